Context: an optimization exercise on an open-source flow, tuned for small area, a short achievable clock period and few clock cycles. The choices shown serve that exercise and are no tape-out recipe. Where RTL was checked, it was by simulation tests only, not by an equivalence proof against the original. Runs are listed by start time; runs that overlapped did not see each other's results, and the first one shown may already differ from the original design. Not every run is shown, and edits may drop behaviour that the tests do not exercise. For run 2, only the layout was checked, not whether the RTL still works. Power is estimated from default activity; no workload was simulated.

### design/flow/run.sh
#!/bin/bash
# synth_recipe.tcl (not shown) runs the flow's synth.tcl, then flattens the netlist and writes it again
# the make line also repeats each setting of config.mk as NAME=value (left out here)
make -C /OpenROAD-flow-scripts/flow DESIGN_CONFIG=/design/flow/config.mk WORK_HOME=/design/flow/orfs CLKGATE_MAP_FILE= SYNTH_SCRIPT=/design/flow/synth_recipe.tcl finish
### design/flow/config.mk
export PLATFORM = sky130hd
export DESIGN_NAME = LASER
export DESIGN_NICKNAME = LASER
export VERILOG_FILES = /design/flow/design.v
export SDC_FILE = /design/flow/constraint.sdc
export NUM_CORES = 4
export LEC_CHECK = 0
export CAP_MARGIN = 20
export CORE_MARGIN = 2
export CORE_UTILIZATION = 40
export PLACE_DENSITY = 0.6
export SLEW_MARGIN = 20
### design/flow/constraint.sdc
create_clock -name core_clock -period 10.0 [get_ports {CLK}]
set_input_delay 2.0000 -clock core_clock [delete_from_list [all_inputs] [get_ports {CLK}]]
set_output_delay 2.0000 -clock core_clock [all_outputs]
set_load 0.01 [all_outputs]
### design/flow/design.v
module LASER (
    input CLK,
    input RST,
    input [3:0] X,
    input [3:0] Y,
    output reg [3:0] C1X,
    output reg [3:0] C1Y,
    output reg [3:0] C2X,
    output reg [3:0] C2Y,
    output reg DONE
);
integer i;
genvar gv_i;
reg [2:0] state, next_state;
localparam Idle = 3'd0;
localparam ReadData = 3'd1;
localparam FindC_0 = 3'd2;
localparam FindC_1 = 3'd3;
localparam Count_0 = 3'd4;
localparam Count_1 = 3'd5;
localparam Compare = 3'd6;
localparam Output = 3'd7;
reg [3:0] pts [39:0][1:0];
reg [5:0] cnt;
wire [5:0] cnt_add_1 = cnt + 6'd1;
wire read_end = (cnt == 6'd39);
wire [4:0] cnt_mul_20 = (cnt == 0) ? 5'd0 : 5'd20;
reg [3:0] cx, cy;
wire [3:0] cx_begin_0 = 4'd15, cy_begin_0 = 4'd0;
wire [3:0] cx_begin_1 = 4'd12, cy_begin_1 = 4'd2; 
wire [3:0] cx_end = 4'd3, cy_end = 4'd12;
wire find_end = (cx == cx_end && cy == cy_end);
wire [3:0] cx_next = (cx == cx_end) ? 4'd13 : cx - 4'd1;
wire [3:0] cy_next = (cx == cx_end) ? cy + 4'd1 : cy;
reg [4:0] cx_max, cy_max;
reg in_curr [39:0];
reg in_curr_max [39:0];
reg in_circle [39:0];
wire in_both [39:0];
wire in [19:0];
generate 
    for (gv_i = 0; gv_i < 20; gv_i = gv_i + 1) begin: CK
        wire [3:0] x_sel = pts[cnt_mul_20 + gv_i][0]; 
        wire [3:0] y_sel = pts[cnt_mul_20 + gv_i][1];
        checkIn u_ck (.x(x_sel), .y(y_sel), .cx(cx), .cy(cy), .in(in[gv_i]));
    end
endgenerate
generate
    for (gv_i = 0; gv_i < 40; gv_i = gv_i + 1) begin
        assign in_both[gv_i] = (in_curr[gv_i] || in_circle[gv_i]); 
    end
endgenerate
wire [1:0] in_both_1 [19:0];
reg  [1:0] in_both_1_reg [19:0];
wire [2:0] in_both_2 [9:0];
wire [3:0] in_both_3 [4:0];
generate
    for (gv_i = 0; (gv_i << 1) < 40; gv_i = gv_i + 1) begin
        assign in_both_1[gv_i] = in_both[(gv_i << 1)] + in_both[(gv_i << 1) + 1];
    end
    for (gv_i = 0; (gv_i << 1) < 20; gv_i = gv_i + 1) begin
        assign in_both_2[gv_i] = in_both_1_reg[(gv_i << 1)] + in_both_1_reg[(gv_i << 1) + 1];
    end
    for (gv_i = 0; (gv_i << 1) < 10; gv_i = gv_i + 1) begin
        assign in_both_3[gv_i] = in_both_2[(gv_i << 1)] + in_both_2[(gv_i << 1) + 1];
    end
endgenerate
wire [4:0] t0 = (in_both_3[4] + in_both_3[3]) , t1 = (in_both_3[2] + in_both_3[1]);
wire [5:0] in_curr_total = t0 + t1 + in_both_3[0]; 
reg [5:0] in_total_max;
reg [5:0] last_in_total_max;
reg last_state;      
reg improve;
wire changeXY = (last_state) ? (C1X != cx || C1Y != cy) : (C2X != cx || C2Y != cy);
always @(*) begin
    next_state = state;
    case(state) 
        Idle:
            next_state = ReadData;
        ReadData:
            if (read_end) next_state = FindC_0;
        FindC_0:
            next_state = FindC_1;
        FindC_1:
            if (cnt == 6'd1) next_state = Count_0;
        Count_0:
            next_state = Count_1;
        Count_1:
            if (find_end) next_state = Compare;
            else next_state = FindC_1;
        Compare: begin
            if (!improve && (last_in_total_max == in_total_max)) begin
                next_state = Output;
            end
            else begin
                next_state = FindC_1;
            end
        end
        Output: begin
            if (DONE) begin
                next_state = ReadData;    
            end 
        end
    endcase
end
always@(posedge CLK or posedge RST) begin
    if (RST) begin 
        DONE <= 1'b0;
        state <= Idle;
    end
    else begin
        if (state == Output && !DONE) begin
            DONE <= 1'b1;
        end
        else begin
            DONE <= 1'b0;
        end
        state <= next_state;        
    end
end
always @(posedge CLK) begin    
    case (state)
        Idle: begin
            C1X <= 4'd0; C1Y <= 4'd0;
            C2X <= 4'd0; C2Y <= 4'd0;
            cx_max <= 0; cy_max <= 0;
            cnt <= 6'd1;
            pts[39][0] <= X;
            pts[39][1] <= Y;
            improve <= 1'b1;
            for (i = 0; i < 40; i = i + 1) begin
                in_curr[i] <= 0;
                in_curr_max[i] <= 0;
                in_circle[i] <= 0;
            end
            for (i = 0; i < 20; i = i + 1) begin
                in_both_1_reg[i] <= 0;
            end
        end
        ReadData: begin
            cnt <= cnt_add_1;
            C1X <= 4'd0; C1Y <= 4'd0;
            C2X <= 4'd0; C2Y <= 4'd0;
            cx_max <= 0; cy_max <= 0;
            improve <= 1'b1;
            for (i = 0; i < 40; i = i + 1) begin
                in_curr[i] <= 0;
                in_curr_max[i] <= 0;
                in_circle[i] <= 0;
            end
            for (i = 0; i < 20; i = i + 1) begin
                in_both_1_reg[i] <= 0;
            end
            pts[39][0] <= X;
            pts[39][1] <= Y;
            for (i = 0; i < 39; i = i + 1) begin
                pts[i][0] <= pts[i+1][0];
                pts[i][1] <= pts[i+1][1];
            end
            in_total_max <= 0;
            last_in_total_max <= 0;
            last_state <= 1'b0;
        end
        FindC_0: begin
            cx <= cx_begin_0;
            cy <= cy_begin_0;
            cnt <= 6'd0;
        end
        FindC_1: begin
            cnt <= cnt_add_1;
            for (i = 0; i < 20; i = i + 1) begin
                in_curr[cnt_mul_20 + i] <= in[i];
            end
        end
        Count_0: begin
            for (i = 0; i < 20; i = i + 1) begin
                in_both_1_reg[i] <= in_both_1[i];
            end
        end
        Count_1: begin
            cnt <= 6'd0;
            if (find_end) begin
                cx <= cx_begin_1;
                cy <= cy_begin_1;
                last_state <= ~last_state;
            end
            else begin
                cx <= cx_next;
                cy <= cy_next;
            end
            if (in_curr_total >= in_total_max) begin
                if (changeXY || (in_curr_total > in_total_max)) begin
                    for (i = 0; i < 40; i = i + 1) begin
                        in_curr_max[i] <= in_curr[i];
                    end
                    cx_max <= cx;
                    cy_max <= cy;
                    in_total_max <= in_curr_total;                    
                end
            end
        end
        Compare: begin
            if (last_state) begin
                C1X <= cx_max;
                C1Y <= cy_max;
            end
            else begin
                C2X <= cx_max;
                C2Y <= cy_max;
            end
            if (last_in_total_max == in_total_max) begin
                if (improve) begin
                    improve <= 1'b0;
                    in_total_max <= 0;
                end
                else begin
                    improve <= 1'b1;
                end
            end
            else begin
                last_in_total_max <= in_total_max;
                in_total_max <= 0;
            end
            for (i = 0; i < 40; i = i + 1) begin
                in_circle[i] <= in_curr_max[i];
            end
        end
        Output: begin
            cnt <= 6'b0;
        end
    endcase
end
endmodule
module checkIn (
    input [3:0] x, y, cx, cy,
    output in
);
    wire [3:0] xd_abs = (x > cx) ? x - cx : cx - x;
    wire [3:0] yd_abs = (y > cy) ? y - cy : cy - y;
    wire [3:0] ld, sd;
    assign ld = (xd_abs > yd_abs) ? xd_abs : yd_abs;
    assign sd = (xd_abs > yd_abs) ? yd_abs : xd_abs;
    assign in = ((ld <= 4'd4 && sd <= 4'd0) || 
                 (ld <= 4'd3 && sd <= 4'd2)); 
endmodule
==> impl_results.md, run 1 <==
* CP max-delay cell: fa_1
* Rows at 108
* Final setup viols at 0
* Setup TNS at 0 ns
* R2r worst-path depth at 20
* Synth unique cells at 76
* DRT Pass-1 Iters at 5
* First-pass GRT wire length at 128000 µm
* Max Used Layer: met4
* Hold Path Origin: pts[68][2]
* Fin crit share at 69.1%
* Critical Path End Type: register
* Clock insertion delay at the later pin of the skew report at 0.63 ns
* Vias per cell at 5.23
* Area growth from synthesis to layout at 10.6%
* Seq/Total Area, Yosys at 44.7%
* Max reg flops at 320
* Synth Cell Area at approximately 35000 µm²
* CP peak stage delay at 0.55 ns
* Min-delay worst type: register to register
* Total Nets Final at 3590
* Die extent in x at 301 µm
* # DRC at 0
* Async set-reset flop share out of synthesis at 0.746%
* FMAX at 145 MHz
* Synth top area share at 42.6%
* Core Box Area at 87000 µm²
* EDFF count, synth at 499
* Metal3 WL at 3080 µm
* Flop and latch count out of synthesis at 536
* Most frequent CP cell: fa_1
* Vias post-DR at 22283
* DP Wirelength at 58000 µm
* Post-synth top area cell: edfxtp_1
* Max Buffers Root-to-Sink at 3
* Hold Fails Final Rpt at 0
* DIE HEIGHT at 301 µm
* Final wirelength at just over 80000 µm
* Antenna Cells at 0
* RSZ-0062 raised after global routing: false
* Post-CTS Setup Bufs at 0
* Starting Density at 40.5%
* Worst hold path stage count at 0
* Syn_nets at 3522
* Post-synthesis cell count at 2994
* Routed met1 length at 38600 µm
* CTS root buf: clkbuf_16
* Max-cap violations at 0
* Inserted Clock Buffers at 60
* Port bufs at 26
* GP Congestion at 0.835
* DRT iter0 DRCs at 1389
* Antenna violations before repair at 0
* Tmin final at 6.91 ns
* Max Clock Skew at 0.0283 ns
* Detail Route met2 WL at 38200 µm
* Die Area at about 90000 µm²
* Hold Path Sink: pts[70][2]
* Largest net degree at the start of global routing at 159
* Final Max Tran Viols at 0
* Rel. slew slack at 29.5%
* Avg WL per Cell at 19.3 µm
* Synth Area per Inst at 11.8 µm²
* R2R Setup Slk at 3.09 ns
* CTS clk-pin slew, worst paths at roughly 0.06 ns
* Critical path required time at 10.26 ns
* Crit Path Max Fanout at 48
* Clock sink count at 536
* Worst slack, placed at between 3 and 4 ns
* WP buf/inv at 3
* Cell family with most CP delay: adder cells
* Slew @ Worst Pin at 1.06 ns
* Status: finished clean
* ANT nets after route at 0
* CP Cell Sequence: fa_1, fa_1, fa_1, fa_1, fa_1, inv_1, fa_1, inv_1, ha_1, fa_1, a21o_1, a21oi_1, xnor2_1, ha_1, nand2_1, or2_2, a311oi_1, a211oi_1, nor3_2, buf_4
* Setup slack after layout at between 3 and 4 ns
* Primary FF master, synth: edfxtp_1
* Hold bufs inserted after CTS at 0
* Post_cts resized at 0
* Io pins at 27
* Worst reg2reg path endpoint: in_curr_max[25]
* WS Path Type: register to register
* Worst setup SP type: register
* Share of cells above drive strength 1 at 8.05%
* Number of global-route vias before repair at 22221
* Top post-synthesis cells by area: edfxtp_1 43%, ha_1 14%, mux2i_1 7.0%
* Reg with most FFs: pts
* CTS tree: built
* GR Overflow Total at 0
* Worst R2R Start: in_both_1_reg[0][1]
* Total GRT Usage at between 10% and 20%
* H-tree lvl count at 2
* CP Data Arrival Time at approximately 7.2 ns
* Yosys warns at 9
synthesized netlist by cell type, types with 47 or more instances:
master / count
mux2i_1: 246
nand2_1: 193
edfxtp_1: 499
and2_1: 110
inv_1: 345
a21oi_1: 173
and3_1: 56
o21ai_0: 47
ha_1: 404
nor2_1: 78
fa_1: 114
xnor2_1: 49
a21o_1: 91
area by class of cell:
class | count | area (µm²)
well taps | 1155 | 1450
flip-flops and latches | 536 | 15700
repair buffers | 60 | 541
fillers | 8138 | 48100
inverters | 346 | 1300
multi-input cells | 2058 | 18000
clock buffers | 76 | 1590
clock inverters | 29 | 313
worst max path at each step:
stage | to | slack, ns | start | cells after the start
2_1_floorplan | cx_max[0] | 0.67 | in_both_1_reg[0][1] | 19
3_3_place_gp | in_curr_max[22] | 3.17 | in_both_1_reg[0][1] | 20
3_5_place_dp | in_curr_max[22] | 3.04 | in_both_1_reg[0][1] | 20
4_1_cts | in_curr_max[13] | 3.01 | in_both_1_reg[0][1] | 20
5_1_grt | in_curr_max[13] | 2.81 | in_both_1_reg[0][1] | 20
6_report | in_curr_max[25] | 3.09 | in_both_1_reg[0][1] | 20
layer usage:
layer,GRT usage (%),vias to the layer above
li1,-,10905
met1,25.2,10899
met2,30.3,363
met3,2.24,116
met4,5.44,0
met5,0,-
stage by stage:
stage          instances  hold WS, ns  utilization, %  cell area, µm²
2_1_floorplan       2994        0.426               -           35200
3_5_place_dp        4155        0.432            42.6           37000
5_1_grt             4260        0.446            44.7           38900
4_1_cts             4260        0.430            44.7           38900
6_report            4260        0.428            44.7           38900
3_3_place_gp        4155        0.427            42.6           37000
cell usage in the layout, fill, tap and decap left out, drive strengths merged, types with 48 or more instances in the layout:
cell,count
mux2,48
o21ai,78
ha,404
xnor2,49
a21oi,189
nor2,78
edfxtp,499
mux2i,250
and2,112
fa,114
a21o,91
inv,349
nand2,193
and3,56
clkbuf,76
kinds of logic after synthesis:
logic type / share of synthesized area (%)
simple gates: 10.2
flops: 44.7
fa+ha+maj: 20.8
compound gates: 9.24
buf+inv: 4.31
mux: 8.78
xor+xnor: 1.89
Testbench counts, summed over its fixed seeds: cycles 237,757.
Power of run 1 is not shown: the default activity estimate is doubtful for this run.
==> inputs of run 2 (changes only) <==
==> design/flow/design.v (replaced) <==
module LASER (
    input CLK,
    input RST,
    input [3:0] X,
    input [3:0] Y,
    output reg [3:0] C1X,
    output reg [3:0] C1Y,
    output reg [3:0] C2X,
    output reg [3:0] C2Y,
    output reg DONE
);
localparam S_LOAD = 3'd0, S_ISSUE = 3'd1, S_W1 = 3'd2, S_W2 = 3'd3,
           S_FIN = 3'd4, S_MEMO = 3'd5, S_DONE = 3'd6;
reg [2:0] st;
reg [5:0] lcnt;
reg [3:0] rcy;           
reg       p1;            
reg       rA;            
reg [3:0] px [0:39];
reg [3:0] py [0:39];
reg       inc [0:39];    
reg [2:0] wc [0:39];     
integer i;
wire issue_row = (st == S_ISSUE);
wire issue_R   = (st == S_FIN);       
wire [3:0] w_cy = issue_R ? by : rcy;
function [2:0] rowcls(input [3:0] y, input [3:0] cy);
    reg [3:0] dy;
    begin
        dy = (y > cy) ? y - cy : cy - y;
        case (dy)
            4'd0: rowcls = 3'd4;
            4'd1, 4'd2: rowcls = 3'd3;
            4'd3: rowcls = 3'd2;
            4'd4: rowcls = 3'd1;
            default: rowcls = 3'd0;
        endcase
    end
endfunction
reg        m_v, m_R, m_mode15, m_first;
reg [1:0]  m_vcls;       
reg [3:0]  m_cy;
reg [3:0] bx, by;        
reg [5:0] mr;            
wire [10:0] mask [0:39];
wire [39:0] inc_new;
wire [39:0] colbits [0:10];
reg  [10:0] m_selh;      
function cov(input [15:0] o, input [2:0] cls, input integer c);
    integer v, ad;
    begin
        cov = 1'b0;
        for (v = 0; v < 16; v = v + 1) begin
            ad = (v > c) ? v - c : c - v;
            if (ad == 0)      cov = cov | (o[v] & (cls != 3'd0));
            else if (ad <= 2) cov = cov | (o[v] & (cls >= 3'd2));
            else if (ad == 3) cov = cov | (o[v] & (cls >= 3'd3));
            else if (ad == 4) cov = cov | (o[v] & (cls == 3'd4));
        end
    end
endfunction
genvar g, u;
generate
    for (g = 0; g < 40; g = g + 1) begin : PT
        wire [15:0] oh = 16'd1 << px[g];
        for (u = 0; u < 11; u = u + 1) begin : UN
            if (u < 2) begin : M2
                assign mask[g][u] = m_mode15 ? cov(oh, wc[g], 15 - u) : cov(oh, wc[g], 13 - u);
            end else begin : M1
                assign mask[g][u] = cov(oh, wc[g], 13 - u);
            end
            assign colbits[u][g] = mask[g][u] | inc[g];
        end
        assign inc_new[g] = |(mask[g] & m_selh);
    end
endgenerate
wire [5:0] pcnt [0:10];
generate
    for (u = 0; u < 11; u = u + 1) begin : PC
        pc40 upc (.v(colbits[u]), .s(pcnt[u]));
    end
endgenerate
reg [5:0]  cnt [0:10];
reg        s_v, s_mode15, s_first;
reg [10:0] s_valid, s_nonref;
reg [3:0]  s_cy;
wire [3:0] refx = ls ? C1X : C2X;
wire [3:0] refy = ls ? C1Y : C2Y;
reg ls;
wire [10:0] m_valid = (m_vcls == 2'd1) ? 11'b00000000011 :
                      (m_vcls == 2'd2) ? 11'b11111111110 : 11'b11111111111;
wire [10:0] m_isref;
generate
    for (u = 0; u < 11; u = u + 1) begin : RF
        wire [3:0] cxu = m_mode15 ? (4'd15 - u) : (4'd13 - u);
        assign m_isref[u] = (cxu == refx) && (m_cy == refy);
    end
endgenerate
wire [10:0] att;
wire [10:0] cand;
generate
    for (u = 0; u < 11; u = u + 1) begin : SU
        wire [10:0] ge;
        for (g = 0; g < 11; g = g + 1) begin : GE
            assign ge[g] = !s_valid[g] || (cnt[u] >= cnt[g]);
        end
        assign att[u] = s_valid[u] && (&ge);
        assign cand[u] = att[u] && s_nonref[u];
    end
endgenerate
reg [5:0] m_row;
reg [3:0] lidx;
reg       hasL;
integer k;
always @(*) begin
    m_row = 6'd0;
    for (k = 0; k < 11; k = k + 1)
        m_row = m_row | (att[k] ? cnt[k] : 6'd0);
    lidx = 4'd0;
    hasL = 1'b0;
    for (k = 0; k < 11; k = k + 1)
        if (cand[k]) begin lidx = k; hasL = 1'b1; end
end
wire [3:0] lx = (s_mode15 ? 4'd15 : 4'd13) - lidx;
reg [5:0] last, mb;
reg       improve;
reg [1:0] np;            
wire fin   = (st == S_FIN) || (st == S_MEMO);
wire [3:0] ox = (st == S_MEMO) ? (ls ? C2X : C1X) : bx;
wire [3:0] oy = (st == S_MEMO) ? (ls ? C2Y : C1Y) : by;
wire [5:0] om = (st == S_MEMO) ? mb : mr;
wire [3:0] vx = ls ? C2X : C1X;
wire [3:0] vy = ls ? C2Y : C1Y;
wire stop = (last == om) && !improve;
wire hit  = (np == 2'd2) && (ox == vx) && (oy == vy);
always @(posedge CLK or posedge RST) begin
    if (RST) begin
        st <= S_LOAD;
        lcnt <= 6'd0;
        DONE <= 1'b0;
        m_v <= 1'b0;
        s_v <= 1'b0;
    end else begin
        DONE <= 1'b0;
        m_v <= issue_row;
        s_v <= m_v;
        case (st)
            S_LOAD: begin
                lcnt <= lcnt + 6'd1;
                if (lcnt == 6'd39) st <= S_ISSUE;
            end
            S_ISSUE: if (rcy == 4'd12 && !rA) st <= S_W1;
            S_W1: st <= S_W2;
            S_W2: st <= S_FIN;
            S_FIN, S_MEMO: begin
                if (stop) begin
                    st <= S_DONE;
                    DONE <= 1'b1;
                end else if (hit) st <= S_MEMO;
                else if (st == S_FIN) st <= S_ISSUE;
            end
            S_DONE: begin
                st <= S_LOAD;
                lcnt <= 6'd0;
            end
            default: st <= S_LOAD;
        endcase
    end
end
always @(posedge CLK) begin
    for (i = 0; i < 39; i = i + 1) begin
        px[i] <= px[i+1];
        py[i] <= py[i+1];
        wc[i] <= rowcls(py[i+1], w_cy);
        inc[i] <= (st == S_LOAD) ? 1'b0 : (m_R ? inc_new[i+1] : inc[i+1]);
    end
    px[39] <= (st == S_LOAD) ? X : px[0];
    py[39] <= (st == S_LOAD) ? Y : py[0];
    wc[39] <= rowcls(py[0], w_cy);
    inc[39] <= (st == S_LOAD) ? 1'b0 : (m_R ? inc_new[0] : inc[0]);
    if (st == S_LOAD) begin
        rcy <= 4'd0;
        rA <= 1'b1;
        p1 <= 1'b1;
    end else if (st == S_ISSUE) begin
        if (rA) rA <= 1'b0;
        else rcy <= rcy + 4'd1;
    end else if (st == S_FIN) begin
        rcy <= 4'd2;
        p1 <= 1'b0;
    end
    m_R <= issue_R;
    m_mode15 <= issue_R ? (bx > 4'd13) : rA;
    m_selh <= 11'd1 << ((bx > 4'd13) ? 4'd15 - bx : 4'd13 - bx);
    m_first <= rA || (!p1 && rcy == 4'd2);
    m_vcls <= rA ? 2'd1 : (!p1 && rcy == 4'd2) ? 2'd2 : 2'd0;
    m_cy <= rcy;
    for (i = 0; i < 11; i = i + 1) cnt[i] <= pcnt[i];
    s_mode15 <= m_mode15;
    s_first <= m_first;
    s_valid <= m_valid;
    s_nonref <= ~m_isref;
    s_cy <= m_cy;
    if (s_v) begin
        if (s_first || m_row > mr) begin
            mr <= m_row;
            bx <= hasL ? lx : refx;
            by <= hasL ? s_cy : refy;
        end else if (m_row == mr && hasL) begin
            bx <= lx;
            by <= s_cy;
        end
    end
    if (st == S_LOAD) begin
        C1X <= 4'd0; C1Y <= 4'd0; C2X <= 4'd0; C2Y <= 4'd0;
        ls <= 1'b0;
        last <= 6'd0;
        improve <= 1'b1;
        np <= 2'd0;
    end else if (fin) begin
        ls <= ~ls;
        if (!ls) begin C1X <= ox; C1Y <= oy; end
        else begin C2X <= ox; C2Y <= oy; end
        mb <= last;
        if (np != 2'd2) np <= np + 2'd1;
        if (last == om) begin
            if (improve) improve <= 1'b0;
        end else last <= om;
    end
end
endmodule
module pc40(input [39:0] v, output [5:0] s);
  wire t1;
  wire t2;
  wire t3;
  wire t4;
  wire t5;
  wire t6;
  wire t7;
  wire t8;
  wire t9;
  wire t10;
  wire t11;
  wire t12;
  wire t13;
  wire t14;
  wire t15;
  wire t16;
  wire t17;
  wire t18;
  wire t19;
  wire t20;
  wire t21;
  wire t22;
  wire t23;
  wire t24;
  wire t25;
  wire t26;
  wire t27;
  wire t28;
  wire t29;
  wire t30;
  wire t31;
  wire t32;
  wire t33;
  wire t34;
  wire t35;
  wire t36;
  wire t37;
  wire t38;
  wire t39;
  wire t40;
  wire t41;
  wire t42;
  wire t43;
  wire t44;
  wire t45;
  wire t46;
  wire t47;
  wire t48;
  wire t49;
  wire t50;
  wire t51;
  wire t52;
  wire t53;
  wire t54;
  wire t55;
  wire t56;
  wire t57;
  wire t58;
  wire t59;
  wire t60;
  wire t61;
  wire t62;
  wire t63;
  wire t64;
  wire t65;
  wire t66;
  assign t1 = v[39] ^ v[38] ^ v[37];
  assign t2 = (v[39] & v[38]) | (v[39] & v[37]) | (v[38] & v[37]);
  assign t3 = v[36] ^ v[35] ^ v[34];
  assign t4 = (v[36] & v[35]) | (v[36] & v[34]) | (v[35] & v[34]);
  assign t5 = v[33] ^ v[32] ^ v[31];
  assign t6 = (v[33] & v[32]) | (v[33] & v[31]) | (v[32] & v[31]);
  assign t7 = v[30] ^ v[29] ^ v[28];
  assign t8 = (v[30] & v[29]) | (v[30] & v[28]) | (v[29] & v[28]);
  assign t9 = v[27] ^ v[26] ^ v[25];
  assign t10 = (v[27] & v[26]) | (v[27] & v[25]) | (v[26] & v[25]);
  assign t11 = v[24] ^ v[23] ^ v[22];
  assign t12 = (v[24] & v[23]) | (v[24] & v[22]) | (v[23] & v[22]);
  assign t13 = v[21] ^ v[20] ^ v[19];
  assign t14 = (v[21] & v[20]) | (v[21] & v[19]) | (v[20] & v[19]);
  assign t15 = v[18] ^ v[17] ^ v[16];
  assign t16 = (v[18] & v[17]) | (v[18] & v[16]) | (v[17] & v[16]);
  assign t17 = v[15] ^ v[14] ^ v[13];
  assign t18 = (v[15] & v[14]) | (v[15] & v[13]) | (v[14] & v[13]);
  assign t19 = v[12] ^ v[11] ^ v[10];
  assign t20 = (v[12] & v[11]) | (v[12] & v[10]) | (v[11] & v[10]);
  assign t21 = v[9] ^ v[8] ^ v[7];
  assign t22 = (v[9] & v[8]) | (v[9] & v[7]) | (v[8] & v[7]);
  assign t23 = v[6] ^ v[5] ^ v[4];
  assign t24 = (v[6] & v[5]) | (v[6] & v[4]) | (v[5] & v[4]);
  assign t25 = v[3] ^ v[2] ^ v[1];
  assign t26 = (v[3] & v[2]) | (v[3] & v[1]) | (v[2] & v[1]);
  assign t27 = v[0] ^ t25 ^ t23;
  assign t28 = (v[0] & t25) | (v[0] & t23) | (t25 & t23);
  assign t29 = t21 ^ t19 ^ t17;
  assign t30 = (t21 & t19) | (t21 & t17) | (t19 & t17);
  assign t31 = t15 ^ t13 ^ t11;
  assign t32 = (t15 & t13) | (t15 & t11) | (t13 & t11);
  assign t33 = t9 ^ t7 ^ t5;
  assign t34 = (t9 & t7) | (t9 & t5) | (t7 & t5);
  assign t35 = t26 ^ t24 ^ t22;
  assign t36 = (t26 & t24) | (t26 & t22) | (t24 & t22);
  assign t37 = t20 ^ t18 ^ t16;
  assign t38 = (t20 & t18) | (t20 & t16) | (t18 & t16);
  assign t39 = t14 ^ t12 ^ t10;
  assign t40 = (t14 & t12) | (t14 & t10) | (t12 & t10);
  assign t41 = t8 ^ t6 ^ t4;
  assign t42 = (t8 & t6) | (t8 & t4) | (t6 & t4);
  assign t43 = t3 ^ t1 ^ t33;
  assign t44 = (t3 & t1) | (t3 & t33) | (t1 & t33);
  assign t45 = t31 ^ t29 ^ t27;
  assign t46 = (t31 & t29) | (t31 & t27) | (t29 & t27);
  assign t47 = t2 ^ t41 ^ t39;
  assign t48 = (t2 & t41) | (t2 & t39) | (t41 & t39);
  assign t49 = t37 ^ t35 ^ t34;
  assign t50 = (t37 & t35) | (t37 & t34) | (t35 & t34);
  assign t51 = t32 ^ t30 ^ t28;
  assign t52 = (t32 & t30) | (t32 & t28) | (t30 & t28);
  assign t53 = t42 ^ t40 ^ t38;
  assign t54 = (t42 & t40) | (t42 & t38) | (t40 & t38);
  assign t55 = t51 ^ t49 ^ t47;
  assign t56 = (t51 & t49) | (t51 & t47) | (t49 & t47);
  assign t57 = t36 ^ t53 ^ t52;
  assign t58 = (t36 & t53) | (t36 & t52) | (t53 & t52);
  assign t59 = t46 ^ t44 ^ t55;
  assign t60 = (t46 & t44) | (t46 & t55) | (t44 & t55);
  assign t61 = t50 ^ t48 ^ t57;
  assign t62 = (t50 & t48) | (t50 & t57) | (t48 & t57);
  assign t63 = t56 ^ t61 ^ t60;
  assign t64 = (t56 & t61) | (t56 & t60) | (t61 & t60);
  assign t65 = t54 ^ t58 ^ t62;
  assign t66 = (t54 & t58) | (t54 & t62) | (t58 & t62);
  assign s = {1'b0,t66,t64,t63,t59,t43} + {1'b0,1'b0,t65,1'b0,1'b0,t45};
endmodule
==> run 2 against run 1 <==
  * Sequential cell count increased by 113
  * Critical path type unchanged
  * Wire length rose to 3.8 times the previous value
  * Final area up 110%
  * Highest routed layer is now met5
  * Non-clock buffer count increased by 59
  * Clock-buffer cell count rose by 34
  * Via count grew to 3.6 times the previous value
  * Register-to-register slack improved by 0.40 ns
  * Synthesized cell count rose to 3.6 times the previous value
  * Still clean on timing, DRC and antenna
  * Worst hold slack worse by 0.095 ns
==> impl_results.md, run 2 <==
* Max Buffers Root-to-Sink at 3 (unchanged)
* Inst Count DP at 12675 (+210%)
* P_leak at 34.0 nW
* Commonest non-fill, non-tap cell in the layout: nor2_1
* Switching power at between 0.008 and 0.009 W
* Antenna violations before repair at 8 (+8)
* Critical path required time at 10.68 ns (+0.42 ns)
* Avg WL per Cell at 24.0 µm (+25%)
* Fin crit share at 65.1% (-4.0 points)
* CTS clk-pin slew, worst paths at 0.06 ns (about the same)
* GR Overflow Total at 0 (unchanged)
* Hold Fails Final Rpt at 0 (unchanged)
* DRT iter0 DRCs at 10803 (+680%)
* Power share of the combinational group at ~60%
* Async set-reset flop share out of synthesis at 1.85% (+1.1 points)
* Primary FF master, synth: dfxtp_1
* Cell area power density at around 210 nW/µm²
* Critical Path End Type: register
* CTS tree: built
* Finished Layout Cells at 12833 (+200%)
* Io pins at 27 (unchanged)
* Area growth from synthesis to layout at 5.90%
* Die Area at 201000 µm² (+120%)
* Die extent in x at 448 µm (+49%)
* Post-CTS Setup Bufs at 0 (unchanged)
* Synth top area share at 15.7% (-27 points)
* Port bufs at 26 (unchanged)
* Syn_nets at 11800 (+240%)
* Status: finished clean
* Synth cell count leaders: 1022 x nor2_1, 1013 x a21oi_1, 998 x nand2_1
* WS Path Type: register to register
* Rel. slew slack at 20.2% (-9.2 points)
* Post_cts resized at 0 (unchanged)
* Clock insertion delay at the later pin of the skew report at 0.77 ns (+0.14 ns)
* Dpl cell area at 80400 µm² (+120%)
* FMAX at 154 MHz (+6.2%)
* H-tree lvl count at 3 (+1)
* Synth Area per Inst at 7.40 µm² (-37%)
* Total Nets Final at 11287 (+210%)
* Rows at 162 (+50%)
* Flop and latch count out of synthesis at 649 (+21%)
* Sequential cell area at 13300 µm² (-16%)
* DP Wirelength at 229000 µm (+290%)
* Clock sink count at 649 (+21%)
* Top post-synthesis cells by area: dfxtp_1 16%, fa_1 11%, ha_1 11%
* Vias per cell at 6.33 (+21%)
* Largest net degree at the start of global routing at 75 (-53%)
* Core Box Area at 195000 µm² (+120%)
* Worst setup SP type: register
* DIE HEIGHT at 448 µm (+49%)
* Number of global-route vias before repair at 74339 (+230%)
* ANT nets after route at 0 (unchanged)
* GP Congestion at 1.07 (+28%)
* Final setup viols at 0 (unchanged)
* Setup slack after layout at 3.49 ns (+0.402 ns)
* Crit Path Max Fanout at 25 (-48%)
* Cell with the most instances after synthesis: nor2_1
* Post-synthesis cell count at 10650 (+260%)
* Post-synth top area cell: dfxtp_1
* Max-cap violations at 0 (unchanged)
* Hold bufs inserted after CTS at 0 (unchanged)
* Largest regs: px x160, py x160, wc x120
* Yosys warns at 11 (+2)
* Min-delay worst type: register to register
* Setup TNS at 0 ns (unchanged)
* RSZ-0062 raised after global routing: false
* Multi-input logic area at 59800 µm² (+230%)
* Synth unique cells at 94 (+24%)
* Inserted Clock Buffers at 84 (+40%)
* CP Data Arrival Time at 7.19 ns (+0.02 ns)
* Share of cells above drive strength 1 at 4.82% (-3.2 points)
* EDFF count, synth at 20 (-96%)
* Final wirelength at 308000 µm (+280%)
* Sequential share of power at 21.6%
* Tmin final at 6.51 ns (-0.402 ns)
* Utilization after layout at 42.7% (-2.0 points)
* DRT Pass-1 Iters at 8 (+3)
* # fillers at 19846 (+140%)
* Total GRT Usage at 29.6% (+11 points)
* Design internal power at 0.00868 W
* Final non-filler cell area at 83500 µm² (+110%)
* Maximum vdd ir drop at approximately 0.25 mV
* Clk pwr share at 19.2%
* CTS root buf: clkbuf_16
* Worst slack, placed at 3.61 ns (+0.562 ns)
* Final Max Tran Viols at 0 (unchanged)
* Slew @ Worst Pin at 1.19 ns (+0.128 ns)
* Seq/Total Area, Yosys at 16.8% (-28 points)
* First-pass GRT wire length at 462000 µm (+260%)
* # DRC at 0 (unchanged)
* Max Clock Skew at 0.0497 ns (+0.0214 ns)
* Vias post-DR at 81216 (+260%)
* Sw Ratio at roughly 50%
* Starting Density at 40.3% (-0.12 points)
* Synth Cell Area at 78800 µm² (+120%)
* Most frequent cells in the layout: 1022 x nor2_1, 1012 x a21oi_1, 998 x nand2_1
-- run 2: cells by family (layout without fill, tap and decap cells) --
family                   after synthesis  count (layout)  synth area share (%)
AO/OA/AOI/OAI                       3587            3587                  29.3
AND/OR/NAND/NOR                     3376            3376                  20.0
buffers and inverters               1551            1106                  7.39
adder cells (fa/ha/maj)             1152            1152                  22.5
flip-flops                           649             649                  16.8
multiplexers                         170             170                  2.20
XOR/XNOR                             165             165                  1.83
other                                  0               4                     0
-- run 2: final cells by class --
type / instances / share of cell area (%)
Clock inverter: 44 / 0.802
Timing Repair Buffer: 119 / 1.16
Clock buffer: 110 / 2.81
Tap cell: 2624 / 3.93
Antenna cell: 4 / 0.0120
Multi-Input combinational cell: 8450 / 71.6
Sequential cell: 649 / 15.9
Inverter: 833 / 3.75
-- run 2: worst max-delay path: stages (launching register included) --
cell and delay, ns:
dfxtp_1 0.86, nor4bb_1 0.45, a21oi_1 0.12, o2bb2ai_1 0.16
mux2_2 0.18, a21oi_1 0.08, maj3_1 0.39, o22ai_1 0.25
nor2_1 0.17, fa_1 0.51, fa_1 0.50, fa_1 0.58
inv_1 0.07, fa_1 0.53, fa_1 0.44, fa_1 0.41
ha_1 0.35, a31oi_1 0.22, xnor2_1 0.15
-- run 2: layer usage --
layer  routed length [µm]  share of wire (%)  GRT usage [%]  up-vias
li1                     -                  -              -    37195
met3                30400                9.9           5.37      883
met2               131000                 42           44.2     4583
met1               128000                 41           40.2    38553
met4                19400                6.3           16.1        2
met5                   12             0.0039              0        -
-- run 2: power groups by stage --
stage | Combinational, W | Clock [W] | Sequential (W)
finish | 0.0103 | 0.00333 | 0.00375
global route | 0.0111 | 0.00350 | 0.00375
CTS | 0.00990 | 0.00341 | 0.00369
detailed placement | 0.00983 | 0 | 0.00375
global placement | 0.00958 | 0 | 0.00375
floorplan | 0.00664 | 0 | 0.00317
-- run 2: final timing paths --
check | depth (start not counted) | startpoint | endpoint | slack [ns]
worst max register to register | 18 | px[30][2] | cnt[1][4] | 3.49
min in group asynchronous | 2 | RST | st[2] | 1.59
worst min register to register | 0 | m_first | s_first | 0.33
max in group asynchronous | 2 | RST | lcnt[2] | 8.07
worst max-delay path | 18 | px[30][2] | cnt[1][4] | 3.49
worst min-delay path | 0 | m_first | s_first | 0.33
-- run 2: metrics by stage --
| stage | hold WS, ns | total power, W |
|---|---|---|
| final | 0.333 | 0.0174 |
| after global routing | 0.344 | 0.0184 |
| after CTS | 0.338 | 0.0170 |
| after detailed placement | 0.324 | 0.0136 |
| after global placement | 0.320 | 0.0133 |
| after floorplan | 0.310 | 0.00981 |
==> inputs of run 3 (changes only) <==
==> design/flow/design.v (replaced) <==
module LASER (
    input CLK,
    input RST,
    input [3:0] X,
    input [3:0] Y,
    output reg [3:0] C1X,
    output reg [3:0] C1Y,
    output reg [3:0] C2X,
    output reg [3:0] C2Y,
    output reg DONE
);
localparam S_LOAD = 3'd0, S_ISSUE = 3'd1, S_W1 = 3'd2,
           S_FIN = 3'd4, S_MEMO = 3'd5, S_DONE = 3'd6;
reg [2:0] st;
reg [5:0] lcnt;
reg [3:0] rcy;           
reg       p1;            
reg       rA;            
reg       ls;
reg [3:0] px [0:39];
reg [3:0] py [0:39];
reg       inc [0:39];    
reg [3:0] bx, by;        
reg [5:0] mr;            
reg [5:0] circ;          
wire [3:0] refx = ls ? C1X : C2X;
wire [3:0] refy = ls ? C1Y : C2Y;
integer i;
genvar g, u;
wire op_row = (st == S_ISSUE);
wire op_R   = (st == S_FIN);           
wire [3:0] o_cy = op_R ? by : rcy;
wire o_mode15 = op_R ? (bx > 4'd13) : rA;
wire [3:0] o_sel = o_mode15 ? 4'd15 - bx : 4'd13 - bx;
wire [10:0] o_selh = 11'd1 << o_sel;
wire [10:0] mask [0:39];
wire [39:0] inc_new;
wire [19:0] colA [0:10];
wire [19:0] colB [0:10];
generate
    for (g = 0; g < 40; g = g + 1) begin : PT
        wire [3:0] dy = (py[g] > o_cy) ? py[g] - o_cy : o_cy - py[g];
        wire keep = !(inc[g] && !op_R);
        wire a0 = keep && (dy <= 4'd4);
        wire a2 = keep && (dy <= 4'd3);
        wire a3 = keep && (dy <= 4'd2);
        wire a4 = keep && (dy == 4'd0);
        wire [24:0] T;         
        for (u = 0; u < 25; u = u + 1) begin : TH
            if (u <= 3) begin : LO assign T[u] = 1'b1; end
            else if (u >= 19) begin : HI assign T[u] = 1'b0; end
            else begin : MID assign T[u] = (px[g] >= u - 3); end
        end
        for (u = 0; u < 11; u = u + 1) begin : UN
            if (u < 2) begin : M2
                assign mask[g][u] = o_mode15 ?
                    ((a0 & T[18-u] & ~T[19-u]) | (a2 & T[16-u] & ~T[21-u]) | (a3 & T[15-u] & ~T[22-u]) | (a4 & T[14-u] & ~T[23-u])) :
                    ((a0 & T[16-u] & ~T[17-u]) | (a2 & T[14-u] & ~T[19-u]) | (a3 & T[13-u] & ~T[20-u]) | (a4 & T[12-u] & ~T[21-u]));
            end else begin : M1
                assign mask[g][u] = (a0 & T[16-u] & ~T[17-u]) | (a2 & T[14-u] & ~T[19-u]) | (a3 & T[13-u] & ~T[20-u]) | (a4 & T[12-u] & ~T[21-u]);
            end
            if (g < 20) begin : CA assign colA[u][g] = mask[g][u]; end
            else begin : CB assign colB[u][g-20] = mask[g][u]; end
        end
        assign inc_new[g] = |(mask[g] & o_selh);
    end
endgenerate
wire [4:0] pa [0:10];
wire [4:0] pb [0:10];
generate
    for (u = 0; u < 11; u = u + 1) begin : PC
        pc20 upa (.v(colA[u]), .s(pa[u]));
        pc20 upb (.v(colB[u]), .s(pb[u]));
    end
endgenerate
wire [10:0] o_valid = rA ? 11'b00000000011 :
                      (!p1 && rcy == 4'd2) ? 11'b11111111110 : 11'b11111111111;
wire [10:0] o_isref;
generate
    for (u = 0; u < 11; u = u + 1) begin : RF
        wire [3:0] cxu = o_mode15 ? (4'd15 - u) : (4'd13 - u);
        assign o_isref[u] = (cxu == refx) && (o_cy == refy);
    end
endgenerate
reg [4:0]  ca [0:10];
reg [4:0]  cb [0:10];
reg        s_v, s_R, s_mode15, s_first;
reg [10:0] s_valid, s_nonref, s_selh;
reg [3:0]  s_cy;
wire [5:0] cnt [0:10];
wire [10:0] att, cand, gtm, eqm;
generate
    for (u = 0; u < 11; u = u + 1) begin : SU
        assign cnt[u] = ca[u] + cb[u];
    end
    for (u = 0; u < 11; u = u + 1) begin : SC
        wire [10:0] ge;
        for (g = 0; g < 11; g = g + 1) begin : GE
            assign ge[g] = !s_valid[g] || (cnt[u] >= cnt[g]);
        end
        assign att[u] = s_R ? s_selh[u] : (s_valid[u] && (&ge));
        assign cand[u] = att[u] && s_nonref[u];
        assign gtm[u] = cnt[u] > mr;
        assign eqm[u] = cnt[u] == mr;
    end
endgenerate
reg [5:0] m_row;
reg [3:0] lidx;
reg       hasL;
integer k;
always @(*) begin
    m_row = 6'd0;
    for (k = 0; k < 11; k = k + 1)
        m_row = m_row | (att[k] ? cnt[k] : 6'd0);
    lidx = 4'd0;
    hasL = 1'b0;
    for (k = 0; k < 11; k = k + 1)
        if (cand[k]) begin lidx = k; hasL = 1'b1; end
end
wire rowgt = |(att & gtm);
wire roweq = |(att & eqm);
wire [3:0] lx = (s_mode15 ? 4'd15 : 4'd13) - lidx;
reg [5:0] last, mb;
reg       improve;
reg [1:0] np;            
wire fin   = (st == S_FIN) || (st == S_MEMO);
wire memo  = (st == S_MEMO);
wire [3:0] vx = ls ? C2X : C1X;      
wire [3:0] vy = ls ? C2Y : C1Y;
wire [3:0] ox = memo ? vx : bx;
wire [3:0] oy = memo ? vy : by;
wire [5:0] om = memo ? mb : mr + circ;
wire stop = (last == om) && !improve;
wire hit  = (np == 2'd2) && (ox == vx) && (oy == vy);
always @(posedge CLK or posedge RST) begin
    if (RST) begin
        st <= S_LOAD;
        lcnt <= 6'd0;
        DONE <= 1'b0;
        s_v <= 1'b0;
        s_R <= 1'b0;
    end else begin
        DONE <= 1'b0;
        s_v <= op_row;
        s_R <= op_R;
        case (st)
            S_LOAD: begin
                lcnt <= lcnt + 6'd1;
                if (lcnt == 6'd39) st <= S_ISSUE;
            end
            S_ISSUE: if (rcy == 4'd12 && !rA) st <= S_W1;
            S_W1: st <= S_FIN;
            S_FIN, S_MEMO: begin
                if (stop) begin
                    st <= S_DONE;
                    DONE <= 1'b1;
                end else if (hit) st <= S_MEMO;
                else if (st == S_FIN) st <= S_ISSUE;
            end
            S_DONE: begin
                st <= S_LOAD;
                lcnt <= 6'd0;
            end
            default: st <= S_LOAD;
        endcase
    end
end
always @(posedge CLK) begin
    for (i = 0; i < 39; i = i + 1) begin
        px[i] <= px[i+1];
        py[i] <= py[i+1];
        inc[i] <= (st == S_LOAD) ? 1'b0 : (op_R ? inc_new[i+1] : inc[i+1]);
    end
    px[39] <= (st == S_LOAD) ? X : px[0];
    py[39] <= (st == S_LOAD) ? Y : py[0];
    inc[39] <= (st == S_LOAD) ? 1'b0 : (op_R ? inc_new[0] : inc[0]);
    if (st == S_LOAD) begin
        rcy <= 4'd0;
        rA <= 1'b1;
        p1 <= 1'b1;
    end else if (st == S_ISSUE) begin
        if (rA) rA <= 1'b0;
        else rcy <= rcy + 4'd1;
    end else if (st == S_FIN) begin
        rcy <= 4'd2;
        p1 <= 1'b0;
    end
    for (i = 0; i < 11; i = i + 1) begin
        ca[i] <= pa[i];
        cb[i] <= pb[i];
    end
    s_mode15 <= o_mode15;
    s_first <= rA || (!p1 && rcy == 4'd2);
    s_valid <= o_valid;
    s_nonref <= ~o_isref;
    s_selh <= o_selh;
    s_cy <= o_cy;
    if (s_v) begin
        if (s_first || rowgt) begin
            mr <= m_row;
            bx <= hasL ? lx : refx;
            by <= hasL ? s_cy : refy;
        end else if (roweq && hasL) begin
            bx <= lx;
            by <= s_cy;
        end
    end
    if (s_R) circ <= m_row;
    if (st == S_LOAD) begin
        C1X <= 4'd0; C1Y <= 4'd0; C2X <= 4'd0; C2Y <= 4'd0;
        ls <= 1'b0;
        last <= 6'd0;
        improve <= 1'b1;
        np <= 2'd0;
        circ <= 6'd0;
    end else if (fin) begin
        ls <= ~ls;
        if (!ls) begin C1X <= ox; C1Y <= oy; end
        else begin C2X <= ox; C2Y <= oy; end
        mb <= last;
        if (np != 2'd2) np <= np + 2'd1;
        if (last == om) begin
            if (improve) improve <= 1'b0;
        end else last <= om;
    end
end
endmodule
module pc20(input [19:0] v, output [4:0] s);
  wire t1;
  wire t2;
  wire t3;
  wire t4;
  wire t5;
  wire t6;
  wire t7;
  wire t8;
  wire t9;
  wire t10;
  wire t11;
  wire t12;
  wire t13;
  wire t14;
  wire t15;
  wire t16;
  wire t17;
  wire t18;
  wire t19;
  wire t20;
  wire t21;
  wire t22;
  wire t23;
  wire t24;
  wire t25;
  wire t26;
  wire t27;
  wire t28;
  assign t1 = v[0] ^ v[1] ^ v[2];
  assign t2 = (v[0] & v[1]) | (v[0] & v[2]) | (v[1] & v[2]);
  assign t3 = v[3] ^ v[4] ^ v[5];
  assign t4 = (v[3] & v[4]) | (v[3] & v[5]) | (v[4] & v[5]);
  assign t5 = v[6] ^ v[7] ^ v[8];
  assign t6 = (v[6] & v[7]) | (v[6] & v[8]) | (v[7] & v[8]);
  assign t7 = v[9] ^ v[10] ^ v[11];
  assign t8 = (v[9] & v[10]) | (v[9] & v[11]) | (v[10] & v[11]);
  assign t9 = v[12] ^ v[13] ^ v[14];
  assign t10 = (v[12] & v[13]) | (v[12] & v[14]) | (v[13] & v[14]);
  assign t11 = v[15] ^ v[16] ^ v[17];
  assign t12 = (v[15] & v[16]) | (v[15] & v[17]) | (v[16] & v[17]);
  assign t13 = t1 ^ t3 ^ t5;
  assign t14 = (t1 & t3) | (t1 & t5) | (t3 & t5);
  assign t15 = t7 ^ t9 ^ t11;
  assign t16 = (t7 & t9) | (t7 & t11) | (t9 & t11);
  assign t17 = t2 ^ t4 ^ t6;
  assign t18 = (t2 & t4) | (t2 & t6) | (t4 & t6);
  assign t19 = t8 ^ t10 ^ t12;
  assign t20 = (t8 & t10) | (t8 & t12) | (t10 & t12);
  assign t21 = t13 ^ t15 ^ v[18];
  assign t22 = (t13 & t15) | (t13 & v[18]) | (t15 & v[18]);
  assign t23 = t14 ^ t16 ^ t17;
  assign t24 = (t14 & t16) | (t14 & t17) | (t16 & t17);
  assign t25 = t22 ^ t23 ^ t19;
  assign t26 = (t22 & t23) | (t22 & t19) | (t23 & t19);
  assign t27 = t24 ^ t18 ^ t20;
  assign t28 = (t24 & t18) | (t24 & t20) | (t18 & t20);
  assign s = {1'b0,t28,t26,t25,t21} + {1'b0,1'b0,t27,1'b0,v[19]};
endmodule
==> run 3 against run 2 <==
  * Non-clock buffer count up 71
  * Critical path depth up 6
  * Power is 50% higher
  * Utilization rose by 0.11 points
  * Synthesized cell count is 2.2% higher
  * Cell count increased by 3.0%
  * Sequential cell count down 79
  * Die area grew 1.9%
  * Sequential power is 18% lower
  * Setup slack got worse by 2.5 ns
  * Largest cell class unchanged
  * Highest routed layer unchanged
==> impl_results.md, run 3 <==
* Status: finished clean
* Critical path required time at 10.69 ns (about the same)
* Final setup viols at 0 (unchanged)
* Slew @ Worst Pin at 1.14 ns (-0.0486 ns)
* Cell with the most instances after synthesis: nand2_1
* CTS tree: built
* Final Max Tran Viols at 0 (unchanged)
* Clock sink count at 570 (-12%)
* Core Box Area at 200000 µm² (+2.2%)
* Total Nets Final at 11573 (+2.5%)
* Vias per cell at 6.79 (+7.3%)
* Worst setup SP type: register
* Commonest non-fill, non-tap cell in the layout: nand2_1
* GP Congestion at 1.05 (-1.7%)
* Synth unique cells at 140 (+49%)
* Final wirelength at 376000 µm (+22%)
* Min Hold Slack at 0.323 ns (-0.00963 ns)
* Critical Path End Type: register
* Sequential share of power at 11.8% (-9.8 points)
* Inserted Clock Buffers at 82 (-2.4%)
* Tmin final at 8.96 ns (+2.45 ns)
* Switching power at 0.0143 W (+64%)
* Inst Count DP at 13053 (+3.0%)
* Largest regs: px x160, py x160
* First-pass GRT wire length at 546000 µm (+18%)
* Max-cap violations at 0 (unchanged)
* Hold bufs inserted after CTS at 0 (unchanged)
* # fillers at 20228 (+1.9%)
* H-tree lvl count at 3 (unchanged)
* Multi-input logic area at 63000 µm² (+5.4%)
* Power share of the combinational group at 75.4% (+16 points)
* Hold Fails Final Rpt at 0 (unchanged)
* # DRC at 0 (unchanged)
* CP Data Arrival Time at 9.64 ns (+2.45 ns)
* Clk pwr share at 12.8% (-6.4 points)
* Min-delay worst type: register to register
* Clock insertion delay at the later pin of the skew report at 0.76 ns (about the same)
* Vias post-DR at 89746 (+11%)
* GR Overflow Total at 0 (unchanged)
* Flop and latch count out of synthesis at 570 (-12%)
* Maximum vdd ir drop at 0.306 mV (+24%)
* WS Path Type: register to register
* Syn_nets at 11980 (+1.5%)
* Setup TNS at 0 ns (unchanged)
* Fin crit share at 89.6% (+25 points)
* Rows at 164 (+1.2%)
* Dpl cell area at 82400 µm² (+2.5%)
* RSZ-0062 raised after global routing: false
* DRT Pass-1 Iters at 14 (+6)
* ANT nets after route at 0 (unchanged)
* Port bufs at 26 (unchanged)
* Number of global-route vias before repair at 81555 (+9.7%)
* Most frequent cells in the layout: 1040 x nand2_1, 924 x nor2_1, 892 x a21oi_1
* Die extent in x at 452 µm (+0.93%)
* Post-CTS Setup Bufs at 0 (unchanged)
* CTS root buf: clkbuf_16
* EDFF count, synth at 20 (unchanged)
* Io pins at 27 (unchanged)
* Yosys warns at 11 (unchanged)
* Share of cells above drive strength 1 at 5.91% (+1.1 points)
* DIE HEIGHT at 452 µm (+0.93%)
* Finished Layout Cells at 13219 (+3.0%)
* FMAX at 112 MHz (-27%)
* Avg WL per Cell at 28.5 µm (+18%)
* Synth Area per Inst at 7.38 µm² (-0.34%)
* Synth cell count leaders: 1049 x nand2_1, 925 x nor2_1, 893 x a21oi_1
* Starting Density at 40.2% (-0.12 points)
* Total GRT Usage at 35.1% (+5.5 points)
* DP Wirelength at 275000 µm (+20%)
* Rel. slew slack at 22.0% (+1.8 points)
* Largest net degree at the start of global routing at 95 (+27%)
* Synth Cell Area at 80300 µm² (+1.9%)
* Area growth from synthesis to layout at 6.48%
* P_leak at 35.1 nW (+3.3%)
* DRT iter0 DRCs at 13928 (+29%)
* Cell area power density at 305 nW/µm² (+46%)
* Primary FF master, synth: dfxtp_1
* Sequential cell area at 11700 µm² (-12%)
* Max Buffers Root-to-Sink at 3 (unchanged)
* Die Area at 204000 µm² (+1.9%)
* Final non-filler cell area at 85500 µm² (+2.4%)
* Async set-reset flop share out of synthesis at 2.11% (+0.26 points)
* Design internal power at 0.0118 W (+36%)
* Seq/Total Area, Yosys at 14.5% (-2.3 points)
* Post-synth top area cell: dfxtp_1
* Post_cts resized at 0 (unchanged)
* Antenna violations before repair at 29 (+21)
* Synth top area share at 13.4% (-2.3 points)
* Top post-synthesis cells by area: dfxtp_1 13%, ha_1 11%, fa_1 9.0%
* Max Clock Skew at 0.0539 ns (+0.00417 ns)
* CTS clk-pin slew, worst paths at 0.06 ns (about the same)
* Post-synthesis cell count at 10888 (+2.2%)
* Crit Path Max Fanout at 19 (-24%)
* Sw Ratio at 54.8% (+4.7 points)
[run 3: cell types whose count changed after synthesis, moves of 70 or more]
cell / change
or2_2: -123
a21oi_1: -120
a31oi_1: +101
nor2_1: -97
clkbuf_1: -95
mux2i_1: -93
nand2b_1: -89
fa_1: -83
a211oi_1: +81
o211ai_1: +80
dfxtp_1: -79
buf_2: +70
nand3_1: +70
[run 3: cell type report]
type	instances	share of cell area [%]
clock inverter	50	0.923
multi-input combinational	8857	73.7
sequential	570	13.7
clock buffer	100	2.60
timing repair buffer	190	1.79
inverter	780	3.44
antenna	16	0.0468
tap	2656	3.89
[run 3: logic make-up (layout without fill, tap and decap cells)]
kind of cell / count (synthesis) / in the layout / share of synthesized area (%)
other: 0 / 16 / 0
buffers and inverters: 1461 / 1120 / 7.18
AND/OR/NAND/NOR: 3526 / 3526 / 21.0
multiplexers: 87 / 87 / 1.14
flip-flops: 570 / 570 / 14.5
XOR/XNOR: 188 / 188 / 2.08
adder cells (fa/ha/maj): 1124 / 1124 / 20.7
AO/OA/AOI/OAI: 3932 / 3932 / 33.3
[run 3: power groups by stage]
stage	sequential (W)	clock, W	combinational, W
2_1_floorplan	0.00276	0	0.0125
3_3_place_gp	0.00311	0	0.0182
3_5_place_dp	0.00311	0	0.0188
4_1_cts	0.00306	0.00337	0.0189
5_1_grt	0.00309	0.00344	0.0211
6_report	0.00308	0.00333	0.0197
[run 3: worst paths after layout]
path	startpoint	endpoint	cells past startpoint	slack (ns)
min in group asynchronous	RST	lcnt[2]	2	1.62
worst max-delay path	st[2]	cb[1][3]	24	1.04
worst max register to register	st[2]	cb[1][3]	24	1.04
max in group asynchronous	RST	s_R	2	7.97
worst min register to register	py[37][2]	py[36][2]	0	0.32
worst min-delay path	py[37][2]	py[36][2]	0	0.32
[run 3: critical path, cell delays in order (launching register included)]
cell and delay, ns:
dfrtp_1 0.72, or3b_4 0.60, inv_4 0.22, nor2_1 0.09, a21oi_4 0.15, clkinv_2 0.49, buf_12 0.40, ha_1 0.41
a41oi_1 0.53, mux2i_1 0.25, nand2_1 0.07, a32oi_1 0.80, nand2b_1 0.47, or4_1 0.60, o311ai_0 0.12, o31a_1 0.26
fa_1 0.47, fa_1 0.56, inv_1 0.06, fa_1 0.44, fa_1 0.43, inv_1 0.06, ha_1 0.26, a31oi_1 0.23
xnor2_1 0.14
[run 3: metal layers]
layer	vias to the layer above	share of wire [%]	GRT usage, %
met5	-	0.057	0
met2	6094	40	50.2
met1	42899	41	48.1
li1	39556	-	-
met4	24	6.1	18.3
met3	1173	12	8.93
[run 3: metrics by stage]
step                      power [W]  utilization [%]  setup slack [ns]
final                        0.0261             42.8              1.04
after global routing         0.0277             42.8             0.675
after CTS                    0.0254             42.8              1.25
after detailed placement     0.0219             41.3              1.29
after global placement       0.0213             41.3              1.47
after floorplan              0.0153                -              1.09
Testbench counts for the RTL of run 3, summed over its fixed seeds: cycles 9,661.
==> inputs of run 4 (changes only) <==
--- a/design/flow/design.v
+++ b/design/flow/design.v
@@ -9,60 +9,84 @@
     output reg [3:0] C2Y,
     output reg DONE
 );
-localparam S_LOAD = 3'd0, S_ISSUE = 3'd1, S_W1 = 3'd2,
+localparam S_LOAD = 3'd0, S_ISSUE = 3'd1, S_W1 = 3'd2, S_W2 = 3'd3,
            S_FIN = 3'd4, S_MEMO = 3'd5, S_DONE = 3'd6;
 reg [2:0] st;
 reg [5:0] lcnt;
 reg [3:0] rcy;           
 reg       p1;            
 reg       rA;            
+reg       selR;          
 reg       ls;
 reg [3:0] px [0:39];
 reg [3:0] py [0:39];
 reg       inc [0:39];    
+reg [2:0] wc [0:39];     
 reg [3:0] bx, by;        
 reg [5:0] mr;            
 reg [5:0] circ;          
 wire [3:0] refx = ls ? C1X : C2X;
 wire [3:0] refy = ls ? C1Y : C2Y;
-integer i;
+integer i, k;
 genvar g, u;
-wire op_row = (st == S_ISSUE);
-wire op_R   = (st == S_FIN);           
-wire [3:0] o_cy = op_R ? by : rcy;
-wire o_mode15 = op_R ? (bx > 4'd13) : rA;
-wire [3:0] o_sel = o_mode15 ? 4'd15 - bx : 4'd13 - bx;
-wire [10:0] o_selh = 11'd1 << o_sel;
+wire [3:0] w_cy = selR ? by : rcy;
+function [2:0] rowcls(input [3:0] y, input [3:0] cy);
+    reg [4:0] d;
+    begin
+        d = {1'b0, y} - {1'b0, cy};
+        case (d)
+            5'd0: rowcls = 3'd4;
+            5'd1, 5'd2, 5'd30, 5'd31: rowcls = 3'd3;
+            5'd3, 5'd29: rowcls = 3'd2;
+            5'd4, 5'd28: rowcls = 3'd1;
+            default: rowcls = 3'd0;
+        endcase
+    end
+endfunction
+reg        m_v, m_R, m_mode15, m_first;
+reg [10:0] m_valid, m_selh;
+reg [3:0]  m_cy;
+function [11:0] winpat(input [1:0] l, input a0, input a2, input a3, input a4);
+    integer kk, dd;
+    begin
+        for (kk = 0; kk < 12; kk = kk + 1) begin
+            dd = kk - 4 - l;
+            if (dd < 0) dd = -dd;
+            winpat[kk] = (dd == 0) ? a0 : (dd <= 2) ? a2 : (dd == 3) ? a3 : (dd == 4) ? a4 : 1'b0;
+        end
+    end
+endfunction
+function covbit(input [11:0] P, input [3:0] H, input integer c);
+    integer h;
+    begin
+        covbit = 1'b0;
+        for (h = 0; h < 4; h = h + 1)
+            if (c - 4*h + 4 >= 0 && c - 4*h + 4 < 12) covbit = covbit | (H[h] & P[c - 4*h + 4]);
+    end
+endfunction
 wire [10:0] mask [0:39];
 wire [39:0] inc_new;
 wire [19:0] colA [0:10];
 wire [19:0] colB [0:10];
 generate
     for (g = 0; g < 40; g = g + 1) begin : PT
-        wire [3:0] dy = (py[g] > o_cy) ? py[g] - o_cy : o_cy - py[g];
-        wire keep = !(inc[g] && !op_R);
-        wire a0 = keep && (dy <= 4'd4);
-        wire a2 = keep && (dy <= 4'd3);
-        wire a3 = keep && (dy <= 4'd2);
-        wire a4 = keep && (dy == 4'd0);
-        wire [24:0] T;         
-        for (u = 0; u < 25; u = u + 1) begin : TH
-            if (u <= 3) begin : LO assign T[u] = 1'b1; end
-            else if (u >= 19) begin : HI assign T[u] = 1'b0; end
-            else begin : MID assign T[u] = (px[g] >= u - 3); end
-        end
+        wire keep = !inc[g] || m_R;
+        wire a0 = keep && (wc[g] != 3'd0);
+        wire a2 = keep && (wc[g] >= 3'd2);
+        wire a3 = keep && (wc[g] >= 3'd3);
+        wire a4 = keep && (wc[g] == 3'd4);
+        wire [11:0] P = winpat(px[g][1:0], a0, a2, a3, a4);
+        wire [3:0] H = 4'd1 << px[g][3:2];
         for (u = 0; u < 11; u = u + 1) begin : UN
             if (u < 2) begin : M2
-                assign mask[g][u] = o_mode15 ?
-                    ((a0 & T[18-u] & ~T[19-u]) | (a2 & T[16-u] & ~T[21-u]) | (a3 & T[15-u] & ~T[22-u]) | (a4 & T[14-u] & ~T[23-u])) :
-                    ((a0 & T[16-u] & ~T[17-u]) | (a2 & T[14-u] & ~T[19-u]) | (a3 & T[13-u] & ~T[20-u]) | (a4 & T[12-u] & ~T[21-u]));
+                assign mask[g][u] = m_mode15 ? covbit(P, H, 15 - u) : covbit(P, H, 13 - u);
             end else begin : M1
-                assign mask[g][u] = (a0 & T[16-u] & ~T[17-u]) | (a2 & T[14-u] & ~T[19-u]) | (a3 & T[13-u] & ~T[20-u]) | (a4 & T[12-u] & ~T[21-u]);
+                assign mask[g][u] = covbit(P, H, 13 - u);
             end
             if (g < 20) begin : CA assign colA[u][g] = mask[g][u]; end
             else begin : CB assign colB[u][g-20] = mask[g][u]; end
         end
-        assign inc_new[g] = |(mask[g] & o_selh);
+        assign inc_new[g] = |(mask[g] & m_selh);
     end
 endgenerate
 wire [4:0] pa [0:10];
@@ -73,13 +97,11 @@
         pc20 upb (.v(colB[u]), .s(pb[u]));
     end
 endgenerate
-wire [10:0] o_valid = rA ? 11'b00000000011 :
-                      (!p1 && rcy == 4'd2) ? 11'b11111111110 : 11'b11111111111;
-wire [10:0] o_isref;
+wire [10:0] m_isref;
 generate
     for (u = 0; u < 11; u = u + 1) begin : RF
-        wire [3:0] cxu = o_mode15 ? (4'd15 - u) : (4'd13 - u);
-        assign o_isref[u] = (cxu == refx) && (o_cy == refy);
+        wire [3:0] cxu = m_mode15 ? (4'd15 - u) : (4'd13 - u);
+        assign m_isref[u] = (cxu == refx) && (m_cy == refy);
     end
 endgenerate
 reg [4:0]  ca [0:10];
@@ -107,7 +129,6 @@
 reg [5:0] m_row;
 reg [3:0] lidx;
 reg       hasL;
-integer k;
 always @(*) begin
     m_row = 6'd0;
     for (k = 0; k < 11; k = k + 1)
@@ -137,19 +158,26 @@
         st <= S_LOAD;
         lcnt <= 6'd0;
         DONE <= 1'b0;
+        m_v <= 1'b0;
         s_v <= 1'b0;
+        m_R <= 1'b0;
         s_R <= 1'b0;
+        selR <= 1'b0;
     end else begin
         DONE <= 1'b0;
-        s_v <= op_row;
-        s_R <= op_R;
+        m_v <= (st == S_ISSUE);
+        s_v <= m_v;
+        m_R <= selR;
+        s_R <= m_R;
+        selR <= (st == S_W2);
         case (st)
             S_LOAD: begin
                 lcnt <= lcnt + 6'd1;
                 if (lcnt == 6'd39) st <= S_ISSUE;
             end
             S_ISSUE: if (rcy == 4'd12 && !rA) st <= S_W1;
-            S_W1: st <= S_FIN;
+            S_W1: st <= S_W2;
+            S_W2: st <= S_FIN;
             S_FIN, S_MEMO: begin
                 if (stop) begin
                     st <= S_DONE;
@@ -169,11 +197,13 @@
     for (i = 0; i < 39; i = i + 1) begin
         px[i] <= px[i+1];
         py[i] <= py[i+1];
-        inc[i] <= (st == S_LOAD) ? 1'b0 : (op_R ? inc_new[i+1] : inc[i+1]);
+        wc[i] <= rowcls(py[i+1], w_cy);
+        inc[i] <= (st == S_LOAD) ? 1'b0 : (m_R ? inc_new[i+1] : inc[i+1]);
     end
     px[39] <= (st == S_LOAD) ? X : px[0];
     py[39] <= (st == S_LOAD) ? Y : py[0];
-    inc[39] <= (st == S_LOAD) ? 1'b0 : (op_R ? inc_new[0] : inc[0]);
+    wc[39] <= rowcls(py[0], w_cy);
+    inc[39] <= (st == S_LOAD) ? 1'b0 : (m_R ? inc_new[0] : inc[0]);
     if (st == S_LOAD) begin
         rcy <= 4'd0;
         rA <= 1'b1;
@@ -185,16 +215,21 @@
         rcy <= 4'd2;
         p1 <= 1'b0;
     end
+    m_mode15 <= selR ? (bx > 4'd13) : rA;
+    m_selh <= 11'd1 << ((bx > 4'd13) ? 4'd15 - bx : 4'd13 - bx);
+    m_first <= rA || (!p1 && rcy == 4'd2);
+    m_valid <= rA ? 11'b00000000011 : (!p1 && rcy == 4'd2) ? 11'b11111111110 : 11'b11111111111;
+    m_cy <= rcy;
     for (i = 0; i < 11; i = i + 1) begin
         ca[i] <= pa[i];
         cb[i] <= pb[i];
     end
-    s_mode15 <= o_mode15;
-    s_first <= rA || (!p1 && rcy == 4'd2);
-    s_valid <= o_valid;
-    s_nonref <= ~o_isref;
-    s_selh <= o_selh;
-    s_cy <= o_cy;
+    s_mode15 <= m_mode15;
+    s_first <= m_first;
+    s_valid <= m_valid;
+    s_nonref <= ~m_isref;
+    s_selh <= m_selh;
+    s_cy <= m_cy;
     if (s_v) begin
         if (s_first || rowgt) begin
             mr <= m_row;
@@ -205,7 +240,6 @@
             by <= s_cy;
         end
     end
-    if (s_R) circ <= m_row;
     if (st == S_LOAD) begin
         C1X <= 4'd0; C1Y <= 4'd0; C2X <= 4'd0; C2Y <= 4'd0;
         ls <= 1'b0;
@@ -213,15 +247,18 @@
         improve <= 1'b1;
         np <= 2'd0;
         circ <= 6'd0;
-    end else if (fin) begin
-        ls <= ~ls;
-        if (!ls) begin C1X <= ox; C1Y <= oy; end
-        else begin C2X <= ox; C2Y <= oy; end
-        mb <= last;
-        if (np != 2'd2) np <= np + 2'd1;
-        if (last == om) begin
-            if (improve) improve <= 1'b0;
-        end else last <= om;
+    end else begin
+        if (s_R) circ <= m_row;
+        if (fin) begin
+            ls <= ~ls;
+            if (!ls) begin C1X <= ox; C1Y <= oy; end
+            else begin C2X <= ox; C2Y <= oy; end
+            mb <= last;
+            if (np != 2'd2) np <= np + 2'd1;
+            if (last == om) begin
+                if (improve) improve <= 1'b0;
+            end else last <= om;
+        end
     end
 end
 endmodule
==> run 4 against run 3 <==
  * Sequential power up 14%
  * Final area up 0.87%
  * Synthesized cell count down 9.1%
  * Still clean
  * Power down 3.1%
  * Register-to-register slack better by 2.4 ns
  * Wire length down 24%
  * Highest routed layer is now met4
  * Clock skew up 0.012 ns
  * Worst hold slack better by 0.0041 ns
  * Combinational power down 7%
  * Area after synthesis about the same
==> impl_results.md, run 4 <==
* Cell area power density at 293 nW/µm² (-3.9%)
* First-pass GRT wire length at 435000 µm (-20%)
* Switching power at 0.0133 W (-7.3%)
* Io pins at 27 (unchanged)
* Cell with the most instances after synthesis: ha_1
* Post-synth top area cell: ha_1
* Worst setup SP type: register
* Total Nets Final at 11250 (-2.8%)
* XOR/XNOR share of the synthesized area at 2.51% (+0.44 points)
* R2r worst-path depth at 19 (-21%)
* CP max-delay cell: dfrtp_4
* ANT nets after route at 0 (unchanged)
* Final Max Tran Viols at 0 (unchanged)
* Fin crit share at 65.4% (-24 points)
* Async set-reset flop share out of synthesis at 2.11% (about the same)
* Rows at 164 (unchanged)
* Synth Cell Area at 80400 µm² (about the same)
* Most frequent cells in the layout: 1172 x ha_1, 946 x a21oi_1, 920 x inv_1
* Largest regs: px x160, py x160, wc x120
* FMAX at 153 MHz (+37%)
* Die Area at 205000 µm² (about the same)
* Critical path required time at 10.58 ns (-0.11 ns)
* EDFF count, synth at 20 (unchanged)
* Starting Density at 40.3% (about the same)
* # DRC at 0 (unchanged)
* Synth top area share at 18.2% (+4.8 points)
* Final setup viols at 0 (unchanged)
* Rel. slew slack at 25.8% (+3.8 points)
* CP Cell Sequence: buf_12, nand2b_1, o21ai_1, nor2_1, nand4b_1, a21oi_1, a21oi_1, nor2_1, a21oi_1, mux4_2, nor2b_1, fa_1, fa_1, inv_1, fa_1, inv_1, fa_1, ha_1, xor2_1
* GR Overflow Total at 0 (unchanged)
* DRT Pass-1 Iters at 9 (-5)
* Min-delay worst type: register to register
* Post-synthesis cell count at 9897 (-9.1%)
* CTS tree: built
* # fillers at 19598 (-3.1%)
* Status: finished clean
* P_leak at 36.3 nW (+3.4%)
* Worst reg2reg path endpoint: ca[1][2]
* GP Congestion at 1.02 (-2.5%)
* Setup crit end: ca[1][2]
* Hold bufs inserted after CTS at 0 (unchanged)
* Primary FF master, synth: dfxtp_1
* CTS clk-pin slew, worst paths at 0.06 ns (about the same)
* CP startpoint: m_R
* DRT iter0 DRCs at 7463 (-46%)
* Vias post-DR at 75616 (-16%)
* Synth unique cells at 104 (-26%)
* Final non-filler cell area at 86300 µm² (+0.87%)
* Max Buffers Root-to-Sink at 3 (unchanged)
* Post-CTS Setup Bufs at 0 (unchanged)
* Core Box Area at 200000 µm² (unchanged)
* Synth Area per Inst at 8.12 µm² (+10%)
* Area growth from synthesis to layout at 7.34%
* Clock sink count at 712 (+25%)
* Design internal power at 0.0120 W (+2.0%)
* Critical Path End Type: register
* Compound-Gate Fraction of Synth Area at 25.2% (-8.1 points)
* Inserted Clock Buffers at 90 (+9.8%)
* Commonest non-fill, non-tap cell in the layout: ha_1
* Flop and latch count out of synthesis at 712 (+25%)
* Power share of the combinational group at 72.6% (-2.8 points)
* Vias per cell at 6.08 (-10%)
* Top post-synthesis cells by area: ha_1 18%, dfxtp_1 17%, fa_1 9.0%
* Total GRT Usage at 27.1% (-8.0 points)
* Final wirelength at 286000 µm (-24%)
* Clock insertion delay at the later pin of the skew report at 0.77 ns (about the same)
* Crit Path Max Fanout at 56 (+37)
* CP Data Arrival Time at 7.12 ns (-2.52 ns)
* Most frequent CP cell: fa_1
* Port bufs at 26 (unchanged)
* Sequential share of power at 13.8% (+2.0 points)
* RSZ-0062 raised after global routing: false
* Max-cap violations at 0 (unchanged)
* Share of cells above drive strength 1 at 5.15% (-0.76 points)
* Seq/Total Area, Yosys at 18.1% (+3.5 points)
* CP peak stage delay at 0.75 ns (-0.05 ns)
* Post-Synth Adder-Cell Area at 27.4% (+6.7 points)
* Number of global-route vias before repair at 72180 (-11%)
* Maximum vdd ir drop at 0.256 mV (-16%)
* Sw Ratio at 52.4% (-2.4 points)
* Avg WL per Cell at 23.0 µm (-19%)
* Dpl cell area at 83200 µm² (+0.90%)
* DIE HEIGHT at 452 µm (about the same)
* Max Clock Skew at 0.0657 ns (+0.0119 ns)
* Setup TNS at 0 ns (unchanged)
* Post_cts resized at 0 (unchanged)
* Tmin final at 6.54 ns (-2.42 ns)
* H-tree lvl count at 3 (unchanged)
* CTS root buf: clkbuf_16
* Simple-gate area share of the yosys netlist at 16.2% (-4.9 points)
* WS Path Type: register to register
* Die extent in x at 452 µm (about the same)
* Hold Path Origin: m_valid[9]
* Combinational family with the most area after synthesis: adder cells
* Post-synthesis mux area share at 4.28% (+3.1 points)
* Hold Fails Final Rpt at 0 (unchanged)
* Antenna violations before repair at 6 (-79%)
* DP Wirelength at 217000 µm (-21%)
* R2R Setup Slk at 3.46 ns (+2.42 ns)
* Worst R2R Start: m_R
* Clk pwr share at 13.6% (+0.8 points)
* Yosys warns at 13 (+2)
* Largest net degree at the start of global routing at 81 (-15%)
* Syn_nets at 11439 (-4.5%)
* Slew @ Worst Pin at 1.10 ns (-0.0337 ns)
* Synth cell count leaders: 1172 x ha_1, 948 x a21oi_1, 927 x inv_1
## run 4: cell type report
type | instances | area (µm²) | share of cell area, %
multi-input cells | 7835 | 60800 | 70.5
clock buffers | 125 | 2550 | 2.96
flip-flops and latches | 712 | 14500 | 16.9
diodes | 1 | 2.50 | 0.00290
repair buffers | 112 | 931 | 1.08
well taps | 2656 | 3320 | 3.85
inverters | 957 | 3600 | 4.18
clock inverters | 43 | 522 | 0.605
## run 4: logic make-up (layout without fill, tap and decap cells)
group | after synthesis | in the layout
compound gates | 3103 | 3103
xor+xnor | 229 | 229
fa+ha+maj | 1547 | 1547
buf+inv | 1350 | 1237
flops | 712 | 712
mux | 291 | 291
other cells | 0 | 1
simple gates | 2665 | 2665
## run 4: per-stage QoR
step / hold WS [ns] / util, % / setup WS [ns] / std cells / total power, W
global placement: 0.318 / 41.7 / 3.58 / 12272 / 0.0207
global route: 0.334 / 43.2 / 3.27 / 12441 / 0.0270
floorplan: 0.310 / - / 2.03 / 9897 / 0.0153
CTS: 0.329 / 43.2 / 3.63 / 12440 / 0.0248
detailed placement: 0.315 / 41.7 / 3.71 / 12272 / 0.0212
finish: 0.328 / 43.2 / 3.46 / 12441 / 0.0253
## run 4: how the worst min path moves through the flow
stage | endpoint | depth (start not counted)
2_1_floorplan | s_first | 0
3_3_place_gp | s_valid[9] | 0
3_5_place_dp | s_valid[9] | 0
4_1_cts | s_valid[9] | 0
5_1_grt | s_valid[9] | 0
6_report | s_valid[9] | 0
## run 4: power groups by stage
stage	clock network [W]	registers, W	logic, W
floorplan	0	0.00339	0.0119
global placement	0	0.00355	0.0172
detailed placement	0	0.00355	0.0176
CTS	0.00352	0.00349	0.0178
global route	0.00364	0.00353	0.0198
finish	0.00343	0.00350	0.0183
## run 4: worst max-delay path: cells and delay by family, from the launching register on
kind | cells | cell delay [ns]
simple gates | 5 | 1.07
mux | 1 | 0.48
compound gates | 4 | 0.64
fa+ha+maj | 5 | 2.29
xor+xnor | 1 | 0.42
flops | 1 | 0.75
buf+inv | 3 | 0.54
## run 4: layer usage
layer	GRT usage (%)	part of all wire, %
met1	36.2	43
met2	41.8	43
met3	5.36	8.7
met4	12.7	5.2
met5	0	0
Testbench counts for the RTL of run 4, summed over its fixed seeds: cycles 10,017.
==> inputs of run 5 (changes only) <==
--- a/design/flow/design.v
+++ b/design/flow/design.v
@@ -10,7 +10,7 @@
     output reg DONE
 );
 localparam S_LOAD = 3'd0, S_ISSUE = 3'd1, S_W1 = 3'd2, S_W2 = 3'd3,
-           S_FIN = 3'd4, S_MEMO = 3'd5, S_DONE = 3'd6;
+           S_FIN = 3'd4, S_MEMO = 3'd5, S_DONE = 3'd6, S_W3 = 3'd7;
 reg [2:0] st;
 reg [5:0] lcnt;
 reg [3:0] rcy;           
@@ -29,17 +29,24 @@
 wire [3:0] refy = ls ? C1Y : C2Y;
 integer i, k;
 genvar g, u;
+wire [39:0] inc_new;
+wire [39:0] inc_d;
+generate
+    for (g = 0; g < 40; g = g + 1) begin : ID
+        assign inc_d[g] = (st == S_LOAD) ? 1'b0 : (m_R ? inc_new[(g+1)%40] : inc[(g+1)%40]);
+    end
+endgenerate
 wire [3:0] w_cy = selR ? by : rcy;
 function [2:0] rowcls(input [3:0] y, input [3:0] cy);
     reg [4:0] d;
     begin
         d = {1'b0, y} - {1'b0, cy};
         case (d)
-            5'd0: rowcls = 3'd4;
-            5'd1, 5'd2, 5'd30, 5'd31: rowcls = 3'd3;
-            5'd3, 5'd29: rowcls = 3'd2;
-            5'd4, 5'd28: rowcls = 3'd1;
-            default: rowcls = 3'd0;
+            5'd0: rowcls = 3'b111;
+            5'd1, 5'd2, 5'd30, 5'd31: rowcls = 3'b110;
+            5'd3, 5'd29: rowcls = 3'b100;
+            5'd4, 5'd28: rowcls = 3'b001;
+            default: rowcls = 3'b000;
         endcase
     end
 endfunction
@@ -47,13 +54,16 @@
 reg [10:0] m_valid, m_selh;
 reg [3:0]  m_cy;
 function [11:0] winpat(input [1:0] l, input a0, input a2, input a3, input a4);
-    integer kk, dd;
+    integer kk, ll, dd;
+    reg [11:0] r [0:3];
     begin
-        for (kk = 0; kk < 12; kk = kk + 1) begin
-            dd = kk - 4 - l;
-            if (dd < 0) dd = -dd;
-            winpat[kk] = (dd == 0) ? a0 : (dd <= 2) ? a2 : (dd == 3) ? a3 : (dd == 4) ? a4 : 1'b0;
-        end
+        for (ll = 0; ll < 4; ll = ll + 1)
+            for (kk = 0; kk < 12; kk = kk + 1) begin
+                dd = kk - 4 - ll;
+                if (dd < 0) dd = -dd;
+                r[ll][kk] = (dd == 0) ? a0 : (dd <= 2) ? a2 : (dd == 3) ? a3 : (dd == 4) ? a4 : 1'b0;
+            end
+        winpat = r[l];
     end
 endfunction
 function covbit(input [11:0] P, input [3:0] H, input integer c);
@@ -65,16 +75,14 @@
     end
 endfunction
 wire [10:0] mask [0:39];
-wire [39:0] inc_new;
 wire [19:0] colA [0:10];
 wire [19:0] colB [0:10];
 generate
     for (g = 0; g < 40; g = g + 1) begin : PT
-        wire keep = !inc[g] || m_R;
-        wire a0 = keep && (wc[g] != 3'd0);
-        wire a2 = keep && (wc[g] >= 3'd2);
-        wire a3 = keep && (wc[g] >= 3'd3);
-        wire a4 = keep && (wc[g] == 3'd4);
+        wire a0 = wc[g][2] | wc[g][0];
+        wire a2 = wc[g][2];
+        wire a3 = wc[g][1];
+        wire a4 = wc[g][1] & wc[g][0];
         wire [11:0] P = winpat(px[g][1:0], a0, a2, a3, a4);
         wire [3:0] H = 4'd1 << px[g][3:2];
         for (u = 0; u < 11; u = u + 1) begin : UN
@@ -107,40 +115,35 @@
 reg [4:0]  ca [0:10];
 reg [4:0]  cb [0:10];
 reg        s_v, s_R, s_mode15, s_first;
-reg [10:0] s_valid, s_nonref, s_selh;
+reg [10:0] s_valid, s_nonref;
 reg [3:0]  s_cy;
-wire [5:0] cnt [0:10];
-wire [10:0] att, cand, gtm, eqm;
-generate
-    for (u = 0; u < 11; u = u + 1) begin : SU
-        assign cnt[u] = ca[u] + cb[u];
+function [10:0] join2(input [10:0] a, input [10:0] b);
+    begin
+        if (b[10:5] > a[10:5]) join2 = b;
+        else if (b[10:5] == a[10:5]) join2 = {a[10:5], b[0] ? b[4:1] : a[4:1], a[0] | b[0]};
+        else join2 = a;
     end
-    for (u = 0; u < 11; u = u + 1) begin : SC
-        wire [10:0] ge;
-        for (g = 0; g < 11; g = g + 1) begin : GE
-            assign ge[g] = !s_valid[g] || (cnt[u] >= cnt[g]);
-        end
-        assign att[u] = s_R ? s_selh[u] : (s_valid[u] && (&ge));
-        assign cand[u] = att[u] && s_nonref[u];
-        assign gtm[u] = cnt[u] > mr;
-        assign eqm[u] = cnt[u] == mr;
+endfunction
+wire [10:0] leaf [0:10];
+generate
+    for (u = 0; u < 11; u = u + 1) begin : LF
+        wire [5:0] cnt = ca[u] + cb[u];
+        assign leaf[u] = {s_valid[u] ? cnt : 6'd0, u[3:0], s_valid[u] & s_nonref[u]};
     end
 endgenerate
-reg [5:0] m_row;
-reg [3:0] lidx;
-reg       hasL;
-always @(*) begin
-    m_row = 6'd0;
-    for (k = 0; k < 11; k = k + 1)
-        m_row = m_row | (att[k] ? cnt[k] : 6'd0);
-    lidx = 4'd0;
-    hasL = 1'b0;
-    for (k = 0; k < 11; k = k + 1)
-        if (cand[k]) begin lidx = k; hasL = 1'b1; end
-end
-wire rowgt = |(att & gtm);
-wire roweq = |(att & eqm);
-wire [3:0] lx = (s_mode15 ? 4'd15 : 4'd13) - lidx;
+wire [10:0] g0 = join2(join2(leaf[0], leaf[1]), join2(leaf[2], leaf[3]));
+wire [10:0] g1 = join2(join2(leaf[4], leaf[5]), join2(leaf[6], leaf[7]));
+wire [10:0] g2 = join2(join2(leaf[8], leaf[9]), leaf[10]);
+reg [10:0] t0, t1, t2;
+reg        t_v, t_R, t_mode15, t_first;
+reg [3:0]  t_cy;
+wire [10:0] row = join2(join2(t0, t1), t2);
+wire [5:0] m_row = row[10:5];
+wire [3:0] lidx = row[4:1];
+wire       hasL = row[0];
+wire rowgt = m_row > mr;
+wire roweq = m_row == mr;
+wire [3:0] lx = (t_mode15 ? 4'd15 : 4'd13) - lidx;
 reg [5:0] last, mb;
 reg       improve;
 reg [1:0] np;            
@@ -160,16 +163,20 @@
         DONE <= 1'b0;
         m_v <= 1'b0;
         s_v <= 1'b0;
+        t_v <= 1'b0;
         m_R <= 1'b0;
         s_R <= 1'b0;
+        t_R <= 1'b0;
         selR <= 1'b0;
     end else begin
         DONE <= 1'b0;
         m_v <= (st == S_ISSUE);
         s_v <= m_v;
+        t_v <= s_v;
         m_R <= selR;
         s_R <= m_R;
-        selR <= (st == S_W2);
+        t_R <= s_R;
+        selR <= (st == S_W3);
         case (st)
             S_LOAD: begin
                 lcnt <= lcnt + 6'd1;
@@ -177,7 +184,8 @@
             end
             S_ISSUE: if (rcy == 4'd12 && !rA) st <= S_W1;
             S_W1: st <= S_W2;
-            S_W2: st <= S_FIN;
+            S_W2: st <= S_W3;
+            S_W3: st <= S_FIN;
             S_FIN, S_MEMO: begin
                 if (stop) begin
                     st <= S_DONE;
@@ -194,16 +202,12 @@
     end
 end
 always @(posedge CLK) begin
-    for (i = 0; i < 39; i = i + 1) begin
-        px[i] <= px[i+1];
-        py[i] <= py[i+1];
-        wc[i] <= rowcls(py[i+1], w_cy);
-        inc[i] <= (st == S_LOAD) ? 1'b0 : (m_R ? inc_new[i+1] : inc[i+1]);
-    end
-    px[39] <= (st == S_LOAD) ? X : px[0];
-    py[39] <= (st == S_LOAD) ? Y : py[0];
-    wc[39] <= rowcls(py[0], w_cy);
-    inc[39] <= (st == S_LOAD) ? 1'b0 : (m_R ? inc_new[0] : inc[0]);
+    for (i = 0; i < 40; i = i + 1) begin
+        px[i] <= (i == 39) ? ((st == S_LOAD) ? X : px[0]) : px[i+1];
+        py[i] <= (i == 39) ? ((st == S_LOAD) ? Y : py[0]) : py[i+1];
+        inc[i] <= inc_d[i];
+        wc[i] <= (selR || !inc_d[i]) ? rowcls(py[(i+1)%40], w_cy) : 3'b000;
+    end
     if (st == S_LOAD) begin
         rcy <= 4'd0;
         rA <= 1'b1;
@@ -226,18 +230,21 @@
     end
     s_mode15 <= m_mode15;
     s_first <= m_first;
-    s_valid <= m_valid;
+    s_valid <= m_R ? m_selh : m_valid;
     s_nonref <= ~m_isref;
-    s_selh <= m_selh;
     s_cy <= m_cy;
-    if (s_v) begin
-        if (s_first || rowgt) begin
+    t0 <= g0; t1 <= g1; t2 <= g2;
+    t_mode15 <= s_mode15;
+    t_first <= s_first;
+    t_cy <= s_cy;
+    if (t_v) begin
+        if (t_first || rowgt) begin
             mr <= m_row;
             bx <= hasL ? lx : refx;
-            by <= hasL ? s_cy : refy;
+            by <= hasL ? t_cy : refy;
         end else if (roweq && hasL) begin
             bx <= lx;
-            by <= s_cy;
+            by <= t_cy;
         end
     end
     if (st == S_LOAD) begin
@@ -248,7 +255,7 @@
         np <= 2'd0;
         circ <= 6'd0;
     end else begin
-        if (s_R) circ <= m_row;
+        if (t_R) circ <= m_row;
         if (fin) begin
             ls <= ~ls;
             if (!ls) begin C1X <= ox; C1Y <= oy; end
--- a/design/flow/config.mk
+++ b/design/flow/config.mk
@@ -7,6 +7,6 @@
 export LEC_CHECK = 0
 export CAP_MARGIN = 20
 export CORE_MARGIN = 2
-export CORE_UTILIZATION = 40
-export PLACE_DENSITY = 0.6
+export CORE_UTILIZATION = 55
+export PLACE_DENSITY = 0.65
 export SLEW_MARGIN = 20
==> run 5 against run 4 <==
  * Register-to-register slack better by 0.91 ns
  * Global-route usage up 11 points
  * Non-clock buffer count down 28
  * Clock skew down 0.015 ns
  * Area after synthesis down 14%
  * Synthesized cell count down 12%
  * Still clean
  * Critical endpoint is now by[1]
  * Sequential cell count up 33
  * Final area down 15%
  * Die area down 37%
  * Clock-buffer cell count unchanged
  * Via count down 11%
  * Worst hold slack worse by 0.0012 ns
==> impl_results.md, run 5 <==
* Status: finished clean
* Rows at 130 (-21%)
* Io pins at 27 (unchanged)
* Post-CTS Setup Bufs at 0 (unchanged)
* Crit Path Max Fanout at 12 (-79%)
* CP max-delay cell: o41ai_1
* CTS root buf: clkbuf_16
* DP Wirelength at 184000 µm (-15%)
* P_leak at 29.7 nW (-18%)
* Synth cell count leaders: 708 x dfxtp_1, 682 x inv_1, 660 x nand2_1
* Fin crit share at 56.3% (-9.1 points)
* Cell area power density at 246 nW/µm² (-16%)
* Async set-reset flop share out of synthesis at 2.28% (+0.18 points)
* Synth unique cells at 114 (+9.6%)
* Total Nets Final at 8995 (-20%)
* Clock sink count at 745 (+4.6%)
* Yosys warns at 93 (+80)
* Most frequent CP cell: a21oi_1
* Vias per cell at 6.71 (+10%)
* Clock insertion delay at the later pin of the skew report at 0.75 ns (-0.02 ns)
* Die extent in x at 359 µm (-21%)
* R2R Setup Slk at 4.37 ns (+0.91 ns)
* Post-synth top area cell: dfxtp_1
* DRT Pass-1 Iters at 9 (unchanged)
* Synth top area share at 20.4% (+2.2 points)
* CP Data Arrival Time at 6.12 ns (-1.00 ns)
* Primary FF master, synth: dfxtp_1
* Die Area at 129000 µm² (-37%)
* Largest regs: px x160, py x160, wc x120
* Post-synthesis cell count at 8725 (-12%)
* Dpl cell area at 69500 µm² (-16%)
* GR Overflow Total at 0 (unchanged)
* Avg WL per Cell at 25.7 µm (+12%)
* Max Buffers Root-to-Sink at 3 (unchanged)
* Max Clock Skew at 0.0511 ns (-0.0146 ns)
* DIE HEIGHT at 359 µm (-21%)
* Port bufs at 26 (unchanged)
* Slew @ Worst Pin at 1.08 ns (-0.0222 ns)
* Worst slack, placed at 4.50 ns (+0.793 ns)
* Area growth from synthesis to layout at 5.08%
* Final non-filler cell area at 72900 µm² (-15%)
* CP Cell Sequence: inv_1, ha_1, o21ai_0, a21oi_1, o41ai_1, nor2_1, mux2i_1, ha_1, or2_2, a21oi_1, a21oi_1, nand2_1, a21oi_1, ha_1, nor2b_1, o21a_1, o21a_1, o21ai_0, a221oi_1, nand2_1, mux2_2
* Syn_nets at 9455 (-17%)
* Tmin final at 5.63 ns (-0.906 ns)
* # DRC at 0 (unchanged)
* Vias post-DR at 67088 (-11%)
* Rel. slew slack at 27.8% (+2.0 points)
* Starting Density at 55.3% (+15 points)
* Inserted Clock Buffers at 91 (+1.1%)
* Final Max Tran Viols at 0 (unchanged)
* Min-delay worst type: register to register
* EDFF count, synth at 20 (unchanged)
* Total GRT Usage at 38.3% (+11 points)
* Setup TNS at 0 ns (unchanged)
* CP peak stage delay at 0.54 ns (-0.21 ns)
* Commonest non-fill, non-tap cell in the layout: dfxtp_1
* First-pass GRT wire length at 383000 µm (-12%)
* Maximum vdd ir drop at 0.372 mV (+45%)
* Final setup viols at 0 (unchanged)
* Min Hold Slack at 0.326 ns (-0.00116 ns)
* Number of global-route vias before repair at 60563 (-16%)
* Synth Area per Inst at 7.95 µm² (-2.1%)
* Hold bufs inserted after CTS at 0 (unchanged)
* Utilization after layout at 58.1% (+15 points)
* Synth Cell Area at 69400 µm² (-14%)
* Core Box Area at 125000 µm² (-37%)
* DRT iter0 DRCs at 10271 (+38%)
* Worst setup SP type: register
* Seq/Total Area, Yosys at 21.9% (+3.8 points)
* Cell with the most instances after synthesis: dfxtp_1
* Top post-synthesis cells by area: dfxtp_1 20%, fa_1 10%, ha_1 6.5%
* Setup slack after layout at 4.37 ns (+0.906 ns)
* RSZ-0062 raised after global routing: false
* WS Path Type: register to register
* Critical Path End Type: register
* GP Congestion at 1.03 (+0.68%)
* CTS tree: built
* Hold Fails Final Rpt at 0 (unchanged)
* FMAX at 178 MHz (+16%)
* Share of cells above drive strength 1 at 5.40% (+0.24 points)
* Flop and latch count out of synthesis at 745 (+4.6%)
* Largest net degree at the start of global routing at 49 (-40%)
* Critical path required time at 10.49 ns (-0.09 ns)
* CTS clk-pin slew, worst paths at 0.06 ns (about the same)
* Final wirelength at 256000 µm (-10%)
* Post_cts resized at 0 (unchanged)
* H-tree lvl count at 3 (unchanged)
* Most frequent cells in the layout: 698 x dfxtp_1, 678 x inv_1, 657 x nand2_1
* Antenna violations before repair at 15 (+9)
* Max-cap violations at 0 (unchanged)
* ANT nets after route at 0 (unchanged)
## run 5: cell count changes after synthesis, sizes merged, moves of 73 or more
cell	delta
ha	-812
a21oi	-358
inv	-251
buf	+183
nor2	-167
nand2	-115
mux2i	-94
nor2b	+86
o21ai	-75
nor3b	+73
## run 5: worst paths after layout
| check | startpoint | end | depth (start not counted) |
|---|---|---|---|
| hold reg to reg | s_cy[3] | t_cy[3] | 0 |
| setup reg to reg | t0[7] | by[1] | 21 |
| max in group asynchronous | RST | m_R | 2 |
| min in group asynchronous | RST | lcnt[3] | 2 |
| setup / recovery | t0[7] | by[1] | 21 |
| hold / removal | s_cy[3] | t_cy[3] | 0 |
## run 5: where the power goes
part	switching [W]	internal, W	total (W)
combinational	0.00626	0.00376	0.0100
clock	0.00150	0.00217	0.00367
sequential	0.000656	0.00356	0.00421
## run 5: cells by family (layout without fill, tap and decap cells)
| kind of cell | after synthesis | in the layout | synth area share (%) |
|---|---|---|---|
| AND/OR/NAND/NOR | 2831 | 2831 | 21.8 |
| AO/OA/AOI/OAI | 2753 | 2753 | 27.1 |
| adder cells (fa/ha/maj) | 720 | 720 | 16.9 |
| buffers and inverters | 1340 | 956 | 7.69 |
| XOR/XNOR | 186 | 186 | 2.35 |
| multiplexers | 150 | 150 | 2.24 |
| other | 0 | 5 | 0 |
| flip-flops | 745 | 745 | 21.9 |
## run 5: routing by layer
metal  wire [µm]  GRT usage, %
met1      111000          55.3
met2      105000          54.5
met3       27700          7.95
met4       13600          17.6
met5          59             0
## run 5: layout make-up
class / count / area (µm²)
tap: 1650 / 2060
fill: 11523 / 52500
multi-input combinational: 6640 / 48900
sequential: 745 / 15200
antenna: 5 / 12.5
inverter: 703 / 2640
clock inverter: 44 / 669
clock buffer: 125 / 2670
timing repair buffer: 84 / 696
## run 5: critical path, delay by kind of cell, from the launching register on
family	cells	cell delay (ns)
buffers and inverters	1	0.04
adder cells (fa/ha/maj)	3	0.89
multiplexers	2	0.67
flip-flops	1	0.32
AO/OA/AOI/OAI	10	2.01
AND/OR/NAND/NOR	5	1.43
## run 5: metrics by stage
stage | std cells | power [W]
detailed placement | 9822 | 0.0139
global placement | 9822 | 0.0138
finish | 9996 | 0.0179
floorplan | 8725 | 0.0107
CTS | 9991 | 0.0177
global route | 9992 | 0.0190
Testbench counts for the RTL of run 5, summed over its fixed seeds: cycles 10,373.
==> inputs of run 6 (changes only) <==
--- a/design/flow/design.v
+++ b/design/flow/design.v
@@ -117,32 +117,59 @@
 reg        s_v, s_R, s_mode15, s_first;
 reg [10:0] s_valid, s_nonref;
 reg [3:0]  s_cy;
-function [10:0] join2(input [10:0] a, input [10:0] b);
+function gt6(input [5:0] x, input [5:0] y);
+    integer i;
+    reg c;
     begin
-        if (b[10:5] > a[10:5]) join2 = b;
-        else if (b[10:5] == a[10:5]) join2 = {a[10:5], b[0] ? b[4:1] : a[4:1], a[0] | b[0]};
-        else join2 = a;
+        c = 1'b0;
+        for (i = 0; i < 6; i = i + 1) c = (x[i] & ~y[i]) | (x[i] & c) | (~y[i] & c);
+        gt6 = c;
     end
 endfunction
-wire [10:0] leaf [0:10];
+wire [5:0] lm [0:10];    
+wire [10:0] lh;          
 generate
     for (u = 0; u < 11; u = u + 1) begin : LF
         wire [5:0] cnt = ca[u] + cb[u];
-        assign leaf[u] = {s_valid[u] ? cnt : 6'd0, u[3:0], s_valid[u] & s_nonref[u]};
+        assign lm[u] = s_valid[u] ? cnt : 6'd0;
+        assign lh[u] = s_valid[u] & s_nonref[u];
     end
 endgenerate
-wire [10:0] g0 = join2(join2(leaf[0], leaf[1]), join2(leaf[2], leaf[3]));
-wire [10:0] g1 = join2(join2(leaf[4], leaf[5]), join2(leaf[6], leaf[7]));
-wire [10:0] g2 = join2(join2(leaf[8], leaf[9]), leaf[10]);
+reg [10:0] gs [0:2];
+reg [10:0] win;
+integer q, r, gi;
+always @(*) begin
+    for (gi = 0; gi < 3; gi = gi + 1) begin
+        for (q = 4*gi; q < 4*gi + 4 && q < 11; q = q + 1) begin
+            win[q] = 1'b1;
+            for (r = 4*gi; r < 4*gi + 4 && r < 11; r = r + 1)
+                if (r != q) win[q] = win[q] & !gt6(lm[r], lm[q]);
+        end
+        gs[gi] = 11'd0;
+        for (q = 4*gi; q < 4*gi + 4 && q < 11; q = q + 1) begin
+            if (win[q]) gs[gi][10:5] = gs[gi][10:5] | lm[q];
+            if (win[q] & lh[q]) begin gs[gi][4:1] = q; gs[gi][0] = 1'b1; end
+        end
+    end
+end
 reg [10:0] t0, t1, t2;
 reg        t_v, t_R, t_mode15, t_first;
 reg [3:0]  t_cy;
-wire [10:0] row = join2(join2(t0, t1), t2);
-wire [5:0] m_row = row[10:5];
-wire [3:0] lidx = row[4:1];
-wire       hasL = row[0];
-wire rowgt = m_row > mr;
-wire roweq = m_row == mr;
+wire [5:0] m0 = t0[10:5], m1 = t1[10:5], m2 = t2[10:5];
+wire g10 = gt6(m1, m0), g01 = gt6(m0, m1);
+wire g20 = gt6(m2, m0), g02 = gt6(m0, m2);
+wire g21 = gt6(m2, m1), g12 = gt6(m1, m2);
+wire w0 = !g10 && !g20;
+wire w1 = !g01 && !g21;
+wire w2 = !g02 && !g12;
+wire [5:0] m_row = (w0 ? m0 : 6'd0) | (w1 ? m1 : 6'd0) | (w2 ? m2 : 6'd0);
+wire h0 = w0 && t0[0], h1 = w1 && t1[0], h2 = w2 && t2[0];
+wire hasL = h0 || h1 || h2;
+wire [3:0] lidx = h2 ? t2[4:1] : h1 ? t1[4:1] : t0[4:1];
+wire x0 = gt6(m0, mr), x1 = gt6(m1, mr), x2 = gt6(m2, mr);
+wire y0 = gt6(mr, m0), y1 = gt6(mr, m1), y2 = gt6(mr, m2);
+wire rowgt = x0 || x1 || x2;
+wire roweq = !rowgt && (!y0 || !y1 || !y2);
 wire [3:0] lx = (t_mode15 ? 4'd15 : 4'd13) - lidx;
 reg [5:0] last, mb;
 reg       improve;
@@ -154,7 +181,7 @@
 wire [3:0] ox = memo ? vx : bx;
 wire [3:0] oy = memo ? vy : by;
 wire [5:0] om = memo ? mb : mr + circ;
-wire stop = (last == om) && !improve;
+wire stop = (last == om) && !improve;    
 wire hit  = (np == 2'd2) && (ox == vx) && (oy == vy);
 always @(posedge CLK or posedge RST) begin
     if (RST) begin
@@ -187,7 +214,7 @@
             S_W2: st <= S_W3;
             S_W3: st <= S_FIN;
             S_FIN, S_MEMO: begin
-                if (stop) begin
+                if (stop || (hit && (last == om))) begin
                     st <= S_DONE;
                     DONE <= 1'b1;
                 end else if (hit) st <= S_MEMO;
@@ -233,7 +260,7 @@
     s_valid <= m_R ? m_selh : m_valid;
     s_nonref <= ~m_isref;
     s_cy <= m_cy;
-    t0 <= g0; t1 <= g1; t2 <= g2;
+    t0 <= gs[0]; t1 <= gs[1]; t2 <= gs[2];
     t_mode15 <= s_mode15;
     t_first <= s_first;
     t_cy <= s_cy;
==> run 6 against run 5 <==
  * Largest power group unchanged
  * Non-clock buffer count shrank 18
  * Sequential share of layout area up 1.7 points
  * Clock power down 8.7%
  * Critical path type unchanged
==> impl_results.md, run 6 <==
* Largest net degree at the start of global routing at 45 (-8.2%)
* Number of global-route vias before repair at 54254 (-10%)
* Critical Path End Type: register
* Status: finished clean
* Setup TNS at 0 ns (unchanged)
* Rows at 124 (-4.6%)
* CP peak stage delay at 0.67 ns (+0.13 ns)
* Share of cells above drive strength 1 at 4.68% (-0.72 points)
* Worst slack, placed at 5.07 ns (+0.572 ns)
* CP Cell Sequence: inv_2, buf_4, mux2_2, nand2_1, fa_1, fa_1, fa_1, fa_1, inv_1, ha_1, a31oi_1, xor2_1
* Cell area power density at 238 nW/µm² (-3.0%)
* Most frequent cells in the layout: 705 x dfxtp_1, 703 x inv_1, 653 x a21oi_1
* WP buf/inv at 3 (+2)
* Post-synth top area cell: dfxtp_1
* Utilization after layout at 58.7% (+0.60 points)
* Sequential cell area at 15200 µm² (about the same)
* Min-delay worst type: register to register
* DIE HEIGHT at 345 µm (-4.0%)
* Post-synthesis cell count at 8077 (-7.4%)
* Final Max Tran Viols at 0 (unchanged)
* # DRC at 0 (unchanged)
* Multi-input logic area at 44000 µm² (-10%)
* Largest regs: px x160, py x160, wc x120
* Die Area at 119000 µm² (-7.9%)
* Inserted Clock Buffers at 87 (-4.4%)
* DP Wirelength at 159000 µm (-14%)
* WS Path Type: register to register
* Top post-synthesis cells by area: dfxtp_1 22%, fa_1 11%, ha_1 5.8%
* First-pass GRT wire length at 329000 µm (-14%)
* Max Clock Skew at 0.0283 ns (-0.0228 ns)
* Cell family with most CP delay: adder cells
* Clock sink count at 745 (unchanged)
* ANT nets after route at 0 (unchanged)
* Fin crit share at 50.8% (-5.5 points)
* Synth cell count leaders: 708 x dfxtp_1, 706 x inv_1, 653 x a21oi_1
* Synth top area share at 22.2% (+1.8 points)
* Worst setup SP type: register
* R2r worst-path depth at 12 (-43%)
* Total Nets Final at 8375 (-6.9%)
* Synth Area per Inst at 7.90 µm² (-0.62%)
* Synth Cell Area at 63800 µm² (-8.0%)
* Max Buffers Root-to-Sink at 3 (unchanged)
* Antenna violations before repair at 2 (-13)
* CTS tree: built
* Critical path required time at 10.63 ns (+0.14 ns)
* Post-CTS Setup Bufs at 0 (unchanged)
* Seq/Total Area, Yosys at 23.8% (+1.9 points)
* DRT Pass-1 Iters at 7 (-2)
* WP depth at 12 (-43%)
* Hold bufs inserted after CTS at 0 (unchanged)
* Maximum vdd ir drop at 0.169 mV (-55%)
* Final wirelength at 217000 µm (-16%)
* Starting Density at 55.7% (+0.35 points)
* GR Overflow Total at 0 (unchanged)
* Async set-reset flop share out of synthesis at 2.28% (unchanged)
* Port bufs at 26 (unchanged)
* Vias post-DR at 59932 (-11%)
* Slew @ Worst Pin at 1.10 ns (+0.0195 ns)
* Vias per cell at 6.45 (-3.9%)
* Clock insertion delay at the later pin of the skew report at 0.71 ns (-0.04 ns)
* DRT iter0 DRCs at 7045 (-31%)
* Io pins at 27 (unchanged)
* H-tree lvl count at 3 (unchanged)
* Die extent in x at 345 µm (-4.0%)
* Worst hold path stage count at 0 (unchanged)
* RSZ-0062 raised after global routing: false
* CTS root buf: clkbuf_16
* Setup slack after layout at 4.92 ns (+0.551 ns)
* P_leak at 28.0 nW (-5.9%)
* Hold Fails Final Rpt at 0 (unchanged)
* CP max-delay cell: buf_4
* Total GRT Usage at 35.7% (-2.7 points)
* Primary FF master, synth: dfxtp_1
* Tmin final at 5.08 ns (-0.551 ns)
* Flop and latch count out of synthesis at 745 (unchanged)
* # fillers at 10480 (-9.1%)
* Most frequent CP cell: fa_1
* Cell with the most instances after synthesis: dfxtp_1
* Syn_nets at 8741 (-7.6%)
* EDFF count, synth at 20 (unchanged)
* CTS clk-pin slew, worst paths at 0.07 ns (about the same)
* Post_cts resized at 0 (unchanged)
* Avg WL per Cell at 23.3 µm (-9.2%)
* Core Box Area at 115000 µm² (-8.6%)
* FMAX at 197 MHz (+11%)
* CP Data Arrival Time at 5.71 ns (-0.41 ns)
* Final setup viols at 0 (unchanged)
* Area growth from synthesis to layout at 5.50%
* Commonest non-fill, non-tap cell in the layout: dfxtp_1
* Crit Path Max Fanout at 38 (+26)
* GP Congestion at 1.05 (+2.4%)
* Synth unique cells at 104 (-8.8%)
* Max-cap violations at 0 (unchanged)
* Rel. slew slack at 25.5% (-2.4 points)
* Yosys warns at 95 (+2.2%)
[run 6: cell families after synthesis]
| family | after synthesis | synth area share (%) |
|---|---|---|
| and+or+nand+nor | 2469 | 19.4 |
| muxes | 165 | 2.72 |
| adders and majority gates | 687 | 17.6 |
| AOI/OAI and AO/OA | 2597 | 26.8 |
| DFF | 745 | 23.8 |
| xor gates and xnor gates | 174 | 2.39 |
| buffers and inverters | 1240 | 7.36 |
[run 6: power breakdown]
group / switching, W / total, W / leakage (nW) / internal [W]
clock network: 0.00142 / 0.00335 / 1.46 / 0.00193
registers: 0.000651 / 0.00410 / 6.30 / 0.00345
logic: 0.00531 / 0.00858 / 20.2 / 0.00328
total: 0.00738 / 0.0160 / 28.0 / 0.00866
[run 6: metal layers]
metal  vias up  track usage [%]  part of all wire (%)
met3       511             8.35                    11
met4         0             15.9                   5.1
met2      3153             51.1                    41
met5         -                0                     0
li1      28090                -                     -
met1     28178             50.8                    43
[run 6: layout make-up]
type | count | share of cell area (%)
Antenna cell | 1 | 0.00372
Clock buffer | 113 | 3.57
Clock inverter | 47 | 0.859
Inverter | 719 | 4.01
Multi-Input combinational cell | 6092 | 65.3
Sequential cell | 745 | 22.6
Tap cell | 1512 | 2.81
Timing Repair Buffer | 66 | 0.832
[run 6: through the flow]
stage | cell area (µm²) | hold WS (ns) | total power [W] | instances
2_1_floorplan | 63800 | 0.310 | 0.00974 | 8077
3_3_place_gp | 64300 | 0.310 | 0.0123 | 9134
3_5_place_dp | 64300 | 0.312 | 0.0124 | 9134
4_1_cts | 67300 | 0.321 | 0.0158 | 9294
5_1_grt | 67300 | 0.322 | 0.0169 | 9294
6_report | 67300 | 0.326 | 0.0160 | 9295
[run 6: worst paths after layout]
kind	startpoint	endpoint	slack [ns]
hold reg to reg	s_cy[1]	t_cy[1]	0.33
max in group asynchronous	RST	m_R	7.73
setup / recovery	m_mode15	ca[1][3]	4.92
hold / removal	s_cy[1]	t_cy[1]	0.33
setup reg to reg	m_mode15	ca[1][3]	4.92
min in group asynchronous	RST	DONE	1.74
Testbench counts for the RTL of run 6, summed over its fixed seeds: cycles 10,268.
==> inputs of run 7 (changes only) <==
--- a/design/flow/design.v
+++ b/design/flow/design.v
@@ -21,7 +21,7 @@
 reg [3:0] px [0:39];
 reg [3:0] py [0:39];
 reg       inc [0:39];    
-reg [2:0] wc [0:39];     
+reg [3:0] wc [0:39];     
 reg [3:0] bx, by;        
 reg [5:0] mr;            
 reg [5:0] circ;          
@@ -31,21 +31,29 @@
 genvar g, u;
 wire [39:0] inc_new;
 wire [39:0] inc_d;
+wire [3:0] pyn [0:39];
+generate
+    for (g = 0; g < 40; g = g + 1) begin : PN
+        if (g == 39) begin : T assign pyn[g] = (st == S_LOAD) ? Y : py[0]; end
+        else begin : R assign pyn[g] = py[g+1]; end
+    end
+endgenerate
 generate
     for (g = 0; g < 40; g = g + 1) begin : ID
         assign inc_d[g] = (st == S_LOAD) ? 1'b0 : (m_R ? inc_new[(g+1)%40] : inc[(g+1)%40]);
     end
 endgenerate
-wire [3:0] w_cy = selR ? by : rcy;
+reg  [3:0] w_cy;         
+wire w_mode15 = selR ? (bx > 4'd13) : rA;
 function [2:0] rowcls(input [3:0] y, input [3:0] cy);
-    reg [4:0] d;
+    reg [4:0] e;
     begin
-        d = {1'b0, y} - {1'b0, cy};
-        case (d)
-            5'd0: rowcls = 3'b111;
-            5'd1, 5'd2, 5'd30, 5'd31: rowcls = 3'b110;
-            5'd3, 5'd29: rowcls = 3'b100;
-            5'd4, 5'd28: rowcls = 3'b001;
+        e = {1'b0, y} + {1'b0, ~cy};
+        case (e)
+            5'd15: rowcls = 3'b111;
+            5'd13, 5'd14, 5'd16, 5'd17: rowcls = 3'b110;
+            5'd12, 5'd18: rowcls = 3'b100;
+            5'd11, 5'd19: rowcls = 3'b001;
             default: rowcls = 3'b000;
         endcase
     end
@@ -53,27 +61,6 @@
 reg        m_v, m_R, m_mode15, m_first;
 reg [10:0] m_valid, m_selh;
 reg [3:0]  m_cy;
-function [11:0] winpat(input [1:0] l, input a0, input a2, input a3, input a4);
-    integer kk, ll, dd;
-    reg [11:0] r [0:3];
-    begin
-        for (ll = 0; ll < 4; ll = ll + 1)
-            for (kk = 0; kk < 12; kk = kk + 1) begin
-                dd = kk - 4 - ll;
-                if (dd < 0) dd = -dd;
-                r[ll][kk] = (dd == 0) ? a0 : (dd <= 2) ? a2 : (dd == 3) ? a3 : (dd == 4) ? a4 : 1'b0;
-            end
-        winpat = r[l];
-    end
-endfunction
-function covbit(input [11:0] P, input [3:0] H, input integer c);
-    integer h;
-    begin
-        covbit = 1'b0;
-        for (h = 0; h < 4; h = h + 1)
-            if (c - 4*h + 4 >= 0 && c - 4*h + 4 < 12) covbit = covbit | (H[h] & P[c - 4*h + 4]);
-    end
-endfunction
 wire [10:0] mask [0:39];
 wire [19:0] colA [0:10];
 wire [19:0] colB [0:10];
@@ -83,14 +70,33 @@
         wire a2 = wc[g][2];
         wire a3 = wc[g][1];
         wire a4 = wc[g][1] & wc[g][0];
-        wire [11:0] P = winpat(px[g][1:0], a0, a2, a3, a4);
+        wire [3:0] L = 4'd1 << px[g][1:0];
         wire [3:0] H = 4'd1 << px[g][3:2];
+        wire [11:0] P;
+        assign P[0] = (L[0] & a4);
+        assign P[1] = (L[0] & a3) | (L[1] & a4);
+        assign P[2] = (L[0] & a2) | (L[1] & a3) | (L[2] & a4);
+        assign P[3] = (L[0] & a2) | (L[1] & a2) | (L[2] & a3) | (L[3] & a4);
+        assign P[4] = (L[0] & a0) | (L[1] & a2) | (L[2] & a2) | (L[3] & a3);
+        assign P[5] = (L[0] & a2) | (L[1] & a0) | (L[2] & a2) | (L[3] & a2);
+        assign P[6] = (L[0] & a2) | (L[1] & a2) | (L[2] & a0) | (L[3] & a2);
+        assign P[7] = (L[0] & a3) | (L[1] & a2) | (L[2] & a2) | (L[3] & a0);
+        assign P[8] = (L[0] & a4) | (L[1] & a3) | (L[2] & a2) | (L[3] & a2);
+        assign P[9] = (L[1] & a4) | (L[2] & a3) | (L[3] & a2);
+        assign P[10] = (L[2] & a4) | (L[3] & a3);
+        assign P[11] = (L[3] & a4);
+        assign mask[g][0] = wc[g][3] ? ((H[2] & P[11]) | (H[3] & P[7])) : ((H[2] & P[9]) | (H[3] & P[5]));
+        assign mask[g][1] = wc[g][3] ? ((H[2] & P[10]) | (H[3] & P[6])) : ((H[2] & P[8]) | (H[3] & P[4]));
+        assign mask[g][2] = (H[1] & P[11]) | (H[2] & P[7]) | (H[3] & P[3]);
+        assign mask[g][3] = (H[1] & P[10]) | (H[2] & P[6]) | (H[3] & P[2]);
+        assign mask[g][4] = (H[1] & P[9]) | (H[2] & P[5]) | (H[3] & P[1]);
+        assign mask[g][5] = (H[1] & P[8]) | (H[2] & P[4]) | (H[3] & P[0]);
+        assign mask[g][6] = (H[0] & P[11]) | (H[1] & P[7]) | (H[2] & P[3]);
+        assign mask[g][7] = (H[0] & P[10]) | (H[1] & P[6]) | (H[2] & P[2]);
+        assign mask[g][8] = (H[0] & P[9]) | (H[1] & P[5]) | (H[2] & P[1]);
+        assign mask[g][9] = (H[0] & P[8]) | (H[1] & P[4]) | (H[2] & P[0]);
+        assign mask[g][10] = (H[0] & P[7]) | (H[1] & P[3]);
         for (u = 0; u < 11; u = u + 1) begin : UN
-            if (u < 2) begin : M2
-                assign mask[g][u] = m_mode15 ? covbit(P, H, 15 - u) : covbit(P, H, 13 - u);
-            end else begin : M1
-                assign mask[g][u] = covbit(P, H, 13 - u);
-            end
             if (g < 20) begin : CA assign colA[u][g] = mask[g][u]; end
             else begin : CB assign colB[u][g-20] = mask[g][u]; end
         end
@@ -171,6 +177,15 @@
 wire rowgt = x0 || x1 || x2;
 wire roweq = !rowgt && (!y0 || !y1 || !y2);
 wire [3:0] lx = (t_mode15 ? 4'd15 : 4'd13) - lidx;
+wire take_new = t_v && (t_first || rowgt);
+wire take_eq  = t_v && !(t_first || rowgt) && roweq && hasL;
+wire [3:0] bx_next = take_new ? (hasL ? lx : refx) : take_eq ? lx : bx;
+wire [3:0] by_next = take_new ? (hasL ? t_cy : refy) : take_eq ? t_cy : by;
+reg spec_ok_r;
+wire spec_ok_next = (bx_next == bx) && (by_next == by);
+wire [3:0] rcy_next = (st == S_LOAD) ? 4'd0 :
+                      (st == S_ISSUE) ? (rA ? rcy : rcy + 4'd1) :
+                      (st == S_FIN) ? (spec_ok_r ? 4'd3 : 4'd2) : rcy;
 reg [5:0] last, mb;
 reg       improve;
 reg [1:0] np;            
@@ -197,13 +212,14 @@
         selR <= 1'b0;
     end else begin
         DONE <= 1'b0;
-        m_v <= (st == S_ISSUE);
+        m_v <= (st == S_ISSUE) || ((st == S_LOAD) && (lcnt == 6'd39)) ||
+               ((st == S_FIN) && spec_ok_r && !(stop || hit));
         s_v <= m_v;
         t_v <= s_v;
         m_R <= selR;
         s_R <= m_R;
         t_R <= s_R;
-        selR <= (st == S_W3);
+        selR <= (st == S_W2) || ((st == S_W3) && !spec_ok_next);
         case (st)
             S_LOAD: begin
                 lcnt <= lcnt + 6'd1;
@@ -233,24 +249,23 @@
         px[i] <= (i == 39) ? ((st == S_LOAD) ? X : px[0]) : px[i+1];
         py[i] <= (i == 39) ? ((st == S_LOAD) ? Y : py[0]) : py[i+1];
         inc[i] <= inc_d[i];
-        wc[i] <= (selR || !inc_d[i]) ? rowcls(py[(i+1)%40], w_cy) : 3'b000;
+        wc[i][2:0] <= (selR || !inc_d[i]) ? rowcls(pyn[i], w_cy) : 3'b000;
+        wc[i][3] <= w_mode15 && (selR || !inc_d[i]) && (rowcls(pyn[i], w_cy) != 3'b000);
     end
+    rcy <= rcy_next;
     if (st == S_LOAD) begin
-        rcy <= 4'd0;
-        rA <= 1'b1;
+        rA <= (lcnt != 6'd39);
         p1 <= 1'b1;
-    end else if (st == S_ISSUE) begin
-        if (rA) rA <= 1'b0;
-        else rcy <= rcy + 4'd1;
+    end else if (st == S_DONE) begin
+        rA <= 1'b1;
     end else if (st == S_FIN) begin
-        rcy <= 4'd2;
         p1 <= 1'b0;
     end
-    m_mode15 <= selR ? (bx > 4'd13) : rA;
+    m_mode15 <= w_mode15;
     m_selh <= 11'd1 << ((bx > 4'd13) ? 4'd15 - bx : 4'd13 - bx);
-    m_first <= rA || (!p1 && rcy == 4'd2);
-    m_valid <= rA ? 11'b00000000011 : (!p1 && rcy == 4'd2) ? 11'b11111111110 : 11'b11111111111;
-    m_cy <= rcy;
+    m_first <= (st == S_FIN) || rA || (!p1 && rcy == 4'd2);
+    m_valid <= rA ? 11'b00000000011 : ((st == S_FIN) || (!p1 && rcy == 4'd2)) ? 11'b11111111110 : 11'b11111111111;
+    m_cy <= (st == S_FIN) ? 4'd2 : rcy;
     for (i = 0; i < 11; i = i + 1) begin
         ca[i] <= pa[i];
         cb[i] <= pb[i];
@@ -264,16 +279,11 @@
     t_mode15 <= s_mode15;
     t_first <= s_first;
     t_cy <= s_cy;
-    if (t_v) begin
-        if (t_first || rowgt) begin
-            mr <= m_row;
-            bx <= hasL ? lx : refx;
-            by <= hasL ? t_cy : refy;
-        end else if (roweq && hasL) begin
-            bx <= lx;
-            by <= t_cy;
-        end
-    end
+    if (t_v && (t_first || rowgt)) mr <= m_row;
+    bx <= bx_next;
+    by <= by_next;
+    w_cy <= (st == S_W2) ? by_next : (st == S_W3) ? (spec_ok_next ? 4'd2 : by_next) : rcy_next;
+    if (st == S_W3) spec_ok_r <= spec_ok_next;
     if (st == S_LOAD) begin
         C1X <= 4'd0; C1Y <= 4'd0; C2X <= 4'd0; C2Y <= 4'd0;
         ls <= 1'b0;
--- a/design/flow/config.mk
+++ b/design/flow/config.mk
@@ -7,6 +7,6 @@
 export LEC_CHECK = 0
 export CAP_MARGIN = 20
 export CORE_MARGIN = 2
-export CORE_UTILIZATION = 55
-export PLACE_DENSITY = 0.65
+export CORE_UTILIZATION = 65
+export PLACE_DENSITY = 0.72
 export SLEW_MARGIN = 20
==> run 7 against run 6 <==
  * Largest cell class unchanged
  * Critical path depth rose by 1
  * Critical endpoint is now cb[9][3]
  * Sequential cell count grew 45
  * Wire length decreased by 4.1%
  * Clock-buffer cell count shrank 2
  * Die area shrank 16%
  * Setup slack better by 0.19 ns
  * Synthesized cell count decreased by 2.2%
  * Area after synthesis is 1.5% lower
  * Maximum frequency is 3.9% higher
  * Utilization increased by 10 points
  * Power fell by 0.81%
  * Largest power group unchanged
  * Global-route usage grew 5.0 points
==> impl_results.md, run 7 <==
* Status: finished clean
* Clock sink count at 790 (+6.0%)
* Post-synth top area cell: dfxtp_1
* Sequential share of power at 26.8% (+1.2 points)
* Synth Cell Area at 62900 µm² (-1.5%)
* Critical Path End Type: register
* Final setup viols at 0 (unchanged)
* Critical path required time at 10.62 ns (about the same)
* Total GRT Usage at 40.7% (+5.0 points)
* Worst setup SP type: register
* DRT iter0 DRCs at 8100 (+15%)
* Max Used Layer: met5
* Share of cells above drive strength 1 at 4.58% (-0.10 points)
* Starting Density at 65.3% (+9.6 points)
* Port bufs at 26 (unchanged)
* Synth Area per Inst at 7.96 µm² (+0.77%)
* FMAX at 205 MHz (+3.9%)
* Top post-synthesis cells by area: dfxtp_1 24%, fa_1 11%, ha_1 5.9%
* Setup TNS at 0 ns (unchanged)
* Switching power at 0.00707 W (-4.3%)
* Area growth from synthesis to layout at 5.49% (about the same)
* Metal3 WL at 25400 µm (+7.7%)
* # DRC at 0 (unchanged)
* CP Data Arrival Time at 5.50 ns (-0.21 ns)
* Fin crit share at 48.9% (-1.9 points)
* H-tree lvl count at 3 (unchanged)
* Crit Path Max Fanout at 20 (-47%)
* Post-synthesis cell count at 7897 (-2.2%)
* Max Buffers Root-to-Sink at 3 (unchanged)
* Max Clock Skew at 0.0415 ns (+0.0133 ns)
* Die Area at 99200 µm² (-16%)
* Sw Ratio at 44.4% (-1.6 points)
* DP Wirelength at 155000 µm (-2.5%)
* Number of global-route vias before repair at 54032 (-0.41%)
* Clock insertion delay at the later pin of the skew report at 0.72 ns (about the same)
* Largest regs: px x160, py x160, wc x160
* CTS clk-pin slew, worst paths at 0.07 ns (about the same)
* Async set-reset flop share out of synthesis at 2.15% (-0.13 points)
* DIE HEIGHT at 315 µm (-8.6%)
* First-pass GRT wire length at 313000 µm (-4.8%)
* Power share of the combinational group at 51.7% (-1.8 points)
* DRT Pass-1 Iters at 9 (+2)
* Synth unique cells at 101 (-2.9%)
* Post_cts resized at 0 (unchanged)
* Hold bufs inserted after CTS at 0 (unchanged)
* Cell with the most instances after synthesis: nand2_1
* Io pins at 27 (unchanged)
* Synth cell count leaders: 800 x nand2_1, 759 x dfxtp_1, 656 x a21oi_1
* Max-cap violations at 0 (unchanged)
* Design internal power at 0.00884 W (+2.1%)
* Flop and latch count out of synthesis at 790 (+6.0%)
* CTS root buf: clkbuf_16
* Hold Fails Final Rpt at 0 (unchanged)
* P_leak at 27.1 nW (-3.0%)
* Detail Route met2 WL at 85800 µm (-2.9%)
* GR Overflow Total at 0 (unchanged)
* Vias per cell at 6.60 (+2.4%)
* Seq/Total Area, Yosys at 25.5% (+1.7 points)
* Antenna violations before repair at 7 (+5)
* Vias post-DR at 58922 (-1.7%)
* Core Box Area at 96300 µm² (-16%)
* Synth top area share at 24.2% (+2.0 points)
* Finished Layout Cells at 8925 (-4.0%)
* Inserted Clock Buffers at 88 (+1.1%)
* Largest net degree at the start of global routing at 50 (+11%)
* Syn_nets at 8561 (-2.1%)
* Inst Count DP at 8762 (-4.1%)
* Final Max Tran Viols at 0 (unchanged)
* RSZ-0062 raised after global routing: false
* WS Path Type: register to register
* GP Congestion at 1.05 (-0.22%)
* Clk pwr share at 21.5% (+0.6 points)
* Rows at 114 (-8.1%)
* Slew @ Worst Pin at 1.20 ns (+0.0980 ns)
* Yosys warns at 15 (-84%)
* Die extent in x at 315 µm (-8.6%)
* ANT nets after route at 0 (unchanged)
* Min-delay worst type: register to register
* Hold Path Origin: s_cy[2]
* Rel. slew slack at 19.2% (-6.2 points)
* EDFF count, synth at 14 (-30%)
* Tmin final at 4.89 ns (-0.192 ns)
* Worst R2R Start: px[28][2]
* Primary FF master, synth: dfxtp_1
* Avg WL per Cell at 23.3 µm (-0.12%)
* Most frequent cells in the layout: 800 x nand2_1, 758 x dfxtp_1, 656 x a21oi_1
* CTS tree: built
* Cell area power density at 240 nW/µm² (+0.69%)
* CP startpoint: px[28][2]
* Total Nets Final at 8240 (-1.6%)
* Post-CTS Setup Bufs at 0 (unchanged)
* Final wirelength at 208000 µm (-4.1%)
* Commonest non-fill, non-tap cell in the layout: nand2_1
* Maximum vdd ir drop at 0.239 mV (+42%)
* Routed met1 length at 84300 µm (-9.9%)
run 7: metal layers:
layer,GRT usage (%),vias to the layer above
met3,11.8,638
met1,55.3,27644
met2,58.3,3291
li1,-,27347
met4,21.8,2
met5,0,-
run 7: layout make-up:
cell class / count / area, µm²
antenna: 1 / 2.50
clock buffer: 111 / 2440
clock inverter: 51 / 638
fill: 7917 / 30000
inverter: 642 / 2410
multi-input combinational: 5988 / 42600
sequential: 790 / 16000
tap: 1276 / 1600
timing repair buffer: 66 / 581
run 7: through the flow:
step                      setup WS [ns]  hold WS, ns  area (µm²)  utilization [%]  total power, W
after floorplan                    4.75        0.310       62900                -         0.00986
after global placement             5.32        0.311       63200             65.7          0.0120
after detailed placement           5.29        0.314       63200             65.7          0.0122
after CTS                          5.21        0.327       66300             68.9          0.0157
after global routing               4.85        0.329       66300             68.9          0.0168
final                              5.11        0.326       66300             68.9          0.0159
run 7: worst paths after layout:
path                            end  slack (ns)  cells after the start
max reg2reg                cb[9][3]        5.11                     13
max                        cb[9][3]        5.11                     13
min reg2reg                 t_cy[2]        0.33                      0
min                         t_cy[2]        0.33                      0
max in group asynchronous      selR        7.68                      2
min in group asynchronous     st[1]        1.76                      2
run 7: worst max-delay path: stages (launching register included):
cell and delay [ns]:
dfxtp_1 0.72, clkinv_1 0.39, a211oi_1 0.36, a21oi_1 0.07, o21ai_0 0.33, o32a_1 0.30
fa_1 0.46, fa_1 0.46, fa_1 0.39, fa_1 0.49, inv_1 0.05, ha_1 0.35
a31oi_1 0.22, xor2_1 0.21
run 7: power by group through the flow:
stage	Combinational (W)	Clock, W	Sequential [W]
finish	0.00822	0.00343	0.00426
global route	0.00894	0.00359	0.00430
CTS	0.00798	0.00346	0.00422
detailed placement	0.00791	0	0.00428
global placement	0.00777	0	0.00428
floorplan	0.00602	0	0.00384
run 7: cells by family (layout without fill, tap and decap cells):
family	after synthesis	count (layout)	share of synthesized area [%]
multiplexers	127	127	2.11
buffers and inverters	1119	870	6.75
flip-flops	790	790	25.5
adder cells (fa/ha/maj)	736	736	18.6
AO/OA/AOI/OAI	2574	2574	26.5
AND/OR/NAND/NOR	2350	2350	17.7
XOR/XNOR	201	201	2.80
other	0	1	0
Testbench counts for the RTL of run 7, summed over its fixed seeds: cycles 10,001.
==> inputs of run 8 (changes only) <==
--- a/design/flow/design.v
+++ b/design/flow/design.v
@@ -62,8 +62,10 @@
 reg [10:0] m_valid, m_selh;
 reg [3:0]  m_cy;
 wire [10:0] mask [0:39];
-wire [19:0] colA [0:10];
-wire [19:0] colB [0:10];
+wire [9:0] colA [0:10];
+wire [9:0] colB [0:10];
+wire [9:0] colC [0:10];
+wire [9:0] colD [0:10];
 generate
     for (g = 0; g < 40; g = g + 1) begin : PT
         wire a0 = wc[g][2] | wc[g][0];
@@ -97,18 +99,24 @@
         assign mask[g][9] = (H[0] & P[8]) | (H[1] & P[4]) | (H[2] & P[0]);
         assign mask[g][10] = (H[0] & P[7]) | (H[1] & P[3]);
         for (u = 0; u < 11; u = u + 1) begin : UN
-            if (g < 20) begin : CA assign colA[u][g] = mask[g][u]; end
-            else begin : CB assign colB[u][g-20] = mask[g][u]; end
+            if (g < 10) begin : CA assign colA[u][g] = mask[g][u]; end
+            else if (g < 20) begin : CB assign colB[u][g-10] = mask[g][u]; end
+            else if (g < 30) begin : CC assign colC[u][g-20] = mask[g][u]; end
+            else begin : CD assign colD[u][g-30] = mask[g][u]; end
         end
         assign inc_new[g] = |(mask[g] & m_selh);
     end
 endgenerate
-wire [4:0] pa [0:10];
-wire [4:0] pb [0:10];
+wire [3:0] pa [0:10];
+wire [3:0] pb [0:10];
+wire [3:0] pc [0:10];
+wire [3:0] pd [0:10];
 generate
     for (u = 0; u < 11; u = u + 1) begin : PC
-        pc20 upa (.v(colA[u]), .s(pa[u]));
-        pc20 upb (.v(colB[u]), .s(pb[u]));
+        pc10 upa (.v(colA[u]), .s(pa[u]));
+        pc10 upb (.v(colB[u]), .s(pb[u]));
+        pc10 upc (.v(colC[u]), .s(pc[u]));
+        pc10 upd (.v(colD[u]), .s(pd[u]));
     end
 endgenerate
 wire [10:0] m_isref;
@@ -118,8 +126,10 @@
         assign m_isref[u] = (cxu == refx) && (m_cy == refy);
     end
 endgenerate
-reg [4:0]  ca [0:10];
-reg [4:0]  cb [0:10];
+reg [3:0]  ca [0:10];
+reg [3:0]  cb [0:10];
+reg [3:0]  cc [0:10];
+reg [3:0]  cd [0:10];
 reg        s_v, s_R, s_mode15, s_first;
 reg [10:0] s_valid, s_nonref;
 reg [3:0]  s_cy;
@@ -136,7 +146,7 @@
 wire [10:0] lh;          
 generate
     for (u = 0; u < 11; u = u + 1) begin : LF
-        wire [5:0] cnt = ca[u] + cb[u];
+        wire [5:0] cnt = ({1'b0, ca[u]} + {1'b0, cb[u]}) + ({1'b0, cc[u]} + {1'b0, cd[u]});
         assign lm[u] = s_valid[u] ? cnt : 6'd0;
         assign lh[u] = s_valid[u] & s_nonref[u];
     end
@@ -269,6 +279,8 @@
     for (i = 0; i < 11; i = i + 1) begin
         ca[i] <= pa[i];
         cb[i] <= pb[i];
+        cc[i] <= pc[i];
+        cd[i] <= pd[i];
     end
     s_mode15 <= m_mode15;
     s_first <= m_first;
@@ -306,7 +318,7 @@
     end
 end
 endmodule
-module pc20(input [19:0] v, output [4:0] s);
+module pc10(input [9:0] v, output [3:0] s);
   wire t1;
   wire t2;
   wire t3;
@@ -317,51 +329,15 @@
   wire t8;
   wire t9;
   wire t10;
-  wire t11;
-  wire t12;
-  wire t13;
-  wire t14;
-  wire t15;
-  wire t16;
-  wire t17;
-  wire t18;
-  wire t19;
-  wire t20;
-  wire t21;
-  wire t22;
-  wire t23;
-  wire t24;
-  wire t25;
-  wire t26;
-  wire t27;
-  wire t28;
   assign t1 = v[0] ^ v[1] ^ v[2];
   assign t2 = (v[0] & v[1]) | (v[0] & v[2]) | (v[1] & v[2]);
   assign t3 = v[3] ^ v[4] ^ v[5];
   assign t4 = (v[3] & v[4]) | (v[3] & v[5]) | (v[4] & v[5]);
   assign t5 = v[6] ^ v[7] ^ v[8];
   assign t6 = (v[6] & v[7]) | (v[6] & v[8]) | (v[7] & v[8]);
-  assign t7 = v[9] ^ v[10] ^ v[11];
-  assign t8 = (v[9] & v[10]) | (v[9] & v[11]) | (v[10] & v[11]);
-  assign t9 = v[12] ^ v[13] ^ v[14];
-  assign t10 = (v[12] & v[13]) | (v[12] & v[14]) | (v[13] & v[14]);
-  assign t11 = v[15] ^ v[16] ^ v[17];
-  assign t12 = (v[15] & v[16]) | (v[15] & v[17]) | (v[16] & v[17]);
-  assign t13 = t1 ^ t3 ^ t5;
-  assign t14 = (t1 & t3) | (t1 & t5) | (t3 & t5);
-  assign t15 = t7 ^ t9 ^ t11;
-  assign t16 = (t7 & t9) | (t7 & t11) | (t9 & t11);
-  assign t17 = t2 ^ t4 ^ t6;
-  assign t18 = (t2 & t4) | (t2 & t6) | (t4 & t6);
-  assign t19 = t8 ^ t10 ^ t12;
-  assign t20 = (t8 & t10) | (t8 & t12) | (t10 & t12);
-  assign t21 = t13 ^ t15 ^ v[18];
-  assign t22 = (t13 & t15) | (t13 & v[18]) | (t15 & v[18]);
-  assign t23 = t14 ^ t16 ^ t17;
-  assign t24 = (t14 & t16) | (t14 & t17) | (t16 & t17);
-  assign t25 = t22 ^ t23 ^ t19;
-  assign t26 = (t22 & t23) | (t22 & t19) | (t23 & t19);
-  assign t27 = t24 ^ t18 ^ t20;
-  assign t28 = (t24 & t18) | (t24 & t20) | (t18 & t20);
-  assign s = {1'b0,t28,t26,t25,t21} + {1'b0,1'b0,t27,1'b0,v[19]};
+  assign t7 = t1 ^ t3 ^ t5;
+  assign t8 = (t1 & t3) | (t1 & t5) | (t3 & t5);
+  assign t9 = t2 ^ t4 ^ t6;
+  assign t10 = (t2 & t4) | (t2 & t6) | (t4 & t6);
+  assign s = {1'b0,t10,t8,t7} + {1'b0,1'b0,t9,v[9]};
 endmodule
==> run 8 against run 7 <==
  * Worst hold slack worse by 0.0029 ns
  * Clock-buffer cell count is 15 higher
  * Via count is 3.7% higher
  * Global-route usage is 0.67 points lower
  * Setup slack better by 0.070 ns
  * Power is 23% higher
  * Still clean
  * Sequential share of layout area is 0.78 points higher
  * Synthesized cell count is 4.3% higher
==> impl_results.md, run 8 <==
* Status: finished clean
* # fillers at 8220 (+3.8%)
* Hold bufs inserted after CTS at 0 (unchanged)
* Multi-input logic area at 43600 µm² (+2.4%)
* Post-synth top area cell: dfxtp_1
* Switching power at 0.00885 W (+25%)
* GR Overflow Total at 0 (unchanged)
* Worst R2R Start: ca[0][1]
* Fin crit share at 48.2% (-0.70 points)
* Sequential cell area at 17400 µm² (+8.3%)
* Area growth from synthesis to layout at 5.68%
* Synth Cell Area at 65800 µm² (+4.7%)
* Total power draw at 0.0196 W (+23%)
* Design internal power at 0.0107 W (+21%)
* Commonest non-fill, non-tap cell in the layout: dfxtp_1
* Vias per cell at 6.52 (-1.2%)
* Slew @ Worst Pin at 1.20 ns (+0.00260 ns)
* CP startpoint: ca[0][1]
* Share of cells above drive strength 1 at 3.71% (-0.86 points)
* RSZ-0062 raised after global routing: false
* Crit Path Max Fanout at 7 (-65%)
* Cell with the most instances after synthesis: dfxtp_1
* Clock sink count at 856 (+8.4%)
* CP Data Arrival Time at 5.42 ns (-0.08 ns)
* Synth Area per Inst at 7.99 µm² (+0.38%)
* Yosys warns at 19 (+4)
* WP depth at 15 (+2)
* Starting Density at 65.6% (+0.34 points)
* Final wirelength at 212000 µm (+2.1%)
* WS Path Type: register to register
* Most frequent cells in the layout: 817 x dfxtp_1, 785 x inv_1, 751 x nand2_1
* H-tree lvl count at 3 (unchanged)
* R2R Setup Slk at 5.18 ns (+0.07 ns)
* Critical path required time at 10.60 ns (-0.02 ns)
* DRT iter0 DRCs at 9052 (+12%)
* CP peak stage delay at 0.64 ns (-0.08 ns)
* Synth unique cells at 95 (-5.9%)
* Max Buffers Root-to-Sink at 3 (unchanged)
* DRT Pass-1 Iters at 10 (+1)
* Worst setup SP type: register
* Utilization after layout at 69.4% (+0.49 points)
* Clk pwr share at 18.8% (-2.7 points)
* Final setup viols at 0 (unchanged)
* Largest net degree at the start of global routing at 37 (-26%)
* WP buf/inv at 2 (unchanged)
* Clock insertion delay at the later pin of the skew report at 0.72 ns (about the same)
* Setup crit end: t0[1]
* Max Clock Skew at 0.0362 ns (-0.00532 ns)
* Core Box Area at 100000 µm² (+4.2%)
* Total GRT Usage at 40.0% (-0.67 points)
* Hold Fails Final Rpt at 0 (unchanged)
* CP Cell Sequence: inv_1, fa_1, fa_1, inv_1, ha_1, and2_0, maj3_1, maj3_1, maj3_1, maj3_1, a21oi_1, o21ai_1, a21oi_1, nand2_1, a32o_1
* Post-synthesis cell count at 8237 (+4.3%)
* CTS clk-pin slew, worst paths at 0.06 ns (about the same)
* Die extent in x at 322 µm (+2.3%)
* Largest regs: px x160, py x160, wc x160
* Rel. slew slack at 19.8% (+0.58 points)
* Tmin final at 4.82 ns (-0.0705 ns)
* Vias post-DR at 61085 (+3.7%)
* CP max-delay cell: a21oi_1
* Die Area at 104000 µm² (+4.6%)
* FMAX at 208 MHz (+1.5%)
* Final non-filler cell area at 69600 µm² (+4.9%)
* Power share of the combinational group at 58.0% (+6.3 points)
* Dpl cell area at 66300 µm² (+4.8%)
* Worst reg2reg path endpoint: t0[1]
* P_leak at 28.7 nW (+5.8%)
* Synth cell count leaders: 825 x dfxtp_1, 792 x inv_1, 751 x nand2_1
* Avg WL per Cell at 22.7 µm (-2.7%)
* Maximum vdd ir drop at 0.299 mV (+25%)
* Primary FF master, synth: dfxtp_1
* Post-CTS Setup Bufs at 0 (unchanged)
* Async set-reset flop share out of synthesis at 1.99% (-0.17 points)
* Antenna violations before repair at 14 (+7)
* Total Nets Final at 8640 (+4.9%)
* First-pass GRT wire length at 324000 µm (+3.7%)
* Sequential share of power at 23.2% (-3.6 points)
* Cell area power density at 281 nW/µm² (+17%)
* Syn_nets at 8956 (+4.6%)
* GP Congestion at 1.04 (-1.2%)
* CTS tree: built
* Inserted Clock Buffers at 94 (+6.8%)
* Synth top area share at 25.1% (+0.92 points)
* Rows at 116 (+1.8%)
* EDFF count, synth at 14 (unchanged)
* DIE HEIGHT at 322 µm (+2.3%)
* Most frequent CP cell: maj3_1
* Flop and latch count out of synthesis at 856 (+8.4%)
* Top post-synthesis cells by area: dfxtp_1 25%, fa_1 12%, ha_1 6.0%
* # DRC at 0 (unchanged)
* CTS root buf: clkbuf_16
* R2r worst-path depth at 15 (+2)
* Sw Ratio at 45.2% (+0.80 points)
* Final Max Tran Viols at 0 (unchanged)
* Cell family with most CP delay: adder cells
* DP Wirelength at 158000 µm (+1.7%)
* Max-cap violations at 0 (unchanged)
* Io pins at 27 (unchanged)
* Setup TNS at 0 ns (unchanged)
* Port bufs at 26 (unchanged)
* Number of global-route vias before repair at 56129 (+3.9%)
* Min-delay worst type: register to register
* ANT nets after route at 0 (unchanged)
* Critical Path End Type: register
* Seq/Total Area, Yosys at 26.4% (+0.86 points)
* Post_cts resized at 0 (unchanged)
[run 8: how the worst min path moves through the flow]
| stage | cells past startpoint | to | slack (ns) | startpoint |
|---|---|---|---|---|
| finish | 0 | s_first | 0.32 | m_first |
| global route | 0 | t_cy[2] | 0.33 | s_cy[2] |
| CTS | 0 | s_first | 0.32 | m_first |
| detailed placement | 0 | s_first | 0.31 | m_first |
| global placement | 0 | t_cy[0] | 0.31 | s_cy[0] |
| floorplan | 0 | s_first | 0.31 | m_first |
[run 8: power groups by stage]
stage | combinational [W] | sequential (W) | clock [W]
2_1_floorplan | 0.00852 | 0.00417 | 0
3_3_place_gp | 0.0108 | 0.00458 | 0
3_5_place_dp | 0.0110 | 0.00459 | 0
4_1_cts | 0.0110 | 0.00452 | 0.00370
5_1_grt | 0.0124 | 0.00460 | 0.00384
6_report | 0.0113 | 0.00455 | 0.00368
[run 8: cells by family (layout without fill, tap and decap cells)]
group | Yosys count | after routing | share of synthesized area [%]
multiplexers | 109 | 109 | 1.70
XOR/XNOR | 179 | 179 | 2.38
buffers and inverters | 1287 | 1051 | 7.37
AND/OR/NAND/NOR | 2405 | 2405 | 17.7
other | 0 | 5 | 0
adder cells (fa/ha/maj) | 776 | 776 | 19.0
AO/OA/AOI/OAI | 2625 | 2625 | 25.5
flip-flops | 856 | 856 | 26.4
[run 8: cell type report]
cell class | count | area share, %
multi-input combinational | 6094 | 62.7
antenna | 5 | 0.0180
tap | 1357 | 2.44
clock buffer | 126 | 3.82
inverter | 811 | 4.38
timing repair buffer | 64 | 0.784
sequential | 856 | 25.0
clock inverter | 50 | 0.870
[run 8: metal layers]
metal | wire [µm] | vias up | global-route usage, %
li1 | - | 28280 | -
met1 | 87200 | 28713 | 54.4
met2 | 90300 | 3442 | 60.2
met3 | 22900 | 638 | 9.28
met4 | 11700 | 12 | 19.1
met5 | 84 | - | 0.278
[run 8: worst reg2reg max path, delay by kind of cell, from the launching register on]
family	cells	cell delay [ns]
fa+ha+maj	7	2.77
compound gates	4	1.15
simple gates	2	0.39
flops	1	0.32
buf+inv	2	0.09
[run 8: metrics by stage]
stage | hold WS, ns | instances | worst slack (ns)
3_3_place_gp | 0.311 | 9182 | 5.38
4_1_cts | 0.322 | 9358 | 5.32
3_5_place_dp | 0.312 | 9182 | 5.31
6_report | 0.323 | 9363 | 5.18
5_1_grt | 0.334 | 9360 | 4.93
2_1_floorplan | 0.310 | 8237 | 4.75
Testbench counts for the RTL of run 8, summed over its fixed seeds: cycles 10,001.
==> inputs of run 9 (changes only) <==
--- a/design/flow/design.v
+++ b/design/flow/design.v
@@ -25,8 +25,7 @@
 reg [3:0] bx, by;        
 reg [5:0] mr;            
 reg [5:0] circ;          
-wire [3:0] refx = ls ? C1X : C2X;
-wire [3:0] refy = ls ? C1Y : C2Y;
+reg  [3:0] refx, refy;    
 integer i, k;
 genvar g, u;
 wire [39:0] inc_new;
@@ -192,10 +191,11 @@
 wire [3:0] bx_next = take_new ? (hasL ? lx : refx) : take_eq ? lx : bx;
 wire [3:0] by_next = take_new ? (hasL ? t_cy : refy) : take_eq ? t_cy : by;
 reg spec_ok_r;
-wire spec_ok_next = (bx_next == bx) && (by_next == by);
+reg [3:0] sx, sy;
+wire spec_ok_next = (bx_next == sx) && (by_next == sy);
 wire [3:0] rcy_next = (st == S_LOAD) ? 4'd0 :
                       (st == S_ISSUE) ? (rA ? rcy : rcy + 4'd1) :
-                      (st == S_FIN) ? (spec_ok_r ? 4'd3 : 4'd2) : rcy;
+                      (st == S_FIN) ? (spec_ok_r ? 4'd4 : 4'd2) : rcy;
 reg [5:0] last, mb;
 reg       improve;
 reg [1:0] np;            
@@ -222,14 +222,14 @@
         selR <= 1'b0;
     end else begin
         DONE <= 1'b0;
-        m_v <= (st == S_ISSUE) || ((st == S_LOAD) && (lcnt == 6'd39)) ||
+        m_v <= (st == S_ISSUE) || ((st == S_LOAD) && (lcnt == 6'd39)) || (st == S_W3) ||
                ((st == S_FIN) && spec_ok_r && !(stop || hit));
-        s_v <= m_v;
+        s_v <= m_v && !((st == S_FIN) && !(spec_ok_r && !(stop || hit)));
         t_v <= s_v;
         m_R <= selR;
         s_R <= m_R;
         t_R <= s_R;
-        selR <= (st == S_W2) || ((st == S_W3) && !spec_ok_next);
+        selR <= (st == S_W1) || ((st == S_W3) && !spec_ok_next);
         case (st)
             S_LOAD: begin
                 lcnt <= lcnt + 6'd1;
@@ -273,9 +273,9 @@
     end
     m_mode15 <= w_mode15;
     m_selh <= 11'd1 << ((bx > 4'd13) ? 4'd15 - bx : 4'd13 - bx);
-    m_first <= (st == S_FIN) || rA || (!p1 && rcy == 4'd2);
-    m_valid <= rA ? 11'b00000000011 : ((st == S_FIN) || (!p1 && rcy == 4'd2)) ? 11'b11111111110 : 11'b11111111111;
-    m_cy <= (st == S_FIN) ? 4'd2 : rcy;
+    m_first <= (st == S_W3) || rA || (!p1 && rcy == 4'd2);
+    m_valid <= rA ? 11'b00000000011 : ((st == S_W3) || (!p1 && rcy == 4'd2)) ? 11'b11111111110 : 11'b11111111111;
+    m_cy <= (st == S_W3) ? 4'd2 : (st == S_FIN) ? 4'd3 : rcy;
     for (i = 0; i < 11; i = i + 1) begin
         ca[i] <= pa[i];
         cb[i] <= pb[i];
@@ -294,8 +294,12 @@
     if (t_v && (t_first || rowgt)) mr <= m_row;
     bx <= bx_next;
     by <= by_next;
-    w_cy <= (st == S_W2) ? by_next : (st == S_W3) ? (spec_ok_next ? 4'd2 : by_next) : rcy_next;
+    w_cy <= (st == S_W1) ? by_next : (st == S_W2) ? 4'd2 :
+            (st == S_W3) ? (spec_ok_next ? 4'd3 : by_next) : rcy_next;
+    if (st == S_W1) begin sx <= bx_next; sy <= by_next; end
     if (st == S_W3) spec_ok_r <= spec_ok_next;
+    if (st == S_LOAD) begin refx <= 4'd0; refy <= 4'd0; end
+    else if (st == S_W3) begin refx <= bx_next; refy <= by_next; end
     if (st == S_LOAD) begin
         C1X <= 4'd0; C1Y <= 4'd0; C2X <= 4'd0; C2Y <= 4'd0;
         ls <= 1'b0;
==> run 9 against run 8 <==
  * Still clean
  * Clock power increased by 5%
  * Worst hold slack barely moved
  * Sequential power up 2%
  * Combinational power increased by 4%
  * Register-to-register slack got worse by 0.08 ns
==> impl_results.md, run 9 <==
* P_leak at 29.1 nW (+1.5%)
* ANT nets after route at 0 (unchanged)
* Cell area power density at 288 nW/µm² (+2.4%)
* Critical path required time at 10.56 ns (-0.04 ns)
* Yosys warns at 19 (unchanged)
* Crit Path Max Fanout at 9 (+2)
* GR Overflow Total at 0 (unchanged)
* DRT Pass-1 Iters at 10 (unchanged)
* Total power draw at 0.0202 W (+3.4%)
* Commonest non-fill, non-tap cell in the layout: nand2_1
* Die Area at 104000 µm² (+0.55%)
* Synth Cell Area at 66200 µm² (+0.56%)
* Fin crit share at 48.9% (+0.75 points)
* CP Data Arrival Time at 5.45 ns (+0.03 ns)
* Vias post-DR at 61188 (+0.17%)
* Min-delay worst type: register to register
* # DRC at 0 (unchanged)
* Starting Density at 65.3% (-0.39 points)
* Rel. slew slack at 17.3% (-2.5 points)
* CTS tree: built
* Port bufs at 26 (unchanged)
* Clock sink count at 872 (+1.9%)
* Most frequent cells in the layout: 853 x nand2_1, 827 x dfxtp_1, 795 x inv_1
* Total Nets Final at 8796 (+1.8%)
* Syn_nets at 9099 (+1.6%)
* Hold Fails Final Rpt at 0 (unchanged)
* Max-cap violations at 0 (unchanged)
* Rows at 117 (+0.86%)
* Post_cts resized at 0 (unchanged)
* Final setup viols at 0 (unchanged)
* First-pass GRT wire length at 322000 µm (-0.78%)
* Synth top area share at 25.2% (+0.10 points)
* Async set-reset flop share out of synthesis at 1.95% (-0.036 points)
* Flop and latch count out of synthesis at 872 (+1.9%)
* Share of cells above drive strength 1 at 3.76% (+0.050 points)
* Io pins at 27 (unchanged)
* Post-CTS Setup Bufs at 0 (unchanged)
* R2R Setup Slk at 5.11 ns (-0.08 ns)
* # fillers at 8356 (+1.7%)
* Clock insertion delay at the later pin of the skew report at 0.72 ns (about the same)
* EDFF count, synth at 22 (+8)
* Post-synthesis cell count at 8380 (+1.7%)
* Utilization after layout at 69.2% (-0.15 points)
* Synth unique cells at 94 (-1.1%)
* Setup TNS at 0 ns (unchanged)
* Worst setup SP type: register
* Seq/Total Area, Yosys at 26.8% (+0.46 points)
* CTS clk-pin slew, worst paths at 0.07 ns (about the same)
* GP Congestion at 1.08 (+3.4%)
* Max Buffers Root-to-Sink at 3 (unchanged)
* Critical Path End Type: register
* Core Box Area at 101000 µm² (+1.2%)
* Status: finished clean
* Avg WL per Cell at 22.2 µm (-2.2%)
* DIE HEIGHT at 323 µm (+0.27%)
* DRT iter0 DRCs at 6811 (-25%)
* Antenna violations before repair at 9 (-5)
* Tmin final at 4.89 ns (+0.0752 ns)
* Number of global-route vias before repair at 55975 (-0.27%)
* Setup slack after layout at 5.11 ns (-0.0752 ns)
* Worst slack, placed at 5.22 ns (-0.0942 ns)
* Vias per cell at 6.42 (-1.6%)
* Cell with the most instances after synthesis: nand2_1
* Synth cell count leaders: 854 x nand2_1, 833 x dfxtp_1, 800 x inv_1
* FMAX at 204 MHz (-1.5%)
* Die extent in x at 323 µm (+0.27%)
* RSZ-0062 raised after global routing: false
* Min Hold Slack at 0.323 ns (-0.000373 ns)
* H-tree lvl count at 3 (unchanged)
* Total GRT Usage at 39.6% (-0.42 points)
* Synth Area per Inst at 7.90 µm² (-1.2%)
* Inserted Clock Buffers at 96 (+2.1%)
* Final Max Tran Viols at 0 (unchanged)
* Slew @ Worst Pin at 1.23 ns (+0.0317 ns)
* WS Path Type: register to register
* Largest regs: px x160, py x160, wc x160
* DP Wirelength at 157000 µm (-0.33%)
* CTS root buf: clkbuf_16
* Top post-synthesis cells by area: dfxtp_1 25%, fa_1 12%, ha_1 6.0%
* Primary FF master, synth: dfxtp_1
* Final wirelength at 211000 µm (-0.47%)
* Largest net degree at the start of global routing at 42 (+14%)
* Maximum vdd ir drop at 0.363 mV (+22%)
* Max Clock Skew at 0.0313 ns (-0.00492 ns)
* Area growth from synthesis to layout at 6.09%
* Post-synth top area cell: dfxtp_1
* Hold bufs inserted after CTS at 0 (unchanged)
## run 9: cell count changes after synthesis, moves of 18 or more
cell and delta:
a2bb2oi_1 -20, o2bb2ai_1 -18, xnor2_1 -22, nor3_1 +20, nand2_1 +103, o22ai_1 +19, a21oi_1 +58, nor2_1 +28
nor2b_1 -26, a22o_1 +20, o21ai_0 +64, nand2b_1 +23
## run 9: critical path, stage by stage, from the launching register on
cell and delay (ns):
dfxtp_1 0.32, inv_1 0.05, fa_1 0.49, fa_1 0.49
inv_1 0.05, ha_1 0.21, fa_1 0.46, xor2_1 0.65
inv_1 0.18, nand2_1 0.13, o21ai_0 0.09, o22a_1 0.18
maj3_1 0.38, o2111ai_1 0.19, o21ai_0 0.15, nand2_1 0.18
inv_1 0.11, a221oi_1 0.28, o21ai_0 0.16
## run 9: kinds of logic after synthesis
group,Yosys count,share of synthesized area (%)
XOR/XNOR,169,2.24
AO/OA/AOI/OAI,2624,24.7
multiplexers,114,1.77
buffers and inverters,1280,7.28
flip-flops,872,26.8
AND/OR/NAND/NOR,2543,18.2
adder cells (fa/ha/maj),778,18.9
## run 9: layer usage
layer	wire length (µm)	track usage, %	vias to the layer above
met5	285	1.44	-
met1	85800	52.8	28639
li1	-	-	28644
met2	88600	58.2	3178
met3	22200	9.84	707
met4	14300	23.2	20
## run 9: final cells by class
class	count	area [µm²]	share of cell area (%)
clock inverters	61	815	1.16
clock buffers	120	2640	3.76
diodes	1	2.50	0.00356
inverters	810	3040	4.33
multi-input cells	6228	43600	62.1
repair buffers	69	603	0.859
well taps	1368	1710	2.44
flip-flops and latches	872	17800	25.3
## run 9: through the flow
stage,instance area (µm²),cells
final,70200,9529
after detailed placement,66800,9347
after CTS,70200,9528
after global routing,70200,9528
after global placement,66700,9346
after floorplan,66200,8380
## run 9: final timing paths
path,startpoint,end,cells past startpoint
max reg2reg,ca[3][1],t0[8],18
min,s_mode15,t_mode15,0
min in group asynchronous,RST,DONE,2
max in group asynchronous,RST,m_R,2
max,ca[3][1],t0[8],18
min reg2reg,s_mode15,t_mode15,0
## run 9: power by group
group | internal, W | switching, W | leakage, nW
Combinational | 0.00466 | 0.00706 | 20.1
Sequential | 0.00403 | 0.000627 | 7.34
Clock | 0.00224 | 0.00162 | 1.65
Testbench counts for the RTL of run 9, summed over its fixed seeds: cycles 9,898.
==> inputs of run 10 (changes only) <==
--- a/design/flow/design.v
+++ b/design/flow/design.v
@@ -132,13 +132,18 @@
 reg        s_v, s_R, s_mode15, s_first;
 reg [10:0] s_valid, s_nonref;
 reg [3:0]  s_cy;
+function gt2(input [1:0] x, input [1:0] y);
+    gt2 = (x[1] & ~y[1]) | ((x[1] | ~y[1]) & x[0] & ~y[0]);
+endfunction
 function gt6(input [5:0] x, input [5:0] y);
-    integer i;
-    reg c;
+    reg g10, g32, g54, ge32, ge54;
     begin
-        c = 1'b0;
-        for (i = 0; i < 6; i = i + 1) c = (x[i] & ~y[i]) | (x[i] & c) | (~y[i] & c);
-        gt6 = c;
+        g10 = gt2(x[1:0], y[1:0]);
+        g32 = gt2(x[3:2], y[3:2]);
+        g54 = gt2(x[5:4], y[5:4]);
+        ge32 = ~gt2(y[3:2], x[3:2]);
+        ge54 = ~gt2(y[5:4], x[5:4]);
+        gt6 = g54 | (ge54 & (g32 | (ge32 & g10)));
     end
 endfunction
 wire [5:0] lm [0:10];    
==> run 10 against run 9 <==
  * Still clean
  * Wire length increased by 0.97%
  * Critical path depth shrank 4
  * Worst hold slack barely moved
  * Die area grew 1.2%
  * Final area rose by 0.79%
  * Sequential power down 2%
  * Maximum frequency is 5.4% higher
  * Largest cell class unchanged
==> impl_results.md, run 10 <==
* R2r worst-path depth at 14 (-4)
* Clock insertion delay at the later pin of the skew report at 0.73 ns (about the same)
* Setup TNS at 0 ns (unchanged)
* WS Path Type: register to register
* Critical path required time at 10.64 ns (+0.08 ns)
* Dpl cell area at 67500 µm² (+1.0%)
* Max-cap violations at 0 (unchanged)
* Post-synth top area cell: dfxtp_1
* GR Overflow Total at 0 (unchanged)
* CTS clk-pin slew, worst paths at 0.06 ns (about the same)
* FMAX at 215 MHz (+5.4%)
* Status: finished clean
* CP Cell Sequence: inv_1, fa_1, fa_1, inv_1, ha_1, fa_1, and2_1, maj3_1, o21ai_0, maj3_1, o22a_1, a211oi_1, nand2_1, o211ai_1
* Clk pwr share at 19.3% (+0.2 points)
* Primary FF master, synth: dfxtp_1
* Worst setup SP type: register
* Worst hold path stage count at 0 (unchanged)
* Min-delay worst type: register to register
* Worst slack, placed at 5.18 ns (-0.0401 ns)
* Final non-filler cell area at 70800 µm² (+0.79%)
* Die Area at 106000 µm² (+1.2%)
* DRT Pass-1 Iters at 7 (-3)
* # fillers at 8403 (+0.56%)
* ANT nets after route at 0 (unchanged)
* Slew @ Worst Pin at 1.14 ns (-0.0938 ns)
* Maximum vdd ir drop at 0.321 mV (-12%)
* Commonest non-fill, non-tap cell in the layout: nand2_1
* Inserted Clock Buffers at 96 (unchanged)
* Worst reg2reg path endpoint: t0[6]
* CP Data Arrival Time at 5.28 ns (-0.17 ns)
* Io pins at 27 (unchanged)
* Top post-synthesis cells by area: dfxtp_1 25%, fa_1 12%, ha_1 5.9%
* Post-synthesis cell count at 8619 (+2.9%)
* DRT iter0 DRCs at 7984 (+17%)
* Starting Density at 65.7% (+0.40 points)
* Max Buffers Root-to-Sink at 3 (unchanged)
* H-tree lvl count at 3 (unchanged)
* Tmin final at 4.64 ns (-0.251 ns)
* Design internal power at 0.0105 W (-4.1%)
* Final setup viols at 0 (unchanged)
* Yosys warns at 19 (unchanged)
* Sequential cell area at 17800 µm² (about the same)
* P_leak at 29.4 nW (+0.84%)
* Most frequent cells in the layout: 939 x nand2_1, 921 x inv_1, 823 x dfxtp_1
* Synth cell count leaders: 939 x nand2_1, 925 x inv_1, 833 x dfxtp_1
* First-pass GRT wire length at 326000 µm (+1.4%)
* Total GRT Usage at 39.0% (-0.59 points)
* Post-CTS Setup Bufs at 0 (unchanged)
* Rows at 117 (unchanged)
* Post-synthesis mux area share at 1.19% (-0.57 points)
* Post-Synth Adder-Cell Area at 18.4% (-0.49 points)
* Hold Path Sink: t_cy[1]
* Port bufs at 26 (unchanged)
* Min Hold Slack at 0.322 ns (-0.000327 ns)
* Seq/Total Area, Yosys at 26.5% (-0.32 points)
* Multi-input logic area at 43900 µm² (+0.60%)
* Combinational family with the most area after synthesis: compound AO/OA/AOI/OAI gates
* Hold Path Origin: s_cy[1]
* CTS tree: built
* # DRC at 0 (unchanged)
* CP peak stage delay at 0.72 ns (+0.07 ns)
* Synth unique cells at 100 (+6.4%)
* Hold bufs inserted after CTS at 0 (unchanged)
* Async set-reset flop share out of synthesis at 1.95% (unchanged)
* Compound-Gate Fraction of Synth Area at 25.3% (+0.52 points)
* Share of cells above drive strength 1 at 3.48% (-0.28 points)
* Antenna violations before repair at 8 (-1)
* Simple-gate area share of the yosys netlist at 18.4% (+0.14 points)
* Number of global-route vias before repair at 57463 (+2.7%)
* Total Nets Final at 9023 (+2.6%)
* CP max-delay cell: a211oi_1
* Synth Cell Area at 67000 µm² (+1.2%)
* DIE HEIGHT at 325 µm (+0.59%)
* Largest regs: px x160, py x160, wc x160
* Crit Path Max Fanout at 6 (-3)
* Setup slack after layout at 5.36 ns (+0.251 ns)
* Max Clock Skew at 0.0407 ns (+0.00945 ns)
* Syn_nets at 9338 (+2.6%)
* GP Congestion at 1.04 (-3.2%)
* Critical Path End Type: register
* Rel. slew slack at 24.0% (+6.7 points)
* Final wirelength at 213000 µm (+0.97%)
* Flop and latch count out of synthesis at 872 (unchanged)
* Final Max Tran Viols at 0 (unchanged)
* Switching power at 0.00882 W (-5.2%)
* Die extent in x at 325 µm (+0.59%)
* Synth Area per Inst at 7.77 µm² (-1.6%)
* Fin crit share at 46.4% (-2.5 points)
* XOR/XNOR share of the synthesized area at 2.25% (+0.013 points)
* RSZ-0062 raised after global routing: false
* Power share of the combinational group at 57.0% (-0.9 points)
* CTS root buf: clkbuf_16
* Clock sink count at 872 (unchanged)
* Area growth from synthesis to layout at 5.66%
* Most frequent CP cell: fa_1
* Post_cts resized at 0 (unchanged)
* Cell area power density at 273 nW/µm² (-5.4%)
* Vias post-DR at 62766 (+2.6%)
* R2R Setup Slk at 5.36 ns (+0.25 ns)
* Vias per cell at 6.43 (+0.21%)
* Worst R2R Start: ca[0][1]
* Sw Ratio at 45.7% (-0.26 points)
* Synth top area share at 24.9% (-0.30 points)
* Core Box Area at 102000 µm² (+0.58%)
* EDFF count, synth at 22 (unchanged)
* Sequential share of power at 23.8% (+0.8 points)
* Cell with the most instances after synthesis: nand2_1
* Largest net degree at the start of global routing at 41 (-2.4%)
* Hold Fails Final Rpt at 0 (unchanged)
* Avg WL per Cell at 21.9 µm (-1.4%)
* DP Wirelength at 159000 µm (+1.3%)
run 10: worst max-delay path by stage:
stage,from,endpoint,cells past startpoint
floorplan,w_cy[1],wc[18][1],8
detailed placement,ca[1][1],t0[6],16
global placement,ca[1][1],t0[6],16
finish,ca[0][1],t0[6],14
CTS,ca[1][1],t0[6],16
global route,ca[1][1],t0[6],18
run 10: kinds of logic after synthesis:
| kind of cell | Yosys count |
|---|---|
| XOR/XNOR | 172 |
| adder cells (fa/ha/maj) | 759 |
| AO/OA/AOI/OAI | 2697 |
| buffers and inverters | 1415 |
| multiplexers | 78 |
| AND/OR/NAND/NOR | 2626 |
| flip-flops | 872 |
run 10: power groups by stage:
| stage | registers, W | clock network [W] | logic (W) |
|---|---|---|---|
| CTS | 0.00456 | 0.00374 | 0.0107 |
| finish | 0.00458 | 0.00372 | 0.0110 |
| detailed placement | 0.00463 | 0 | 0.0106 |
| global placement | 0.00463 | 0 | 0.0104 |
| floorplan | 0.00424 | 0 | 0.00803 |
| global route | 0.00463 | 0.00388 | 0.0120 |
run 10: layout make-up:
cell class	instances	share of cell area [%]
Inverter	937	4.97
Sequential cell	872	25.1
Multi-Input combinational cell	6332	62.0
Antenna cell	6	0.0212
Clock inverter	52	0.981
Clock buffer	122	3.69
Timing Repair Buffer	65	0.781
Tap cell	1368	2.42
run 10: worst max-delay path, delay by kind of cell (launching register included):
kind / cells / cell delay, ns
flip-flops: 1 / 0.31
buffers and inverters: 2 / 0.10
AO/OA/AOI/OAI: 4 / 1.25
adder cells (fa/ha/maj): 6 / 2.43
AND/OR/NAND/NOR: 2 / 0.46
run 10: metal layers:
metal	routed length [µm]	global-route usage, %	share of wire [%]
met1	85500	51.6	40
met2	90500	58.4	42
met3	23200	9.47	11
met4	13700	22.2	6.4
met5	152	0.861	0.071
run 10: per-stage QoR:
| stage | utilization, % | std cells | total power (W) |
|---|---|---|---|
| after floorplan | - | 8619 | 0.0123 |
| after global placement | 66.1 | 9574 | 0.0151 |
| after detailed placement | 66.1 | 9574 | 0.0152 |
| after CTS | 69.4 | 9748 | 0.0190 |
| after global routing | 69.4 | 9748 | 0.0205 |
| final | 69.4 | 9754 | 0.0193 |
Testbench counts for the RTL of run 10, summed over its fixed seeds: cycles 9,898.
==> inputs of run 11 (changes only) <==
--- a/design/flow/design.v
+++ b/design/flow/design.v
@@ -9,9 +9,9 @@
     output reg [3:0] C2Y,
     output reg DONE
 );
-localparam S_LOAD = 3'd0, S_ISSUE = 3'd1, S_W1 = 3'd2, S_W2 = 3'd3,
-           S_FIN = 3'd4, S_MEMO = 3'd5, S_DONE = 3'd6, S_W3 = 3'd7;
-reg [2:0] st;
+localparam S_LOAD = 4'd0, S_ISSUE = 4'd1, S_W1 = 4'd2, S_W2 = 4'd3,
+           S_FIN = 4'd4, S_MEMO = 4'd5, S_DONE = 4'd6, S_W3 = 4'd7, S_W4 = 4'd8;
+reg [3:0] st;
 reg [5:0] lcnt;
 reg [3:0] rcy;           
 reg       p1;            
@@ -146,24 +146,20 @@
         gt6 = g54 | (ge54 & (g32 | (ge32 & g10)));
     end
 endfunction
-wire [5:0] lm [0:10];    
-wire [10:0] lh;          
-generate
-    for (u = 0; u < 11; u = u + 1) begin : LF
-        wire [5:0] cnt = ({1'b0, ca[u]} + {1'b0, cb[u]}) + ({1'b0, cc[u]} + {1'b0, cd[u]});
-        assign lm[u] = s_valid[u] ? cnt : 6'd0;
-        assign lh[u] = s_valid[u] & s_nonref[u];
-    end
-endgenerate
+reg [5:0]  lm [0:10];    
+reg        u_v, u_R, u_mode15, u_first;
+reg [10:0] u_valid, u_nonref;
+reg [3:0]  u_cy;
+wire [10:0] lh = u_valid & u_nonref;    
 reg [10:0] gs [0:2];
 reg [10:0] win;
 integer q, r, gi;
 always @(*) begin
     for (gi = 0; gi < 3; gi = gi + 1) begin
         for (q = 4*gi; q < 4*gi + 4 && q < 11; q = q + 1) begin
-            win[q] = 1'b1;
+            win[q] = u_valid[q];
             for (r = 4*gi; r < 4*gi + 4 && r < 11; r = r + 1)
-                if (r != q) win[q] = win[q] & !gt6(lm[r], lm[q]);
+                if (r != q) win[q] = win[q] & (!u_valid[r] | !gt6(lm[r], lm[q]));
         end
         gs[gi] = 11'd0;
         for (q = 4*gi; q < 4*gi + 4 && q < 11; q = q + 1) begin
@@ -220,21 +216,25 @@
         DONE <= 1'b0;
         m_v <= 1'b0;
         s_v <= 1'b0;
+        u_v <= 1'b0;
         t_v <= 1'b0;
         m_R <= 1'b0;
         s_R <= 1'b0;
+        u_R <= 1'b0;
         t_R <= 1'b0;
         selR <= 1'b0;
     end else begin
         DONE <= 1'b0;
-        m_v <= (st == S_ISSUE) || ((st == S_LOAD) && (lcnt == 6'd39)) || (st == S_W3) ||
+        m_v <= (st == S_ISSUE) || ((st == S_LOAD) && (lcnt == 6'd39)) || (st == S_W4) ||
                ((st == S_FIN) && spec_ok_r && !(stop || hit));
         s_v <= m_v && !((st == S_FIN) && !(spec_ok_r && !(stop || hit)));
-        t_v <= s_v;
+        u_v <= s_v;
+        t_v <= u_v;
         m_R <= selR;
         s_R <= m_R;
-        t_R <= s_R;
-        selR <= (st == S_W1) || ((st == S_W3) && !spec_ok_next);
+        u_R <= s_R;
+        t_R <= u_R;
+        selR <= (st == S_W2) || ((st == S_W4) && !spec_ok_next);
         case (st)
             S_LOAD: begin
                 lcnt <= lcnt + 6'd1;
@@ -243,7 +243,8 @@
             S_ISSUE: if (rcy == 4'd12 && !rA) st <= S_W1;
             S_W1: st <= S_W2;
             S_W2: st <= S_W3;
-            S_W3: st <= S_FIN;
+            S_W3: st <= S_W4;
+            S_W4: st <= S_FIN;
             S_FIN, S_MEMO: begin
                 if (stop || (hit && (last == om))) begin
                     st <= S_DONE;
@@ -278,9 +279,9 @@
     end
     m_mode15 <= w_mode15;
     m_selh <= 11'd1 << ((bx > 4'd13) ? 4'd15 - bx : 4'd13 - bx);
-    m_first <= (st == S_W3) || rA || (!p1 && rcy == 4'd2);
-    m_valid <= rA ? 11'b00000000011 : ((st == S_W3) || (!p1 && rcy == 4'd2)) ? 11'b11111111110 : 11'b11111111111;
-    m_cy <= (st == S_W3) ? 4'd2 : (st == S_FIN) ? 4'd3 : rcy;
+    m_first <= (st == S_W4) || rA || (!p1 && rcy == 4'd2);
+    m_valid <= rA ? 11'b00000000011 : ((st == S_W4) || (!p1 && rcy == 4'd2)) ? 11'b11111111110 : 11'b11111111111;
+    m_cy <= (st == S_W4) ? 4'd2 : (st == S_FIN) ? 4'd3 : rcy;
     for (i = 0; i < 11; i = i + 1) begin
         ca[i] <= pa[i];
         cb[i] <= pb[i];
@@ -292,19 +293,26 @@
     s_valid <= m_R ? m_selh : m_valid;
     s_nonref <= ~m_isref;
     s_cy <= m_cy;
+    for (i = 0; i < 11; i = i + 1)
+        lm[i] <= ({1'b0, ca[i]} + {1'b0, cb[i]}) + ({1'b0, cc[i]} + {1'b0, cd[i]});
+    u_mode15 <= s_mode15;
+    u_first <= s_first;
+    u_valid <= s_valid;
+    u_nonref <= s_nonref;
+    u_cy <= s_cy;
     t0 <= gs[0]; t1 <= gs[1]; t2 <= gs[2];
-    t_mode15 <= s_mode15;
-    t_first <= s_first;
-    t_cy <= s_cy;
+    t_mode15 <= u_mode15;
+    t_first <= u_first;
+    t_cy <= u_cy;
     if (t_v && (t_first || rowgt)) mr <= m_row;
     bx <= bx_next;
     by <= by_next;
-    w_cy <= (st == S_W1) ? by_next : (st == S_W2) ? 4'd2 :
-            (st == S_W3) ? (spec_ok_next ? 4'd3 : by_next) : rcy_next;
-    if (st == S_W1) begin sx <= bx_next; sy <= by_next; end
-    if (st == S_W3) spec_ok_r <= spec_ok_next;
+    w_cy <= (st == S_W2) ? by_next : (st == S_W3) ? 4'd2 :
+            (st == S_W4) ? (spec_ok_next ? 4'd3 : by_next) : rcy_next;
+    if (st == S_W2) begin sx <= bx_next; sy <= by_next; end
+    if (st == S_W4) spec_ok_r <= spec_ok_next;
     if (st == S_LOAD) begin refx <= 4'd0; refy <= 4'd0; end
-    else if (st == S_W3) begin refx <= bx_next; refy <= by_next; end
+    else if (st == S_W4) begin refx <= bx_next; refy <= by_next; end
     if (st == S_LOAD) begin
         C1X <= 4'd0; C1Y <= 4'd0; C2X <= 4'd0; C2Y <= 4'd0;
         ls <= 1'b0;
==> run 11 against run 10 <==
  * Sequential power grew 15%
  * Cell count fell by 2.3%
  * Highest routed layer is now met4
  * Register-to-register slack improved by 0.47 ns
  * Setup slack gained 0.47 ns
  * Clock skew up 0.023 ns
  * Worst hold slack worse by 0.0078 ns
  * Largest power group unchanged
  * Global-route usage fell by 0.33 points
==> impl_results.md, run 11 <==
* Rel. slew slack at 22.6% (-1.4 points)
* Slew @ Worst Pin at 1.16 ns (+0.0216 ns)
* Cell with the most instances after synthesis: dfxtp_1
* Worst setup SP type: register
* DIE HEIGHT at 327 µm (+0.48%)
* Synth top area share at 27.4% (+2.5 points)
* Seq/Total Area, Yosys at 29.2% (+2.6 points)
* Sequential cell area at 19700 µm² (+11%)
* First-pass GRT wire length at 323000 µm (-0.97%)
* Min-delay worst type: register to register
* Io pins at 27 (unchanged)
* Cell area power density at 216 nW/µm² (-21%)
* Maximum vdd ir drop at 0.180 mV (-44%)
* Antenna violations before repair at 3 (-5)
* Largest net degree at the start of global routing at 50 (+22%)
* Max-cap violations at 0 (unchanged)
* Async set-reset flop share out of synthesis at 2.06% (+0.11 points)
* Die Area at 107000 µm² (+0.96%)
* Setup crit end: cd[1][2]
* Area growth from synthesis to layout at 6.52%
* Hold bufs inserted after CTS at 0 (unchanged)
* DP Wirelength at 156000 µm (-1.6%)
* FMAX at 240 MHz (+11%)
* H-tree lvl count at 3 (unchanged)
* Max Clock Skew at 0.0635 ns (+0.0228 ns)
* Hold Fails Final Rpt at 0 (unchanged)
* Synth Cell Area at 67600 µm² (+0.97%)
* Share of cells above drive strength 1 at 3.98% (+0.49 points)
* Setup TNS at 0 ns (unchanged)
* Tmin final at 4.17 ns (-0.467 ns)
* Synth unique cells at 98 (-2.0%)
* Most frequent cells in the layout: 918 x dfxtp_1, 896 x nand2_1, 778 x inv_1
* CTS clk-pin slew, worst paths at 0.06 ns (about the same)
* # DRC at 0 (unchanged)
* Critical Path End Type: register
* Worst slack, placed at 5.78 ns (+0.605 ns)
* Crit Path Max Fanout at 22 (+16)
* Cell family with most CP delay: adder cells
* Vias post-DR at 61117 (-2.6%)
* CP peak stage delay at 0.76 ns (+0.04 ns)
* Worst reg2reg path endpoint: cd[1][2]
* CTS tree: built
* Finished Layout Cells at 9530 (-2.3%)
* Starting Density at 65.5% (-0.20 points)
* RSZ-0062 raised after global routing: false
* Inserted Clock Buffers at 106 (+10%)
* Fin crit share at 41.7% (-4.7 points)
* Post-synth top area cell: dfxtp_1
* Inst Count DP at 9328 (-2.6%)
* Number of global-route vias before repair at 56623 (-1.5%)
* DRT Pass-1 Iters at 8 (+1)
* Status: finished clean
* Utilization after layout at 69.7% (+0.34 points)
* Commonest non-fill, non-tap cell in the layout: dfxtp_1
* Vias per cell at 6.41 (-0.34%)
* Post-synthesis cell count at 8352 (-3.1%)
* Final wirelength at 212000 µm (-0.62%)
* CP startpoint: px[35][1]
* GR Overflow Total at 0 (unchanged)
* Clock insertion delay at the later pin of the skew report at 0.75 ns (+0.02 ns)
* R2R Setup Slk at 5.83 ns (+0.47 ns)
* CP max-delay cell: dfxtp_1
* Yosys warns at 21 (+2)
* Critical path required time at 10.59 ns (-0.05 ns)
* Flop and latch count out of synthesis at 969 (+11%)
* Final Max Tran Viols at 0 (unchanged)
* WS Path Type: register to register
* Core Box Area at 103000 µm² (+1.3%)
* # fillers at 8423 (+0.24%)
* R2r worst-path depth at 14 (unchanged)
* Clock sink count at 969 (+11%)
* Post_cts resized at 0 (unchanged)
* Largest regs: px x160, py x160, wc x160
* Min Hold Slack at 0.315 ns (-0.00776 ns)
* Post-CTS Setup Bufs at 0 (unchanged)
* DRT iter0 DRCs at 7182 (-10%)
* CTS root buf: clkbuf_16
* Synth cell count leaders: 927 x dfxtp_1, 897 x nand2_1, 783 x inv_1
* CP Data Arrival Time at 4.76 ns (-0.52 ns)
* GP Congestion at 1.01 (-3.0%)
* WP depth at 14 (unchanged)
* ANT nets after route at 0 (unchanged)
* Max Buffers Root-to-Sink at 3 (unchanged)
* Final setup viols at 0 (unchanged)
* Multi-input logic area at 43200 µm² (-1.6%)
* Primary FF master, synth: dfxtp_1
* Rows at 118 (+0.85%)
* CP Cell Sequence: nor2_1, a22oi_1, nor2_1, a211oi_1, nor2_1, a211oi_1, fa_1, inv_1, fa_1, inv_1, ha_1, inv_1, fa_1, xnor2_1
* Avg WL per Cell at 22.2 µm (+1.7%)
* Synth Area per Inst at 8.10 µm² (+4.2%)
* WP buf/inv at 3 (+1)
* Worst R2R Start: px[35][1]
* EDFF count, synth at 22 (unchanged)
* Total Nets Final at 8776 (-2.7%)
* Setup slack after layout at 5.83 ns (+0.467 ns)
* Port bufs at 26 (unchanged)
* P_leak at 29.9 nW (+1.8%)
* Top post-synthesis cells by area: dfxtp_1 27%, fa_1 12%, ha_1 5.8%
* Total GRT Usage at 38.7% (-0.33 points)
* Die extent in x at 327 µm (+0.48%)
* Syn_nets at 9071 (-2.9%)
run 11: cell types whose count changed in the layout (fill, tap and decap cells not counted), moves of 17 or more:
cell      delta
inv_1      -143
dfxtp_1     +95
o21a_1      -18
nor2_1      -75
nand2b_1    +38
a22o_1      -26
nor3b_1     -17
nand3_1     -37
nand2_1     -43
maj3_1      +32
o21ai_0     -96
run 11: cell families after synthesis:
family                     Yosys count  share of synthesized area (%)
DFF                                969                           29.2
and+or+nand+nor                   2473                           17.3
AOI/OAI and AO/OA                 2606                           24.4
adders and majority gates          784                           18.6
muxes                               83                           1.26
xor gates and xnor gates           179                           2.32
buffers and inverters             1258                           7.04
run 11: how the worst min path moves through the flow:
stage / from / end / slack [ns] / depth (start not counted)
after floorplan: m_first / s_first / 0.31 / 0
after global placement: s_cy[3] / u_cy[3] / 0.31 / 0
after detailed placement: s_valid[5] / u_valid[5] / 0.31 / 0
after CTS: s_valid[8] / u_valid[8] / 0.31 / 0
after global routing: s_valid[8] / u_valid[8] / 0.32 / 0
final: py[3][0] / py[2][0] / 0.31 / 0
run 11: report_power, final:
part           internal (W)  switching [W]
sequential          0.00447       0.000798
combinational       0.00241        0.00357
clock               0.00255        0.00174
total               0.00942        0.00611
run 11: per-layer routing:
layer  vias to the layer above  track usage (%)  routed length [µm]  share of wire [%]
met2                      3191             58.7               91100                 43
met4                         0             19.4               12100                5.7
met5                         -                0                   0                  0
li1                      28638                -                   -                  -
met1                     28694             51.8               86800                 41
met3                       594             9.12               21900                 10
run 11: cell type report:
type,count,share of cell area [%]
timing repair buffer,59,0.733
sequential,969,27.4
multi-input combinational,6125,59.9
antenna,1,0.00347
inverter,796,4.15
clock inverter,62,1.23
clock buffer,138,4.16
tap,1380,2.40
run 11: per-stage QoR:
stage                     total power [W]  instance area (µm²)
after global placement             0.0109                68100
after floorplan                   0.00914                67600
final                              0.0155                72100
after detailed placement           0.0111                68100
after global routing               0.0164                72100
after CTS                          0.0154                72000
Testbench counts for the RTL of run 11, summed over its fixed seeds: cycles 10,254.
==> inputs of run 12 (changes only) <==
--- a/design/flow/config.mk
+++ b/design/flow/config.mk
@@ -7,6 +7,6 @@
 export LEC_CHECK = 0
 export CAP_MARGIN = 20
 export CORE_MARGIN = 2
-export CORE_UTILIZATION = 65
-export PLACE_DENSITY = 0.72
+export CORE_UTILIZATION = 72
+export PLACE_DENSITY = 0.78
 export SLEW_MARGIN = 20
==> run 12 against run 11 <==
  * Utilization increased by 7.0 points
  * Cell count down 1.4%
  * Sequential power about the same
==> impl_results.md, run 12 <==
* Status: finished clean
* Final wirelength at 213000 µm (+0.37%)
* Clk pwr share at 26.2% (-1.4 points)
* Total GRT Usage at 42.8% (+4.1 points)
* Synth Area per Inst at 8.10 µm² (unchanged)
* Sequential share of power at 34.4% (+0.5 points)
* Final Max Tran Viols at 0 (unchanged)
* Syn_nets at 9071 (unchanged)
* Switching power at 0.00614 W (+0.39%)
* Most frequent cells in the layout: 920 x dfxtp_1, 896 x nand2_1, 777 x inv_1
* Sw Ratio at 40.0% (+0.65 points)
* Total Nets Final at 8770 (-0.068%)
* DRT iter0 DRCs at 8994 (+25%)
* Power share of the combinational group at 39.4% (+0.9 points)
* Design internal power at 0.00921 W (-2.3%)
* Worst setup SP type: register
* Cell area power density at 214 nW/µm² (-0.53%)
* WP buf/inv at 3 (unchanged)
* Antenna violations before repair at 6 (+3)
* Synth unique cells at 98 (unchanged)
* Slew @ Worst Pin at 1.29 ns (+0.125 ns)
* Vias per cell at 6.67 (+4.1%)
* Top post-synthesis cells by area: dfxtp_1 27%, fa_1 12%, ha_1 5.8%
* First-pass GRT wire length at 326000 µm (+1.0%)
* Die Area at 96400 µm² (-9.6%)
* Starting Density at 72.6% (+7.1 points)
* Post_cts resized at 0 (unchanged)
* EDFF count, synth at 22 (unchanged)
* Min-delay worst type: register to register
* Fin crit share at 41.9% (+0.20 points)
* RSZ-0062 raised after global routing: false
* CP peak stage delay at 0.75 ns (about the same)
* Share of cells above drive strength 1 at 3.74% (-0.24 points)
* Yosys warns at 21 (unchanged)
* Clock insertion delay at the later pin of the skew report at 0.72 ns (-0.03 ns)
* Max Clock Skew at 0.0355 ns (-0.0280 ns)
* Final setup viols at 0 (unchanged)
* Area growth from synthesis to layout at 5.75%
* GR Overflow Total at 0 (unchanged)
* Synth top area share at 27.4% (unchanged)
* Cell family with most CP delay: adder cells
* DRT Pass-1 Iters at 7 (-1)
* CTS tree: built
* Vias post-DR at 62714 (+2.6%)
* Seq/Total Area, Yosys at 29.2% (unchanged)
* Port bufs at 26 (unchanged)
* Total power draw at 0.0153 W (-1.3%)
* CTS clk-pin slew, worst paths at 0.08 ns (+0.02 ns)
* Die extent in x at 311 µm (-4.9%)
* CP Cell Sequence: nor2_1, a22oi_1, nor2_1, a211oi_1, nor2_1, a211oi_1, fa_1, inv_1, fa_1, inv_1, ha_1, inv_1, fa_1, xnor2_1
* Setup TNS at 0 ns (unchanged)
* Clock sink count at 969 (unchanged)
* Max-cap violations at 0 (unchanged)
* Hold Fails Final Rpt at 0 (unchanged)
* Final non-filler cell area at 71500 µm² (-0.72%)
* H-tree lvl count at 3 (unchanged)
* # DRC at 0 (unchanged)
* Core Box Area at 93200 µm² (-9.8%)
* Rel. slew slack at 13.8% (-8.9 points)
* Avg WL per Cell at 22.6 µm (+1.8%)
* Min Hold Slack at 0.312 ns (-0.00296 ns)
* Inserted Clock Buffers at 102 (-3.8%)
* Commonest non-fill, non-tap cell in the layout: dfxtp_1
* Largest net degree at the start of global routing at 57 (+14%)
* Number of global-route vias before repair at 57969 (+2.4%)
* Tmin final at 4.19 ns (+0.0202 ns)
* CP Data Arrival Time at 4.85 ns (+0.09 ns)
* DP Wirelength at 154000 µm (-1.6%)
* Rows at 112 (-5.1%)
* Maximum vdd ir drop at 0.199 mV (+10%)
* Io pins at 27 (unchanged)
* Flop and latch count out of synthesis at 969 (unchanged)
* Max Buffers Root-to-Sink at 3 (unchanged)
* Hold bufs inserted after CTS at 0 (unchanged)
* P_leak at 29.7 nW (-0.63%)
* Largest regs: px x160, py x160, wc x160
* GP Congestion at 1.05 (+4.2%)
* Dpl cell area at 68000 µm² (-0.25%)
* ANT nets after route at 0 (unchanged)
* Post-synthesis cell count at 8352 (unchanged)
* Synth Cell Area at 67600 µm² (unchanged)
* CTS root buf: clkbuf_16
* WS Path Type: register to register
* DIE HEIGHT at 311 µm (-4.9%)
* Critical Path End Type: register
* Critical path required time at 10.65 ns (+0.06 ns)
* Primary FF master, synth: dfxtp_1
* Cell with the most instances after synthesis: dfxtp_1
* Post-CTS Setup Bufs at 0 (unchanged)
* Synth cell count leaders: 927 x dfxtp_1, 897 x nand2_1, 783 x inv_1
* CP max-delay cell: dfxtp_1
* Post-synth top area cell: dfxtp_1
* FMAX at 238 MHz (-0.48%)
* Crit Path Max Fanout at 22 (unchanged)
* Async set-reset flop share out of synthesis at 2.06% (unchanged)
## run 12: cell counts after synthesis
Identical to the previous run, type by type.
## run 12: through the flow
stage	worst slack [ns]	std cells	utilization, %
finish	5.81	9396	76.8
detailed placement	5.82	9201	72.9
global placement	5.85	9201	72.9
global route	5.49	9392	76.8
CTS	5.85	9392	76.8
floorplan	4.75	8352	-
## run 12: path summary, 6_finish.rpt
path / from / end / slack [ns] / cells past startpoint
min in group asynchronous: RST / st[0] / 1.81 / 2
max: px[35][1] / cd[1][2] / 5.81 / 14
max in group asynchronous: RST / m_R / 7.48 / 2
max reg2reg: px[35][1] / cd[1][2] / 5.81 / 14
min reg2reg: s_valid[10] / u_valid[10] / 0.31 / 0
min: s_valid[10] / u_valid[10] / 0.31 / 0
## run 12: power by group through the flow
| stage | registers [W] | clock network, W | logic [W] |
|---|---|---|---|
| finish | 0.00528 | 0.00402 | 0.00604 |
| global route | 0.00533 | 0.00417 | 0.00658 |
| CTS | 0.00524 | 0.00402 | 0.00584 |
| detailed placement | 0.00531 | 0 | 0.00573 |
| global placement | 0.00530 | 0 | 0.00549 |
| floorplan | 0.00482 | 0 | 0.00433 |
## run 12: logic make-up after synthesis
group / share of synthesized area (%)
AOI/OAI and AO/OA: 24.4
buffers and inverters: 7.04
muxes: 1.26
DFF: 29.2
xor gates and xnor gates: 2.32
adders and majority gates: 18.6
and+or+nand+nor: 17.3
## run 12: final cells by class
type                       count  area, µm²
multi-input combinational   6125      43200
fill                        6692      21700
sequential                   969      19700
inverter                     796       2990
clock buffer                 138       2900
tap                         1254       1570
clock inverter                53        648
timing repair buffer          57        493
antenna                        4       10.0
## run 12: metal layers
| metal | global-route usage [%] | routed length (µm) | part of all wire (%) |
|---|---|---|---|
| met2 | 63.5 | 89600 | 42 |
| met3 | 11.2 | 25700 | 12 |
| met5 | 0 | 29 | 0.014 |
| met4 | 26.3 | 15300 | 7.2 |
| met1 | 55.8 | 82000 | 39 |
==> inputs of run 13 (changes only) <==
--- a/design/flow/design.v
+++ b/design/flow/design.v
@@ -106,16 +106,16 @@
         assign inc_new[g] = |(mask[g] & m_selh);
     end
 endgenerate
-wire [3:0] pa [0:10];
-wire [3:0] pb [0:10];
-wire [3:0] pc [0:10];
-wire [3:0] pd [0:10];
+wire [7:0] pa [0:10];
+wire [7:0] pb [0:10];
+wire [7:0] pc [0:10];
+wire [7:0] pd [0:10];
 generate
     for (u = 0; u < 11; u = u + 1) begin : PC
-        pc10 upa (.v(colA[u]), .s(pa[u]));
-        pc10 upb (.v(colB[u]), .s(pb[u]));
-        pc10 upc (.v(colC[u]), .s(pc[u]));
-        pc10 upd (.v(colD[u]), .s(pd[u]));
+        pc10cs upa (.v(colA[u]), .s(pa[u]));
+        pc10cs upb (.v(colB[u]), .s(pb[u]));
+        pc10cs upc (.v(colC[u]), .s(pc[u]));
+        pc10cs upd (.v(colD[u]), .s(pd[u]));
     end
 endgenerate
 wire [10:0] m_isref;
@@ -125,10 +125,10 @@
         assign m_isref[u] = (cxu == refx) && (m_cy == refy);
     end
 endgenerate
-reg [3:0]  ca [0:10];
-reg [3:0]  cb [0:10];
-reg [3:0]  cc [0:10];
-reg [3:0]  cd [0:10];
+reg [7:0]  ca [0:10];
+reg [7:0]  cb [0:10];
+reg [7:0]  cc [0:10];
+reg [7:0]  cd [0:10];
 reg        s_v, s_R, s_mode15, s_first;
 reg [10:0] s_valid, s_nonref;
 reg [3:0]  s_cy;
@@ -294,7 +294,8 @@
     s_nonref <= ~m_isref;
     s_cy <= m_cy;
     for (i = 0; i < 11; i = i + 1)
-        lm[i] <= ({1'b0, ca[i]} + {1'b0, cb[i]}) + ({1'b0, cc[i]} + {1'b0, cd[i]});
+        lm[i] <= ((({2'b0, ca[i][3:0]} + {2'b0, ca[i][7:4]}) + ({2'b0, cb[i][3:0]} + {2'b0, cb[i][7:4]})) +
+                  (({2'b0, cc[i][3:0]} + {2'b0, cc[i][7:4]}) + ({2'b0, cd[i][3:0]} + {2'b0, cd[i][7:4]})));
     u_mode15 <= s_mode15;
     u_first <= s_first;
     u_valid <= s_valid;
@@ -335,7 +336,7 @@
     end
 end
 endmodule
-module pc10(input [9:0] v, output [3:0] s);
+module pc10cs(input [9:0] v, output [7:0] s);
   wire t1;
   wire t2;
   wire t3;
@@ -356,5 +357,5 @@
   assign t8 = (t1 & t3) | (t1 & t5) | (t3 & t5);
   assign t9 = t2 ^ t4 ^ t6;
   assign t10 = (t2 & t4) | (t2 & t6) | (t4 & t6);
-  assign s = {1'b0,t10,t8,t7} + {1'b0,1'b0,t9,v[9]};
+  assign s = {1'b0,1'b0,t9,v[9],1'b0,t10,t8,t7};
 endmodule
--- a/design/flow/config.mk
+++ b/design/flow/config.mk
@@ -7,6 +7,6 @@
 export LEC_CHECK = 0
 export CAP_MARGIN = 20
 export CORE_MARGIN = 2
-export CORE_UTILIZATION = 72
-export PLACE_DENSITY = 0.78
+export CORE_UTILIZATION = 65
+export PLACE_DENSITY = 0.72
 export SLEW_MARGIN = 20
==> run 13 against run 12 <==
  * Area after synthesis decreased by 0.95%
  * Wire length increased by 1.2%
  * Sequential cell count increased by 44
  * Via count decreased by 5.0%
  * Power increased by 8.5%
==> impl_results.md, run 13 <==
* CP Data Arrival Time at 4.70 ns (-0.15 ns)
* ANT nets after route at 0 (unchanged)
* Post-synth top area cell: dfxtp_1
* GR Overflow Total at 0 (unchanged)
* Final non-filler cell area at 71300 µm² (-0.38%)
* Number of global-route vias before repair at 55201 (-4.8%)
* DIE HEIGHT at 325 µm (+4.7%)
* Synth top area share at 29.0% (+1.6 points)
* Die extent in x at 325 µm (+4.7%)
* Vias post-DR at 59608 (-5.0%)
* Vias per cell at 6.47 (-3.0%)
* GP Congestion at 1.05 (-0.31%)
* Post_cts resized at 0 (unchanged)
* Inserted Clock Buffers at 107 (+4.9%)
* RSZ-0062 raised after global routing: false
* DRT iter0 DRCs at 8249 (-8.3%)
* Final setup viols at 0 (unchanged)
* Worst slack, placed at 5.76 ns (-0.0606 ns)
* Seq/Total Area, Yosys at 30.7% (+1.6 points)
* CTS root buf: clkbuf_16
* Hold Path Sink: u_nonref[6]
* Fin crit share at 42.5% (+0.57 points)
* Setup TNS at 0 ns (unchanged)
* Status: finished clean
* Synth Area per Inst at 8.32 µm² (+2.7%)
* Die Area at 106000 µm² (+9.6%)
* Async set-reset flop share out of synthesis at 1.97% (-0.090 points)
* Top post-synthesis cells by area: dfxtp_1 29%, fa_1 12%, o21ai_0 5.1%
* Antenna violations before repair at 13 (+7)
* EDFF count, synth at 22 (unchanged)
* Switching power at 0.00668 W (+8.8%)
* Worst reg2reg path endpoint: spec_ok_r
* Final wirelength at 215000 µm (+1.2%)
* DP Wirelength at 161000 µm (+4.6%)
* Flop and latch count out of synthesis at 1013 (+4.5%)
* Io pins at 27 (unchanged)
* Clock sink count at 1013 (+4.5%)
* Hold Path Origin: s_nonref[6]
* Critical Path End Type: register
* Most frequent cells in the layout: 968 x dfxtp_1, 798 x inv_1, 689 x o21ai_0
* Total GRT Usage at 39.8% (-2.9 points)
* Min Hold Slack at 0.326 ns (+0.0146 ns)
* Max Clock Skew at 0.0214 ns (-0.0141 ns)
* Cell with the most instances after synthesis: dfxtp_1
* DRT Pass-1 Iters at 8 (+1)
* Power share of the combinational group at 41.4% (+2.0 points)
* R2R Setup Slk at 5.75 ns (-0.06 ns)
* Hold bufs inserted after CTS at 0 (unchanged)
* Synth unique cells at 104 (+6.1%)
* H-tree lvl count at 3 (unchanged)
* Primary FF master, synth: dfxtp_1
* R2r worst-path depth at 15 (+1)
* Maximum vdd ir drop at 0.180 mV (-9.6%)
* Min-delay worst type: register to register
* Rows at 117 (+4.5%)
* Largest regs: px x160, py x160, wc x160
* Rel. slew slack at 16.3% (+2.6 points)
* Slew @ Worst Pin at 1.25 ns (-0.0320 ns)
* WS Path Type: register to register
* Largest net degree at the start of global routing at 50 (-12%)
* Commonest non-fill, non-tap cell in the layout: dfxtp_1
* Setup slack after layout at 5.75 ns (-0.0566 ns)
* Final Max Tran Viols at 0 (unchanged)
* # DRC at 0 (unchanged)
* Starting Density at 65.7% (-6.9 points)
* Clock insertion delay at the later pin of the skew report at 0.72 ns (about the same)
* FMAX at 235 MHz (-1.3%)
* Crit Path Max Fanout at 11 (-50%)
* Port bufs at 26 (unchanged)
* Synth Cell Area at 67000 µm² (-0.95%)
* Core Box Area at 102000 µm² (+9.5%)
* Max-cap violations at 0 (unchanged)
* Design internal power at 0.00996 W (+8.2%)
* Utilization after layout at 69.8% (-6.9 points)
* Hold Fails Final Rpt at 0 (unchanged)
* Syn_nets at 8742 (-3.6%)
* Worst R2R Start: t1[9]
* Dpl cell area at 67400 µm² (-0.79%)
* CTS clk-pin slew, worst paths at 0.06 ns (-0.02 ns)
* CTS tree: built
* Worst setup SP type: register
* Cell area power density at 234 nW/µm² (+8.9%)
* Sequential share of power at 32.6% (-1.8 points)
* Yosys warns at 21 (unchanged)
* Clk pwr share at 26.0% (-0.2 points)
* Critical path required time at 10.45 ns (-0.20 ns)
* Worst hold path stage count at 0 (unchanged)
* Tmin final at 4.25 ns (+0.0566 ns)
* Post-synthesis cell count at 8056 (-3.5%)
* P_leak at 29.6 nW (-0.38%)
* Synth cell count leaders: 971 x dfxtp_1, 802 x inv_1, 689 x o21ai_0
* Max Buffers Root-to-Sink at 3 (unchanged)
* First-pass GRT wire length at 327000 µm (+0.19%)
* Post-CTS Setup Bufs at 0 (unchanged)
* Sw Ratio at 40.1% (+0.13 points)
* Total Nets Final at 8433 (-3.8%)
* Avg WL per Cell at 23.4 µm (+3.3%)
* Share of cells above drive strength 1 at 4.02% (+0.29 points)
* Area growth from synthesis to layout at 6.35%
## run 13: cell types whose count changed after synthesis, sizes merged, moves of 37 or more
cell,change
nand3,+59
a31oi,+51
maj3,+38
mux2i,+37
nor2,-72
ha,-55
a22oi,-70
xnor2,-54
o22ai,-133
dfxtp,+44
nor2b,-64
nand2,-210
## run 13: worst max path at each step
stage / to / start / slack (ns)
global placement: wc[39][3] / Y[0] / 5.71
detailed placement: selR / t1[9] / 5.76
CTS: spec_ok_r / t1[9] / 5.75
finish: spec_ok_r / t1[9] / 5.75
floorplan: wc[6][3] / w_cy[1] / 4.85
global route: selR / t0[5] / 5.41
## run 13: through the flow
step / power, W / cells
2_1_floorplan: 0.00986 / 8056
3_3_place_gp: 0.0119 / 9006
3_5_place_dp: 0.0121 / 9006
4_1_cts: 0.0164 / 9202
5_1_grt: 0.0176 / 9202
6_report: 0.0166 / 9206
## run 13: cell type report
cell class | instances | area (µm²)
diodes | 4 | 10.0
clock buffers | 142 | 3080
clock inverters | 54 | 728
fillers | 8129 | 30800
inverters | 832 | 3130
multi-input cells | 5725 | 41400
flip-flops and latches | 1013 | 20600
well taps | 1368 | 1710
repair buffers | 68 | 576
## run 13: per-layer routing
metal	global-route usage [%]	share of wire (%)	up-vias
met5	0	0.034	-
li1	-	-	27408
met1	54.5	41	28126
met4	20.5	6.0	12
met3	9.67	11	657
met2	58.6	42	3405
## run 13: critical path, stage by stage (launching register included)
cell and delay [ns]:
dfxtp_1 0.54, nand2b_1 0.11, maj3_2 0.37, and2_4 0.18, a221oi_4 0.34, nand3_1 0.21, nand2_1 0.15, a31oi_1 0.11
ha_1 0.19, ha_1 0.21, or3_1 0.39, o311ai_0 0.11, a21oi_1 0.15, nor3_1 0.19, o221ai_1 0.22, nor4b_1 0.51
## run 13: logic make-up (layout without fill, tap and decap cells)
kind of cell / Yosys count / after routing / share of synthesized area [%]
buffers and inverters: 1318 / 1096 / 7.48
AND/OR/NAND/NOR: 2181 / 2181 / 15.6
XOR/XNOR: 134 / 134 / 1.75
adder cells (fa/ha/maj): 789 / 789 / 19.0
other: 0 / 4 / 0
multiplexers: 110 / 110 / 1.66
flip-flops: 1013 / 1013 / 30.7
AO/OA/AOI/OAI: 2511 / 2511 / 23.8
## run 13: power by group through the flow
stage | registers, W | clock network (W) | logic (W)
2_1_floorplan | 0.00498 | 0 | 0.00489
3_3_place_gp | 0.00546 | 0 | 0.00643
3_5_place_dp | 0.00547 | 0 | 0.00659
4_1_cts | 0.00539 | 0.00436 | 0.00669
5_1_grt | 0.00548 | 0.00451 | 0.00756
6_report | 0.00542 | 0.00433 | 0.00688
Testbench counts for the RTL of run 13, summed over its fixed seeds: cycles 10,254.
==> inputs of run 14 (changes only) <==
--- a/design/flow/design.v
+++ b/design/flow/design.v
@@ -12,6 +12,7 @@
 localparam S_LOAD = 4'd0, S_ISSUE = 4'd1, S_W1 = 4'd2, S_W2 = 4'd3,
            S_FIN = 4'd4, S_MEMO = 4'd5, S_DONE = 4'd6, S_W3 = 4'd7, S_W4 = 4'd8;
 reg [3:0] st;
+reg       ld;            
 reg [5:0] lcnt;
 reg [3:0] rcy;           
 reg       p1;            
@@ -33,13 +34,13 @@
 wire [3:0] pyn [0:39];
 generate
     for (g = 0; g < 40; g = g + 1) begin : PN
-        if (g == 39) begin : T assign pyn[g] = (st == S_LOAD) ? Y : py[0]; end
+        if (g == 39) begin : T assign pyn[g] = ld ? Y : py[0]; end
         else begin : R assign pyn[g] = py[g+1]; end
     end
 endgenerate
 generate
     for (g = 0; g < 40; g = g + 1) begin : ID
-        assign inc_d[g] = (st == S_LOAD) ? 1'b0 : (m_R ? inc_new[(g+1)%40] : inc[(g+1)%40]);
+        assign inc_d[g] = ld ? 1'b0 : (m_R ? inc_new[(g+1)%40] : inc[(g+1)%40]);
     end
 endgenerate
 reg  [3:0] w_cy;         
@@ -192,8 +193,8 @@
 wire [3:0] bx_next = take_new ? (hasL ? lx : refx) : take_eq ? lx : bx;
 wire [3:0] by_next = take_new ? (hasL ? t_cy : refy) : take_eq ? t_cy : by;
 reg spec_ok_r;
-reg [3:0] sx, sy;
-wire spec_ok_next = (bx_next == sx) && (by_next == sy);
+reg keep11;              
+wire spec_ok_next = keep11 && !(take_new || take_eq);
 wire [3:0] rcy_next = (st == S_LOAD) ? 4'd0 :
                       (st == S_ISSUE) ? (rA ? rcy : rcy + 4'd1) :
                       (st == S_FIN) ? (spec_ok_r ? 4'd4 : 4'd2) : rcy;
@@ -212,6 +213,7 @@
 always @(posedge CLK or posedge RST) begin
     if (RST) begin
         st <= S_LOAD;
+        ld <= 1'b1;
         lcnt <= 6'd0;
         DONE <= 1'b0;
         m_v <= 1'b0;
@@ -225,6 +227,7 @@
         selR <= 1'b0;
     end else begin
         DONE <= 1'b0;
+        ld <= (st == S_DONE) || ((st == S_LOAD) && (lcnt != 6'd39));
         m_v <= (st == S_ISSUE) || ((st == S_LOAD) && (lcnt == 6'd39)) || (st == S_W4) ||
                ((st == S_FIN) && spec_ok_r && !(stop || hit));
         s_v <= m_v && !((st == S_FIN) && !(spec_ok_r && !(stop || hit)));
@@ -262,8 +265,8 @@
 end
 always @(posedge CLK) begin
     for (i = 0; i < 40; i = i + 1) begin
-        px[i] <= (i == 39) ? ((st == S_LOAD) ? X : px[0]) : px[i+1];
-        py[i] <= (i == 39) ? ((st == S_LOAD) ? Y : py[0]) : py[i+1];
+        px[i] <= (i == 39) ? (ld ? X : px[0]) : px[i+1];
+        py[i] <= (i == 39) ? (ld ? Y : py[0]) : py[i+1];
         inc[i] <= inc_d[i];
         wc[i][2:0] <= (selR || !inc_d[i]) ? rowcls(pyn[i], w_cy) : 3'b000;
         wc[i][3] <= w_mode15 && (selR || !inc_d[i]) && (rowcls(pyn[i], w_cy) != 3'b000);
@@ -310,7 +313,7 @@
     by <= by_next;
     w_cy <= (st == S_W2) ? by_next : (st == S_W3) ? 4'd2 :
             (st == S_W4) ? (spec_ok_next ? 4'd3 : by_next) : rcy_next;
-    if (st == S_W2) begin sx <= bx_next; sy <= by_next; end
+    if (st == S_W3) keep11 <= !(take_new || take_eq);
     if (st == S_W4) spec_ok_r <= spec_ok_next;
     if (st == S_LOAD) begin refx <= 4'd0; refy <= 4'd0; end
     else if (st == S_W4) begin refx <= bx_next; refy <= by_next; end
==> run 14 against run 13 <==
  * Still clean
  * Sequential power about the same
  * Setup slack better by 0.56 ns
  * Global-route usage up 2.3 points
  * Area after synthesis up 3.1%
  * Non-clock buffer count down 2
  * Cell count up 1.7%
  * Die area up 3.1%
  * Clock skew up 0.029 ns
  * Critical path type is now register to output port
  * Highest routed layer unchanged
==> impl_results.md, run 14 <==
* ANT nets after route at 0 (unchanged)
* Post-CTS Setup Bufs at 0 (unchanged)
* Critical path required time at 8.00 ns (-2.45 ns)
* Most frequent cells in the layout: 968 x dfxtp_1, 825 x inv_1, 657 x o21ai_0
* Flop and latch count out of synthesis at 1007 (-0.59%)
* EDFF count, synth at 15 (-32%)
* Share of cells above drive strength 1 at 5.48% (+1.5 points)
* Fin crit share at 36.9% (-5.6 points)
* Crit Path Max Fanout at 3 (-8)
* Min Hold Slack at 0.325 ns (-0.00159 ns)
* Top post-synthesis cells by area: dfxtp_1 28%, fa_1 12%, o21ai_0 4.8%
* Max Clock Skew at 0.0501 ns (+0.0286 ns)
* Primary FF master, synth: dfxtp_1
* Final wirelength at 233000 µm (+8.2%)
* CTS tree: built
* Hold Fails Final Rpt at 0 (unchanged)
* P_leak at 31.2 nW (+5.4%)
* # fillers at 8364 (+2.9%)
* Max Buffers Root-to-Sink at 3 (unchanged)
* Total GRT Usage at 42.1% (+2.3 points)
* DP Wirelength at 174000 µm (+8.2%)
* Critical Path End Type: output port
* Status: finished clean
* DIE HEIGHT at 330 µm (+1.5%)
* Maximum vdd ir drop at 0.181 mV (+0.38%)
* Yosys warns at 21 (unchanged)
* First-pass GRT wire length at 350000 µm (+6.9%)
* FMAX at 271 MHz (+15%)
* RSZ-0062 raised after global routing: false
* Vias per cell at 6.64 (+2.5%)
* Hold Path Sink: t_cy[3]
* GR Overflow Total at 0 (unchanged)
* Synth Cell Area at 69100 µm² (+3.1%)
* Worst setup SP type: register
* Rows at 119 (+1.7%)
* Clock insertion delay at the later pin of the skew report at 0.74 ns (+0.02 ns)
* Clock sink count at 1007 (-0.59%)
* Synth top area share at 28.1% (-0.88 points)
* Post_cts resized at 0 (unchanged)
* Power share of the combinational group at 42.2% (+0.8 points)
* Worst hold path stage count at 0 (unchanged)
* CTS clk-pin slew, worst paths at 0.06 ns (about the same)
* Rel. slew slack at 24.1% (+7.8 points)
* Port bufs at 26 (unchanged)
* Cell area power density at 232 nW/µm² (-0.61%)
* Largest net degree at the start of global routing at 40 (-20%)
* Commonest non-fill, non-tap cell in the layout: dfxtp_1
* Area growth from synthesis to layout at 6.46% (about the same)
* Vias post-DR at 62159 (+4.3%)
* WP buf/inv at 1 (+1)
* # DRC at 0 (unchanged)
* Post-synthesis cell count at 8188 (+1.6%)
* CP max-delay cell: clkdlybuf4s50_1
* Switching power at 0.00699 W (+4.6%)
* CP peak stage delay at 0.56 ns (+0.02 ns)
* Final Max Tran Viols at 0 (unchanged)
* CTS root buf: clkbuf_16
* Core Box Area at 105000 µm² (+3.3%)
* Inserted Clock Buffers at 111 (+3.7%)
* CP Cell Sequence: clkdlybuf4s50_1
* Post-synth top area cell: dfxtp_1
* Largest regs: px x160, py x160, wc x160
* Async set-reset flop share out of synthesis at 2.09% (+0.11 points)
* H-tree lvl count at 3 (unchanged)
* Number of global-route vias before repair at 57880 (+4.9%)
* Avg WL per Cell at 24.9 µm (+6.4%)
* Worst reg2reg path endpoint: wc[32][3]
* Sequential share of power at 31.7% (-0.9 points)
* GP Congestion at 1.06 (+0.80%)
* DRT iter0 DRCs at 8600 (+4.3%)
* Cell with the most instances after synthesis: dfxtp_1
* CP Data Arrival Time at 1.69 ns (-3.01 ns)
* Synth Area per Inst at 8.44 µm² (+1.5%)
* Synth cell count leaders: 971 x dfxtp_1, 831 x inv_1, 658 x o21ai_0
* Sw Ratio at 40.9% (+0.79 points)
* R2R Setup Slk at 6.38 ns (+0.63 ns)
* Antenna violations before repair at 33 (+20)
* Hold Path Origin: u_cy[3]
* Design internal power at 0.0101 W (+1.3%)
* Io pins at 27 (unchanged)
* Die extent in x at 330 µm (+1.5%)
* Max-cap violations at 0 (unchanged)
* Slew @ Worst Pin at 1.13 ns (-0.124 ns)
* Synth unique cells at 98 (-5.8%)
* Starting Density at 65.6% (-0.11 points)
* R2r worst-path depth at 10 (-5)
* WS Path Type: register to output port
* Final setup viols at 0 (unchanged)
* Seq/Total Area, Yosys at 29.5% (-1.2 points)
* Die Area at 109000 µm² (+3.1%)
* Tmin final at 3.69 ns (-0.557 ns)
* DRT Pass-1 Iters at 19 (+11)
* Min-delay worst type: register to register
* Syn_nets at 8874 (+1.5%)
* Clk pwr share at 26.1% (about the same)
* Hold bufs inserted after CTS at 0 (unchanged)
* Cell family with most CP delay: buffers and inverters
* Worst R2R Start: m_selh[10]
* Setup TNS at 0 ns (unchanged)
* Total Nets Final at 8565 (+1.6%)
==> run 14: cell types whose count changed after synthesis, moves of 38 or more <==
cell	delta
o21a_1	+42
mux2i_1	-49
maj3_1	-54
a21boi_0	-39
nand2_1	-115
nor2_1	-126
nor3b_1	+80
and3b_1	+46
o211ai_1	+46
or3_1	+38
a21o_1	+63
==> run 14: kinds of logic after synthesis <==
group                      synth area share, %
and+or+nand+nor                           16.2
DFF                                       29.5
adders and majority gates                 17.8
AOI/OAI and AO/OA                         25.7
xor gates and xnor gates                  1.70
muxes                                     1.66
buffers and inverters                     7.35
==> run 14: area by class of cell <==
type                       instances  area (µm²)  share of cell area [%]
antenna                            1        2.50                 0.00340
inverter                         851        3190                    4.34
clock buffer                     148        3180                    4.32
multi-input combinational       5842       43600                    59.3
tap                             1391        1740                    2.37
sequential                      1007       20400                    27.8
clock inverter                    61         830                    1.13
timing repair buffer              66         561                   0.762
==> run 14: worst max path at each step <==
stage | startpoint | endpoint | slack [ns] | cells after the start
4_1_cts | C1X[1] | C1X[1] | 6.28 | 1
2_1_floorplan | w_cy[1] | wc[18][1] | 4.72 | 8
3_5_place_dp | Y[1] | wc[39][3] | 5.83 | 10
6_report | C1X[1] | C1X[1] | 6.31 | 1
3_3_place_gp | Y[0] | wc[39][3] | 5.79 | 10
5_1_grt | w_cy[1] | wc[18][1] | 6.19 | 10
==> run 14: per-layer routing <==
layer  routed length (µm)  vias to the layer above  GRT usage, %
met1                90300                    29500          54.3
met4                18300                       30          28.3
li1                     -                    28318             -
met5                  211                        -        0.0870
met3                24900                      792          9.67
met2                99200                     3519          63.1
==> run 14: metrics by stage <==
step	area (µm²)	std cells	power (W)	worst slack [ns]	utilization, %
floorplan	69100	8188	0.00993	4.72	-
global placement	69600	9157	0.0122	5.79	66.0
detailed placement	69600	9157	0.0124	5.83	66.0
CTS	73600	9366	0.0169	6.28	69.8
global route	73600	9366	0.0180	6.19	69.8
finish	73600	9367	0.0171	6.31	69.8
==> run 14: power groups by stage <==
stage	sequential (W)	clock (W)	combinational (W)
global placement	0.00544	0	0.00671
global route	0.00547	0.00465	0.00787
detailed placement	0.00546	0	0.00690
floorplan	0.00495	0	0.00498
finish	0.00541	0.00446	0.00720
CTS	0.00537	0.00448	0.00701
==> run 14: worst reg2reg max path: stages (launching register included) <==
cell and delay (ns):
dfxtp_1 0.42, buf_4 0.39, clkinv_1 0.25, buf_4 0.38
a2111oi_0 0.52, a31o_2 0.17, a221oi_1 0.05, and4_1 0.24
a41oi_1 0.62, nand2b_1 0.23, and3_1 0.23
Testbench counts for the RTL of run 14, summed over its fixed seeds: cycles 10,254.

## what the ideal ports hide
How much do the figures lean on ideal ports? The routed layouts below were timed once more, with nothing changed but the port constraints. Step 1, drivers: a clkbuf_16 drives CLK and a buf_2 each remaining input, both assumed. Step 2, shift: input delay + t, output delay - t, t = (earliest + latest rising clock arrival at the registers) / 2. This alone moves slack from input paths to output paths. Slacks: ideal / step 1 / step 2; pairs: ideal / step 1.
| run | t (ns) | setup WS [ns] | worst slew at a driven data input, ns | pins driven straight from the clock port |
|---|---|---|---|---|
| run 1 | 0.691 | 3.092 / 3.092 / 3.092 | 0.03 | 1 |
| run 2 | 0.829 | 3.493 / 3.493 / 3.493 | 0.07 | 1 |
| run 3 | 0.832 | 1.043 / 1.043 / 1.043 | 0.04 | 1 |
| run 4 | 0.829 | 3.463 / 3.463 / 3.463 | 0.04 | 1 |
| run 5 | 0.805 | 4.369 / 4.369 / 4.369 | 0.04 | 1 |
| run 6 | 0.774 | 4.920 / 4.920 / 4.920 | 0.07 | 1 |
| run 7 | 0.775 | 5.112 / 5.112 / 5.112 | 0.07 | 1 |
| run 8 | 0.781 | 5.183 / 5.183 / 5.183 | 0.05 | 1 |
| run 9 | 0.778 | 5.107 / 5.107 / 5.107 | 0.05 | 1 |
| run 10 | 0.782 | 5.359 / 5.359 / 5.359 | 0.03 | 1 |
| run 11 | 0.794 | 5.826 / 5.826 / 5.808 | 0.08 | 1 |
| run 12 | 0.786 | 5.805 / 5.805 / 5.743 | 0.06 | 1 |
| run 13 | 0.785 | 5.749 / 5.749 / 5.749 | 0.06 | 1 |
| run 14 | 0.793 | 6.306 / 6.229 / 5.783 | 0.08 | 1 |
After both steps every run listed still meets setup and hold. For run 14, which loses most, drivers alone change the setup slack by -0.077 ns; drivers and shift together by -0.523 ns.
